What follows belongs to an exercise in optimizing a design on an open flow for a short achievable clock period and few clock cycles; a production flow would make more cautious choices. RTL that was checked went through simulation tests only; none was proved equivalent to the original. Order is by start time. A run may have started before the one above it ended, and the first run may already hold edits. Some runs may be left out. An edit can pass the tests and still lose a function that they never use. Only the layout flow was run in run 5; the RTL was not checked for function there.

--- flow/design.v ---
module GeMIPS (
           input     wire               rst,           
           input     wire               clk,           
           output    wire[31:0]         rom_addr_o,    
           output    wire               ce_o,          
           input     wire[31:0]         rom_data_i,     
           input    wire[31:0]          ram2_data_i,
           output   wire[31:0]          ram2_addr_o,
           output   wire[31:0]          ram2_data_o,
           output   wire                ram2_we_o,
           output   wire[3:0]           ram2_sel_o,
           output   wire                ram2_ce_o
       );
wire id_stop,           
     mem_stop_end,
     if_stop;
STOPS STOPS_1 (
          .clk              (clk         ),
          .rst              (rst         ),
          .id_stop          (id_stop     ),
          .mem_stop_end     (mem_stop_end),
          .if_stop          (if_stop     )
      );
wire[31:0] pc_addr;          
assign rom_addr_o = pc_addr;
wire         pc_branch_flag_i;
wire[31:0]   pc_branch_address_i ;
pc_reg pc_reg_1(
           .rst     (rst),
           .clk     (clk),
           .pc      (pc_addr),
           .ce      (ce_o),
           .branch_flag_i               (pc_branch_flag_i),
           .branch_address_i            (pc_branch_address_i),
           .stops_stop              (if_stop)
       );
wire[31:0] id_pc;
wire[31:0] id_inst;
if_id if_id_1 (
          .rst      (rst),
          .clk      (clk),
          .if_pc    (pc_addr),
          .if_inst  (rom_data_i),
          .id_pc    (id_pc),
          .id_inst  (id_inst),
          .stops_stop              (if_stop)
      );
wire[4:0]   reg_waddr_i;
wire[31:0]  reg_wdata_i;
wire        reg_we_i;
wire[4:0]   reg_raddr_1_i;
wire        reg_re_1_i;
wire[31:0]  reg_wdata_1_o;
wire[4:0]   reg_raddr_2_i;
wire        reg_re_2_i;
wire[31:0]  reg_wdata_2_o;
regfile regfile_1(
            .rst        (rst),
            .clk        (clk),
            .waddr      (reg_waddr_i),
            .wdata      (reg_wdata_i),
            .we         (reg_we_i),
            .raddr_1    (reg_raddr_1_i),
            .re_1       (reg_re_1_i),
            .rdata_1    (reg_wdata_1_o),
            .raddr_2    (reg_raddr_2_i),
            .re_2       (reg_re_2_i),
            .rdata_2    (reg_wdata_2_o)
        );
wire[7:0]   id_aluop_o;
wire[3:0]   id_alusel_o;
wire[31:0]  id_reg_1_o;
wire[31:0]  id_reg_2_o;
wire[4:0]   id_waddr_o;
wire        id_we_o;
wire [31:0]  ex_wdata_o;
wire [4:0]   ex_waddr_o;
wire         ex_we_o;
wire[31:0]   id_link_addr_o;
wire         mem_we_o;
wire[4:0]    mem_waddr_o;
wire[31:0]   mem_wdata_o;
wire[31:0]   id_inst_o;
id id_1 (
       .rst                 (rst),
       .clk                 (clk),
       .pc                  (id_pc),
       .inst                (id_inst),
       .raddr_1             (reg_raddr_1_i),
       .re_1                (reg_re_1_i),
       .rdata_1             (reg_wdata_1_o),
       .raddr_2             (reg_raddr_2_i),
       .re_2                (reg_re_2_i),
       .rdata_2             (reg_wdata_2_o),
       .aluop               (id_aluop_o),
       .alusel              (id_alusel_o),
       .reg_1               (id_reg_1_o),
       .reg_2               (id_reg_2_o),
       .waddr               (id_waddr_o),
       .we                  (id_we_o),
       .ex_we_i             (ex_we_o),
       .ex_waddr_i          (ex_waddr_o),
       .ex_wdata_i          (ex_wdata_o),
       .mem_we_i            (mem_we_o),
       .mem_waddr_i         (mem_waddr_o),
       .mem_wdata_i         (mem_wdata_o),
       .branch_flag_o       (pc_branch_flag_i),
       .target_address_o    (pc_branch_address_i),
       .link_addr_o         (id_link_addr_o),
       .inst_o              (id_inst_o),
       .is_stop             (id_stop)
   );
wire[3:0]   id_ex_alusel_o;
wire[7:0]   id_ex_aluop_o;
wire[31:0]  id_ex_reg_1_o;
wire[31:0]  id_ex_reg_2_o;
wire[4:0]   id_ex_waddr_o;
wire        id_ex_we_o;
wire[31:0]  id_ex_link_addr_o;
wire[31:0]  id_ex_inst_o;
id_ex id_ex_1 (
          .rst          (rst),
          .clk          (clk),
          .id_alusel    (id_alusel_o),
          .id_aluop     (id_aluop_o),
          .id_reg_1     (id_reg_1_o),
          .id_reg_2     (id_reg_2_o),
          .id_waddr     (id_waddr_o),
          .id_we        (id_we_o),
          .ex_alusel    (id_ex_alusel_o),
          .ex_aluop     (id_ex_aluop_o),
          .ex_reg_1     (id_ex_reg_1_o),
          .ex_reg_2     (id_ex_reg_2_o),
          .ex_waddr     (id_ex_waddr_o),
          .ex_we        (id_ex_we_o),
          .id_link_addr_i   (id_link_addr_o),
          .ex_link_addr_o   (id_ex_link_addr_o),
          .id_inst          (id_inst_o),
          .ex_inst          (id_ex_inst_o)
      );
wire[7:0]    mem_op;
wire[31:0]   mem_addr_o;
wire[31:0]   mem_data_o;
ex ex_1(
       .rst         (rst),
       .clk         (clk),
       .alusel      (id_ex_alusel_o),
       .aluop       (id_ex_aluop_o),
       .reg_1       (id_ex_reg_1_o),
       .reg_2       (id_ex_reg_2_o),
       .waddr       (id_ex_waddr_o),
       .we          (id_ex_we_o),
       .wdata_o     (ex_wdata_o),
       .waddr_o     (ex_waddr_o),
       .we_o        (ex_we_o),
       .link_addr_i (id_ex_link_addr_o),
       .inst_i      (id_ex_inst_o),
       .mem_op      (mem_op),
       .mem_addr_o  (mem_addr_o),
       .mem_data_o  (mem_data_o)
   );
wire        ex_mem_we_o;
wire[4: 0]  ex_mem_waddr_o;
wire[31:0]  ex_mem_wdata_o;
wire[7:0]  mem_mem_op;
wire[31:0]  mem_mem_addr_o;
wire[31:0]  mem_mem_data_o;
ex_mem ex_mem_1(
           .rst         (rst),
           .clk         (clk),
           .ex_we       (ex_we_o),
           .ex_waddr    (ex_waddr_o),
           .ex_wdata    (ex_wdata_o),
           .mem_we      (ex_mem_we_o),
           .mem_waddr   (ex_mem_waddr_o),
           .mem_wdata   (ex_mem_wdata_o),
           .ex_mem_op       (mem_op),
           .ex_mem_addr_i   (mem_addr_o),
           .ex_mem_data_i   (mem_data_o),
           .mem_mem_op      (mem_mem_op),
           .mem_mem_addr_o  (mem_mem_addr_o),
           .mem_mem_data_o  (mem_mem_data_o)
       );
mem mem_1(
        .rst        (rst),
        .clk        (clk),
        .we_i       (ex_mem_we_o),
        .waddr_i    (ex_mem_waddr_o),
        .wdata_i    (ex_mem_wdata_o),
        .we_o       (mem_we_o),
        .waddr_o    (mem_waddr_o),
        .wdata_o    (mem_wdata_o),
        .mem_op         (mem_mem_op),
        .mem_addr_i     (mem_mem_addr_o),
        .mem_data_i     (mem_mem_data_o),
        .ram_data_i     (ram2_data_i),  
        .mem_addr_o     (ram2_addr_o),
        .mem_data_o     (ram2_data_o),
        .mem_we_o       (ram2_we_o),  
        .mem_sel_o      (ram2_sel_o),
        .mem_ce_o       (ram2_ce_o),     
        .stop_end       (mem_stop_end)
    );
wire        mem_wb_we_o;
wire[4:0]   mem_wb_waddr_o;
wire[31:0]  mem_wb_wdata_o;
mem_wb mem_wb_1 (
           .rst             (rst),
           .clk             (clk),
           .mem_we_i        (mem_we_o),
           .mem_waddr_i     (mem_waddr_o),
           .mem_wdata_i     (mem_wdata_o),
           .wb_we_o         (mem_wb_we_o),
           .wb_waddr_o      (mem_wb_waddr_o),
           .wb_wdata_o      (mem_wb_wdata_o)
       );
wb wb_1(
       .rst         (rst),
       .clk         (clk),
       .wd_i        (mem_wb_we_o),
       .waddr_i     (mem_wb_waddr_o),
       .wdata_i     (mem_wb_wdata_o),
       .wd_o        (reg_we_i),
       .waddr_o     (reg_waddr_i),
       .wdata_o     (reg_wdata_i)
   );
endmodule
module STOPS (
           input    wire    clk,             
           input    wire    rst,
           input    wire    id_stop,         
           input    wire    mem_stop_end,    
           output   reg     if_stop          
       );
reg[3:0] len;        
always @(negedge clk) begin
    if(rst) begin
        if_stop <= 1'b0;
        len <= 4'b0000;
    end
    else begin
        if(id_stop) begin
            len <= 4'b0001;
            if_stop <= 1'b1;
        end
        else begin
            case (len)
                4'b0001: begin
                    len <= 4'b0010;
                    if_stop <= 1'b1;
                end
                4'b0010: begin
                    len <= 4'b0100;
                    if_stop <= 1'b1;
                end
                4'b0100: begin
                    len <= 4'b1000;
                    if_stop <= 1'b1;
                end
                4'b1000: begin
                    len <= 4'b0000;
                    if_stop <= 1'b0;
                end
                default: begin
                    len <= 4'b0000;
                    if_stop <= 1'b0;
                end
            endcase
        end
    end
end
endmodule
module pc_reg (
           input    wire        rst,     
           input    wire        clk,     
           output   reg [31:0]  pc,      
           output   reg         ce,       
           input     wire       branch_flag_i,
           input    wire[31:0]  branch_address_i,
           input    wire        stops_stop       
       );
reg [31:0] next_pc;
always@(posedge clk) begin
    if(rst) begin
        ce <= 1'b0;
        pc <= 32'h8000_0000;
        next_pc <= 32'h8000_0004;
    end
    else begin
        if (stops_stop) begin
            ce <= ce;
            next_pc <= next_pc;
            pc <= pc;
        end
        else if(branch_flag_i) begin
            ce <= 1'b1;
            next_pc <= branch_address_i + 4'b0100;
            pc <= branch_address_i;
        end
        else begin
            ce <= 1'b1;
            next_pc <= next_pc + 4'b0100;
            pc <= next_pc;
        end
    end
end
endmodule
module if_id (
           input    wire        rst,             
           input    wire        clk,             
           input    wire[31:0]  if_pc,           
           input    wire[31:0]  if_inst,         
           output   reg [31:0]  id_pc,           
           output   reg [31:0]  id_inst,         
           input    wire        stops_stop       
       );
always @(posedge clk) begin
    if(rst) begin
        id_pc <= 32'h00000000;
        id_inst <= 32'h00000000;
    end
    else if (stops_stop) begin
        id_pc <= 32'h00000000;
        id_inst <= 32'h00000000;
    end
    else begin
        id_pc <= if_pc;
        id_inst <= if_inst;
    end
end
endmodule
module id (
           input    wire        rst,             
           input    wire        clk,             
           input    wire[31:0]  pc,              
           input    wire[31:0]  inst,            
           output   reg [4:0]   raddr_1,         
           output   reg         re_1,            
           input    wire[31:0]  rdata_1,         
           output   reg [4:0]   raddr_2,         
           output   reg         re_2,            
           input    wire[31:0]  rdata_2,         
           output   reg [7:0]   aluop,           
           output   reg [3:0]   alusel,          
           output   reg [31:0]  reg_1,           
           output   reg [31:0]  reg_2,           
           output   reg [4:0]   waddr,           
           output   reg         we,              
           input    wire        ex_we_i,         
           input    wire[4:0]   ex_waddr_i,      
           input    wire[31:0]  ex_wdata_i,      
           input    wire        mem_we_i,        
           input    wire[4:0]   mem_waddr_i,     
           input    wire[31:0]  mem_wdata_i,      
           output   reg         branch_flag_o,
           output   reg[31:0]   target_address_o,
           output   reg[31:0]   link_addr_o,
           output  wire[31:0]   inst_o,            
           output   reg         is_stop
       );
assign inst_o = inst;
wire[5:0] opcode       = inst[31:26];
wire[4:0] rs           = inst[25:21];
wire[4:0] rt           = inst[20:16];
wire[15:0] immediate   = inst[15:0];
wire[25:0] instr_index = inst[25:0];
wire[4:0] rd           = inst[15:11];
wire[4:0] sa           = inst[10:6];
wire[5:0] func         = inst[5:0];
wire[15:0] offset      = inst[15:0];
wire[31:0] immu = {16'b0000_0000_0000_0000, immediate};    
wire[31:0] imms = {{16{immediate[15]}}, immediate};         
wire[31:0] next_pc;      
assign next_pc = pc + 4'h4;
reg       uos;
reg       use_sa;
always @(*) begin
    if(rst) begin
        branch_flag_o <= 1'b0;
        target_address_o <= 32'h00000000;
        link_addr_o <= 32'h0000_0000;
    end
    else begin
        case (opcode)
            6'b000000: begin
                case (func)
                    6'b001000: begin
                        branch_flag_o <= 1'b1;
                        target_address_o <= reg_1;
                        link_addr_o <= 32'h0000_0000;
                    end
                    default : begin
                        branch_flag_o <= 1'b0;
                        target_address_o <= 32'h00000000;
                        link_addr_o <= 32'h0000_0000;
                    end
                endcase
            end
            6'b000100: begin
                if( reg_1 == reg_2) begin
                    branch_flag_o <= 1'b1;
                    target_address_o <= pc + {{14{offset[15]}},{offset[15:0], 2'b00}} + 32'h0000_0004;
                    link_addr_o <= 32'h0000_0000;
                end
                else begin
                    branch_flag_o <= 1'b0;
                    target_address_o <= 32'h00000000;
                    link_addr_o <= 32'h0000_0000;
                end
            end
            6'b000101: begin
                if( reg_1 != reg_2) begin
                    branch_flag_o <= 1'b1;
                    target_address_o <= pc + {{14{offset[15]}},{offset[15:0], 2'b00}} + 32'h0000_0004;
                    link_addr_o <= 32'h0000_0000;
                end
                else begin
                    branch_flag_o <= 1'b0;
                    target_address_o <= 32'h00000000;
                    link_addr_o <= 32'h0000_0000;
                end
            end
            6'b000111: begin
                if( $signed(reg_1) > 0) begin
                    branch_flag_o <= 1'b1;
                    target_address_o <= pc + {{14{offset[15]}},{offset[15:0], 2'b00}} + 32'h0000_0004;
                    link_addr_o <= 32'h0000_0000;
                end
                else begin
                    branch_flag_o <= 1'b0;
                    target_address_o <= 32'h00000000;
                    link_addr_o <= 32'h0000_0000;
                end
            end
            6'b000010: begin
                branch_flag_o <= 1'b1;
                target_address_o <= {next_pc[31:28], {instr_index, 2'b00}};
                link_addr_o <= 32'h0000_0000;
            end
            6'b000011: begin
                branch_flag_o <= 1'b1;
                target_address_o <= {next_pc[31:28], {instr_index, 2'b00}};
                link_addr_o <= pc + 8;
            end
            default : begin
                branch_flag_o <= 1'b0;
                target_address_o <= 32'h00000000;
                link_addr_o <= 32'h0000_0000;
            end
        endcase
    end
end
always @(*) begin
    if(rst) begin
        is_stop <= 1'b0;
    end
    else begin
        case (opcode)
            6'b101000,
            6'b101011,
            6'b100011,
            6'b100000: begin
                is_stop <= 1'b1;
            end
            default: begin
                is_stop <= 1'b0;
            end
        endcase
    end
end
always @(*) begin
    if(rst || inst == 32'h0000_0000) begin
        waddr <= 5'b00000;
        we <= 1'b0;
    end
    else begin
        case (opcode)
            6'b000000 : begin
                case (func)
                    6'b001000: begin
                        waddr <= rd;
                        we <= 1'b0;
                    end
                    default : begin
                        waddr <= rd;
                        we <= 1'b1;
                    end
                endcase
            end
            6'b100011,
            6'b100000,
            6'b001110,
            6'b001111,
            6'b001001,
            6'b001100,
            6'b001101: begin
                waddr <= rt;
                we <= 1'b1;
            end
            6'b000011: begin
                waddr <= 5'b11111;
                we <= 1'b1;
            end
            6'b011100: begin
                waddr <= rd;
                we <= 1'b1;
            end
            default : begin
                waddr <= 5'b00000;
                we <= 1'b0;
            end
        endcase
    end
end
always @(*) begin
    if(rst) begin
        alusel <= 4'b0000;
        aluop <= 8'b00000000;
    end
    else begin
        alusel <= 4'b0000;
        case (opcode)
            6'b000000 : begin
                case (func)
                    6'b100001: begin
                        aluop <= 8'b00001000;
                    end
                    6'b100100: begin
                        aluop <= 8'b00000001;
                    end
                    6'b100101: begin
                        aluop <= 8'b00000010;
                    end
                    6'b100110: begin
                        aluop <= 8'b00000101;
                    end
                    6'b000000: begin
                        aluop <= 8'b00000110;
                    end
                    6'b000010: begin
                        aluop <= 8'b00000111;
                    end
                    default: begin
                        aluop <= 8'b00000000;
                    end
                endcase
            end
            6'b001101: begin
                aluop <= 8'b00000010;
            end
            6'b001001: begin
                aluop <= 8'b00001000;
            end
            6'b001100: begin
                aluop <= 8'b00000001;
            end
            6'b001111: begin
                aluop <= 8'b00001101;
            end
            6'b001110: begin
                aluop <= 8'b00000101;
            end
            6'b000011: begin
                aluop <= 8'b00001110;
            end
            6'b011100: begin
                if(func == 6'b000010) begin
                    aluop <= 8'b00001011;
                end
                else begin
                    aluop <= 8'b00000000;
                end
            end
            default: begin
                aluop <= 8'b00000000;
            end
        endcase
    end
end
always @(*) begin
    if(rst || inst == 32'h0000_0000) begin
        raddr_1 <= 5'b00000;
        re_1 <= 1'b0;
        raddr_2 <= 5'b00000;
        re_2 <= 1'b0;
    end
    else begin
        case (opcode)
            6'b000000 : begin
                case (func)
                    6'b001000,
                    6'b100110,
                    6'b100101,
                    6'b100001,
                    6'b100100: begin
                        raddr_1 <= rs;
                        re_1 <= 1'b1;
                        raddr_2 <= rt;
                        re_2 <= 1'b1;
                    end
                    6'b000010,
                    6'b000000: begin
                        raddr_1 <= rt;
                        re_1 <= 1'b1;
                        raddr_2 <= 5'b00000;
                        re_2 <= 1'b0;
                    end
                    default : begin
                        raddr_1 <= rs;
                        re_1 <= 1'b1;
                        raddr_2 <= rt;
                        re_2 <= 1'b1;
                    end
                endcase
            end
            6'b000111,
            6'b001001,
            6'b001100,
            6'b001110,
            6'b001101: begin
                raddr_1 <= rs;
                re_1 <= 1'b1;
                raddr_2 <= rs;
                re_2 <= 1'b0;
            end
            6'b001111: begin
                raddr_1 <= rs;
                re_1 <= 1'b0;
                raddr_2 <= rs;
                re_2 <= 1'b0;
            end
            6'b101011,
            6'b101000,
            6'b000101,
            6'b000100: begin
                raddr_1 <= rs;
                re_1 <= 1'b1;
                raddr_2 <= rt;
                re_2 <= 1'b1;
            end
            6'b100011,
            6'b100000: begin
                raddr_1 <= rs;
                re_1 <= 1'b1;
                raddr_2 <= rt;
                re_2 <= 1'b0;
            end
            6'b011100: begin
                if(func == 6'b000010) begin
                    raddr_1 <= rs;
                    re_1 <= 1'b1;
                    raddr_2 <= rt;
                    re_2 <= 1'b1;
                end
                else begin
                    raddr_1 <= 5'b00000;
                    re_1 <= 1'b0;
                    raddr_2 <= 5'b00000;
                    re_2 <= 1'b0;
                end
            end
            default: begin
                raddr_1 <= 5'b00000;
                re_1 <= 1'b0;
                raddr_2 <= 5'b00000;
                re_2 <= 1'b0;
            end
        endcase
    end
end
always @(*) begin
    if(rst) begin
        uos <= 1'b0;
    end
    else begin
        case (opcode)
            6'b001111,
            6'b001100,
            6'b001110,
            6'b001101: begin
                uos <= 1'b0;         
            end
            6'b100000,
            6'b001001: begin
                uos <= 1'b1;         
            end
            default: begin
                uos <= 1'b0;
            end
        endcase
    end
end
always @(*) begin
    if(rst) begin
        use_sa <= 1'b0;
    end
    else begin
        case (opcode)
            6'b000000: begin
                case (func)
                    6'b000010,
                    6'b000000: begin
                        use_sa <= 1'b1;
                    end
                    default: begin
                        use_sa <= 1'b0;
                    end
                endcase
            end
            default: begin
                use_sa <= 1'b0;
            end
        endcase
    end
end
always @(*) begin
    if(rst) begin
        reg_1 <= 32'h00000000;
    end
    else begin
        if ((re_1 == 1'b1 && ex_we_i==1'b1 && ex_waddr_i != 5'b00000) &&
                (raddr_1 == ex_waddr_i)) begin
            reg_1 <= ex_wdata_i;
        end
        else if ((re_1 == 1'b1 && mem_we_i==1'b1 && mem_waddr_i != 5'b00000) &&
                 (raddr_1 == mem_waddr_i)) begin
            reg_1 <= mem_wdata_i;
        end
        else if (re_1 == 1'b1) begin
            reg_1 <= rdata_1;
        end
        else if (re_1 == 1'b0) begin
            if(use_sa) begin
                reg_1 <= {{27{1'b0}}, sa};
            end
            else if(uos) begin
                reg_1 <= imms;
            end
            else begin
                reg_1 <= immu;
            end
        end
        else begin
            reg_1 <= 32'h00000000;
        end
    end
end
always @(*) begin
    if(rst) begin
        reg_2 <= 32'h00000000;
    end
    else begin
        if ((re_2 == 1'b1 && ex_we_i==1'b1 && ex_waddr_i != 5'b00000) &&
                (raddr_2 == ex_waddr_i)) begin
            reg_2 <= ex_wdata_i;
        end
        else if ((re_2 == 1'b1 && mem_we_i==1'b1 && mem_waddr_i != 5'b00000) &&
                 (raddr_2 == mem_waddr_i)) begin
            reg_2 <= mem_wdata_i;
        end
        else if (re_2 == 1'b1) begin
            reg_2 <= rdata_2;
        end
        else if (re_2 == 1'b0) begin
            if(use_sa) begin
                reg_2 <= {{27{1'b0}}, sa};
            end
            else if(uos) begin
                reg_2 <= imms;               
            end
            else begin
                reg_2 <= immu;               
            end
        end
        else begin
            reg_2 <= 32'h00000000;
        end
    end
end
endmodule
module regfile (
           input    wire        rst,     
           input    wire        clk,     
           (*mark_debug = "true"*)input    wire[4:0]   waddr,   
           (*mark_debug = "true"*)input    wire[31:0]  wdata,   
           (*mark_debug = "true"*)input    wire        we,      
           input    wire[4:0]   raddr_1, 
           input    wire        re_1,    
           output   reg [31:0]  rdata_1, 
           input    wire[4:0]   raddr_2, 
           input    wire        re_2,    
           output   reg [31:0]  rdata_2  
       );
reg[31:0] regs[0:31];  
(*mark_debug = "true"*)wire[31:0] debug_regs_zero_0 = regs[0];
(*mark_debug = "true"*)wire[31:0] debug_regs_at_1 = regs[1];
(*mark_debug = "true"*)wire[31:0] debug_regs_v0_2 = regs[2];
(*mark_debug = "true"*)wire[31:0] debug_regs_v1_3 = regs[3];
(*mark_debug = "true"*)wire[31:0] debug_regs_a0_4 = regs[4];
(*mark_debug = "true"*)wire[31:0] debug_regs_a1_5 = regs[5];
(*mark_debug = "true"*)wire[31:0] debug_regs_a2_6 = regs[6];
(*mark_debug = "true"*)wire[31:0] debug_regs_a3_7 = regs[7];
(*mark_debug = "true"*)wire[31:0] debug_regs_t0_8 = regs[8];
(*mark_debug = "true"*)wire[31:0] debug_regs_t1_9 = regs[9];
(*mark_debug = "true"*)wire[31:0] debug_regs_t2_10 = regs[10];
(*mark_debug = "true"*)wire[31:0] debug_regs_t3_11 = regs[11];
(*mark_debug = "true"*)wire[31:0] debug_regs_t4_12 = regs[12];
(*mark_debug = "true"*)wire[31:0] debug_regs_t5_13 = regs[13];
(*mark_debug = "true"*)wire[31:0] debug_regs_t6_14 = regs[14];
(*mark_debug = "true"*)wire[31:0] debug_regs_t7_15 = regs[15];
(*mark_debug = "true"*)wire[31:0] debug_regs_s0_16 = regs[16];
(*mark_debug = "true"*)wire[31:0] debug_regs_s1_17 = regs[17];
(*mark_debug = "true"*)wire[31:0] debug_regs_s2_18 = regs[18];
(*mark_debug = "true"*)wire[31:0] debug_regs_s3_19 = regs[19];
(*mark_debug = "true"*)wire[31:0] debug_regs_s4_20 = regs[20];
(*mark_debug = "true"*)wire[31:0] debug_regs_s5_21 = regs[21];
(*mark_debug = "true"*)wire[31:0] debug_regs_s6_22 = regs[22];
(*mark_debug = "true"*)wire[31:0] debug_regs_s7_23 = regs[23];
(*mark_debug = "true"*)wire[31:0] debug_regs_t8_24 = regs[24];
(*mark_debug = "true"*)wire[31:0] debug_regs_t9_25 = regs[25];
(*mark_debug = "true"*)wire[31:0] debug_regs_26 = regs[26];
(*mark_debug = "true"*)wire[31:0] debug_regs_27 = regs[27];
(*mark_debug = "true"*)wire[31:0] debug_regs_gp_28 = regs[28];
(*mark_debug = "true"*)wire[31:0] debug_regs_sp_29 = regs[29];
(*mark_debug = "true"*)wire[31:0] debug_regs_fp_30 = regs[30];
(*mark_debug = "true"*)wire[31:0] debug_regs_ra_31 = regs[31];
integer i;
always@(negedge clk) begin
    if(rst) begin
        for ( i= 0;i < 32;i = i+1 ) begin
            regs[i] <= 32'h00000000;
        end
    end
    else begin
        if(we == 1'b1) begin
            if(waddr != 5'b00000) begin
                regs[waddr] <= wdata;
            end
            else begin
                for ( i= 0;i < 32;i = i+1 ) begin
                    regs[i] <= regs[i];
                end
            end
        end
        else begin
            for ( i= 0;i < 32;i = i+1 ) begin
                regs[i] <= regs[i];
            end
        end
    end
end
always @(*) begin
    if(rst) begin
        rdata_1 <= 32'h00000000;
    end
    else begin
        if(re_1) begin
            if(raddr_1 == 5'b00000) begin
                rdata_1 <= 32'h00000000;
            end
            else if (raddr_1 == waddr) begin
                rdata_1 <= wdata;
            end
            else begin
                rdata_1 <= regs[raddr_1];
            end
        end
        else begin
            rdata_1 <= 32'h00000000;
        end
    end
end
always @(*) begin
    if(rst) begin
        rdata_2 <= 32'h00000000;
    end
    else begin
        if(re_2) begin
            if(raddr_2 == 5'b00000) begin
                rdata_2 <= 32'h00000000;
            end
            else if (raddr_2 == waddr) begin
                rdata_2 <= wdata;
            end
            else begin
                rdata_2 <= regs[raddr_2];
            end
        end
        else begin
            rdata_2 <= 32'h00000000;
        end
    end
end
endmodule
module id_ex (
           input    wire        rst,         
           input    wire        clk,         
           input    wire[3:0]   id_alusel,
           input    wire[7:0]   id_aluop,
           input    wire[31:0]  id_reg_1,
           input    wire[31:0]  id_reg_2,
           input    wire[4:0]   id_waddr,
           input    wire        id_we,
           output   reg [3:0]   ex_alusel,
           output   reg [7:0]   ex_aluop,
           output   reg [31:0]  ex_reg_1,
           output   reg [31:0]  ex_reg_2,
           output   reg [4:0]   ex_waddr,
           output   reg         ex_we,
           input    wire[31:0]      id_link_addr_i,
           output   reg[31:0]       ex_link_addr_o,
           input    wire[31:0]      id_inst,
           output   reg[31:0]       ex_inst
       );
always @(posedge clk) begin
    if(rst) begin
        ex_alusel <= 4'b0000;
        ex_aluop <= 8'b00000000;
        ex_reg_1 <= 32'h00000000;
        ex_reg_2 <= 32'h00000000;
        ex_waddr <= 5'b00000;
        ex_we <= 1'b0;
        ex_link_addr_o  <= 32'h00000000;
        ex_inst <= 32'h00000000;
    end
    else begin
        ex_alusel <= id_alusel;
        ex_aluop <= id_aluop;
        ex_reg_1 <= id_reg_1;
        ex_reg_2 <= id_reg_2;
        ex_waddr <= id_waddr;
        ex_we <= id_we;
        ex_link_addr_o  <= id_link_addr_i;
        ex_inst <= id_inst;
    end
end
endmodule
module ex (
           input   wire        rst,     
           input   wire        clk,     
           input   wire[3:0]   alusel,
           input   wire[7:0]   aluop,
           input   wire[31:0]  reg_1,
           input   wire[31:0]  reg_2,
           input   wire[4:0]   waddr,
           input   wire        we,
           output  reg [31:0]  wdata_o,
           output  reg [4:0]   waddr_o,
           output  reg         we_o,
           input   wire[31:0]  link_addr_i,
           input    wire[31:0]  inst_i,          
           output   reg[7:0]    mem_op,          
           output   reg[31:0]   mem_addr_o,      
           output   reg[31:0]   mem_data_o       
       );
wire [31:0]     multiplier;                      
wire [31:0]     multiplicand;                    
wire [63:0]     mul_tmp;                         
wire [31:0]     mul_tmp_32;                      
assign multiplier = reg_1[31] ? (~reg_1 +1'b1) : reg_1;
assign multiplicand = reg_2[31] ? (~reg_2 +1'b1) : reg_2;
assign mul_tmp = multiplier * multiplicand;
assign mul_tmp_32 = mul_tmp[31:0];
always@(*) begin
    if(rst) begin
        wdata_o <= 32'h00000000;
        waddr_o <= 5'b00000;
        we_o <= 1'b0;
    end
    else begin
        waddr_o <= waddr;
        we_o <= we;
        case (aluop)
            8'b00000010: begin
                wdata_o <= reg_1 | reg_2;
            end
            8'b00000001: begin
                wdata_o <= reg_1 & reg_2;
            end
            8'b00000011: begin
                wdata_o <= ~reg_1;
            end
            8'b00001000: begin
                wdata_o <= reg_1 + reg_2;
            end
            8'b00001011: begin
                if(reg_1[31] ^ reg_2[31] == 1'b1) begin
                    wdata_o <= ~mul_tmp_32+1;
                end
                else begin
                    wdata_o <= mul_tmp_32;
                end
            end
            8'b00001101: begin
                wdata_o <= { reg_1[15:0], {16{1'b0}}};
            end
            8'b00000101: begin
                wdata_o <= reg_1 ^ reg_2;
            end
            8'b00000110: begin
                wdata_o <= reg_1 << reg_2;
            end
            8'b00000111: begin
                wdata_o <= reg_1 >> reg_2;
            end
            8'b00001110: begin
                wdata_o <= link_addr_i;
            end
            default: begin
                wdata_o <= 32'h00000000;
            end
        endcase
    end
end
wire[5:0] opcode       = inst_i[31:26];
wire[4:0] rs           = inst_i[25:21];
wire[4:0] rt           = inst_i[20:16];
wire[15:0] immediate   = inst_i[15:0];
wire[25:0] instr_index = inst_i[25:0];
wire[4:0] rd           = inst_i[15:11];
wire[4:0] sa           = inst_i[10:6];
wire[5:0] func         = inst_i[5:0];
wire[15:0] offset      = inst_i[15:0];
wire[31:0] immu = {16'b0000_0000_0000_0000, immediate};    
wire[31:0] imms = {{16{immediate[15]}}, immediate};         
always@(*) begin
    if(rst) begin
        mem_op <= 8'b00000000;
        mem_addr_o <= 32'b0000_0000;
        mem_data_o <= 32'b0000_0000;
    end
    else begin
        case (opcode)
            6'b100000: begin
                mem_op <= 8'b00000001;
                mem_addr_o <= reg_1 + {{16{immediate[15]}}, immediate};
                mem_data_o <= 32'b0000_0000;
            end
            6'b100011: begin
                mem_op <= 8'b00000010;
                mem_addr_o <= reg_1 + imms;
                mem_data_o <= 32'b0000_0000;
            end
            6'b101000: begin
                mem_op <= 8'b00000011;
                mem_addr_o <= reg_1 + imms;
                mem_data_o <= {4{reg_2[7:0]}};
            end
            6'b101011: begin
                mem_op <= 8'b00000100;
                mem_addr_o <= reg_1 + imms;
                mem_data_o <= reg_2;
            end
            default: begin
                mem_op <= 8'b00000000;
                mem_addr_o <= 32'b0000_0000;
                mem_data_o <= 32'b0000_0000;
            end
        endcase
    end
end
endmodule
module ex_mem (
           input    wire        rst,         
           input    wire        clk,         
           input    wire        ex_we,
           input    wire[4:0]   ex_waddr,
           input    wire[31:0]  ex_wdata,
           output   reg        mem_we,
           output   reg[4:0]   mem_waddr,
           output   reg[31:0]  mem_wdata,
           input    wire[7:0]    ex_mem_op,
           input    wire[31:0]   ex_mem_addr_i,
           input    wire[31:0]   ex_mem_data_i,
           output    reg[7:0]    mem_mem_op,
           output    reg[31:0]   mem_mem_addr_o,
           output    reg[31:0]   mem_mem_data_o
       );
always@(posedge clk) begin
    if (rst) begin
        mem_we <= 1'b0;
        mem_waddr <= 5'b00000;
        mem_wdata <= 32'h00000000;
        mem_mem_op <= 8'b00000000;
        mem_mem_addr_o <= 32'h00000000;
        mem_mem_data_o <= 32'h00000000;
    end
    else begin
        mem_we <= ex_we;
        mem_waddr <= ex_waddr;
        mem_wdata <= ex_wdata;
        mem_mem_op <= ex_mem_op;
        mem_mem_addr_o <= ex_mem_addr_i;
        mem_mem_data_o <= ex_mem_data_i;
    end
end
endmodule
module mem (
           input        wire        rst,         
           input        wire        clk,         
           input        wire        we_i,        
           input        wire[4:0]   waddr_i,     
           input        wire[31:0]  wdata_i,     
           output       reg         we_o,        
           output       reg[4:0]    waddr_o,     
           output       reg[31:0]   wdata_o,     
           input        wire[7:0]   mem_op,      
           input        wire[31:0]  mem_addr_i,  
           input        wire[31:0]  mem_data_i,  
           input      wire[31:0]    ram_data_i,   
           output      reg[31:0]    mem_addr_o,   
           output      reg[31:0]    mem_data_o,   
           output      reg          mem_we_o,     
           output      reg[3:0]     mem_sel_o,    
           output      reg          mem_ce_o,      
           output      reg          stop_end     
       );
always@(*) begin
    if(rst) begin
        we_o <= 1'b0;
        waddr_o <= 5'b00000;
        wdata_o <= 32'h00000000;
        mem_addr_o <= 32'b00000000;
        mem_data_o <= 32'b00000000;
        mem_we_o <= 1'b0;
        mem_ce_o <= 1'b0;
    end
    else begin
        we_o <= we_i;
        waddr_o <= waddr_i;
        case (mem_op)
            8'b00000001:  begin
                mem_addr_o <= mem_addr_i;
                mem_data_o <= 32'b00000000;
                mem_we_o <= 1'b1;
                mem_ce_o <= 1'b1;
                wdata_o <= ram_data_i;
            end
            8'b00000010:  begin
                mem_addr_o <= mem_addr_i;
                mem_data_o <= 32'b00000000;
                mem_we_o <= 1'b1;
                mem_ce_o <= 1'b1;
                wdata_o <= ram_data_i;
            end
            8'b00000011:  begin
                mem_addr_o <= mem_addr_i;
                mem_data_o <= mem_data_i;
                mem_we_o <= 1'b0;
                mem_ce_o <= 1'b1;
                wdata_o <= 32'b00000000;
            end
            8'b00000100:  begin
                mem_addr_o <= mem_addr_i;
                mem_data_o <= mem_data_i;
                mem_we_o <= 1'b0;
                mem_ce_o <= 1'b1;
                wdata_o <= 32'b00000000;
            end
            default: begin
                wdata_o <= wdata_i;
                mem_addr_o <= 32'b00000000;
                mem_data_o <= 32'b00000000;
                mem_we_o <= 1'b0;
                mem_ce_o <= 1'b0;
            end
        endcase
    end
end
always @(*)  begin
    if(rst) begin
        mem_sel_o <= 4'b0000;
    end
    else begin
        case (mem_op)
            8'b00000001,
            8'b00000011:  begin
                case (mem_addr_i[1:0])
                    2'b00: begin
                        mem_sel_o <= 4'b1110;
                    end
                    2'b01: begin
                        mem_sel_o <= 4'b1101;
                    end
                    2'b10: begin
                        mem_sel_o <= 4'b1011;
                    end
                    2'b11: begin
                        mem_sel_o <= 4'b0111;
                    end
                    default: begin
                        mem_sel_o <= 4'b1111;
                    end
                endcase
            end
            8'b00000010,
            8'b00000100:  begin
                mem_sel_o <=  4'b0000;
            end
            default: begin
                mem_sel_o <= 4'b1111;
            end
        endcase
    end
end
always@(*) begin
    if(rst) begin
        stop_end <= 1'b0;
    end
    else begin
        case (mem_op)
            8'b00000011,
            8'b00000100,
            8'b00000001,
            8'b00000010:  begin
                stop_end <= 1'b1;
            end
            default: begin
                stop_end <= 1'b0;
            end
        endcase
    end
end
endmodule
module mem_wb (
           input    wire        rst,             
           input    wire        clk,             
           input    wire        mem_we_i,
           input    wire[4:0]   mem_waddr_i,
           input    wire[31:0]  mem_wdata_i,
           output    reg        wb_we_o,
           output    reg[4:0]   wb_waddr_o,
           output    reg[31:0]  wb_wdata_o
       );
always@(posedge clk) begin
    if(rst) begin
        wb_we_o <= 1'b0;
        wb_waddr_o <= 5'b00000;
        wb_wdata_o <= 32'h00000000;
    end
    else begin
        wb_we_o    <= mem_we_i;
        wb_waddr_o <= mem_waddr_i;
        wb_wdata_o <= mem_wdata_i;
    end
end
endmodule
module wb (
           input        wire        rst,     
           input        wire        clk,     
           input        wire        wd_i,
           input        wire[4:0]   waddr_i,
           input        wire[31:0]  wdata_i,
           output       reg         wd_o,
           output       reg[4:0]    waddr_o,
           output       reg[31:0]   wdata_o
       );
always@(*) begin
    if(rst) begin
        wd_o <= 1'b0;
        waddr_o <= 5'b00000;
        wdata_o <= 32'h00000000;
    end
    else begin
        wd_o    <= wd_i;
        waddr_o <= waddr_i;
        wdata_o <= wdata_i;
    end
end
endmodule
--- flow/run.sh ---
#!/bin/bash
# synth_recipe.tcl (not shown) runs the flow's synth.tcl, then flattens the netlist and writes it again
# the make line also repeats each setting of config.mk as NAME=value (left out here)
make -C /OpenROAD-flow-scripts/flow DESIGN_CONFIG=/design/flow/config.mk WORK_HOME=/design/flow/orfs CLKGATE_MAP_FILE= SYNTH_SCRIPT=/design/flow/synth_recipe.tcl finish
--- flow/config.mk ---
export PLATFORM = sky130hd
export DESIGN_NAME = GeMIPS
export DESIGN_NICKNAME = GeMIPS
export VERILOG_FILES = /design/flow/design.v
export SDC_FILE = /design/flow/constraint.sdc
export NUM_CORES = 8
export LEC_CHECK = 0
export CAP_MARGIN = 20
export CORE_MARGIN = 2
export CORE_UTILIZATION = 40
export SLEW_MARGIN = 20
--- flow/constraint.sdc ---
create_clock -name core_clock -period 14.5 [get_ports {clk}]
set_input_delay 2.9000 -clock core_clock [delete_from_list [all_inputs] [get_ports {clk}]]
set_output_delay 2.9000 -clock core_clock [all_outputs]
set_load 0.01 [all_outputs]
==> results by group, run 1 <==
Die
  – Chip width: 509 microns
  – Die height: 509 microns
  – Core Region: 0.254 sq mm
  – Initial Util: 0.402
  – Std cell rows: 185
  – Die area: about 0.26 sq mm
  – IO Count: 169

Synthesis
  – Largest cells by area after synthesis: edfxtp_1, fa_1, dfxtp_1, and2_1, nand2_1
  – Post-synth EDFFs: between 1000 and 1500
  – Warnings from Yosys: 11
  – Top post-synthesis cells by count: nand2_1, and2_1, edfxtp_1
  – Synthesized area: 0.102 sq mm
  – Mean Syn Cell Area: 9.23 sq um
  – Count leader, synth: nand2_1
  – Synth async-reset ratio: 0
  – Synth Flop Type: edfxtp_1
  – Sequential share of the synthesized area: 0.381
  – Count of cell types in the netlist: 106
  – Syn Inst Count: 11100
  – Cell taking the most area after synthesis: edfxtp_1
  – Post-synth top area share: 0.301
  – Register bit total from synthesis: 1429

Drt
  – Total Wirelength: 545000 microns
  – DRT antenna net count: 0
  – Iter 0 DRT Violations: 16700
  – DR vias: 103000
  – DRC: 0
  – Vias/cell: approximately 6.5
  – Drt pass-1 iters: 9
  – DR WL/cell: between 30 and 40 microns

Worst setup path
  – Req. time, crit path: 15240 ps
  – Setup crit end kind: flip-flop
  – Crit path largest cell delay: 600 ps
  – Arr. time, crit path: ~15000 ps
  – CP Max Fanout: 6
  – R2R Setup Slk: 120 ps
  – Critical path type: flip-flop to flip-flop
  – Worst Path Buf+Inv: 2
  – Startpoint types: flip-flop
  – Delay-heaviest family, CP: compound AO/OA/AOI/OAI gates
  – Slowest stage cell, crit path: edfxtp_1

Cells and area
  – Area growth, synth to finish: 18.1%
  – Largest register FFs: 1024
  – Top reg by flops: regfile_1.regs
  – Proportion of layout cells with a drive suffix above 1: 0.102
  – Fin util: 0.475
  – Filler cells: 24100
  – Final #Nets: 12900

STA
  – TNS Setup: 0 ps
  – Relative slew slack: 0.137
  – Max Clock Skew: 99.3 ps
  – Final Hold Fails: 0
  – Tightest Pin Transition: ~1300 ps
  – Final setup violation count: 0
  – Hold_ws: 464 ps
  – Worst Slack Setup Final: 120 ps
  – Fin. max-slew vios: 0

GRT
  – GR Util All Layers: 0.409
  – Vias in the first global route: between 100k and 150k
  – Largest net degree at the start of global routing: ~120
  – Initial antenna violation count: 57
  – First-pass GRT wire length: 752000 microns
  – Total grt overflow: 0

Clock tree
  – Clk root buf: clkbuf_16
  – Worst-Skew Late Latency: 890 ps
  – Clock buffer count from CTS: between 150 and 200
  – Setup bufs post-CTS: 0
  – CTS clk-pin slew, worst paths: about 60 ps
  – Max H-tree Level: 4
  – Clock buffer depth: 3
  – Cells resized by post-CTS repair: 0
  – CTS tree: yes
  – Clock sinks: 1429
  – Hold Buf Count CTS: 0

Placed design
  – Dpl hpwl: between 300000 and 400000 microns
  – PortBufs: 168
  – Placer congestion estimate: 1.06
  – Pre-CTS setup slack: 235 ps

Outcome
  – Status: complete, no violations

Min path
  – Hold crit path type: flip-flop to flip-flop

Run
  – Maxcap violations: 0
-- layer usage --
layer  GRT usage  up-vias  share of wire
li1            -    41600              -
met1       0.469    49700           0.34
met2       0.604     8743           0.42
met3       0.142     2507           0.13
met4       0.357       32           0.10
met5           0        -        0.00044
-- final timing paths --
kind | startpoint | depth (start not counted) | endpoint
max reg2reg | regfile_1.regs[27][10] | 26 | pc_reg_1.next_pc[16]
min | pc_reg_1.ce | 1 | pc_reg_1.ce
min reg2reg | pc_reg_1.ce | 1 | pc_reg_1.ce
max | regfile_1.regs[27][10] | 26 | pc_reg_1.next_pc[16]
-- per-stage QoR --
stage | area [sq um] | instances
2_1_floorplan | 102000 | 11100
3_5_place_dp | 111000 | 14300
3_3_place_gp | 111000 | 14300
5_1_grt | 120000 | 15700
4_1_cts | 120000 | 15700
6_report | 121000 | 15800
-- cell usage in the layout (no fill, tap or decap), drive strengths merged, types with 67 or more instances in the layout --
cell type	Yosys	layout
buf	235	627
nand3	262	262
nand2	1197	1197
a211oi	120	120
inv	574	1644
a22oi	78	78
clkbuf	664	186
a31oi	96	96
and2	1088	1088
clkdlybuf4s50	0	167
nor3	256	256
fa	411	411
o22ai	91	91
xor2	87	87
a221o	72	72
a21oi	528	528
nor2b	85	85
xnor2	268	268
mux2	88	88
a221oi	211	211
o21ai	479	479
dfxtp	405	405
o211ai	67	67
mux2i	330	330
o221ai	103	103
ha	280	280
edfxtp	1024	1024
nor2	939	939
-- cell type report --
type,count,area [sq um],area share
timing repair buffer,796,6920,0.0574
clock inverter,1156,5350,0.0444
clock buffer,184,4340,0.0360
multi-input combinational,8182,58500,0.485
inverter,576,2160,0.0180
tap,3366,4210,0.0349
antenna,65,163,0.00135
sequential,1429,38900,0.323
-- logic make-up (layout without fill, tap and decap cells) --
kind of cell | Yosys count | in the layout | synth area share
AOI/OAI and AO/OA | 2412 | 2412 | 0.163
and+or+nand+nor | 4238 | 4238 | 0.204
adders and majority gates | 691 | 691 | 0.115
DFF | 1429 | 1429 | 0.381
buffers and inverters | 1476 | 2712 | 0.0567
muxes | 453 | 453 | 0.0498
xor gates and xnor gates | 356 | 356 | 0.0307
other | 1 | 97 | 0.0000367
Testbench counts, summed over its fixed seeds: cycles 324,192.
Power of run 1 is not shown: the default activity estimate is doubtful for this run.
--- run 2: outline of the changes from run 1 ---
flow/design.v: 1270 -> 2007 lines; modules unchanged: 0
  GeMIPS: edited, 227 -> 210 lines
  gm_mul: new, 1797 lines, shown in part
  removed: STOPS, pc_reg, if_id, id, regfile, id_ex, ex, ex_mem, mem, mem_wb, wb
==> module GeMIPS as of run 2 <==
module GeMIPS (
           input     wire               rst,
           input     wire               clk,
           output    wire[31:0]         rom_addr_o,
           output    wire               ce_o,
           input     wire[31:0]         rom_data_i,
           input    wire[31:0]          ram2_data_i,
           output   wire[31:0]          ram2_addr_o,
           output   wire[31:0]          ram2_data_o,
           output   wire                ram2_we_o,
           output   wire[3:0]           ram2_sel_o,
           output   wire                ram2_ce_o
       );
reg [31:0] pc_f;
reg        ce_q;
reg [31:0] inst_d;
reg        v_d;
reg [31:0] a_e, b_e;
reg [15:0] imm_e;
reg [4:0]  sa_e;
reg        fam_e, faw_e, fbm_e, fbw_e;      
reg        add_e, and_e, or_e, xor_e, sll_e, srl_e;
reg        mul_e, ld_e, st_e, byte_e;
reg        beq_e, bne_e, bgtz_e, pred_e, jr_e;
reg [31:0] alt_pc_e;
reg        we_e;
reg [4:0]  rd_e;
reg [31:0] res_m;
reg        we_m, ld_m, mul_m;
reg [4:0]  rd_m;
reg        ce_m, rd_n_m;                     
reg [31:0] addr_m, data_m;
reg [3:0]  sel_m;
reg [31:0] res_w;
reg        we_w;
reg [4:0]  rd_w;
reg [31:0] regs [1:31];
assign rom_addr_o  = pc_f;
assign ce_o        = ce_q;
assign ram2_ce_o   = ce_m;
assign ram2_we_o   = rd_n_m;
assign ram2_addr_o = addr_m;
assign ram2_data_o = data_m;
assign ram2_sel_o  = sel_m;
wire [5:0]  op  = inst_d[31:26];
wire [4:0]  rs  = inst_d[25:21];
wire [4:0]  rt  = inst_d[20:16];
wire [4:0]  rd  = inst_d[15:11];
wire [4:0]  sa  = inst_d[10:6];
wire [5:0]  fn  = inst_d[5:0];
wire [15:0] imm = inst_d[15:0];
wire is_special = (op == 6'b000000);
wire is_ralu    = is_special & fn[5];                       
wire is_shift   = is_special & ~fn[5] & ~fn[3];             
wire is_jr      = is_special & ~fn[5] & fn[3];              
wire is_mul     = (op == 6'b011100);
wire is_ialu    = (op[5:3] == 3'b001);                      
wire is_lui     = is_ialu & (op[2:0] == 3'b111);
wire is_bc      = (op[5:2] == 4'b0001);                     
wire is_beq     = is_bc & (op[1:0] == 2'b00);
wire is_bne     = is_bc & (op[1:0] == 2'b01);
wire is_bgtz    = is_bc & op[1];
wire is_jmp     = (op[5:1] == 5'b00001);                    
wire is_jal     = is_jmp & op[0];
wire is_mem     = op[5];                                    
wire is_ld      = is_mem & ~op[3];
wire is_st      = is_mem & op[3];
wire is_byte    = ~op[1];
wire [2:0] f3 = is_special ? fn[2:0] : op[2:0];
wire d_add = (is_ralu | is_ialu) & ((f3 == 3'b001) | (f3 == 3'b111)) | is_jal;
wire d_and = (is_ralu | is_ialu) & (f3 == 3'b100);
wire d_or  = (is_ralu | is_ialu) & (f3 == 3'b101);
wire d_xor = (is_ralu | is_ialu) & (f3 == 3'b110);
wire d_sll = is_shift & ~fn[1];
wire d_srl = is_shift & fn[1];
wire [4:0] dst = is_jal ? 5'd31 : (is_ralu | is_shift | is_mul) ? rd : rt;
wire       d_we = v_d & (is_ralu | is_shift | is_mul | is_ialu | is_ld | is_jal) & (dst != 5'd0);
wire use_a = v_d & ~is_jmp;
wire use_b = v_d & (is_special | is_mul | is_st | is_beq | is_bne);
wire ldmul_e = we_e & (ld_e | mul_e);
wire stall_d = ldmul_e & ((use_a & (rs == rd_e)) | (use_b & (rt == rd_e)));
wire [31:0] pc_f4  = pc_f + 32'd4;
wire [31:0] br_tgt = pc_f + {{14{imm[15]}}, imm, 2'b00};
wire [31:0] j_tgt  = {pc_f[31:28], inst_d[25:0], 2'b00};
wire        pred_t = is_jmp | (is_bc & imm[15]);
wire        take_d = v_d & pred_t & ~stall_d;
wire [31:0] rf_a = (rs == 5'd0) ? 32'd0 : (we_w & (rd_w == rs)) ? res_w : regs[rs];
wire [31:0] rf_b = (rt == 5'd0) ? 32'd0 : (we_w & (rd_w == rt)) ? res_w : regs[rt];
wire fam_d = use_a & we_e & (rd_e == rs);
wire faw_d = use_a & we_m & (rd_m == rs) & ~fam_d;
wire fbm_d = use_b & we_e & (rd_e == rt);
wire fbw_d = use_b & we_m & (rd_m == rt) & ~fbm_d;
wire [31:0] immx = is_lui ? {imm, 16'd0} :
                   (op[2:0] == 3'b001) ? {{16{imm[15]}}, imm} : {16'd0, imm};
wire [31:0] b_d  = is_jal ? pc_f4 : is_ialu ? immx : rf_b;
wire [31:0] a_d  = is_jal ? 32'd0 : rf_a;
wire [31:0] fa = fam_e ? res_m : faw_e ? res_w : a_e;
wire [31:0] fb = fbm_e ? res_m : fbw_e ? res_w : b_e;
wire [31:0] sum   = fa + fb;
wire [31:0] shl   = fb << sa_e;
wire [31:0] shr   = fb >> sa_e;
wire [31:0] alu_r = ({32{add_e}} & sum) |
                    ({32{and_e}} & (fa & fb)) |
                    ({32{or_e}}  & (fa | fb)) |
                    ({32{xor_e}} & (fa ^ fb)) |
                    ({32{sll_e}} & shl) |
                    ({32{srl_e}} & shr);
wire [31:0] agu   = fa + {{16{imm_e[15]}}, imm_e};
wire [3:0]  sel_x = byte_e ? ~(4'b0001 << agu[1:0]) : 4'b0000;
wire [31:0] std_x = byte_e ? {4{fb[7:0]}} : fb;
wire eq      = (fa == fb);
wire gtz     = ~fa[31] & (|fa);
wire cond    = (beq_e & eq) | (bne_e & ~eq) | (bgtz_e & gtz);
wire is_br_e = beq_e | bne_e | bgtz_e;
wire redir   = jr_e | (is_br_e & (cond ^ pred_e));
wire [31:0] redir_pc = jr_e ? fa : alt_pc_e;
wire [31:0] prod;
gm_mul mul_1 (
           .clk (clk),
           .en  (1'b1),
           .a   (fa),
           .b   (fb),
           .p   (prod)
       );
always @(posedge clk) begin
    ce_q <= ~rst;
end
always @(posedge clk) begin
    if (rst)
        pc_f <= 32'h8000_0000;
    else if (redir)
        pc_f <= redir_pc;
    else if (!stall_d)
        pc_f <= take_d ? (is_jmp ? j_tgt : br_tgt) : pc_f4;
end
always @(posedge clk) begin
    if (rst | redir)
        v_d <= 1'b0;
    else if (!stall_d)
        v_d <= 1'b1;
    if (!stall_d)
        inst_d <= rom_data_i;
end
wire go_d = v_d & ~stall_d;
always @(posedge clk) begin
    if (rst) begin
        we_e <= 1'b0;
        mul_e <= 1'b0; ld_e <= 1'b0; st_e <= 1'b0;
        beq_e <= 1'b0; bne_e <= 1'b0; bgtz_e <= 1'b0; jr_e <= 1'b0;
    end
    else begin
        we_e   <= go_d & d_we;
        mul_e  <= go_d & is_mul;
        ld_e   <= go_d & is_ld;
        st_e   <= go_d & is_st;
        beq_e  <= go_d & is_beq;
        bne_e  <= go_d & is_bne;
        bgtz_e <= go_d & is_bgtz;
        jr_e   <= go_d & is_jr;
    end
    rd_e     <= dst;
    a_e      <= a_d;
    b_e      <= b_d;
    imm_e    <= imm;
    sa_e     <= sa;
    fam_e    <= fam_d;
    faw_e    <= faw_d;
    fbm_e    <= fbm_d;
    fbw_e    <= fbw_d;
    add_e    <= d_add;
    and_e    <= d_and;
    or_e     <= d_or;
    xor_e    <= d_xor;
    sll_e    <= d_sll;
    srl_e    <= d_srl;
    byte_e   <= is_byte;
    pred_e   <= pred_t;
    alt_pc_e <= pred_t ? pc_f4 : br_tgt;
end
always @(posedge clk) begin
    if (rst) begin
        we_m <= 1'b0;
        ce_m <= 1'b0;
    end
    else begin
        we_m <= we_e;
        ce_m <= ld_e | st_e;
    end
    ld_m   <= ld_e;
    mul_m  <= mul_e;
    rd_m   <= rd_e;
    res_m  <= alu_r;
    rd_n_m <= ld_e;
    addr_m <= agu;
    data_m <= std_x;
    sel_m  <= sel_x;
end
always @(posedge clk) begin
    if (rst)
        we_w <= 1'b0;
    else
        we_w <= we_m;
    rd_w  <= rd_m;
    res_w <= ld_m ? ram2_data_i : mul_m ? prod : res_m;
end
always @(posedge clk) begin
    if (we_w)
        regs[rd_w] <= res_w;
end
endmodule
==> module gm_mul as of run 2, first 67 of 1797 lines <==
module gm_mul (
    input  wire        clk,
    input  wire        en,
    input  wire [31:0] a,
    input  wire [31:0] b,
    output wire [31:0] p
);
wire pp0_0 = a[0] & b[0];
wire pp0_1 = a[1] & b[0];
wire pp0_2 = a[2] & b[0];
wire pp0_3 = a[3] & b[0];
wire pp0_4 = a[4] & b[0];
wire pp0_5 = a[5] & b[0];
wire pp0_6 = a[6] & b[0];
wire pp0_7 = a[7] & b[0];
wire pp0_8 = a[8] & b[0];
wire pp0_9 = a[9] & b[0];
wire pp0_10 = a[10] & b[0];
wire pp0_11 = a[11] & b[0];
wire pp0_12 = a[12] & b[0];
wire pp0_13 = a[13] & b[0];
wire pp0_14 = a[14] & b[0];
wire pp0_15 = a[15] & b[0];
wire pp0_16 = a[16] & b[0];
wire pp0_17 = a[17] & b[0];
wire pp0_18 = a[18] & b[0];
wire pp0_19 = a[19] & b[0];
wire pp0_20 = a[20] & b[0];
wire pp0_21 = a[21] & b[0];
wire pp0_22 = a[22] & b[0];
wire pp0_23 = a[23] & b[0];
wire pp0_24 = a[24] & b[0];
wire pp0_25 = a[25] & b[0];
wire pp0_26 = a[26] & b[0];
wire pp0_27 = a[27] & b[0];
wire pp0_28 = a[28] & b[0];
wire pp0_29 = a[29] & b[0];
wire pp0_30 = a[30] & b[0];
wire pp0_31 = a[31] & b[0];
wire pp1_0 = a[0] & b[1];
wire pp1_1 = a[1] & b[1];
wire pp1_2 = a[2] & b[1];
wire pp1_3 = a[3] & b[1];
wire pp1_4 = a[4] & b[1];
wire pp1_5 = a[5] & b[1];
wire pp1_6 = a[6] & b[1];
wire pp1_7 = a[7] & b[1];
wire pp1_8 = a[8] & b[1];
wire pp1_9 = a[9] & b[1];
wire pp1_10 = a[10] & b[1];
wire pp1_11 = a[11] & b[1];
wire pp1_12 = a[12] & b[1];
wire pp1_13 = a[13] & b[1];
wire pp1_14 = a[14] & b[1];
wire pp1_15 = a[15] & b[1];
wire pp1_16 = a[16] & b[1];
wire pp1_17 = a[17] & b[1];
wire pp1_18 = a[18] & b[1];
wire pp1_19 = a[19] & b[1];
wire pp1_20 = a[20] & b[1];
wire pp1_21 = a[21] & b[1];
wire pp1_22 = a[22] & b[1];
wire pp1_23 = a[23] & b[1];
wire pp1_24 = a[24] & b[1];
wire pp1_25 = a[25] & b[1];
wire pp1_26 = a[26] & b[1];
wire pp1_27 = a[27] & b[1];
==> run 2 against run 1 <==
Synthesized cell count decreased by 37%; critical path depth is 10 lower; area after synthesis fell by 15%; clock skew is 38 ps lower; die area down 14%; via count is 41% lower; non-clock buffer count decreased by 452; first-iteration DRC count shrank 54%.
==> results by group, run 2 <==
Clock tree
  – Cells resized by post-CTS repair: 0 (unchanged)
  – Worst-Skew Late Latency: 840 ps (-50 ps)
  – Clock sinks: 1524 (+6.6%)
  – Clock buffer count from CTS: 170 (+0.59%)
  – CTS clk-pin slew, worst paths: 60 ps (about the same)
  – CTS tree: yes
  – Clk root buf: clkbuf_16
  – Hold Buf Count CTS: 0 (unchanged)
  – Max H-tree Level: 4 (unchanged)
  – Setup bufs post-CTS: 0 (unchanged)
  – Clock buffer depth: 3 (unchanged)

Die
  – Chip width: 471 microns (-7.5%)
  – IO Count: 169 (unchanged)
  – Die height: 471 microns (-7.5%)
  – Core Region: 0.217 sq mm (-15%)
  – Die area: 0.222 sq mm (-14%)
  – Initial Util: 0.402 (about the same)
  – Std cell rows: 171 (-7.6%)

Placed design
  – Dpl hpwl: 211000 microns (-43%)
  – PortBufs: 168 (unchanged)
  – Pre-CTS setup slack: 8870 ps (+8630 ps)
  – Placer congestion estimate: 0.987 (-7.0%)

STA
  – RSZ-0062 raised after global routing: false
  – Fin. max-slew vios: 0 (unchanged)
  – Hold_ws: 392 ps (-71.6 ps)
  – Fin crit share: 0.400
  – Min cycle time layout: 5790 ps
  – Fmax: 173 MHz
  – TNS Setup: 0 ps (unchanged)
  – Worst Slack Setup Final: 8710 ps (+8590 ps)
  – Max Clock Skew: 61.4 ps (-37.9 ps)
  – Final Hold Fails: 0 (unchanged)
  – Relative slew slack: 0.192 (+0.0552)
  – Final setup violation count: 0 (unchanged)
  – Tightest Pin Transition: 1210 ps (-71.0 ps)

GRT
  – Initial antenna violation count: 24 (-58%)
  – GR Util All Layers: 0.279 (-0.130)
  – Total grt overflow: 0 (unchanged)
  – Vias in the first global route: 60500 (-40%)
  – Largest net degree at the start of global routing: 121 (-0.82%)
  – First-pass GRT wire length: 444000 microns (-41%)

Worst setup path
  – Cell mode on critical path: mux2i_1
  – Req. time, crit path: 15230 ps (about the same)
  – Arr. time, crit path: 6530 ps (-8590 ps)
  – Reg2Reg Depth: 16 (-38%)
  – Startpoint types: flip-flop
  – Setup crit end kind: flip-flop
  – Delay-heaviest family, CP: compound AO/OA/AOI/OAI gates
  – Worst path depth: 16 (-38%)
  – Worst Path Buf+Inv: 2 (unchanged)
  – Critical-path cell list: buf_4 -> mux2i_1 -> o21a_1 -> clkinv_1 -> ha_1 -> fa_1 -> a21o_1 -> a21oi_1 -> o211ai_1 -> a311oi_1 -> o21ai_0 -> a31o_2 -> a31oi_1 -> o31ai_1 -> mux2i_1 -> a221o_1
  – Critical path type: flip-flop to flip-flop
  – CP Max Fanout: 32 (+26)
  – Slowest stage cell, crit path: a311oi_1
  – Crit path largest cell delay: 610 ps (about the same)

Cells and area
  – Filler cells: 19500 (-19%)
  – FF+latch area: 0.0408 sq mm (+5.0%)
  – Proportion of layout cells with a drive suffix above 1: 0.156 (+0.0542)
  – Final #Nets: 7626 (-41%)
  – Largest register FFs: 992 (-3.1%)
  – Multi-input logic area: 0.0424 sq mm (-28%)
  – Commonest non-fill, non-tap cell in the layout: edfxtp_1
  – Top reg by flops: regs
  – Most frequent cells in the layout: edfxtp_1, nor2_1, inv_1
  – Area growth, synth to finish: 12.3%

Drt
  – DR WL/cell: 31.5 microns (-8.9%)
  – DRC: 0 (unchanged)
  – Total Wirelength: 314000 microns (-42%)
  – DRT antenna net count: 0 (unchanged)
  – Iter 0 DRT Violations: 7729 (-54%)
  – DR vias: 60300 (-41%)
  – Vias/cell: 6.06 (-7.0%)
  – Drt pass-1 iters: 9 (unchanged)

Synthesis
  – Count leader, synth: edfxtp_1
  – Register bit total from synthesis: 1524 (+6.6%)
  – Sequential share of the synthesized area: 0.468 (+0.0868)
  – Top post-synthesis cells by count: edfxtp_1, nor2_1, inv_1
  – Synth Flop Type: edfxtp_1
  – Largest cells by area after synthesis: edfxtp_1, mux4_2, dfxtp_1, fa_1, mux2i_1
  – Mean Syn Cell Area: 12.6 sq um (+37%)
  – Synth async-reset ratio: 0 (unchanged)
  – Syn Inst Count: 6914 (-37%)
  – Count of cell types in the netlist: 85 (-20%)
  – Synthesized area: 0.0872 sq mm (-15%)
  – Post-synth EDFFs: 1024 (unchanged)
  – Warnings from Yosys: 2 (-9)
  – Cell taking the most area after synthesis: edfxtp_1
  – Post-synth top area share: 0.353 (+0.0514)

Min path
  – Hold crit path type: flip-flop to flip-flop
  – Hold Crit Depth: 0 (-1)

Outcome
  – Status: complete, no violations

Run
  – Maxcap violations: 0 (unchanged)
-- run 2: cell families (layout without fill, tap and decap cells) --
logic type               after synthesis  after routing  share of synthesized area
AO/OA/AOI/OAI                       1104           1104                     0.0809
XOR/XNOR                             219            219                     0.0220
adder cells (fa/ha/maj)              594            594                      0.121
buffers and inverters               1118           1305                     0.0500
flip-flops                          1524           1524                      0.468
multiplexers                         950            950                      0.191
other                                  0              6                          0
AND/OR/NAND/NOR                     1405           1405                     0.0677
-- run 2: layout make-up --
class | count | area share
sequential | 1524 | 0.417
inverter | 654 | 0.0251
timing repair buffer | 344 | 0.0316
antenna | 6 | 0.000153
multi-input combinational | 4272 | 0.433
clock inverter | 85 | 0.00917
clock buffer | 222 | 0.0474
tap | 2854 | 0.0365
-- run 2: final timing paths --
| path | from | endpoint | slack, ps |
|---|---|---|---|
| worst max-delay path | fbw_e | res_m[28] | 8710 |
| worst min-delay path | rd_e[2] | rd_m[2] | 390 |
| worst max register to register | fbw_e | res_m[28] | 8710 |
| worst min register to register | rd_e[2] | rd_m[2] | 390 |
-- run 2: per-layer routing --
metal	vias to the layer above	wire, microns	track usage
met5	-	66	0
met4	10	20200	0.153
met3	830	28600	0.0542
met2	3472	147000	0.447
met1	30800	118000	0.356
li1	25200	-	-
-- run 2: per-stage QoR --
step | instances | utilization | area (sq um)
floorplan | 6914 | - | 87200
global route | 9956 | 0.451 | 97900
finish | 9961 | 0.451 | 97900
detailed placement | 9648 | 0.425 | 92300
CTS | 9955 | 0.451 | 97800
global placement | 9648 | 0.425 | 92300
Testbench counts for the RTL of run 2, summed over its fixed seeds: cycles 181,986.
Power of run 2 is not shown: the default activity estimate is doubtful for this run.
==> run 3, diff against run 2 <==
==> flow/flow/run.sh (new file) <==
#!/bin/bash
# Standard ORFS layout (standard.sh, standard synthesis unchanged), with the
# timing repair steps asked to keep a large setup margin so that they size and buffer
# the critical paths even though the design meets the 14.5 ns period easily.
set -euo pipefail
MARGIN=9.5
bash standard.sh SETUP_SLACK_MARGIN=$MARGIN finish > standard_flow.log 2>&1
==> flow/standard.sh (new file) <==
#!/bin/bash
# synth_recipe.tcl (not shown) runs the flow's synth.tcl, then flattens the netlist and writes it again
# the make line also repeats each setting of config.mk as NAME=value (left out here)
make -C /OpenROAD-flow-scripts/flow DESIGN_CONFIG=/design/flow/config.mk WORK_HOME=/design/flow/orfs CLKGATE_MAP_FILE= SYNTH_SCRIPT=/design/flow/synth_recipe.tcl "${@:-finish}"
removed: flow/run.sh
==> run 3 against run 2 <==
Still clean on timing, DRC and antenna; wire length rose by 0.15%; final cell count up 0.18%; maximum frequency grew 16%; critical path depth decreased by 15; sequential share of layout area fell by 0.19 points; global-route usage about the same; synthesized cell count unchanged; register-to-register slack improved by 880 ps; non-clock buffer count up 19; critical path type is now flip-flop to primary output.
==> results by group, run 3 <==
Placed design
  – Dpl hpwl: 211000 microns (unchanged)
  – PortBufs: 168 (unchanged)
  – Placer congestion estimate: 0.987 (unchanged)
  – Pre-CTS setup slack: 8870 ps (unchanged)

Min path
  – Hold crit path type: flip-flop to flip-flop

Drt
  – Drt pass-1 iters: 7 (-2)
  – DR vias: 60500 (+0.37%)
  – DR WL/cell: 31.5 microns (about the same)
  – DRC: 0 (unchanged)
  – Vias/cell: 6.07 (+0.19%)
  – DRT antenna net count: 0 (unchanged)
  – Iter 0 DRT Violations: 7824 (+1.2%)
  – Total Wirelength: 315000 microns (+0.15%)

GRT
  – Initial antenna violation count: 21 (-13%)
  – GR Util All Layers: 0.279 (+0.000422)
  – Total grt overflow: 0 (unchanged)
  – First-pass GRT wire length: 445000 microns (+0.17%)
  – Largest net degree at the start of global routing: 121 (unchanged)
  – Vias in the first global route: 60500 (+0.13%)

Clock tree
  – CTS clk-pin slew, worst paths: 60 ps (about the same)
  – Max H-tree Level: 4 (unchanged)
  – Worst-Skew Late Latency: 850 ps (about the same)
  – Clk root buf: clkbuf_16
  – Clock sinks: 1524 (unchanged)
  – Clock buffer count from CTS: 170 (unchanged)
  – Clock buffer depth: 3 (unchanged)
  – CTS tree: yes

STA
  – Final setup violation count: 0 (unchanged)
  – RSZ-0062 raised after global routing: false
  – Tightest Pin Transition: 1110 ps (-105 ps)
  – Min cycle time layout: 4980 ps (-811 ps)
  – Final Hold Fails: 0 (unchanged)
  – Relative slew slack: 0.257 (+0.0650)
  – Max Clock Skew: 62.5 ps (+1.04 ps)
  – Fmax: 201 MHz (+16%)
  – Hold_ws: 392 ps (+0.0770 ps)
  – Worst Slack Setup Final: 9520 ps (+811 ps)
  – Fin. max-slew vios: 0 (unchanged)
  – Fin crit share: 0.344 (-0.0559)
  – TNS Setup: 0 ps (unchanged)

Die
  – IO Count: 169 (unchanged)
  – Std cell rows: 171 (unchanged)
  – Die height: 471 microns (unchanged)
  – Core Region: 0.217 sq mm (unchanged)
  – Chip width: 471 microns (unchanged)
  – Die area: 0.222 sq mm (unchanged)
  – Initial Util: 0.402 (unchanged)

Synthesis
  – Cell taking the most area after synthesis: edfxtp_1
  – Syn Inst Count: 6914 (unchanged)
  – Top post-synthesis cells by count: edfxtp_1, nor2_1, inv_1
  – Warnings from Yosys: 2 (unchanged)
  – Post-synth EDFFs: 1024 (unchanged)
  – Post-synth top area share: 0.353 (unchanged)
  – Register bit total from synthesis: 1524 (unchanged)
  – Mean Syn Cell Area: 12.6 sq um (unchanged)
  – Count of cell types in the netlist: 85 (unchanged)
  – Synth async-reset ratio: 0 (unchanged)
  – Count leader, synth: edfxtp_1
  – Synth Flop Type: edfxtp_1
  – Sequential share of the synthesized area: 0.468 (unchanged)
  – Synthesized area: 0.0872 sq mm (unchanged)
  – Largest cells by area after synthesis: edfxtp_1, mux4_2, dfxtp_1, fa_1, mux2i_1

Worst setup path
  – Setup crit end kind: primary output
  – Delay-heaviest family, CP: flip-flops
  – Req. time, crit path: 11600 ps (-3630 ps)
  – CP Max Fanout: 6 (-81%)
  – Worst Path Buf+Inv: 1 (-1)
  – Arr. time, crit path: 2080 ps (-4450 ps)
  – Startpoint types: flip-flop
  – Slowest stage cell, crit path: dfxtp_1
  – Critical path type: flip-flop to primary output
  – Crit path largest cell delay: 630 ps (+20 ps)
  – Critical-path cell list: clkdlybuf4s50_1

Cells and area
  – Fin util: 0.453 (+0.00223)
  – Largest register FFs: 992 (unchanged)
  – Proportion of layout cells with a drive suffix above 1: 0.165 (+0.00885)
  – Filler cells: 19400 (-0.18%)
  – Final #Nets: 7645 (+0.25%)
  – Top reg by flops: regs
  – Commonest non-fill, non-tap cell in the layout: edfxtp_1
  – Most frequent cells in the layout: edfxtp_1, nor2_1, inv_1
  – Area growth, synth to finish: 12.8%

Run
  – Maxcap violations: 0 (unchanged)

Outcome
  – Status: complete, no violations
[run 3: metrics by stage]
stage	std cells	cell area, sq um
after floorplan	6914	87200
after global placement	9648	92300
after detailed placement	9648	92300
after CTS	9957	98100
after global routing	9975	98300
final	9979	98400
[run 3: final cells by class]
type	instances	area, sq um	share of cell area
multi-input cells	4272	42600	0.433
flip-flops and latches	1524	40800	0.415
clock buffers	222	4640	0.0471
well taps	2854	3570	0.0363
repair buffers	363	3330	0.0338
inverters	654	2490	0.0253
clock inverters	85	897	0.00912
diodes	5	12.5	0.000127
[run 3: kinds of logic after synthesis]
group,count (synthesis),synth area share
buffers and inverters,1118,0.0500
adders and majority gates,594,0.121
and+or+nand+nor,1405,0.0677
DFF,1524,0.468
muxes,950,0.191
AOI/OAI and AO/OA,1104,0.0809
xor gates and xnor gates,219,0.0220
[run 3: worst paths after layout]
kind,slack (ps),start,cells past startpoint,to
min,390,rd_e[2],0,rd_m[2]
max,9520,pc_f[7],1,rom_addr_o[7]
min reg2reg,390,rd_e[2],0,rd_m[2]
max reg2reg,9590,flip-flop,8,b_e[20]
[run 3: metal layers]
metal	wire length [microns]	GRT usage
met5	113	0
met3	28200	0.0539
met4	20200	0.153
met2	147000	0.448
met1	119000	0.357
[run 3: repair_timing]
action                                  in CTS  in global routing
buffers inserted                             2                 17
pin swaps                                    1                  2
endpoints found under the setup margin      67                 57
hold buffers                                 0                  0
endpoints found under the hold margin        0                  0
resized for setup                           52                 37
cloned                                       0                  0
Power of run 3 is not shown: the default activity estimate is doubtful for this run.
==> run 4, diff against run 3 <==
--- a/flow/flow/run.sh
+++ b/flow/flow/run.sh
@@ -3,5 +3,5 @@
 # timing repair steps asked to keep a large setup margin so that they size and buffer
 # the critical paths even though the design meets the 14.5 ns period easily.
 set -euo pipefail
-MARGIN=9.5
+MARGIN=10.5
 bash standard.sh SETUP_SLACK_MARGIN=$MARGIN finish > standard_flow.log 2>&1
==> run 4 against run 3 <==
Area after synthesis unchanged; utilization is 3.3 points higher; synthesized cell count did not move; global-route usage up 2.7 points; hold slack gained 1.0 ps; flip-flop and latch count unchanged; die area did not move; wire length increased by 11%; final cell count grew 3.6%; count of clock-buffer cells in the layout grew 8; worst setup slack improved by 520 ps; still clean; first-iteration DRC count is 17% higher.
==> results by group, run 4 <==
Synthesis
  – Count leader, synth: edfxtp_1
  – Largest cells by area after synthesis: edfxtp_1, mux4_2, dfxtp_1, fa_1, mux2i_1
  – Mean Syn Cell Area: 12.6 sq um (unchanged)
  – Post-synth EDFFs: 1024 (unchanged)
  – Post-synth top area share: 0.353 (unchanged)
  – Warnings from Yosys: 2 (unchanged)
  – Sequential share of the synthesized area: 0.468 (unchanged)
  – Top post-synthesis cells by count: edfxtp_1, nor2_1, inv_1
  – Synth async-reset ratio: 0 (unchanged)
  – Synth Flop Type: edfxtp_1
  – Synthesized area: 0.0872 sq mm (unchanged)
  – Cell taking the most area after synthesis: edfxtp_1
  – Syn Inst Count: 6914 (unchanged)
  – Count of cell types in the netlist: 85 (unchanged)
  – Register bit total from synthesis: 1524 (unchanged)

Worst setup path
  – Crit path largest cell delay: 540 ps (-90 ps)
  – Arr. time, crit path: 5160 ps (+3080 ps)
  – End of the critical path: res_w[30]
  – Req. time, crit path: 15190 ps (+3590 ps)
  – CP startpoint: mul_1.r_17_2
  – Critical-path cell list: inv_1 -> fa_1 -> inv_1 -> fa_1 -> inv_1 -> fa_1 -> inv_1 -> ha_1 -> inv_1 -> o21ai_1 -> a31oi_1 -> o41ai_4 -> a21oi_4 -> o21ai_4 -> a31oi_4 -> nor3_1 -> a211o_1
  – R2R Path End: res_w[30]
  – Reg2Reg Depth: 17 (+9)
  – Slowest stage cell, crit path: fa_1
  – Cell mode on critical path: inv_1
  – Startpoint types: flip-flop
  – Worst r2r src: mul_1.r_17_2
  – Setup crit end kind: flip-flop
  – R2R Setup Slk: 10030 ps (+440 ps)
  – CP Max Fanout: 5 (-1)
  – Critical path type: flip-flop to flip-flop

Drt
  – DR WL/cell: 33.9 microns (+7.5%)
  – Drt pass-1 iters: 7 (unchanged)
  – Vias/cell: 6.22 (+2.6%)
  – Total Wirelength: 350000 microns (+11%)
  – DRT antenna net count: 0 (unchanged)
  – DR vias: 64300 (+6.3%)
  – DRC: 0 (unchanged)
  – Iter 0 DRT Violations: 9174 (+17%)

STA
  – Worst Slack Setup Final: 10030 ps (+516 ps)
  – Fin. max-slew vios: 0 (unchanged)
  – Final setup violation count: 0 (unchanged)
  – Max Clock Skew: 64.9 ps (+2.42 ps)
  – Tightest Pin Transition: 1050 ps (-52.0 ps)
  – TNS Setup: 0 ps (unchanged)
  – Relative slew slack: 0.292 (+0.0349)
  – Fin crit share: 0.308 (-0.0356)
  – Min cycle time layout: 4470 ps (-516 ps)
  – Fmax: 224 MHz (+12%)
  – Final Hold Fails: 0 (unchanged)
  – RSZ-0062 raised after global routing: true

Placed design
  – Placer congestion estimate: 1.00 (+1.5%)
  – Pre-CTS setup slack: 8690 ps (-183 ps)
  – PortBufs: 168 (unchanged)
  – Dpl hpwl: 216000 microns (+2.8%)

Cells and area
  – Top reg by flops: regs
  – Filler cells: 18900 (-3.0%)
  – Proportion of layout cells with a drive suffix above 1: 0.279 (+0.114)
  – Largest register FFs: 992 (unchanged)
  – Commonest non-fill, non-tap cell in the layout: edfxtp_1
  – Area growth, synth to finish: 21.1%
  – Fin util: 0.486 (+0.0331)
  – Most frequent cells in the layout: edfxtp_1, nor2_1, inv_1
  – Final #Nets: 7998 (+4.6%)

Die
  – Chip width: 471 microns (unchanged)
  – Initial Util: 0.402 (unchanged)
  – Die height: 471 microns (unchanged)
  – Std cell rows: 171 (unchanged)
  – Die area: 0.222 sq mm (unchanged)
  – Core Region: 0.217 sq mm (unchanged)
  – IO Count: 169 (unchanged)

Clock tree
  – Clock sinks: 1524 (unchanged)
  – Worst-Skew Late Latency: 860 ps (about the same)
  – CTS tree: yes
  – Clk root buf: clkbuf_16
  – CTS clk-pin slew, worst paths: 60 ps (about the same)
  – Clock buffer count from CTS: 169 (-0.59%)
  – Max H-tree Level: 4 (unchanged)
  – Clock buffer depth: 3 (unchanged)

GRT
  – Vias in the first global route: 62900 (+3.9%)
  – Total grt overflow: 0 (unchanged)
  – Largest net degree at the start of global routing: 126 (+4.1%)
  – Initial antenna violation count: 25 (+19%)
  – GR Util All Layers: 0.306 (+0.0270)
  – First-pass GRT wire length: 481000 microns (+8.1%)

Min path
  – Hold crit path type: flip-flop to flip-flop

Outcome
  – Status: complete, no violations

Run
  – Maxcap violations: 0 (unchanged)
-- run 4: cell counts after synthesis --
Identical to the previous run, type by type.
-- run 4: kinds of logic after synthesis --
logic type | synth area share
fa+ha+maj | 0.121
simple gates | 0.0677
xor+xnor | 0.0220
mux | 0.191
compound gates | 0.0809
flops | 0.468
buf+inv | 0.0500
-- run 4: what timing repair did --
action | 4_1_cts | 5_1_grt
hold buffers | 0 | 0
hold endpoints to repair | 0 | 0
setup endpoints to repair | 339 | 262
pin swaps | 128 | 211
resized for setup | 1095 | 395
setup buffers | 221 | 105
gates cloned | 25 | 13
-- run 4: layer usage --
layer,track usage,part of all wire,vias to the layer above,wire length (microns)
met1,0.387,0.37,32800,128000
met3,0.0624,0.10,1143,34900
met2,0.482,0.46,4310,160000
li1,-,-,26000,-
met5,0,0.00046,-,161
met4,0.193,0.077,18,27000
-- run 4: cell type report --
| class | instances | area (sq um) | area share |
|---|---|---|---|
| antenna | 13 | 32.5 | 0.000308 |
| clock buffer | 230 | 4620 | 0.0438 |
| clock inverter | 73 | 900 | 0.00852 |
| inverter | 654 | 2580 | 0.0245 |
| multi-input combinational | 4273 | 44900 | 0.425 |
| sequential | 1524 | 41000 | 0.389 |
| tap | 2854 | 3570 | 0.0338 |
| timing repair buffer | 716 | 7890 | 0.0748 |
-- run 4: worst min-delay path by stage --
stage,start,to,slack [ps],depth (start not counted)
finish,rd_m[4],rd_w[4],390,0
global route,rd_m[4],rd_w[4],400,0
CTS,rd_m[3],rd_w[3],400,0
global placement,mul_e,mul_m,370,0
floorplan,mul_e,mul_m,340,0
detailed placement,mul_e,mul_m,370,0
-- run 4: critical path: cells and delay by family (launching register included) --
family	cells	cell delay (ps)
AO/OA/AOI/OAI	7	1590
AND/OR/NAND/NOR	1	70
flip-flops	1	320
adder cells (fa/ha/maj)	4	1850
buffers and inverters	5	500
-- run 4: metrics by stage --
step | cells | instance area [sq um] | hold WS (ps)
6_report | 10300 | 106000 | 393
5_1_grt | 10300 | 106000 | 404
4_1_cts | 10200 | 103000 | 397
3_5_place_dp | 9657 | 92500 | 368
3_3_place_gp | 9657 | 92500 | 369
2_1_floorplan | 6914 | 87400 | 344
Power of run 4 is not shown: the default activity estimate is doubtful for this run.
==> run 5: too many edits to list; what changed since run 4 <==
flow/design.v: 2007 -> 2390 lines; modules unchanged: 0
  GeMIPS: edited, 210 -> 348 lines
  gm_dec: new, 68 lines
  gm_mul: edited, 1797 -> 1922 lines, shown in part
  gm_exu: new, 27 lines
  gm_fwd: new, 16 lines
  gm_hz: new, 9 lines
==> module GeMIPS as of run 5 <==
module GeMIPS (
           input     wire               rst,
           input     wire               clk,
           output    wire[31:0]         rom_addr_o,
           output    wire               ce_o,
           input     wire[31:0]         rom_data_i,
           input    wire[31:0]          ram2_data_i,
           output   wire[31:0]          ram2_addr_o,
           output   wire[31:0]          ram2_data_o,
           output   wire                ram2_we_o,
           output   wire[3:0]           ram2_sel_o,
           output   wire                ram2_ce_o
       );
integer i;
reg        ce_q;
reg [31:0] fa0, fa1;
reg [31:0] cdat [0:31];
reg [31:0] cval;
reg [24:0] ctag [0:3];
reg [5:0]  qv;
reg [31:0] qi [0:5];
reg [31:0] qp [0:5];
reg [5:0]  qk;                               
reg [31:0] aA_e, bA_e, aB_e, bB_e;
reg [15:0] immA_e, immB_e;
reg [4:0]  saA_e, saB_e;
reg        addA_e, andA_e, orA_e, xorA_e, sllA_e, srlA_e;
reg        addB_e, andB_e, orB_e, xorB_e, sllB_e, srlB_e;
reg        beqA_e, bneA_e, bgtzA_e, jrA_e, tkA_e, dsA_e;
reg        beqB_e, bneB_e, bgtzB_e, jrB_e, tkB_e;
reg [31:0] altA_e, alt4A_e, altB_e, alt4B_e;
reg        weA_e, weB_e, ldA_e, ldB_e, mulA_e, mulB_e;
reg [4:0]  rdA_e, rdB_e;
reg        mem_e, memB_e, st_e, byte_e;      
reg [31:0] ma_e, mb_e;                       
reg [31:0] resA_m, resB_m;
reg        weA_m, weB_m, ldA_m, ldB_m, mulA_m, mulB_m;
reg [4:0]  rdA_m, rdB_m;
reg        ce_m, rd_n_m;
reg [31:0] addr_m, data_m;
reg [3:0]  sel_m;
reg [31:0] resA_w, resB_w;
reg        weA_w, weB_w, mulA_w, mulB_w;
reg [4:0]  rdA_w, rdB_w;
reg [31:0] regs [1:31];
assign rom_addr_o  = fa0;
assign ce_o        = ce_q;
assign ram2_ce_o   = ce_m;
assign ram2_we_o   = rd_n_m;
assign ram2_addr_o = addr_m;
assign ram2_data_o = data_m;
assign ram2_sel_o  = sel_m;
wire [31:0] resA_x, aguA, resB_x, aguB;
wire        misA, misB;
gm_exu exu_a (
           .a(aA_e), .b(bA_e), .imm(immA_e), .sa(saA_e),
           .add(addA_e), .and_(andA_e), .or_(orA_e), .xor_(xorA_e), .sll(sllA_e), .srl(srlA_e),
           .beq(beqA_e), .bne(bneA_e), .bgtz(bgtzA_e), .tk(tkA_e),
           .res(resA_x), .agu(aguA), .mis(misA)
       );
gm_exu exu_b (
           .a(aB_e), .b(bB_e), .imm(immB_e), .sa(saB_e),
           .add(addB_e), .and_(andB_e), .or_(orB_e), .xor_(xorB_e), .sll(sllB_e), .srl(srlB_e),
           .beq(beqB_e), .bne(bneB_e), .bgtz(bgtzB_e), .tk(tkB_e),
           .res(resB_x), .agu(aguB), .mis(misB)
       );
wire redA  = misA | jrA_e;
wire redB  = misB | jrB_e;
wire redir = redA | redB;
wire [31:0] redir_pc  = redA ? (jrA_e ? aA_e : altA_e) : (jrB_e ? aB_e : altB_e);
wire [31:0] redir_pc4 = redA ? (jrA_e ? aA_e + 32'd4 : alt4A_e) : (jrB_e ? aB_e + 32'd4 : alt4B_e);
wire ds_pend = redA ? dsA_e : 1'b1;
wire [31:0] agu   = memB_e ? aguB : aguA;
wire [31:0] std_b = memB_e ? bB_e : bA_e;
wire [3:0]  sel_x = byte_e ? ~(4'b0001 << agu[1:0]) : 4'b0000;
wire [31:0] std_x = byte_e ? {4{std_b[7:0]}} : std_b;
wire [31:0] prod;
gm_mul mul_1 (
           .clk (clk),
           .a   (ma_e),
           .b   (mb_e),
           .p   (prod)
       );
wire [31:0] mresA = ldA_m ? ram2_data_i : resA_m;
wire [31:0] mresB = ldB_m ? ram2_data_i : resB_m;
wire [31:0] wresA = mulA_w ? prod : resA_w;
wire [31:0] wresB = mulB_w ? prod : resB_w;
wire [31:0] s0 = rom_data_i;
wire [4:0]  wi1 = fa1[6:2];
wire        hit1 = cval[wi1] & (ctag[fa1[6:5]] == fa1[31:7]);
wire [31:0] s1 = cdat[wi1];
wire [31:0] fa0p4 = fa0 + 32'd4;
wire [31:0] fa0p8 = fa0 + 32'd8;
wire [31:0] fa1p4 = fa1 + 32'd4;
wire [31:0] fa1p8 = fa1 + 32'd8;
wire        jmp0 = (s0[31:27] == 5'b00001);
wire        tk0  = jmp0 | ((s0[31:28] == 4'b0001) & s0[15]);
wire [31:0] off0 = {{14{s0[15]}}, s0[15:0], 2'b00};
wire [29:0] jw0  = {fa0p4[31:28], s0[25:0]};
wire [29:0] jw0p = jw0 + 30'd1;
wire [31:0] tgt0   = jmp0 ? {jw0, 2'b00}  : fa0p4 + off0;
wire [31:0] tgt0p4 = jmp0 ? {jw0p, 2'b00} : fa0p8 + off0;
wire        jmp1 = (s1[31:27] == 5'b00001);
wire        tk1  = jmp1 | ((s1[31:28] == 4'b0001) & s1[15]);
wire [31:0] tgt1 = jmp1 ? {fa1p4[31:28], s1[25:0], 2'b00} : fa1p4 + {{14{s1[15]}}, s1[15:0], 2'b00};
wire fen = ~qv[4];           
wire two = fen & hit1;
wire [4:0]  rs0, rt0, dst0, sa0, rs1, rt1, dst1, sa1;
wire        we0, ua0, ub0, ld0, st0, mem0, byte0, mul0, beq0, bne0, bgtz0, jr0, jal0, ialu0;
wire        we1, ua1, ub1, ld1, st1, mem1, byte1, mul1, beq1, bne1, bgtz1, jr1, jal1, ialu1;
wire        add0, and0, or0, xor0, sll0, srl0, add1, and1, or1, xor1, sll1, srl1;
wire [31:0] immx0, immx1;
wire [15:0] imm0, imm1;
gm_dec dec_0 (
           .v(qv[0]), .inst(qi[0]),
           .rs(rs0), .rt(rt0), .dst(dst0), .we(we0), .use_a(ua0), .use_b(ub0),
           .is_ld(ld0), .is_st(st0), .is_mem(mem0), .is_byte(byte0), .is_mul(mul0),
           .is_beq(beq0), .is_bne(bne0), .is_bgtz(bgtz0), .is_jr(jr0), .is_jal(jal0), .is_ialu(ialu0),
           .d_add(add0), .d_and(and0), .d_or(or0), .d_xor(xor0), .d_sll(sll0), .d_srl(srl0),
           .immx(immx0), .imm(imm0), .sa(sa0)
       );
gm_dec dec_1 (
           .v(qv[1]), .inst(qi[1]),
           .rs(rs1), .rt(rt1), .dst(dst1), .we(we1), .use_a(ua1), .use_b(ub1),
           .is_ld(ld1), .is_st(st1), .is_mem(mem1), .is_byte(byte1), .is_mul(mul1),
           .is_beq(beq1), .is_bne(bne1), .is_bgtz(bgtz1), .is_jr(jr1), .is_jal(jal1), .is_ialu(ialu1),
           .d_add(add1), .d_and(and1), .d_or(or1), .d_xor(xor1), .d_sll(sll1), .d_srl(srl1),
           .immx(immx1), .imm(imm1), .sa(sa1)
       );
wire lateA_e = weA_e & (ldA_e | mulA_e);
wire lateB_e = weB_e & (ldB_e | mulB_e);
wire lateA_m = weA_m & mulA_m;
wire lateB_m = weB_m & mulB_m;
wire hz_a0, hz_b0, hz_a1, hz_b1;
gm_hz hza0 (.r(rs0), .la_e(lateA_e), .lb_e(lateB_e), .la_m(lateA_m), .lb_m(lateB_m),
            .rda_e(rdA_e), .rdb_e(rdB_e), .rda_m(rdA_m), .rdb_m(rdB_m), .hz(hz_a0));
gm_hz hzb0 (.r(rt0), .la_e(lateA_e), .lb_e(lateB_e), .la_m(lateA_m), .lb_m(lateB_m),
            .rda_e(rdA_e), .rdb_e(rdB_e), .rda_m(rdA_m), .rdb_m(rdB_m), .hz(hz_b0));
gm_hz hza1 (.r(rs1), .la_e(lateA_e), .lb_e(lateB_e), .la_m(lateA_m), .lb_m(lateB_m),
            .rda_e(rdA_e), .rdb_e(rdB_e), .rda_m(rdA_m), .rdb_m(rdB_m), .hz(hz_a1));
gm_hz hzb1 (.r(rt1), .la_e(lateA_e), .lb_e(lateB_e), .la_m(lateA_m), .lb_m(lateB_m),
            .rda_e(rdA_e), .rdb_e(rdB_e), .rda_m(rdA_m), .rdb_m(rdB_m), .hz(hz_b1));
wire hz0 = (ua0 & hz_a0) | (ub0 & hz_b0);
wire hz1 = (ua1 & hz_a1) | (ub1 & hz_b1);
wire dep = we0 & ((ua1 & (rs1 == dst0)) | (ub1 & (rt1 == dst0)));
wire i0p  = qv[0] & ~hz0;
wire i1p  = i0p & qv[1] & ~hz1 & ~dep & ~(mem0 & mem1) & ~(mul0 & mul1);
wire i0   = i0p & ~(redir & ~ds_pend);
wire i1   = i1p & ~redir;
wire [31:0] fa0v, fb0v, fa1v, fb1v;
gm_fwd fwa0 (.r(rs0), .rfv(regs[rs0]), .fv(fa0v),
             .web_e(weB_e), .rdb_e(rdB_e), .vb_e(resB_x), .wea_e(weA_e), .rda_e(rdA_e), .va_e(resA_x),
             .web_m(weB_m), .rdb_m(rdB_m), .vb_m(mresB),  .wea_m(weA_m), .rda_m(rdA_m), .va_m(mresA),
             .web_w(weB_w), .rdb_w(rdB_w), .vb_w(wresB),  .wea_w(weA_w), .rda_w(rdA_w), .va_w(wresA));
gm_fwd fwb0 (.r(rt0), .rfv(regs[rt0]), .fv(fb0v),
             .web_e(weB_e), .rdb_e(rdB_e), .vb_e(resB_x), .wea_e(weA_e), .rda_e(rdA_e), .va_e(resA_x),
             .web_m(weB_m), .rdb_m(rdB_m), .vb_m(mresB),  .wea_m(weA_m), .rda_m(rdA_m), .va_m(mresA),
             .web_w(weB_w), .rdb_w(rdB_w), .vb_w(wresB),  .wea_w(weA_w), .rda_w(rdA_w), .va_w(wresA));
gm_fwd fwa1 (.r(rs1), .rfv(regs[rs1]), .fv(fa1v),
             .web_e(weB_e), .rdb_e(rdB_e), .vb_e(resB_x), .wea_e(weA_e), .rda_e(rdA_e), .va_e(resA_x),
             .web_m(weB_m), .rdb_m(rdB_m), .vb_m(mresB),  .wea_m(weA_m), .rda_m(rdA_m), .va_m(mresA),
             .web_w(weB_w), .rdb_w(rdB_w), .vb_w(wresB),  .wea_w(weA_w), .rda_w(rdA_w), .va_w(wresA));
gm_fwd fwb1 (.r(rt1), .rfv(regs[rt1]), .fv(fb1v),
             .web_e(weB_e), .rdb_e(rdB_e), .vb_e(resB_x), .wea_e(weA_e), .rda_e(rdA_e), .va_e(resA_x),
             .web_m(weB_m), .rdb_m(rdB_m), .vb_m(mresB),  .wea_m(weA_m), .rda_m(rdA_m), .va_m(mresA),
             .web_w(weB_w), .rdb_w(rdB_w), .vb_w(wresB),  .wea_w(weA_w), .rda_w(rdA_w), .va_w(wresA));
wire [31:0] pc0_8 = qp[0] + 32'd8;
wire [31:0] pc1_8 = qp[1] + 32'd8;
wire [31:0] a0 = jal0 ? 32'd0 : fa0v;
wire [31:0] b0 = jal0 ? pc0_8 : ialu0 ? immx0 : fb0v;
wire [31:0] a1 = jal1 ? 32'd0 : fa1v;
wire [31:0] b1 = jal1 ? pc1_8 : ialu1 ? immx1 : fb1v;
wire [31:0] boff0 = {{14{imm0[15]}}, imm0, 2'b00};
wire [31:0] boff1 = {{14{imm1[15]}}, imm1, 2'b00};
wire [31:0] alt0  = qk[0] ? pc0_8 : qp[0] + 32'd4 + boff0;
wire [31:0] alt40 = qk[0] ? qp[0] + 32'd12 : pc0_8 + boff0;
wire [31:0] alt1  = qk[1] ? pc1_8 : qp[1] + 32'd4 + boff1;
wire [31:0] alt41 = qk[1] ? qp[1] + 32'd12 : pc1_8 + boff1;
wire [1:0]  nis  = {1'b0, i0} + {1'b0, i1};
wire [2:0]  occ  = {2'b0, qv[0]} + {2'b0, qv[1]} + {2'b0, qv[2]} +
                   {2'b0, qv[3]} + {2'b0, qv[4]} + {2'b0, qv[5]};
wire [2:0]  left = occ - {1'b0, nis};
wire [1:0]  nf   = fen ? (two ? 2'd2 : 2'd1) : 2'd0;
reg [5:0]  nqv;
reg [31:0] nqi [0:5];
reg [31:0] nqp [0:5];
reg [5:0]  nqk;
integer    j, src;
always @(*) begin
    for (j = 0; j < 6; j = j + 1) begin
        src = j + nis;
        if (j < left) begin
            nqi[j] = qi[src];
            nqp[j] = qp[src];
            nqk[j] = qk[src];
        end
        else if (j == left) begin
            nqi[j] = s0;
            nqp[j] = fa0;
            nqk[j] = tk0;
        end
        else begin
            nqi[j] = s1;
            nqp[j] = fa1;
            nqk[j] = tk1;
        end
        nqv[j] = (j < left + nf);
    end
end
always @(posedge clk) begin
    ce_q <= ~rst;
end
always @(posedge clk) begin
    if (rst) begin
        fa0 <= 32'h8000_0000;
        fa1 <= 32'h8000_0004;
    end
    else if (redir) begin
        fa0 <= redir_pc;
        fa1 <= redir_pc4;
    end
    else if (two) begin
        if (tk0) begin
            fa0 <= tgt0;
            fa1 <= tgt0p4;
        end
        else begin
            fa0 <= fa1p4;
            fa1 <= tk1 ? tgt1 : fa1p8;
        end
    end
    else if (fen) begin
        fa0 <= fa1;
        fa1 <= tk0 ? tgt0 : fa1p4;
    end
end
always @(posedge clk) begin
    if (rst)
        cval <= 32'd0;
    else if (ctag[fa0[6:5]] == fa0[31:7])
        cval[fa0[6:2]] <= 1'b1;
    else begin
        ctag[fa0[6:5]] <= fa0[31:7];
        for (i = 0; i < 32; i = i + 1)
            if ((i >> 3) == fa0[6:5])
                cval[i] <= ((i & 7) == fa0[4:2]);
    end
    cdat[fa0[6:2]] <= rom_data_i;
end
always @(posedge clk) begin
    if (rst)
        qv <= 6'd0;
    else if (redir)
        qv <= {5'b00000, ds_pend & qv[0] & ~i0};
    else
        qv <= nqv;
    for (i = 0; i < 6; i = i + 1) begin
        qi[i] <= nqi[i];
        qp[i] <= nqp[i];
    end
    qk <= nqk;
end
always @(posedge clk) begin
    if (rst) begin
        weA_e <= 1'b0; ldA_e <= 1'b0; mulA_e <= 1'b0;
        beqA_e <= 1'b0; bneA_e <= 1'b0; bgtzA_e <= 1'b0; jrA_e <= 1'b0;
        weB_e <= 1'b0; ldB_e <= 1'b0; mulB_e <= 1'b0;
        beqB_e <= 1'b0; bneB_e <= 1'b0; bgtzB_e <= 1'b0; jrB_e <= 1'b0;
        mem_e <= 1'b0;
    end
    else begin
        weA_e   <= i0 & we0;
        ldA_e   <= i0 & ld0;
        mulA_e  <= i0 & mul0;
        beqA_e  <= i0 & beq0;
        bneA_e  <= i0 & bne0;
        bgtzA_e <= i0 & bgtz0;
        jrA_e   <= i0 & jr0;
        weB_e   <= i1 & we1;
        ldB_e   <= i1 & ld1;
        mulB_e  <= i1 & mul1;
        beqB_e  <= i1 & beq1;
        bneB_e  <= i1 & bne1;
        bgtzB_e <= i1 & bgtz1;
        jrB_e   <= i1 & jr1;
        mem_e   <= (i0 & mem0) | (i1 & mem1);
    end
    memB_e <= ~mem0;
    st_e   <= mem0 ? st0 : st1;
    byte_e <= mem0 ? byte0 : byte1;
    ma_e   <= mul0 ? a0 : a1;
    mb_e   <= mul0 ? b0 : b1;
    aA_e <= a0;   bA_e <= b0;   immA_e <= imm0; saA_e <= sa0;   rdA_e <= dst0;
    aB_e <= a1;   bB_e <= b1;   immB_e <= imm1; saB_e <= sa1;   rdB_e <= dst1;
    addA_e <= add0; andA_e <= and0; orA_e <= or0; xorA_e <= xor0; sllA_e <= sll0; srlA_e <= srl0;
    addB_e <= add1; andB_e <= and1; orB_e <= or1; xorB_e <= xor1; sllB_e <= sll1; srlB_e <= srl1;
    tkA_e <= qk[0]; altA_e <= alt0; alt4A_e <= alt40; dsA_e <= ~i1;
    tkB_e <= qk[1]; altB_e <= alt1; alt4B_e <= alt41;
end
always @(posedge clk) begin
    if (rst) begin
        weA_m <= 1'b0;
        weB_m <= 1'b0;
        ce_m  <= 1'b0;
    end
    else begin
        weA_m <= weA_e;
        weB_m <= weB_e;
        ce_m  <= mem_e;
    end
    ldA_m  <= ldA_e;
    ldB_m  <= ldB_e;
    mulA_m <= mulA_e;
    mulB_m <= mulB_e;
    rdA_m  <= rdA_e;
    rdB_m  <= rdB_e;
    resA_m <= resA_x;
    resB_m <= resB_x;
    rd_n_m <= ~st_e;
    addr_m <= agu;
    data_m <= std_x;
    sel_m  <= sel_x;
end
always @(posedge clk) begin
    if (rst) begin
        weA_w <= 1'b0;
        weB_w <= 1'b0;
    end
    else begin
        weA_w <= weA_m;
        weB_w <= weB_m;
    end
    mulA_w <= mulA_m;
    mulB_w <= mulB_m;
    rdA_w  <= rdA_m;
    rdB_w  <= rdB_m;
    resA_w <= mresA;
    resB_w <= mresB;
end
always @(posedge clk) begin
    for (i = 1; i < 32; i = i + 1) begin
        if (weB_w & (rdB_w == i))
            regs[i] <= wresB;
        else if (weA_w & (rdA_w == i))
            regs[i] <= wresA;
    end
end
endmodule
==> module gm_dec as of run 5 <==
module gm_dec (
           input  wire        v,           
           input  wire [31:0] inst,
           output wire [4:0]  rs,
           output wire [4:0]  rt,
           output wire [4:0]  dst,
           output wire        we,          
           output wire        use_a,       
           output wire        use_b,       
           output wire        is_ld,
           output wire        is_st,
           output wire        is_mem,
           output wire        is_byte,
           output wire        is_mul,
           output wire        is_beq,
           output wire        is_bne,
           output wire        is_bgtz,
           output wire        is_jr,
           output wire        is_jal,
           output wire        is_ialu,
           output wire        d_add,
           output wire        d_and,
           output wire        d_or,
           output wire        d_xor,
           output wire        d_sll,
           output wire        d_srl,
           output wire [31:0] immx,        
           output wire [15:0] imm,
           output wire [4:0]  sa
       );
wire [5:0] op = inst[31:26];
wire [4:0] rd = inst[15:11];
wire [5:0] fn = inst[5:0];
assign rs  = inst[25:21];
assign rt  = inst[20:16];
assign sa  = inst[10:6];
assign imm = inst[15:0];
wire is_special = (op == 6'b000000);
wire is_ralu    = is_special & fn[5];                       
wire is_shift   = is_special & ~fn[5] & ~fn[3];             
assign is_jr    = is_special & ~fn[5] & fn[3];              
assign is_mul   = (op == 6'b011100);
assign is_ialu  = (op[5:3] == 3'b001);                      
wire is_lui     = is_ialu & (op[2:0] == 3'b111);
wire is_bc      = (op[5:2] == 4'b0001);                     
assign is_beq   = is_bc & (op[1:0] == 2'b00);
assign is_bne   = is_bc & (op[1:0] == 2'b01);
assign is_bgtz  = is_bc & op[1];
wire is_jmp     = (op[5:1] == 5'b00001);                    
assign is_jal   = is_jmp & op[0];
assign is_mem   = op[5];                                    
assign is_ld    = is_mem & ~op[3];
assign is_st    = is_mem & op[3];
assign is_byte  = ~op[1];
wire [2:0] f3 = is_special ? fn[2:0] : op[2:0];
assign d_add = (is_ralu | is_ialu) & ((f3 == 3'b001) | (f3 == 3'b111)) | is_jal;
assign d_and = (is_ralu | is_ialu) & (f3 == 3'b100);
assign d_or  = (is_ralu | is_ialu) & (f3 == 3'b101);
assign d_xor = (is_ralu | is_ialu) & (f3 == 3'b110);
assign d_sll = is_shift & ~fn[1];
assign d_srl = is_shift & fn[1];
assign dst   = is_jal ? 5'd31 : (is_ralu | is_shift | is_mul) ? rd : rt;
assign we    = v & (is_ralu | is_shift | is_mul | is_ialu | is_ld | is_jal) & (dst != 5'd0);
assign use_a = v & ~is_jmp;
assign use_b = v & (is_special | is_mul | is_st | is_beq | is_bne);
assign immx = is_lui ? {imm, 16'd0} :
              (op[2:0] == 3'b001) ? {{16{imm[15]}}, imm} : {16'd0, imm};
endmodule
==> module gm_mul as of run 5, first 67 of 1922 lines <==
module gm_mul (
    input  wire        clk,
    input  wire [31:0] a,
    input  wire [31:0] b,
    output wire [31:0] p
);
wire pp0_0 = a[0] & b[0];
wire pp0_1 = a[1] & b[0];
wire pp0_2 = a[2] & b[0];
wire pp0_3 = a[3] & b[0];
wire pp0_4 = a[4] & b[0];
wire pp0_5 = a[5] & b[0];
wire pp0_6 = a[6] & b[0];
wire pp0_7 = a[7] & b[0];
wire pp0_8 = a[8] & b[0];
wire pp0_9 = a[9] & b[0];
wire pp0_10 = a[10] & b[0];
wire pp0_11 = a[11] & b[0];
wire pp0_12 = a[12] & b[0];
wire pp0_13 = a[13] & b[0];
wire pp0_14 = a[14] & b[0];
wire pp0_15 = a[15] & b[0];
wire pp0_16 = a[16] & b[0];
wire pp0_17 = a[17] & b[0];
wire pp0_18 = a[18] & b[0];
wire pp0_19 = a[19] & b[0];
wire pp0_20 = a[20] & b[0];
wire pp0_21 = a[21] & b[0];
wire pp0_22 = a[22] & b[0];
wire pp0_23 = a[23] & b[0];
wire pp0_24 = a[24] & b[0];
wire pp0_25 = a[25] & b[0];
wire pp0_26 = a[26] & b[0];
wire pp0_27 = a[27] & b[0];
wire pp0_28 = a[28] & b[0];
wire pp0_29 = a[29] & b[0];
wire pp0_30 = a[30] & b[0];
wire pp0_31 = a[31] & b[0];
wire pp1_0 = a[0] & b[1];
wire pp1_1 = a[1] & b[1];
wire pp1_2 = a[2] & b[1];
wire pp1_3 = a[3] & b[1];
wire pp1_4 = a[4] & b[1];
wire pp1_5 = a[5] & b[1];
wire pp1_6 = a[6] & b[1];
wire pp1_7 = a[7] & b[1];
wire pp1_8 = a[8] & b[1];
wire pp1_9 = a[9] & b[1];
wire pp1_10 = a[10] & b[1];
wire pp1_11 = a[11] & b[1];
wire pp1_12 = a[12] & b[1];
wire pp1_13 = a[13] & b[1];
wire pp1_14 = a[14] & b[1];
wire pp1_15 = a[15] & b[1];
wire pp1_16 = a[16] & b[1];
wire pp1_17 = a[17] & b[1];
wire pp1_18 = a[18] & b[1];
wire pp1_19 = a[19] & b[1];
wire pp1_20 = a[20] & b[1];
wire pp1_21 = a[21] & b[1];
wire pp1_22 = a[22] & b[1];
wire pp1_23 = a[23] & b[1];
wire pp1_24 = a[24] & b[1];
wire pp1_25 = a[25] & b[1];
wire pp1_26 = a[26] & b[1];
wire pp1_27 = a[27] & b[1];
wire pp1_28 = a[28] & b[1];
==> module gm_exu as of run 5 <==
module gm_exu (
           input  wire [31:0] a,
           input  wire [31:0] b,
           input  wire [15:0] imm,
           input  wire [4:0]  sa,
           input  wire        add, and_, or_, xor_, sll, srl,
           input  wire        beq, bne, bgtz,
           input  wire        tk,            
           output wire [31:0] res,
           output wire [31:0] agu,
           output wire        mis            
       );
wire [31:0] sum = a + b;
wire [31:0] shl = b << sa;
wire [31:0] shr = b >> sa;
assign res = ({32{add}}  & sum) |
             ({32{and_}} & (a & b)) |
             ({32{or_}}  & (a | b)) |
             ({32{xor_}} & (a ^ b)) |
             ({32{sll}}  & shl) |
             ({32{srl}}  & shr);
assign agu = a + {{16{imm[15]}}, imm};
wire eq   = (a == b);
wire gtz  = ~a[31] & (|a);
wire cond = (beq & eq) | (bne & ~eq) | (bgtz & gtz);
assign mis = (beq | bne | bgtz) & (cond ^ tk);
endmodule
==> module gm_fwd as of run 5 <==
module gm_fwd (
           input  wire [4:0]  r,
           input  wire [31:0] rfv,
           output wire [31:0] fv,
           input  wire        web_e, wea_e, web_m, wea_m, web_w, wea_w,
           input  wire [4:0]  rdb_e, rda_e, rdb_m, rda_m, rdb_w, rda_w,
           input  wire [31:0] vb_e, va_e, vb_m, va_m, vb_w, va_w
       );
assign fv = (web_e & (r == rdb_e)) ? vb_e :
            (wea_e & (r == rda_e)) ? va_e :
            (web_m & (r == rdb_m)) ? vb_m :
            (wea_m & (r == rda_m)) ? va_m :
            (r == 5'd0)            ? 32'd0 :
            (web_w & (r == rdb_w)) ? vb_w :
            (wea_w & (r == rda_w)) ? va_w : rfv;
endmodule
==> module gm_hz as of run 5 <==
module gm_hz (
           input  wire [4:0] r,
           input  wire       la_e, lb_e, la_m, lb_m,
           input  wire [4:0] rda_e, rdb_e, rda_m, rdb_m,
           output wire       hz
       );
assign hz = (la_e & (r == rda_e)) | (lb_e & (r == rdb_e)) |
            (la_m & (r == rda_m)) | (lb_m & (r == rdb_m));
endmodule
--- a/flow/flow/run.sh
+++ b/flow/flow/run.sh
@@ -3,5 +3,5 @@
 # timing repair steps asked to keep a large setup margin so that they size and buffer
 # the critical paths even though the design meets the 14.5 ns period easily.
 set -euo pipefail
-MARGIN=10.5
+MARGIN=11
 bash standard.sh SETUP_SLACK_MARGIN=$MARGIN finish > standard_flow.log 2>&1
==> run 5 against run 4 <==
The flow now stops in global routing (5_1_grt); synthesized cell count rose to 3.4 times the previous value; area after synthesis rose to 2.6 times the previous value.
==> results by group, run 5 <==
GRT
  – Total grt overflow: 1
  – Largest net degree at the start of global routing: around 160
  – GR Util All Layers: 0.577

Synthesis
  – Sequential share of the synthesized area: 0.423 (-0.0447)
  – Count leader, synth: edfxtp_1
  – Post-synth top area share: 0.336 (-0.0168)
  – Register bit total from synthesis: 3475 (+130%)
  – Synthesized area: 0.224 sq mm (+160%)
  – Cell taking the most area after synthesis: edfxtp_1
  – Top post-synthesis cells by count: edfxtp_1, a21oi_1, nor2_1
  – Largest cells by area after synthesis: edfxtp_1, dfxtp_1, a22oi_1, a21oi_1, mux4_2
  – Count of cell types in the netlist: 109 (+28%)
  – Synth async-reset ratio: 0 (unchanged)
  – Post-synth EDFFs: 2503 (+140%)
  – Synth Flop Type: edfxtp_1
  – Warnings from Yosys: 44 (+42)
  – Mean Syn Cell Area: 9.62 sq um (-24%)
  – Syn Inst Count: 23300 (+240%)

Clock tree
  – Clk root buf: clkbuf_16
  – Clock buffer count from CTS: 406 (+140%)
  – Clock sinks: 3475 (+130%)
  – Clock buffer depth: 4 (+1)
  – Max H-tree Level: 5 (+1)

Die
  – Die height: 752 microns (+60%)
  – Initial Util: 0.402 (about the same)
  – Chip width: 752 microns (+60%)
  – Std cell rows: 274 (+60%)
  – IO Count: 169 (unchanged)

Outcome
  – Error msg: [ERROR GRT-0232] Routing congestion too high. Check the congestion heatmap in the GUI.
  – Status: stopped before the end
  – Stopped at: global routing (5_1_grt)

Placed design
  – Dpl hpwl: 1010000 microns (+370%)
  – PortBufs: 168 (unchanged)
  – Placer congestion estimate: 1.14 (+14%)
  – Post-DP Area: 0.239 sq mm (+160%)
  – Pre-CTS setup slack: 4290 ps (-4400 ps)
run 5: changes by cell type after synthesis, sizes merged, moves of 1320 or more:
cell and change:
nand2 +1376, a22oi +1702, clkbuf +1320, nor2 +1534, edfxtp +1479, a21oi +1987
run 5: repair_timing:
action	4_1_cts
hold buffers	0
gates cloned	245
resized for setup	5198
setup endpoints to repair	2481
pin swaps	1184
setup buffers	1535
run 5: cell families after synthesis:
family	synth area share
AOI/OAI and AO/OA	0.217
and+or+nand+nor	0.136
DFF	0.423
buffers and inverters	0.0498
muxes	0.0738
adders and majority gates	0.0696
xor gates and xnor gates	0.0303
run 5: worst max path at each step:
| stage | to | cells after the start | slack, ps | from |
|---|---|---|---|---|
| 2_1_floorplan | qi[0][0] | 22 | 7680 | qi[0][29] |
| 3_3_place_gp | qi[4][27] | 24 | 4410 | aB_e[17] |
| 3_5_place_dp | qi[4][31] | 23 | 4290 | aB_e[17] |
| 4_1_cts | qi[4][13] | 28 | 7620 | qi[0][29] |
run 5: per-stage QoR:
step | instances | utilization
2_1_floorplan | 23300 | -
3_5_place_dp | 29900 | 0.429
3_3_place_gp | 29800 | 0.428
4_1_cts | 32400 | 0.524
run 5: per-layer routing:
metal | GRT usage | overflow
met5 | 0.203 | 0
met3 | 0.410 | 0
met1 | 0.650 | 0
met4 | 0.455 | 0
met2 | 0.714 | 1
==> run 6, diff against run 5 <==
--- a/flow/design.v
+++ b/flow/design.v
@@ -11,409 +11,207 @@
            output   wire[3:0]           ram2_sel_o,
            output   wire                ram2_ce_o
        );
-integer i;
+reg [31:0] pc_f;
 reg        ce_q;
-reg [31:0] fa0, fa1;
-reg [31:0] cdat [0:31];
-reg [31:0] cval;
-reg [24:0] ctag [0:3];
-reg [5:0]  qv;
-reg [31:0] qi [0:5];
-reg [31:0] qp [0:5];
-reg [5:0]  qk;                               
-reg [31:0] aA_e, bA_e, aB_e, bB_e;
-reg [15:0] immA_e, immB_e;
-reg [4:0]  saA_e, saB_e;
-reg        addA_e, andA_e, orA_e, xorA_e, sllA_e, srlA_e;
-reg        addB_e, andB_e, orB_e, xorB_e, sllB_e, srlB_e;
-reg        beqA_e, bneA_e, bgtzA_e, jrA_e, tkA_e, dsA_e;
-reg        beqB_e, bneB_e, bgtzB_e, jrB_e, tkB_e;
-reg [31:0] altA_e, alt4A_e, altB_e, alt4B_e;
-reg        weA_e, weB_e, ldA_e, ldB_e, mulA_e, mulB_e;
-reg [4:0]  rdA_e, rdB_e;
-reg        mem_e, memB_e, st_e, byte_e;      
-reg [31:0] ma_e, mb_e;                       
-reg [31:0] resA_m, resB_m;
-reg        weA_m, weB_m, ldA_m, ldB_m, mulA_m, mulB_m;
-reg [4:0]  rdA_m, rdB_m;
-reg        ce_m, rd_n_m;
+reg [31:0] inst_d;
+reg        v_d;
+reg [31:0] a_e, b_e;
+reg [15:0] imm_e;
+reg [4:0]  sa_e;
+reg        add_e, and_e, or_e, xor_e, sll_e, srl_e;
+reg        mul_e, ld_e, st_e, byte_e;
+reg        beq_e, bne_e, bgtz_e, pred_e, jr_e;
+reg [31:0] alt_pc_e;
+reg        we_e;
+reg [4:0]  rd_e;
+reg [31:0] res_m;
+reg        we_m, ld_m, mul_m;
+reg [4:0]  rd_m;
+reg        ce_m, rd_n_m;                     
 reg [31:0] addr_m, data_m;
 reg [3:0]  sel_m;
-reg [31:0] resA_w, resB_w;
-reg        weA_w, weB_w, mulA_w, mulB_w;
-reg [4:0]  rdA_w, rdB_w;
+reg [31:0] res_w;
+reg        we_w, mul_w;
+reg [4:0]  rd_w;
 reg [31:0] regs [1:31];
-assign rom_addr_o  = fa0;
+assign rom_addr_o  = pc_f;
 assign ce_o        = ce_q;
 assign ram2_ce_o   = ce_m;
 assign ram2_we_o   = rd_n_m;
 assign ram2_addr_o = addr_m;
 assign ram2_data_o = data_m;
 assign ram2_sel_o  = sel_m;
-wire [31:0] resA_x, aguA, resB_x, aguB;
-wire        misA, misB;
-gm_exu exu_a (
-           .a(aA_e), .b(bA_e), .imm(immA_e), .sa(saA_e),
-           .add(addA_e), .and_(andA_e), .or_(orA_e), .xor_(xorA_e), .sll(sllA_e), .srl(srlA_e),
-           .beq(beqA_e), .bne(bneA_e), .bgtz(bgtzA_e), .tk(tkA_e),
-           .res(resA_x), .agu(aguA), .mis(misA)
-       );
-gm_exu exu_b (
-           .a(aB_e), .b(bB_e), .imm(immB_e), .sa(saB_e),
-           .add(addB_e), .and_(andB_e), .or_(orB_e), .xor_(xorB_e), .sll(sllB_e), .srl(srlB_e),
-           .beq(beqB_e), .bne(bneB_e), .bgtz(bgtzB_e), .tk(tkB_e),
-           .res(resB_x), .agu(aguB), .mis(misB)
-       );
-wire redA  = misA | jrA_e;
-wire redB  = misB | jrB_e;
-wire redir = redA | redB;
-wire [31:0] redir_pc  = redA ? (jrA_e ? aA_e : altA_e) : (jrB_e ? aB_e : altB_e);
-wire [31:0] redir_pc4 = redA ? (jrA_e ? aA_e + 32'd4 : alt4A_e) : (jrB_e ? aB_e + 32'd4 : alt4B_e);
-wire ds_pend = redA ? dsA_e : 1'b1;
-wire [31:0] agu   = memB_e ? aguB : aguA;
-wire [31:0] std_b = memB_e ? bB_e : bA_e;
-wire [3:0]  sel_x = byte_e ? ~(4'b0001 << agu[1:0]) : 4'b0000;
-wire [31:0] std_x = byte_e ? {4{std_b[7:0]}} : std_b;
+wire [5:0]  op  = inst_d[31:26];
+wire [4:0]  rs  = inst_d[25:21];
+wire [4:0]  rt  = inst_d[20:16];
+wire [4:0]  rd  = inst_d[15:11];
+wire [4:0]  sa  = inst_d[10:6];
+wire [5:0]  fn  = inst_d[5:0];
+wire [15:0] imm = inst_d[15:0];
+wire is_special = (op == 6'b000000);
+wire is_ralu    = is_special & fn[5];                       
+wire is_shift   = is_special & ~fn[5] & ~fn[3];             
+wire is_jr      = is_special & ~fn[5] & fn[3];              
+wire is_mul     = (op == 6'b011100);
+wire is_ialu    = (op[5:3] == 3'b001);                      
+wire is_lui     = is_ialu & (op[2:0] == 3'b111);
+wire is_bc      = (op[5:2] == 4'b0001);                     
+wire is_beq     = is_bc & (op[1:0] == 2'b00);
+wire is_bne     = is_bc & (op[1:0] == 2'b01);
+wire is_bgtz    = is_bc & op[1];
+wire is_jmp     = (op[5:1] == 5'b00001);                    
+wire is_jal     = is_jmp & op[0];
+wire is_mem     = op[5];                                    
+wire is_ld      = is_mem & ~op[3];
+wire is_st      = is_mem & op[3];
+wire is_byte    = ~op[1];
+wire [2:0] f3 = is_special ? fn[2:0] : op[2:0];
+wire d_add = (is_ralu | is_ialu) & ((f3 == 3'b001) | (f3 == 3'b111)) | is_jal;
+wire d_and = (is_ralu | is_ialu) & (f3 == 3'b100);
+wire d_or  = (is_ralu | is_ialu) & (f3 == 3'b101);
+wire d_xor = (is_ralu | is_ialu) & (f3 == 3'b110);
+wire d_sll = is_shift & ~fn[1];
+wire d_srl = is_shift & fn[1];
+wire [4:0] dst = is_jal ? 5'd31 : (is_ralu | is_shift | is_mul) ? rd : rt;
+wire       d_we = v_d & (is_ralu | is_shift | is_mul | is_ialu | is_ld | is_jal) & (dst != 5'd0);
+wire use_a = v_d & ~is_jmp;
+wire use_b = v_d & (is_special | is_mul | is_st | is_beq | is_bne);
+wire a_eq_e = (rs == rd_e);
+wire b_eq_e = (rt == rd_e);
+wire a_eq_m = (rs == rd_m);
+wire b_eq_m = (rt == rd_m);
+wire late_e  = we_e & (ld_e | mul_e);
+wire late_m  = we_m & mul_m;
+wire stall_d = (late_e & ((use_a & a_eq_e) | (use_b & b_eq_e))) |
+               (late_m & ((use_a & a_eq_m) | (use_b & b_eq_m)));
+wire [31:0] pc_f4  = pc_f + 32'd4;
+wire [31:0] br_tgt = pc_f + {{14{imm[15]}}, imm, 2'b00};
+wire [31:0] j_tgt  = {pc_f[31:28], inst_d[25:0], 2'b00};
+wire        pred_t = is_jmp | (is_bc & imm[15]);
+wire        take_d = v_d & pred_t & ~stall_d;
 wire [31:0] prod;
+wire [31:0] res_x;       
+wire [31:0] wres  = mul_w ? prod : res_w;
+wire [31:0] mres  = ld_m ? ram2_data_i : res_m;
+wire [31:0] rf_a = (rs == 5'd0) ? 32'd0 : (we_w & (rd_w == rs)) ? wres : regs[rs];
+wire [31:0] rf_b = (rt == 5'd0) ? 32'd0 : (we_w & (rd_w == rt)) ? wres : regs[rt];
+wire fa_e = we_e & a_eq_e;
+wire fa_m = we_m & a_eq_m;
+wire fb_e = we_e & b_eq_e;
+wire fb_m = we_m & b_eq_m;
+wire [31:0] fwd_a = fa_e ? res_x : fa_m ? mres : rf_a;
+wire [31:0] fwd_b = fb_e ? res_x : fb_m ? mres : rf_b;
+wire [31:0] immx = is_lui ? {imm, 16'd0} :
+                   (op[2:0] == 3'b001) ? {{16{imm[15]}}, imm} : {16'd0, imm};
+wire [31:0] a_d  = is_jal ? 32'd0 : fwd_a;
+wire [31:0] b_d  = is_jal ? pc_f4 : is_ialu ? immx : fwd_b;
+wire [31:0] sum   = a_e + b_e;
+wire [31:0] shl   = b_e << sa_e;
+wire [31:0] shr   = b_e >> sa_e;
+assign res_x      = ({32{add_e}} & sum) |
+                    ({32{and_e}} & (a_e & b_e)) |
+                    ({32{or_e}}  & (a_e | b_e)) |
+                    ({32{xor_e}} & (a_e ^ b_e)) |
+                    ({32{sll_e}} & shl) |
+                    ({32{srl_e}} & shr);
+wire [31:0] agu   = a_e + {{16{imm_e[15]}}, imm_e};
+wire [3:0]  sel_x = byte_e ? ~(4'b0001 << agu[1:0]) : 4'b0000;
+wire [31:0] std_x = byte_e ? {4{b_e[7:0]}} : b_e;
+wire eq      = (a_e == b_e);
+wire gtz     = ~a_e[31] & (|a_e);
+wire cond    = (beq_e & eq) | (bne_e & ~eq) | (bgtz_e & gtz);
+wire is_br_e = beq_e | bne_e | bgtz_e;
+wire redir   = jr_e | (is_br_e & (cond ^ pred_e));
+wire [31:0] redir_pc = jr_e ? a_e : alt_pc_e;
 gm_mul mul_1 (
            .clk (clk),
-           .a   (ma_e),
-           .b   (mb_e),
+           .a   (a_e),
+           .b   (b_e),
            .p   (prod)
        );
-wire [31:0] mresA = ldA_m ? ram2_data_i : resA_m;
-wire [31:0] mresB = ldB_m ? ram2_data_i : resB_m;
-wire [31:0] wresA = mulA_w ? prod : resA_w;
-wire [31:0] wresB = mulB_w ? prod : resB_w;
-wire [31:0] s0 = rom_data_i;
-wire [4:0]  wi1 = fa1[6:2];
-wire        hit1 = cval[wi1] & (ctag[fa1[6:5]] == fa1[31:7]);
-wire [31:0] s1 = cdat[wi1];
-wire [31:0] fa0p4 = fa0 + 32'd4;
-wire [31:0] fa0p8 = fa0 + 32'd8;
-wire [31:0] fa1p4 = fa1 + 32'd4;
-wire [31:0] fa1p8 = fa1 + 32'd8;
-wire        jmp0 = (s0[31:27] == 5'b00001);
-wire        tk0  = jmp0 | ((s0[31:28] == 4'b0001) & s0[15]);
-wire [31:0] off0 = {{14{s0[15]}}, s0[15:0], 2'b00};
-wire [29:0] jw0  = {fa0p4[31:28], s0[25:0]};
-wire [29:0] jw0p = jw0 + 30'd1;
-wire [31:0] tgt0   = jmp0 ? {jw0, 2'b00}  : fa0p4 + off0;
-wire [31:0] tgt0p4 = jmp0 ? {jw0p, 2'b00} : fa0p8 + off0;
-wire        jmp1 = (s1[31:27] == 5'b00001);
-wire        tk1  = jmp1 | ((s1[31:28] == 4'b0001) & s1[15]);
-wire [31:0] tgt1 = jmp1 ? {fa1p4[31:28], s1[25:0], 2'b00} : fa1p4 + {{14{s1[15]}}, s1[15:0], 2'b00};
-wire fen = ~qv[4];           
-wire two = fen & hit1;
-wire [4:0]  rs0, rt0, dst0, sa0, rs1, rt1, dst1, sa1;
-wire        we0, ua0, ub0, ld0, st0, mem0, byte0, mul0, beq0, bne0, bgtz0, jr0, jal0, ialu0;
-wire        we1, ua1, ub1, ld1, st1, mem1, byte1, mul1, beq1, bne1, bgtz1, jr1, jal1, ialu1;
-wire        add0, and0, or0, xor0, sll0, srl0, add1, and1, or1, xor1, sll1, srl1;
-wire [31:0] immx0, immx1;
-wire [15:0] imm0, imm1;
-gm_dec dec_0 (
-           .v(qv[0]), .inst(qi[0]),
-           .rs(rs0), .rt(rt0), .dst(dst0), .we(we0), .use_a(ua0), .use_b(ub0),
-           .is_ld(ld0), .is_st(st0), .is_mem(mem0), .is_byte(byte0), .is_mul(mul0),
-           .is_beq(beq0), .is_bne(bne0), .is_bgtz(bgtz0), .is_jr(jr0), .is_jal(jal0), .is_ialu(ialu0),
-           .d_add(add0), .d_and(and0), .d_or(or0), .d_xor(xor0), .d_sll(sll0), .d_srl(srl0),
-           .immx(immx0), .imm(imm0), .sa(sa0)
-       );
-gm_dec dec_1 (
-           .v(qv[1]), .inst(qi[1]),
-           .rs(rs1), .rt(rt1), .dst(dst1), .we(we1), .use_a(ua1), .use_b(ub1),
-           .is_ld(ld1), .is_st(st1), .is_mem(mem1), .is_byte(byte1), .is_mul(mul1),
-           .is_beq(beq1), .is_bne(bne1), .is_bgtz(bgtz1), .is_jr(jr1), .is_jal(jal1), .is_ialu(ialu1),
-           .d_add(add1), .d_and(and1), .d_or(or1), .d_xor(xor1), .d_sll(sll1), .d_srl(srl1),
-           .immx(immx1), .imm(imm1), .sa(sa1)
-       );
-wire lateA_e = weA_e & (ldA_e | mulA_e);
-wire lateB_e = weB_e & (ldB_e | mulB_e);
-wire lateA_m = weA_m & mulA_m;
-wire lateB_m = weB_m & mulB_m;
-wire hz_a0, hz_b0, hz_a1, hz_b1;
-gm_hz hza0 (.r(rs0), .la_e(lateA_e), .lb_e(lateB_e), .la_m(lateA_m), .lb_m(lateB_m),
-            .rda_e(rdA_e), .rdb_e(rdB_e), .rda_m(rdA_m), .rdb_m(rdB_m), .hz(hz_a0));
-gm_hz hzb0 (.r(rt0), .la_e(lateA_e), .lb_e(lateB_e), .la_m(lateA_m), .lb_m(lateB_m),
-            .rda_e(rdA_e), .rdb_e(rdB_e), .rda_m(rdA_m), .rdb_m(rdB_m), .hz(hz_b0));
-gm_hz hza1 (.r(rs1), .la_e(lateA_e), .lb_e(lateB_e), .la_m(lateA_m), .lb_m(lateB_m),
-            .rda_e(rdA_e), .rdb_e(rdB_e), .rda_m(rdA_m), .rdb_m(rdB_m), .hz(hz_a1));
-gm_hz hzb1 (.r(rt1), .la_e(lateA_e), .lb_e(lateB_e), .la_m(lateA_m), .lb_m(lateB_m),
-            .rda_e(rdA_e), .rdb_e(rdB_e), .rda_m(rdA_m), .rdb_m(rdB_m), .hz(hz_b1));
-wire hz0 = (ua0 & hz_a0) | (ub0 & hz_b0);
-wire hz1 = (ua1 & hz_a1) | (ub1 & hz_b1);
-wire dep = we0 & ((ua1 & (rs1 == dst0)) | (ub1 & (rt1 == dst0)));
-wire i0p  = qv[0] & ~hz0;
-wire i1p  = i0p & qv[1] & ~hz1 & ~dep & ~(mem0 & mem1) & ~(mul0 & mul1);
-wire i0   = i0p & ~(redir & ~ds_pend);
-wire i1   = i1p & ~redir;
-wire [31:0] fa0v, fb0v, fa1v, fb1v;
-gm_fwd fwa0 (.r(rs0), .rfv(regs[rs0]), .fv(fa0v),
-             .web_e(weB_e), .rdb_e(rdB_e), .vb_e(resB_x), .wea_e(weA_e), .rda_e(rdA_e), .va_e(resA_x),
-             .web_m(weB_m), .rdb_m(rdB_m), .vb_m(mresB),  .wea_m(weA_m), .rda_m(rdA_m), .va_m(mresA),
-             .web_w(weB_w), .rdb_w(rdB_w), .vb_w(wresB),  .wea_w(weA_w), .rda_w(rdA_w), .va_w(wresA));
-gm_fwd fwb0 (.r(rt0), .rfv(regs[rt0]), .fv(fb0v),
-             .web_e(weB_e), .rdb_e(rdB_e), .vb_e(resB_x), .wea_e(weA_e), .rda_e(rdA_e), .va_e(resA_x),
-             .web_m(weB_m), .rdb_m(rdB_m), .vb_m(mresB),  .wea_m(weA_m), .rda_m(rdA_m), .va_m(mresA),
-             .web_w(weB_w), .rdb_w(rdB_w), .vb_w(wresB),  .wea_w(weA_w), .rda_w(rdA_w), .va_w(wresA));
-gm_fwd fwa1 (.r(rs1), .rfv(regs[rs1]), .fv(fa1v),
-             .web_e(weB_e), .rdb_e(rdB_e), .vb_e(resB_x), .wea_e(weA_e), .rda_e(rdA_e), .va_e(resA_x),
-             .web_m(weB_m), .rdb_m(rdB_m), .vb_m(mresB),  .wea_m(weA_m), .rda_m(rdA_m), .va_m(mresA),
-             .web_w(weB_w), .rdb_w(rdB_w), .vb_w(wresB),  .wea_w(weA_w), .rda_w(rdA_w), .va_w(wresA));
-gm_fwd fwb1 (.r(rt1), .rfv(regs[rt1]), .fv(fb1v),
-             .web_e(weB_e), .rdb_e(rdB_e), .vb_e(resB_x), .wea_e(weA_e), .rda_e(rdA_e), .va_e(resA_x),
-             .web_m(weB_m), .rdb_m(rdB_m), .vb_m(mresB),  .wea_m(weA_m), .rda_m(rdA_m), .va_m(mresA),
-             .web_w(weB_w), .rdb_w(rdB_w), .vb_w(wresB),  .wea_w(weA_w), .rda_w(rdA_w), .va_w(wresA));
-wire [31:0] pc0_8 = qp[0] + 32'd8;
-wire [31:0] pc1_8 = qp[1] + 32'd8;
-wire [31:0] a0 = jal0 ? 32'd0 : fa0v;
-wire [31:0] b0 = jal0 ? pc0_8 : ialu0 ? immx0 : fb0v;
-wire [31:0] a1 = jal1 ? 32'd0 : fa1v;
-wire [31:0] b1 = jal1 ? pc1_8 : ialu1 ? immx1 : fb1v;
-wire [31:0] boff0 = {{14{imm0[15]}}, imm0, 2'b00};
-wire [31:0] boff1 = {{14{imm1[15]}}, imm1, 2'b00};
-wire [31:0] alt0  = qk[0] ? pc0_8 : qp[0] + 32'd4 + boff0;
-wire [31:0] alt40 = qk[0] ? qp[0] + 32'd12 : pc0_8 + boff0;
-wire [31:0] alt1  = qk[1] ? pc1_8 : qp[1] + 32'd4 + boff1;
-wire [31:0] alt41 = qk[1] ? qp[1] + 32'd12 : pc1_8 + boff1;
-wire [1:0]  nis  = {1'b0, i0} + {1'b0, i1};
-wire [2:0]  occ  = {2'b0, qv[0]} + {2'b0, qv[1]} + {2'b0, qv[2]} +
-                   {2'b0, qv[3]} + {2'b0, qv[4]} + {2'b0, qv[5]};
-wire [2:0]  left = occ - {1'b0, nis};
-wire [1:0]  nf   = fen ? (two ? 2'd2 : 2'd1) : 2'd0;
-reg [5:0]  nqv;
-reg [31:0] nqi [0:5];
-reg [31:0] nqp [0:5];
-reg [5:0]  nqk;
-integer    j, src;
-always @(*) begin
-    for (j = 0; j < 6; j = j + 1) begin
-        src = j + nis;
-        if (j < left) begin
-            nqi[j] = qi[src];
-            nqp[j] = qp[src];
-            nqk[j] = qk[src];
-        end
-        else if (j == left) begin
-            nqi[j] = s0;
-            nqp[j] = fa0;
-            nqk[j] = tk0;
-        end
-        else begin
-            nqi[j] = s1;
-            nqp[j] = fa1;
-            nqk[j] = tk1;
-        end
-        nqv[j] = (j < left + nf);
-    end
-end
 always @(posedge clk) begin
     ce_q <= ~rst;
 end
 always @(posedge clk) begin
-    if (rst) begin
-        fa0 <= 32'h8000_0000;
-        fa1 <= 32'h8000_0004;
-    end
-    else if (redir) begin
-        fa0 <= redir_pc;
-        fa1 <= redir_pc4;
-    end
-    else if (two) begin
-        if (tk0) begin
-            fa0 <= tgt0;
-            fa1 <= tgt0p4;
-        end
-        else begin
-            fa0 <= fa1p4;
-            fa1 <= tk1 ? tgt1 : fa1p8;
-        end
-    end
-    else if (fen) begin
-        fa0 <= fa1;
-        fa1 <= tk0 ? tgt0 : fa1p4;
-    end
-end
-always @(posedge clk) begin
     if (rst)
-        cval <= 32'd0;
-    else if (ctag[fa0[6:5]] == fa0[31:7])
-        cval[fa0[6:2]] <= 1'b1;
-    else begin
-        ctag[fa0[6:5]] <= fa0[31:7];
-        for (i = 0; i < 32; i = i + 1)
-            if ((i >> 3) == fa0[6:5])
-                cval[i] <= ((i & 7) == fa0[4:2]);
-    end
-    cdat[fa0[6:2]] <= rom_data_i;
+        pc_f <= 32'h8000_0000;
+    else if (redir)
+        pc_f <= redir_pc;
+    else if (!stall_d)
+        pc_f <= take_d ? (is_jmp ? j_tgt : br_tgt) : pc_f4;
 end
 always @(posedge clk) begin
     if (rst)
-        qv <= 6'd0;
-    else if (redir)
-        qv <= {5'b00000, ds_pend & qv[0] & ~i0};
-    else
-        qv <= nqv;
-    for (i = 0; i < 6; i = i + 1) begin
-        qi[i] <= nqi[i];
-        qp[i] <= nqp[i];
-    end
-    qk <= nqk;
+        v_d <= 1'b0;
+    else if (!stall_d)
+        v_d <= ~redir;
+    if (!stall_d)
+        inst_d <= rom_data_i;
 end
+wire go_d = v_d & ~stall_d;
 always @(posedge clk) begin
     if (rst) begin
-        weA_e <= 1'b0; ldA_e <= 1'b0; mulA_e <= 1'b0;
-        beqA_e <= 1'b0; bneA_e <= 1'b0; bgtzA_e <= 1'b0; jrA_e <= 1'b0;
-        weB_e <= 1'b0; ldB_e <= 1'b0; mulB_e <= 1'b0;
-        beqB_e <= 1'b0; bneB_e <= 1'b0; bgtzB_e <= 1'b0; jrB_e <= 1'b0;
-        mem_e <= 1'b0;
+        we_e <= 1'b0;
+        mul_e <= 1'b0; ld_e <= 1'b0; st_e <= 1'b0;
+        beq_e <= 1'b0; bne_e <= 1'b0; bgtz_e <= 1'b0; jr_e <= 1'b0;
     end
     else begin
-        weA_e   <= i0 & we0;
-        ldA_e   <= i0 & ld0;
-        mulA_e  <= i0 & mul0;
-        beqA_e  <= i0 & beq0;
-        bneA_e  <= i0 & bne0;
-        bgtzA_e <= i0 & bgtz0;
-        jrA_e   <= i0 & jr0;
-        weB_e   <= i1 & we1;
-        ldB_e   <= i1 & ld1;
-        mulB_e  <= i1 & mul1;
-        beqB_e  <= i1 & beq1;
-        bneB_e  <= i1 & bne1;
-        bgtzB_e <= i1 & bgtz1;
-        jrB_e   <= i1 & jr1;
-        mem_e   <= (i0 & mem0) | (i1 & mem1);
+        we_e   <= go_d & d_we;
+        mul_e  <= go_d & is_mul;
+        ld_e   <= go_d & is_ld;
+        st_e   <= go_d & is_st;
+        beq_e  <= go_d & is_beq;
+        bne_e  <= go_d & is_bne;
+        bgtz_e <= go_d & is_bgtz;
+        jr_e   <= go_d & is_jr;
     end
-    memB_e <= ~mem0;
-    st_e   <= mem0 ? st0 : st1;
-    byte_e <= mem0 ? byte0 : byte1;
-    ma_e   <= mul0 ? a0 : a1;
-    mb_e   <= mul0 ? b0 : b1;
-    aA_e <= a0;   bA_e <= b0;   immA_e <= imm0; saA_e <= sa0;   rdA_e <= dst0;
-    aB_e <= a1;   bB_e <= b1;   immB_e <= imm1; saB_e <= sa1;   rdB_e <= dst1;
-    addA_e <= add0; andA_e <= and0; orA_e <= or0; xorA_e <= xor0; sllA_e <= sll0; srlA_e <= srl0;
-    addB_e <= add1; andB_e <= and1; orB_e <= or1; xorB_e <= xor1; sllB_e <= sll1; srlB_e <= srl1;
-    tkA_e <= qk[0]; altA_e <= alt0; alt4A_e <= alt40; dsA_e <= ~i1;
-    tkB_e <= qk[1]; altB_e <= alt1; alt4B_e <= alt41;
+    rd_e     <= dst;
+    a_e      <= a_d;
+    b_e      <= b_d;
+    imm_e    <= imm;
+    sa_e     <= sa;
+    add_e    <= d_add;
+    and_e    <= d_and;
+    or_e     <= d_or;
+    xor_e    <= d_xor;
+    sll_e    <= d_sll;
+    srl_e    <= d_srl;
+    byte_e   <= is_byte;
+    pred_e   <= pred_t;
+    alt_pc_e <= pred_t ? pc_f4 : br_tgt;
 end
 always @(posedge clk) begin
     if (rst) begin
-        weA_m <= 1'b0;
-        weB_m <= 1'b0;
-        ce_m  <= 1'b0;
+        we_m <= 1'b0;
+        ce_m <= 1'b0;
     end
     else begin
-        weA_m <= weA_e;
-        weB_m <= weB_e;
-        ce_m  <= mem_e;
+        we_m <= we_e;
+        ce_m <= ld_e | st_e;
     end
-    ldA_m  <= ldA_e;
-    ldB_m  <= ldB_e;
-    mulA_m <= mulA_e;
-    mulB_m <= mulB_e;
-    rdA_m  <= rdA_e;
-    rdB_m  <= rdB_e;
-    resA_m <= resA_x;
-    resB_m <= resB_x;
-    rd_n_m <= ~st_e;
+    ld_m   <= ld_e;
+    mul_m  <= mul_e;
+    rd_m   <= rd_e;
+    res_m  <= res_x;
+    rd_n_m <= ld_e;
     addr_m <= agu;
     data_m <= std_x;
     sel_m  <= sel_x;
 end
 always @(posedge clk) begin
-    if (rst) begin
-        weA_w <= 1'b0;
-        weB_w <= 1'b0;
-    end
-    else begin
-        weA_w <= weA_m;
-        weB_w <= weB_m;
-    end
-    mulA_w <= mulA_m;
-    mulB_w <= mulB_m;
-    rdA_w  <= rdA_m;
-    rdB_w  <= rdB_m;
-    resA_w <= mresA;
-    resB_w <= mresB;
+    if (rst)
+        we_w <= 1'b0;
+    else
+        we_w <= we_m;
+    mul_w <= mul_m;
+    rd_w  <= rd_m;
+    res_w <= mres;
 end
 always @(posedge clk) begin
-    for (i = 1; i < 32; i = i + 1) begin
-        if (weB_w & (rdB_w == i))
-            regs[i] <= wresB;
-        else if (weA_w & (rdA_w == i))
-            regs[i] <= wresA;
-    end
+    if (we_w)
+        regs[rd_w] <= wres;
 end
 endmodule
-module gm_dec (
-           input  wire        v,           
-           input  wire [31:0] inst,
-           output wire [4:0]  rs,
-           output wire [4:0]  rt,
-           output wire [4:0]  dst,
-           output wire        we,          
-           output wire        use_a,       
-           output wire        use_b,       
-           output wire        is_ld,
-           output wire        is_st,
-           output wire        is_mem,
-           output wire        is_byte,
-           output wire        is_mul,
-           output wire        is_beq,
-           output wire        is_bne,
-           output wire        is_bgtz,
-           output wire        is_jr,
-           output wire        is_jal,
-           output wire        is_ialu,
-           output wire        d_add,
-           output wire        d_and,
-           output wire        d_or,
-           output wire        d_xor,
-           output wire        d_sll,
-           output wire        d_srl,
-           output wire [31:0] immx,        
-           output wire [15:0] imm,
-           output wire [4:0]  sa
-       );
-wire [5:0] op = inst[31:26];
-wire [4:0] rd = inst[15:11];
-wire [5:0] fn = inst[5:0];
-assign rs  = inst[25:21];
-assign rt  = inst[20:16];
-assign sa  = inst[10:6];
-assign imm = inst[15:0];
-wire is_special = (op == 6'b000000);
-wire is_ralu    = is_special & fn[5];                       
-wire is_shift   = is_special & ~fn[5] & ~fn[3];             
-assign is_jr    = is_special & ~fn[5] & fn[3];              
-assign is_mul   = (op == 6'b011100);
-assign is_ialu  = (op[5:3] == 3'b001);                      
-wire is_lui     = is_ialu & (op[2:0] == 3'b111);
-wire is_bc      = (op[5:2] == 4'b0001);                     
-assign is_beq   = is_bc & (op[1:0] == 2'b00);
-assign is_bne   = is_bc & (op[1:0] == 2'b01);
-assign is_bgtz  = is_bc & op[1];
-wire is_jmp     = (op[5:1] == 5'b00001);                    
-assign is_jal   = is_jmp & op[0];
-assign is_mem   = op[5];                                    
-assign is_ld    = is_mem & ~op[3];
-assign is_st    = is_mem & op[3];
-assign is_byte  = ~op[1];
-wire [2:0] f3 = is_special ? fn[2:0] : op[2:0];
-assign d_add = (is_ralu | is_ialu) & ((f3 == 3'b001) | (f3 == 3'b111)) | is_jal;
-assign d_and = (is_ralu | is_ialu) & (f3 == 3'b100);
-assign d_or  = (is_ralu | is_ialu) & (f3 == 3'b101);
-assign d_xor = (is_ralu | is_ialu) & (f3 == 3'b110);
-assign d_sll = is_shift & ~fn[1];
-assign d_srl = is_shift & fn[1];
-assign dst   = is_jal ? 5'd31 : (is_ralu | is_shift | is_mul) ? rd : rt;
-assign we    = v & (is_ralu | is_shift | is_mul | is_ialu | is_ld | is_jal) & (dst != 5'd0);
-assign use_a = v & ~is_jmp;
-assign use_b = v & (is_special | is_mul | is_st | is_beq | is_bne);
-assign immx = is_lui ? {imm, 16'd0} :
-              (op[2:0] == 3'b001) ? {{16{imm[15]}}, imm} : {16'd0, imm};
-endmodule
 module gm_mul (
     input  wire        clk,
     input  wire [31:0] a,
@@ -2336,55 +2134,3 @@
 wire [31:0] row1 = {q_31_1, q_30_1, q_29_1, q_28_1, q_27_1, q_26_1, q_25_1, q_24_1, q_23_1, q_22_1, q_21_1, q_20_1, q_19_1, q_18_1, q_17_1, q_16_1, q_15_1, q_14_1, q_13_1, q_12_1, q_11_1, q_10_1, q_9_1, q_8_1, q_7_1, q_6_1, q_5_1, q_4_1, q_3_1, q_2_1, q_1_1, 1'b0};
 assign p = row0 + row1;
 endmodule
-module gm_exu (
-           input  wire [31:0] a,
-           input  wire [31:0] b,
-           input  wire [15:0] imm,
-           input  wire [4:0]  sa,
-           input  wire        add, and_, or_, xor_, sll, srl,
-           input  wire        beq, bne, bgtz,
-           input  wire        tk,            
-           output wire [31:0] res,
-           output wire [31:0] agu,
-           output wire        mis            
-       );
-wire [31:0] sum = a + b;
-wire [31:0] shl = b << sa;
-wire [31:0] shr = b >> sa;
-assign res = ({32{add}}  & sum) |
-             ({32{and_}} & (a & b)) |
-             ({32{or_}}  & (a | b)) |
-             ({32{xor_}} & (a ^ b)) |
-             ({32{sll}}  & shl) |
-             ({32{srl}}  & shr);
-assign agu = a + {{16{imm[15]}}, imm};
-wire eq   = (a == b);
-wire gtz  = ~a[31] & (|a);
-wire cond = (beq & eq) | (bne & ~eq) | (bgtz & gtz);
-assign mis = (beq | bne | bgtz) & (cond ^ tk);
-endmodule
-module gm_fwd (
-           input  wire [4:0]  r,
-           input  wire [31:0] rfv,
-           output wire [31:0] fv,
-           input  wire        web_e, wea_e, web_m, wea_m, web_w, wea_w,
-           input  wire [4:0]  rdb_e, rda_e, rdb_m, rda_m, rdb_w, rda_w,
-           input  wire [31:0] vb_e, va_e, vb_m, va_m, vb_w, va_w
-       );
-assign fv = (web_e & (r == rdb_e)) ? vb_e :
-            (wea_e & (r == rda_e)) ? va_e :
-            (web_m & (r == rdb_m)) ? vb_m :
-            (wea_m & (r == rda_m)) ? va_m :
-            (r == 5'd0)            ? 32'd0 :
-            (web_w & (r == rdb_w)) ? vb_w :
-            (wea_w & (r == rda_w)) ? va_w : rfv;
-endmodule
-module gm_hz (
-           input  wire [4:0] r,
-           input  wire       la_e, lb_e, la_m, lb_m,
-           input  wire [4:0] rda_e, rdb_e, rda_m, rdb_m,
-           output wire       hz
-       );
-assign hz = (la_e & (r == rda_e)) | (lb_e & (r == rdb_e)) |
-            (la_m & (r == rda_m)) | (lb_m & (r == rdb_m));
-endmodule
==> run 6 against run 5 <==
Now clean on timing, DRC and antenna; area after synthesis fell by 60%; synthesized cell count down 70%.
==> results by group, run 6 <==
Worst setup path
  – CP Max Fanout: 2
  – Critical path type: flip-flop to primary output
  – Req. time, crit path: 11600 ps
  – Startpoint types: flip-flop
  – Arr. time, crit path: 1420 ps
  – Crit path largest cell delay: around 350 ps
  – Critical-path cell list: buf_12 -> buf_6
  – Worst Path Buf+Inv: 2
  – Delay-heaviest family, CP: flip-flops
  – Slowest stage cell, crit path: dfxtp_4
  – Setup crit end kind: primary output

Clock tree
  – Hold Buf Count CTS: 0 (unchanged)
  – Clock sinks: 1589 (-54%)
  – CTS tree: yes
  – Clock buffer depth: 3 (-1)
  – Worst-Skew Late Latency: 880 ps
  – Clk root buf: clkbuf_16
  – Clock buffer count from CTS: 171 (-58%)
  – CTS clk-pin slew, worst paths: 60 ps
  – Max H-tree Level: 4 (-1)

Synthesis
  – Warnings from Yosys: 2 (-95%)
  – Register bit total from synthesis: 1589 (-54%)
  – Count leader, synth: edfxtp_1
  – Top post-synthesis cells by count: edfxtp_1, nor2_1, inv_1
  – Sequential share of the synthesized area: 0.473 (+0.0498)
  – Count of cell types in the netlist: 87 (-20%)
  – Synth async-reset ratio: 0 (unchanged)
  – Post-synth top area share: 0.346 (+0.00965)
  – Synthesized area: 0.0890 sq mm (-60%)
  – Synth Flop Type: edfxtp_1
  – Syn Inst Count: 7060 (-70%)
  – Largest cells by area after synthesis: edfxtp_1, mux4_2, dfxtp_1, fa_1, nor2_1
  – Cell taking the most area after synthesis: edfxtp_1
  – Mean Syn Cell Area: 12.6 sq um (+31%)
  – Post-synth EDFFs: 1024 (-59%)

GRT
  – First-pass GRT wire length: 499000 microns
  – Total grt overflow: 0
  – Initial antenna violation count: 30
  – GR Util All Layers: 0.316
  – Largest net degree at the start of global routing: 102
  – Vias in the first global route: around 64000

Drt
  – DR WL/cell: 34.8 microns
  – Iter 0 DRT Violations: 8468
  – DRT antenna net count: 0
  – Total Wirelength: approximately 370000 microns
  – Vias/cell: 6.22
  – DRC: 0
  – DR vias: 65600
  – Drt pass-1 iters: 8

Cells and area
  – Proportion of layout cells with a drive suffix above 1: 0.274
  – Multi-input logic area: 0.0454 sq mm
  – Area growth, synth to finish: 20.0%
  – Commonest non-fill, non-tap cell in the layout: edfxtp_1
  – Top reg by flops: regs
  – Most frequent cells in the layout: edfxtp_1, nor2_1, mux4_2
  – Final #Nets: 8065
  – Largest register FFs: 992
  – Filler cells: roughly 19000
  – FF+latch area: 0.0423 sq mm

STA
  – Fin. max-slew vios: 0
  – Max Clock Skew: 72.4 ps
  – Tightest Pin Transition: between 1000 and 1500 ps
  – RSZ-0062 raised after global routing: true
  – Final Hold Fails: 0
  – Fmax: approximately 230 MHz
  – Relative slew slack: 0.179
  – TNS Setup: 0 ps
  – Fin crit share: 0.298
  – Final setup violation count: 0
  – Min cycle time layout: 4320 ps
  – Worst Slack Setup Final: 10180 ps

Placed design
  – Dpl hpwl: 235000 microns (-77%)
  – Placer congestion estimate: 1.03 (-9.3%)
  – PortBufs: 168 (unchanged)
  – Pre-CTS setup slack: 9150 ps (+4870 ps)

Run
  – Maxcap violations: 0

Outcome
  – Status: complete, no violations

Die
  – Core Region: 0.222 sq mm
  – Die height: 476 microns (-37%)
  – Std cell rows: 173 (-37%)
  – Chip width: 476 microns (-37%)
  – IO Count: 169 (unchanged)
  – Die area: 0.226 sq mm
  – Initial Util: 0.402 (about the same)

Min path
  – Hold crit path type: flip-flop to flip-flop
-- run 6: changes by cell type after synthesis, moves of 481 or more --
cell      change
a21oi_1    -1941
a22oi_1    -1685
and2_1      -481
clkbuf_1   -1306
edfxtp_1   -1479
nand2_1    -1343
nor2_1     -1519
o21ai_0    -1079
-- run 6: path summary, 6_finish.rpt --
check                      to   startpoint  depth (start not counted)  slack, ps
hold reg to reg   mul_1.q_1_0  mul_1.r_1_0                          0        300
hold / removal    mul_1.q_1_0  mul_1.r_1_0                          0        300
setup / recovery    ram2_we_o       rd_n_m                          2      10180
setup reg to reg      b_e[30]       b_e[0]                         17      10920
-- run 6: final cells by class --
| type | count | area share |
|---|---|---|
| timing repair buffer | 632 | 0.0627 |
| multi-input combinational | 4377 | 0.425 |
| inverter | 628 | 0.0246 |
| clock buffer | 213 | 0.0434 |
| tap | 2975 | 0.0349 |
| sequential | 1589 | 0.396 |
| clock inverter | 106 | 0.0127 |
| timing repair inverter | 6 | 0.000351 |
| antenna | 18 | 0.000422 |
-- run 6: through the flow --
| stage | cell area (sq um) | hold WS [ps] | util | cells |
|---|---|---|---|---|
| after floorplan | 89400 | 310 | - | 7060 |
| after global placement | 94800 | 313 | 0.428 | 9950 |
| after detailed placement | 94800 | 312 | 0.428 | 9950 |
| after CTS | 104000 | 300 | 0.471 | 10400 |
| after global routing | 107000 | 301 | 0.482 | 10500 |
| final | 107000 | 301 | 0.482 | 10500 |
-- run 6: worst reg2reg max path: cells and delay by family, from the launching register on --
kind,cells,cell delay (ps)
buffers and inverters,5,560
flip-flops,1,340
AND/OR/NAND/NOR,2,330
adder cells (fa/ha/maj),2,510
AO/OA/AOI/OAI,8,1710
-- run 6: kinds of logic after synthesis --
family | after synthesis | synth area share
compound gates | 1154 | 0.0836
xor+xnor | 215 | 0.0212
fa+ha+maj | 594 | 0.118
buf+inv | 1107 | 0.0494
flops | 1589 | 0.473
mux | 862 | 0.182
simple gates | 1539 | 0.0735
-- run 6: layer usage --
metal	track usage	vias up	routed length (microns)
met4	0.198	20	27700
met5	0	-	136
met3	0.0734	1116	38800
li1	-	26500	-
met1	0.411	33600	138000
met2	0.476	4358	162000
-- run 6: timing repair --
| item | in CTS | in global routing |
|---|---|---|
| hold endpoints to repair | 0 | 0 |
| setup buffers | 133 | 82 |
| gates cloned | 24 | 18 |
| gates resized for setup | 1052 | 302 |
| setup endpoints to repair | 740 | 430 |
| pin swaps | 37 | 71 |
Testbench counts for the RTL of run 6, summed over its fixed seeds: cycles 181,986.
Power of run 6 is not shown: the default activity estimate is doubtful for this run.

## static timing again, ports no longer ideal
The results above use ideal ports. As a check the final layouts listed here were re-extracted and re-timed, cells and wires unchanged. Step 1 sets driving cells, clkbuf_16 on the clock port and buf_2 on the other inputs (assumed; they add their load-dependent delay and slew). Step 2 also shifts input and output timing later by t, the mid clock arrival at the registers, as if the neighbouring blocks saw the same clock. Three values: no drivers, after step 1, after step 2; two values: the first two.
run | t, ns | setup slack, ns | clock arrival spread, ns | slew at the worst register clock pin (ns) | worst slew at a driven data input, ns
run 2 | 0.901 | 8.706 / 8.706 / 8.706 | 0.063 / 0.063 | 0.07 / 0.07 | 0.08
run 3 | 0.901 | 9.516 / 9.430 / 9.501 | 0.063 / 0.063 | 0.07 / 0.07 | 0.09
run 4 | 0.923 | 10.033 / 10.033 / 9.670 | 0.074 / 0.074 | 0.07 / 0.07 | 0.09
run 6 | 0.927 | 10.180 / 10.098 / 10.073 | 0.073 / 0.073 | 0.07 / 0.07 | 0.14
After both steps setup and hold are still met in every run listed. For run 4, which loses most, drivers alone change the setup slack by 0.000 ns; drivers and shift together by -0.363 ns.
